This is an optimization exercise on Yosys and OpenROAD, whose aim is small area and a short achievable clock period, not a production implementation. Where RTL was checked, it was by simulation tests only, not by an equivalence proof against the original. Order is by start time. A run may have started before the one above it ended, and the first run may already hold edits. The series may have gaps, and a smaller design here may also do less where the tests do not look. Only the layout flow was run in runs 1 to 4, 10, 11 and 15 to 23; the RTL was not checked for function there.

$ cat flow/run.sh
#!/bin/bash
# synth_recipe.tcl (not shown) runs the flow's synth.tcl, then flattens the netlist and writes it again
# the make line also repeats each setting of config.mk as NAME=value (left out here)
make -C /OpenROAD-flow-scripts/flow DESIGN_CONFIG=/design/flow/config.mk WORK_HOME=/design/flow/orfs CLKGATE_MAP_FILE= SYNTH_SCRIPT=/design/flow/synth_recipe.tcl finish
$ cat flow/config.mk
export PLATFORM = sky130hd
export DESIGN_NAME = roadrash_top
export DESIGN_NICKNAME = roadrash_top
export VERILOG_FILES = /design/flow/design.v
export SDC_FILE = /design/flow/constraint.sdc
export NUM_CORES = 4
export LEC_CHECK = 0
export CAP_MARGIN = 20
export CORE_MARGIN = 2
export CORE_UTILIZATION = 40
export SLEW_MARGIN = 20
$ cat flow/constraint.sdc
create_clock -name core_clock -period 80.0 [get_ports {clk}]
set_input_delay 16.0000 -clock core_clock [delete_from_list [all_inputs] [get_ports {clk}]]
set_output_delay 16.0000 -clock core_clock [all_outputs]
set_load 0.01 [all_outputs]
$ cat flow/design.v
`timescale 1ns / 1ps
module final_main #(
    parameter integer CLK_FREQUENCY_HZ = 20000
    )(
    input clk, reset,
    input [5:0] pBtns,
    output  reg [9:0]	bike_col_position,
	output	reg	[9:0]	left_car_row, left_car_column, right_car_row, right_car_column, middle_car_row, middle_car_column,
	output	reg	[2:0]	left_car_icon_num, right_car_icon_num, middle_car_icon_num, background_num,
	output  reg [7:0]   speed,
	output  reg [15:0]  distance
    );
	localparam  DIST_MAX            = 16'd30000;
	localparam  BIKE_INIT_ROW       = 10'd485;
	localparam  BIKE_INIT_COL       = 10'd454;
	localparam  BIKE_MAX_COL        = 10'd908;
	localparam  BIKE_MIN_COL        = 10'd0;
	localparam  BIKE_COL_PIXELS     = 10'd116;
	localparam  BIKE_COL_CHANGE     = 10'd8;
	localparam      COLUMN_MIN                      = 10'd0;
	localparam      COLUMN_MAX                      = 10'd1023;
	localparam		LEFT_CAR_POSITION_2				= 10'd400;
	localparam		LEFT_CAR_POSITION_3				= 10'd415;
	localparam		LEFT_CAR_POSITION_4				= 10'd430;
	localparam		LEFT_CAR_POSITION_5				= 10'd470;
	localparam		LEFT_CAR_POSITION_6				= 10'd512;
	localparam		LEFT_CAR_ROW_INIT				= 10'd400;
	localparam		LEFT_CAR_COL_INIT				= 10'd500;
	localparam		LEFT_CAR_POSITION_MAX   		= 10'd768;
	localparam		LEFT_CAR_COL_POSITION_4			= 10'd440;
	localparam		LEFT_CAR_COL_POSITION_5			= 10'd380;
	localparam		ROW_MAX							= 10'd767;
	localparam		RIGHT_CAR_POSITION_2			= 10'd400;
	localparam		RIGHT_CAR_POSITION_3			= 10'd415;
	localparam		RIGHT_CAR_POSITION_4			= 10'd430;
	localparam		RIGHT_CAR_POSITION_5			= 10'd470;
	localparam		RIGHT_CAR_POSITION_6			= 10'd512;
	localparam		RIGHT_CAR_ROW_INIT				= 10'd400;
	localparam		RIGHT_CAR_COL_INIT				= 10'd524;
	localparam		MIDDLE_CAR_POSITION_2			= 10'd400;
	localparam		MIDDLE_CAR_POSITION_3			= 10'd415;
	localparam		MIDDLE_CAR_POSITION_4			= 10'd430;
	localparam		MIDDLE_CAR_POSITION_5			= 10'd470;
	localparam		MIDDLE_CAR_POSITION_6			= 10'd512;
	localparam		MIDDLE_CAR_COL_POSITION_2		= 10'd495;
	localparam		MIDDLE_CAR_COL_POSITION_3		= 10'd495;
	localparam		MIDDLE_CAR_COL_POSITION_4		= 10'd479;
	localparam		MIDDLE_CAR_COL_POSITION_5		= 10'd383;
	localparam		MIDDLE_CAR_COL_POSITION_6		= 10'd383;
	localparam		MIDDLE_CAR_ROW_INIT				= 10'd400;
	localparam		MIDDLE_CAR_COL_INIT				= 10'd495;
	localparam		MIDDLE_CAR_ROW_MAX				= 10'd512;
    localparam          ONE_BIT_HIGH   = 1'b1;
    localparam          ONE_BIT_LOW    = 1'b0;
	localparam			UPDATE_FREQUENCY_1HZ	= 1;
	localparam			UPDATE_FREQUENCY_5HZ	= 5;
	localparam			UPDATE_FREQUENCY_10HZ	= 10;
    localparam          UPDATE_FREQUENCY_20HZ   = 20;
    localparam          UPDATE_FREQUENCY_40HZ   = 40;
	localparam			UPDATE_FREQUENCY_50HZ	= 50;
	localparam		 	CNTR_WIDTH 				= 32;
	localparam			COUNT_1_3HZ				= 3;
	localparam			COUNT_INIT				= 3'd2;
	reg			[CNTR_WIDTH-1:0]	clk_cnt_5hz, clk_cnt_10hz, clk_cnt_20hz, clk_cnt_40hz, clk_cnt_50hz, clk_cnt_1hz;
	reg			[7:0]				clk_cnt_1_3hz;
	wire		[CNTR_WIDTH-1:0]	top_cnt_1hz = ((CLK_FREQUENCY_HZ / UPDATE_FREQUENCY_1HZ) - 1);
    wire        [CNTR_WIDTH-1:0]    top_cnt_5hz = ((CLK_FREQUENCY_HZ / UPDATE_FREQUENCY_5HZ) - 1);
	wire		[CNTR_WIDTH-1:0]	top_cnt_10hz = ((CLK_FREQUENCY_HZ / UPDATE_FREQUENCY_10HZ) - 1);
    wire        [CNTR_WIDTH-1:0]    top_cnt_20hz = ((CLK_FREQUENCY_HZ / UPDATE_FREQUENCY_20HZ) - 1);
    wire        [CNTR_WIDTH-1:0]    top_cnt_40hz = ((CLK_FREQUENCY_HZ / UPDATE_FREQUENCY_40HZ) - 1);
    wire        [CNTR_WIDTH-1:0]    top_cnt_50hz = ((CLK_FREQUENCY_HZ / UPDATE_FREQUENCY_50HZ) - 1);
	reg								tick1hz, tick5hz, tick10hz, tick20hz, tick40hz, tick50hz, tick_1_3hz;	     
	reg				left_car_display_flag, right_car_display_flag, middle_car_display_flag;
	reg     [3:0]  	obstacle_flag;
	reg     [2:0]   count_init;
	reg             left_obstacle_flag, right_obstacle_flag, middle_obstacle_flag;
	reg     [7:0]   acceleration;
	reg             acceleration_flag, deceleration_flag;  
	always @(posedge clk) begin
		if (reset) begin
			clk_cnt_1hz <= {CNTR_WIDTH{1'b0}};
            tick1hz <= 1'b0;
            tick_1_3hz <= 1'b0;
            clk_cnt_1_3hz <= 2'd0;
            count_init <= COUNT_INIT;
            obstacle_flag <= 4'd2;
            left_obstacle_flag <= 1'b0;
            right_obstacle_flag <= 1'b0;
            middle_obstacle_flag <= 1'b0;
		end
		else if (clk_cnt_1hz == top_cnt_1hz) begin
		    tick1hz <= 1'b1;
    	   if (clk_cnt_1_3hz == COUNT_1_3HZ) begin
                tick_1_3hz <= 1'b1;
                clk_cnt_1_3hz <= 2'd0;
                if(count_init == 3'd0) begin
                    obstacle_flag <= obstacle_flag + 4'd7;					 
                    if (obstacle_flag[3:1] == 3'b111) begin					 
                        left_obstacle_flag <= 1'b0;							 
                        right_obstacle_flag <= 1'b0;
                        middle_obstacle_flag <= 1'b0;
                    end
                    else begin
                        left_obstacle_flag <= obstacle_flag[3];
                        right_obstacle_flag <= obstacle_flag[2];
                        middle_obstacle_flag <= obstacle_flag[1];
                    end                    
                end
                else begin
                    obstacle_flag <= obstacle_flag;
                    count_init <= count_init - 3'd1;
                    left_obstacle_flag <= 1'b0;
                    right_obstacle_flag <= 1'b0;
                    middle_obstacle_flag <= 1'b0;
                end
            end
            else begin
                clk_cnt_1_3hz <= clk_cnt_1_3hz + 2'd1;
                tick_1_3hz <= 1'b0;
                left_obstacle_flag <= 1'b0;
                right_obstacle_flag <= 1'b0;
                middle_obstacle_flag <= 1'b0;
            end
		    clk_cnt_1hz <= {CNTR_WIDTH{1'b0}};
		end
		else begin
		    clk_cnt_1hz <= clk_cnt_1hz + 1'b1;
		    tick1hz <= 1'b0;
		end
	end  
	always @(posedge clk) begin
		if (reset) begin
			clk_cnt_5hz <= {CNTR_WIDTH{1'b0}};
			tick5hz <= 1'b0;
		end
		else if (clk_cnt_5hz == top_cnt_5hz) begin
		    tick5hz <= 1'b1;
		    clk_cnt_5hz <= {CNTR_WIDTH{1'b0}};
		end
		else begin
		    clk_cnt_5hz <= clk_cnt_5hz + 1'b1;
		    tick5hz <= 1'b0;
		end
	end  
    always @(posedge clk) begin
        if (reset) begin
            clk_cnt_10hz <= {CNTR_WIDTH{1'b0}};
            tick10hz <= 1'b0;
        end
        else if (clk_cnt_10hz == top_cnt_10hz) begin
            tick10hz <= 1'b1;
            clk_cnt_10hz <= {CNTR_WIDTH{1'b0}};
        end
        else begin
            clk_cnt_10hz <= clk_cnt_10hz + 1'b1;
            tick10hz <= 1'b0;
        end
    end  
    always @(posedge clk) begin
        if (reset) begin
            clk_cnt_20hz <= {CNTR_WIDTH{1'b0}};
            tick20hz <= 1'b0;
        end
        else if (clk_cnt_20hz == top_cnt_20hz) begin
            tick20hz <= 1'b1;
            clk_cnt_20hz <= {CNTR_WIDTH{1'b0}};
        end
        else begin
            clk_cnt_20hz <= clk_cnt_20hz + 1'b1;
            tick20hz <= 1'b0;
        end
    end  
    always @(posedge clk) begin
        if (reset) begin
            clk_cnt_40hz <= {CNTR_WIDTH{1'b0}};
            tick40hz <= 1'b0;
        end
        else if (clk_cnt_40hz == top_cnt_40hz) begin
            tick40hz <= 1'b1;
            clk_cnt_40hz <= {CNTR_WIDTH{1'b0}};
        end
        else begin
            clk_cnt_40hz <= clk_cnt_40hz + 1'b1;
            tick40hz <= 1'b0;
        end
    end  
	always @(posedge clk) begin
		if (reset) begin
			clk_cnt_50hz <= {CNTR_WIDTH{1'b0}};
			tick50hz <= 1'b0;
		end
		else if (clk_cnt_50hz == top_cnt_50hz) begin
		    tick50hz <= 1'b1;
		    clk_cnt_50hz <= {CNTR_WIDTH{1'b0}};
		end
		else begin
		    clk_cnt_50hz <= clk_cnt_50hz + 1'b1;
		    tick50hz <= 1'b0;
		end
	end  
always @(posedge clk) begin
    if(reset) begin
        acceleration        <= 8'd0;
        deceleration_flag   <= 1'd0;
        acceleration_flag   <= 1'd0;
    end
    else if(tick50hz) begin
        if(pBtns[1]) begin
            if(acceleration == 8'd255) begin
                acceleration <= acceleration;
                acceleration_flag <= 1'd0;
                deceleration_flag <= 1'd1;
            end
            else begin
                acceleration <= acceleration + 8'd1;
                acceleration_flag <= 1'd0;
                deceleration_flag <= 1'd1;
            end
        end
        else if(pBtns[3]) begin
            if(acceleration == 8'd255) begin
                acceleration <= acceleration;
                acceleration_flag <= 1'd1;
                deceleration_flag <= 1'd0;
            end
            else begin
                acceleration <= acceleration + 8'd1;
                acceleration_flag <= 1'd1;
                deceleration_flag <= 1'd0;
            end
        end
        else begin
            acceleration <= 8'd0;
            acceleration_flag <= 1'd0;
            deceleration_flag <= 1'd1;
        end
    end
end
always @(posedge clk) begin
    if(reset) begin
        speed        <= 8'd0;
    end
    else if(tick50hz) begin
        if(deceleration_flag) begin
            if(speed > 8'd8) begin
                if(acceleration > 8'd63) begin
                    speed <= speed - 8'd2;
                end
                else if(acceleration > 8'd127) begin
                    speed <= speed - 8'd4;
                end
                else if(acceleration > 8'd191) begin
                    speed <= speed - 8'd8;
                end
                else begin
                    speed <= speed - 8'd1;
                end
            end
            else begin
                speed <= 8'd0;
            end
        end
        else if(acceleration_flag) begin
            if(speed < 8'd248) begin
                if(acceleration > 8'd191 ) begin
                    speed <= speed + 8'd8;
                end
                else if(acceleration > 8'd127) begin
                    speed <= speed + 8'd4;
                end
                else if(acceleration > 8'd63) begin
                    speed <= speed + 8'd2;
                end
                else begin
                    speed <= speed + 8'd1;
                end
            end
            else begin
                speed <= 8'd255;
            end
        end
    end
end
always @(posedge clk) begin
    if (reset) begin
        distance <= 16'd0;
    end
    else if(tick50hz) begin
        if(distance < (DIST_MAX - 16'd8)) begin
            if(speed < 8'd64) begin
                distance <= distance + 16'd1;
            end
            else if(speed < 8'd128) begin
                distance <= distance + 16'd2;
            end
            else if(speed < 8'd192) begin
                distance <= distance + 16'd4;
            end
            else begin
                distance <= distance + 16'd8;
            end
        end
        else begin
            distance <= DIST_MAX;
        end
    end
end
always @(posedge clk) begin
    if (reset) begin
        background_num <= 3'd0;
    end
    else if(speed == 8'd0) begin
        background_num <= background_num;
    end
    else if(speed < 8'd64) begin
        if(tick5hz) begin
            background_num <= background_num + 3'd1;
        end
        else begin
            background_num <= background_num;
        end
    end
    else if(speed < 8'd128) begin
        if(tick10hz) begin
            background_num <= background_num + 3'd1;
        end
        else begin
            background_num <= background_num;
        end
    end
    else if(speed < 8'd192) begin
        if(tick20hz) begin
            background_num <= background_num + 3'd1;
        end
        else begin
            background_num <= background_num;
        end
    end
    else begin
        if(tick40hz) begin
            background_num <= background_num + 3'd1;
        end
        else begin
            background_num <= background_num;
        end
    end
end
always @(posedge clk) begin
    if(reset) begin
        bike_col_position <= BIKE_INIT_COL;
    end
    else if(tick50hz) begin
        if(pBtns[2]) begin
            if(bike_col_position < BIKE_MAX_COL - BIKE_COL_CHANGE) begin
                bike_col_position <= bike_col_position + BIKE_COL_CHANGE;
            end
            else begin
                bike_col_position <= BIKE_MAX_COL;
            end
        end
        else if(pBtns[4]) begin
            if(bike_col_position > BIKE_COL_CHANGE) begin
                bike_col_position <= bike_col_position - BIKE_COL_CHANGE;
            end
            else begin
                bike_col_position <= BIKE_MIN_COL;
            end
        end
        else begin
            bike_col_position <= bike_col_position;
        end
    end
end
always @(posedge clk) begin
	if(reset) begin
		left_car_row <= ROW_MAX;
		left_car_column <= COLUMN_MAX;
		left_car_icon_num <= 3'd0;
	end
	else if(tick50hz) begin
        if(left_obstacle_flag) begin
            left_car_row <= LEFT_CAR_ROW_INIT;
            left_car_column <= LEFT_CAR_COL_INIT;
    		left_car_icon_num <= 3'd0;
        end
        else if(left_car_column < (COLUMN_MIN + 10'd5)) begin
            left_car_row <= left_car_row;
            left_car_column <= left_car_column;
            left_car_icon_num <= 3'd0;
        end
        else if(left_car_row < LEFT_CAR_POSITION_2) begin
            left_car_row <= left_car_row + 10'd1;
            left_car_column <= left_car_column - 10'd2;
            left_car_icon_num <= 3'd1;
        end
        else if(left_car_row < LEFT_CAR_POSITION_3) begin
            left_car_row <= left_car_row + 10'd1;
            left_car_column <= left_car_column - 10'd3;
            left_car_icon_num <= 3'd2;
        end
        else if(left_car_row == LEFT_CAR_POSITION_3) begin
            left_car_row <= left_car_row + 10'd1;
            left_car_column <= LEFT_CAR_COL_POSITION_4;
            left_car_icon_num <= 3'd3;
        end
        else if(left_car_row < LEFT_CAR_POSITION_4) begin
            left_car_row <= left_car_row + 10'd1;
            left_car_column <= left_car_column - 10'd4;
            left_car_icon_num <= 3'd3;
        end
        else if(left_car_row == LEFT_CAR_POSITION_4) begin
            left_car_row <= left_car_row + 10'd1;
            left_car_column <= LEFT_CAR_COL_POSITION_5;
            left_car_icon_num <= 3'd4;
        end
        else if(left_car_row < LEFT_CAR_POSITION_5) begin
            left_car_row <= left_car_row + 10'd1;
            left_car_column <= left_car_column - 10'd5;
            left_car_icon_num <= 3'd4;
        end
        else if(left_car_row < LEFT_CAR_POSITION_6) begin
            left_car_row <= left_car_row + 10'd1;
            left_car_column <= left_car_column - 10'd6;
            left_car_icon_num <= 3'd5;
        end
        else begin
            left_car_row <= left_car_row;
            left_car_column <= left_car_column;
            left_car_icon_num <= 3'd0;
        end
    end
end
always @(posedge clk) begin
	if(reset) begin
	    right_car_row <= ROW_MAX;
		right_car_column <= COLUMN_MAX;
		right_car_icon_num <= 3'd0;
	end
	else if(tick50hz) begin
        if(right_obstacle_flag) begin
            right_car_row <= RIGHT_CAR_ROW_INIT;
            right_car_column <= RIGHT_CAR_COL_INIT;
    		right_car_icon_num <= 3'd0;
        end
        else if(right_car_column > (COLUMN_MAX - 10'd5)) begin
            right_car_row <= right_car_row;
            right_car_column <= right_car_column;
            right_car_icon_num <= 3'd0;
        end
        else if(right_car_row < RIGHT_CAR_POSITION_2) begin
            right_car_row <= right_car_row + 10'd1;
            right_car_column <= right_car_column + 10'd2;
            right_car_icon_num <= 3'd1;
        end
        else if(right_car_row < RIGHT_CAR_POSITION_3) begin
            right_car_row <= right_car_row + 10'd1;
            right_car_column <= right_car_column + 10'd3;
            right_car_icon_num <= 3'd2;
        end
        else if(right_car_row < RIGHT_CAR_POSITION_4) begin
            right_car_row <= right_car_row + 10'd1;
            right_car_column <= right_car_column + 10'd4;
            right_car_icon_num <= 3'd3;
        end
        else if(right_car_row < RIGHT_CAR_POSITION_5) begin
            right_car_row <= right_car_row + 10'd1;
            right_car_column <= right_car_column + 10'd5;
            right_car_icon_num <= 3'd4;
        end
        else if(right_car_row < RIGHT_CAR_POSITION_6) begin
            right_car_row <= right_car_row + 10'd1;
            right_car_column <= right_car_column + 10'd6;
            right_car_icon_num <= 3'd5;
        end
        else begin
            right_car_row <= right_car_row;
            right_car_column <= right_car_column;
            right_car_icon_num <= 3'd0;
        end
    end
end
always @(posedge clk) begin
	if(reset) begin
		middle_car_row <= MIDDLE_CAR_ROW_INIT;
		middle_car_column <= MIDDLE_CAR_COL_INIT;
		middle_car_icon_num <= 3'd0;
	end
	else if(tick50hz) begin
        if(middle_obstacle_flag) begin
            middle_car_row <= MIDDLE_CAR_ROW_INIT;
            middle_car_column <= MIDDLE_CAR_COL_INIT;
    		middle_car_icon_num <= 3'd0;
        end
        else if(middle_car_row < MIDDLE_CAR_POSITION_2) begin
            middle_car_row <= middle_car_row + 10'd1;
            middle_car_column <= MIDDLE_CAR_COL_POSITION_2;
            middle_car_icon_num <= 3'd1;
        end
        else if(middle_car_row < MIDDLE_CAR_POSITION_3) begin
            middle_car_row <= middle_car_row + 10'd1;
            middle_car_column <= MIDDLE_CAR_COL_POSITION_3;
            middle_car_icon_num <= 3'd2;
        end
        else if(middle_car_row < MIDDLE_CAR_POSITION_4) begin
            middle_car_row <= middle_car_row + 10'd1;
            middle_car_column <= MIDDLE_CAR_COL_POSITION_4;
            middle_car_icon_num <= 3'd3;
        end
        else if(middle_car_row < MIDDLE_CAR_POSITION_5) begin
            middle_car_row <= middle_car_row + 10'd1;
            middle_car_column <= MIDDLE_CAR_COL_POSITION_5;
            middle_car_icon_num <= 3'd4;
        end
        else if(middle_car_row < MIDDLE_CAR_POSITION_6) begin
            middle_car_row <= middle_car_row + 10'd1;
            middle_car_column <= MIDDLE_CAR_COL_POSITION_6;
            middle_car_icon_num <= 3'd5;
        end
        else begin
            middle_car_row <= middle_car_row;
            middle_car_column <= middle_car_column;
            middle_car_icon_num <= 3'd0;
        end
    end
	else begin
        middle_car_row <= middle_car_row;
        middle_car_column <= middle_car_column;
        middle_car_icon_num <= 3'd0;
    end
end
endmodule
`timescale 1ns / 1ps
module bcd_module(
    input       clk,
    input       reset,
    input [19:0] score,
    input [7:0] speed,
    output reg [3:0] speed_hunds,
    output reg [3:0] speed_tens,
    output reg [3:0] speed_ones,
    output reg [3:0] score_ones,
    output reg [3:0] score_tens,
    output reg [3:0] score_hunds,
    output reg [3:0] score_thous,
    output reg [3:0] score_tenthous,
    output reg [3:0] score_hundthous
    );
    reg [7:0]   speed_temp;
    reg [19:0]  score_temp;
always @(*) begin
    speed_temp = speed;
    speed_ones = speed_temp % 8'd10;
    speed_temp = speed_temp / 8'd10;
    speed_tens = speed_temp % 8'd10;
    speed_temp = speed_temp / 8'd10;
    speed_hunds = speed_temp;
end
always @(*) begin
    score_temp = score;
    score_ones = score_temp % 20'd10;
    score_temp = score_temp / 20'd10;
    score_tens = score_temp % 20'd10;
    score_temp = score_temp / 20'd10;
    score_hunds = score_temp % 20'd10;
    score_temp = score_temp / 20'd10;
    score_thous = score_temp % 20'd10;
    score_temp = score_temp / 20'd10;
    score_tenthous = score_temp % 20'd10;
    score_temp = score_temp / 20'd10;
    score_hundthous = score_temp % 20'd10;
end
endmodule
module pwm_audio											 
#(  parameter integer   CLK_FREQUENCY_HZ        = 100000000, 
	parameter integer   OFFSET_MULT             = 30,
	parameter integer   OFFSET_ADD              = 400,
	parameter integer 	CNTR_WIDTH 	    		= 32,
	parameter DUTY_CYCLE_WIDTH                  = 8			
	)
    (input         					clk,				 	 
	input                           reset,
	input [7:0]                     speed,
	input [DUTY_CYCLE_WIDTH - 1:0]	duty_cycle,
	output	reg			pwm_audio_out
 );
   wire [15:0] speed_freq;
   assign speed_freq = (speed*OFFSET_MULT) + OFFSET_ADD; 	 
     reg            [DUTY_CYCLE_WIDTH-1:0]  counter;
     reg			[CNTR_WIDTH-1:0]	clk_cnt; 			 
   	 wire	        [CNTR_WIDTH-1:0]	top_cnt = ((CLK_FREQUENCY_HZ / speed_freq ) - 1);  
	 reg			tickhz;	
	always @(posedge clk) begin
            if (reset) begin
                clk_cnt <= {CNTR_WIDTH{1'b0}};   			 
                tickhz <= 1'b0;
            end 
            else if (clk_cnt >= top_cnt) begin   			 
                tickhz <= 1'b1;
                clk_cnt <= {CNTR_WIDTH{1'b0}};  
            end
            else begin
                clk_cnt <= clk_cnt + 1'b1;       			 
                tickhz <= 1'b0;
            end
        end
    always @(posedge clk) begin
	if (reset) begin										 
		pwm_audio_out 	<= 1'b0;
		counter	        <= 0;
	end
	else if (tickhz)  begin
		counter <= counter + 1;
		pwm_audio_out <= (duty_cycle) ? ((counter <= duty_cycle) ? 1'b1 : 1'b0) : 1'b0;  
	end
end
endmodule
`timescale 1ns / 1ps
module roadrash_top (
    input         clk,
    input         reset,
    input  [5:0]  pBtns,
    input  [7:0]  duty_cycle,
    output [9:0]  bike_col_position,
    output [9:0]  left_car_row, left_car_column,
    output [9:0]  right_car_row, right_car_column,
    output [9:0]  middle_car_row, middle_car_column,
    output [2:0]  left_car_icon_num, right_car_icon_num, middle_car_icon_num,
    output [2:0]  background_num,
    output [3:0]  speed_hunds, speed_tens, speed_ones,
    output [3:0]  score_ones, score_tens, score_hunds,
    output [3:0]  score_thous, score_tenthous, score_hundthous,
    output        pwm_audio_out
    );
    localparam integer CLK_FREQUENCY_HZ = 20000;
    wire [7:0]  speed;
    wire [15:0] distance;
    final_main #(.CLK_FREQUENCY_HZ(CLK_FREQUENCY_HZ)) CONTROLLER (
        .clk(clk), .reset(reset), .pBtns(pBtns),
        .bike_col_position(bike_col_position),
        .left_car_row(left_car_row), .left_car_column(left_car_column),
        .right_car_row(right_car_row), .right_car_column(right_car_column),
        .middle_car_row(middle_car_row), .middle_car_column(middle_car_column),
        .left_car_icon_num(left_car_icon_num), .right_car_icon_num(right_car_icon_num),
        .middle_car_icon_num(middle_car_icon_num), .background_num(background_num),
        .speed(speed), .distance(distance)
    );
    bcd_module BCD (
        .clk(clk), .reset(reset),
        .score({4'd0, distance}), .speed(speed),
        .speed_hunds(speed_hunds), .speed_tens(speed_tens), .speed_ones(speed_ones),
        .score_ones(score_ones), .score_tens(score_tens), .score_hunds(score_hunds),
        .score_thous(score_thous), .score_tenthous(score_tenthous),
        .score_hundthous(score_hundthous)
    );
    pwm_audio #(.CLK_FREQUENCY_HZ(CLK_FREQUENCY_HZ)) AUDIO (
        .clk(clk), .reset(reset), .speed(speed), .duty_cycle(duty_cycle),
        .pwm_audio_out(pwm_audio_out)
    );
endmodule
==> summary.md, run 1 <==
| Metric | Value |
|---|---|
| Vias/cell | 5.83 |
| Clk_skew | 51.0 ps |
| Crit path time final | ~75000 ps |
| Root buffer cell | clkbuf_16 |
| Core Box Area | 118000 sq um |
| GRT Util Overall | 0.225 |
| Nets@finish | around 7400 |
| EDFF count, synth | 0 |
| Top_reg_cell synth | dfxtp_1 |
| Setup slack after layout | 5190 ps |
| First-pass GRT wire length | ~230 mm |
| Slew HR | 0.227 |
| Sequential fraction of the synthesis area | 0.153 |
| Critical path's top delay family | compound AO/OA/AOI/OAI gates |
| Antenna violations before repair | 3 |
| CP most frequent cell | a21o_1 |
| Slew of the pin with the lowest slew margin | 1150 ps |
| Final Setup Violations | 0 |
| FF+latch area | around 7300 sq um |
| CP Capture Type | register |
| R2R depth | roughly 420 |
| # fillers | roughly 12000 |
| Yosys top cell area share | 0.153 |
| Area leader, netlist | dfxtp_1 |
| Buf/Inv on CP | 36 |
| Skew-Pair Late Insertion Delay | ~600 ps |
| Commonest cells in the netlist | nor2_1 (831), nand2_1 (598), a21oi_1 (554), ha_1 (422), o21ai_0 (398) |
| Max cap viols | 0 |
| Pin count of the biggest net entering global routing | 79 |
| Final period util | 0.935 |
| HPWL after DPL | 110 mm |
| IO Count | 135 |
| Detailed-route via count | 49417 |
| Detail Route Antenna Nets | 0 |
| Initial DRC Count | ~3300 |
| Antenna diodes | 0 |
| Worst min-delay path class | reg -> reg |
| Worst-path clk slew | roughly 60 ps |
| Largest cells by area after synthesis | dfxtp_1 (15%), ha_1 (11%), nor2_1 (6.5%), a21oi_1 (5.8%), xnor2_1 (5.8%) |
| Arr. time, crit path | 75300 ps |
| Async SR Flop Fraction | 0 |
| # DRC | 0 |
| CTS tree | yes |
| Initial core utilization | 0.403 |
| Die area | roughly 120000 sq um |
| Area grow syn2layout | 14.1% |
| Hold Fails Final Rpt | 0 |
| CP max FO | 15 |
| Multi-input gate area | 39200 sq um |
| Yosys warns | 3 |
| Kind of critical path | reg -> reg |
| CP Depth | 423 |
| CTS max path bufs | 3 |
| Wire per inst | 17.1 microns |
| First-pass DRT Iterations | 6 |
| #FFs+latches synth | 365 |
| Worst hold path depth | 1 |
| Mapped Avg Cell Area | 7.14 sq um |
| Chip width | ~350 microns |
| Post-synthesis cell count | 6678 |
| Slowest stage delay, CP | between 500 and 600 ps |
| Worst Path Required | 80490 ps |
| Site row count | 126 |
| Vias in the first global route | 45433 |
| GP Congestion | 0.916 |
| Setup_tns | 0 ps |
| Worst slack, placed | 539 ps |
| Die Height | 349 microns |
| H-tree depth | 2 |
| CP startpoint kind | register |
| Top-count cell post-synth | nor2_1 |
| Final Max Slew Viols | 0 |
| CP max-delay cell | fa_2 |
| FMAX | approximately 13 MHz |
| Global route overflow | 0 |
| Clk sinks | 365 |
| Total Wirelength | 145 mm |
| CTS Buf Count | 42 |
| Unique cell type count in the Yosys netlist | ~130 |
| IO buf count | 119 |
| Share of layout cells above drive strength 1 | 0.107 |
| Cell Area, Synth | between 40000 and 50000 sq um |
| Status | finished clean |
## registers in the layout, summed over array words and instances, names as in the netlist, 4 cells and up
signal and flops:
CONTROLLER.clk_cnt_1hz 32, CONTROLLER.clk_cnt_20hz 32, AUDIO.counter 8, CONTROLLER.right_car_column 10, AUDIO.clk_cnt 32, CONTROLLER.clk_cnt_40hz 32, CONTROLLER.clk_cnt_5hz 32, CONTROLLER.distance 16
CONTROLLER.clk_cnt_1_3hz 8, CONTROLLER.obstacle_flag 4, CONTROLLER.left_car_column 10, CONTROLLER.bike_col_position 9, CONTROLLER.clk_cnt_50hz 32, CONTROLLER.middle_car_row 10, CONTROLLER.acceleration 8, CONTROLLER.left_car_row 10
CONTROLLER.right_car_row 10, CONTROLLER.clk_cnt_10hz 32, CONTROLLER.speed 8
## layout by cell type, fill, tap and decap left out, types with 49 or more instances in the layout
master	count
a211oi_1	49
a21o_1	193
a21oi_1	527
a31oi_1	63
and2_1	75
and3_1	107
buf_4	283
clkdlybuf4s50_1	118
dfxtp_1	361
ha_1	413
inv_1	241
mux2_2	66
mux2i_1	57
nand2_1	595
nand2b_1	102
nand3_1	247
nand4_1	116
nor2_1	818
nor2b_1	67
nor3_1	149
nor4_1	77
o21a_1	81
o21ai_0	356
o21ai_1	62
or3_1	72
xnor2_1	310
xor2_1	279
## cell type report
class,count,area share
multi-input combinational,5831,0.720
sequential,365,0.134
timing repair buffer,416,0.0649
tap,1536,0.0353
clock buffer,52,0.0217
inverter,257,0.0181
clock inverter,24,0.00547
## per-stage QoR
| step | util | instance area [sq um] | hold slack, ps | cells |
|---|---|---|---|---|
| detailed placement | 0.439 | 51800 | 443 | 8349 |
| global placement | 0.438 | 51800 | 428 | 8347 |
| CTS | 0.451 | 53300 | 454 | 8425 |
| global route | 0.460 | 54400 | 490 | 8481 |
| floorplan | - | 47800 | 418 | 6699 |
| finish | 0.460 | 54400 | 450 | 8481 |
## path summary, 6_finish.rpt
| check | start | endpoint | slack (ps) |
|---|---|---|---|
| hold reg to reg | CONTROLLER.clk_cnt_20hz[0] | CONTROLLER.clk_cnt_20hz[0] | 450 |
| setup / recovery | CONTROLLER.speed[2] | AUDIO.clk_cnt[4] | 5190 |
| hold / removal | CONTROLLER.clk_cnt_20hz[0] | CONTROLLER.clk_cnt_20hz[0] | 450 |
| setup reg to reg | CONTROLLER.speed[2] | AUDIO.clk_cnt[4] | 5190 |
## kinds of logic (layout without fill, tap and decap cells)
family,after synthesis,in the layout,synth area share
and+or+nand+nor,2672,2674,0.274
xor gates and xnor gates,598,598,0.110
muxes,132,133,0.0306
buffers and inverters,506,749,0.0425
other,2,23,0.000157
DFF,365,365,0.153
adders and majority gates,443,443,0.118
AOI/OAI and AO/OA,1960,1960,0.271
## routing by layer
layer	routed length (microns)	GRT usage	vias up
met4	2830	0.0450	0
met5	0	0	-
met1	70000	0.314	23258
li1	-	-	24845
met3	6690	0.0194	169
met2	65700	0.379	1145
## what timing repair did
action,CTS,global route
resized for setup,0,200
setup endpoints to repair,0,33
hold endpoints to repair,0,0
buffers inserted,0,51
hold buffers,0,0
## worst reg2reg max path: cells and delay by family, from the launching register on
family	cells	cell delay [ps]
and+or+nand+nor	126	20580
muxes	8	1920
DFF	1	370
xor gates and xnor gates	3	550
adders and majority gates	31	9870
AOI/OAI and AO/OA	219	36110
buffers and inverters	36	5330
Power of run 1 is not shown: default switching activity piles up to over one toggle a cycle in this logic, so the estimate is an artifact.
==> run 2, diff against run 1 <==
==> flow/design.v (replaced) <==
`timescale 1ns / 1ps
module final_main #(
    parameter integer CLK_FREQUENCY_HZ = 20000
) (
    input             clk,
    input             reset,
    input       [5:0] pBtns,
    output reg  [9:0] bike_col_position,
    output reg  [9:0] left_car_row, left_car_column,
    output reg  [9:0] right_car_row, right_car_column,
    output reg  [9:0] middle_car_row, middle_car_column,
    output reg  [2:0] left_car_icon_num, right_car_icon_num, middle_car_icon_num,
    output reg  [2:0] background_num,
    output reg  [7:0] speed,
    output reg  [3:0] dist_ones, dist_tens, dist_hunds, dist_thous,
    output reg  [1:0] dist_tenthous
);
    reg [6:0] c;           
    reg [2:0] h8;          
    reg [2:0] d5, e5;      
    reg       tick50hz;
    reg       bg_step;
    wire w100 = (c == 7'd99);
    wire d4   = (d5 == 3'd4);
    wire ev50 = w100 & (h8[1:0] == 2'd3);
    wire ev40 = w100 & d4;
    wire ev20 = w100 & d4 & h8[0];
    wire ev10 = w100 & d4 & (h8[1:0] == 2'd3);
    wire ev5  = w100 & d4 & (h8 == 3'd7);
    wire ev1  = ev5 & (e5 == 3'd4);
    always @(posedge clk) begin
        if (reset) begin
            c  <= 7'd0;
            h8 <= 3'd0;
            d5 <= 3'd0;
            e5 <= 3'd0;
        end else if (w100) begin
            c  <= 7'd0;
            h8 <= h8 + 3'd1;
            d5 <= d4 ? 3'd0 : d5 + 3'd1;
            if (d4) e5 <= (e5 == 3'd4) ? 3'd0 : e5 + 3'd1;
        end else begin
            c <= c + 7'd1;
        end
    end
    always @(posedge clk) begin
        if (reset) begin
            tick50hz <= 1'b0;
            bg_step  <= 1'b0;
        end else begin
            tick50hz <= ev50;
            bg_step  <= (speed != 8'd0) &
                        ((speed < 8'd64)  ? ev5  :
                         (speed < 8'd128) ? ev10 :
                         (speed < 8'd192) ? ev20 : ev40);
        end
    end
    reg [1:0] sec_cnt;
    reg [1:0] count_init;
    reg [3:0] obstacle_flag;
    reg       left_obstacle_flag, right_obstacle_flag, middle_obstacle_flag;
    always @(posedge clk) begin
        if (reset) begin
            sec_cnt              <= 2'd0;
            count_init           <= 2'd2;
            obstacle_flag        <= 4'd2;
            left_obstacle_flag   <= 1'b0;
            right_obstacle_flag  <= 1'b0;
            middle_obstacle_flag <= 1'b0;
        end else if (ev1) begin
            sec_cnt              <= sec_cnt + 2'd1;
            left_obstacle_flag   <= 1'b0;
            right_obstacle_flag  <= 1'b0;
            middle_obstacle_flag <= 1'b0;
            if (sec_cnt == 2'd3) begin
                if (count_init == 2'd0) begin
                    obstacle_flag <= obstacle_flag + 4'd7;
                    if (obstacle_flag[3:1] != 3'b111) begin
                        left_obstacle_flag   <= obstacle_flag[3];
                        right_obstacle_flag  <= obstacle_flag[2];
                        middle_obstacle_flag <= obstacle_flag[1];
                    end
                end else begin
                    count_init <= count_init - 2'd1;
                end
            end
        end
    end
    reg [7:0] acceleration;
    reg       acceleration_flag, deceleration_flag;
    always @(posedge clk) begin
        if (reset) begin
            acceleration      <= 8'd0;
            acceleration_flag <= 1'b0;
            deceleration_flag <= 1'b0;
        end else if (tick50hz) begin
            if (pBtns[1] | pBtns[3]) begin
                if (acceleration[7:6] != 2'b11)
                    acceleration <= acceleration + 8'd1;
                acceleration_flag <= ~pBtns[1];
                deceleration_flag <= pBtns[1];
            end else begin
                acceleration      <= 8'd0;
                acceleration_flag <= 1'b0;
                deceleration_flag <= 1'b1;
            end
        end
    end
    always @(posedge clk) begin
        if (reset) begin
            speed <= 8'd0;
        end else if (tick50hz) begin
            if (deceleration_flag) begin
                if (speed > 8'd8)
                    speed <= speed - ((acceleration[7:6] != 2'b00) ? 8'd2 : 8'd1);
                else
                    speed <= 8'd0;
            end else if (acceleration_flag) begin
                if (speed < 8'd248)
                    speed <= speed + (acceleration[7:6] == 2'b11 ? 8'd8 :
                                      acceleration[7:6] == 2'b10 ? 8'd4 :
                                      acceleration[7:6] == 2'b01 ? 8'd2 : 8'd1);
                else
                    speed <= 8'd255;
            end
        end
    end
    wire [4:0] dist_add = (speed[7:6] == 2'b00) ? 5'd1 :
                          (speed[7:6] == 2'b01) ? 5'd2 :
                          (speed[7:6] == 2'b10) ? 5'd4 : 5'd8;
    wire [4:0] ones_sum = dist_add + dist_ones;
    wire       c0 = (ones_sum >= 5'd10);
    wire       c1 = c0 & (dist_tens == 4'd9);
    wire       c2 = c1 & (dist_hunds == 4'd9);
    wire       c3 = c2 & (dist_thous == 4'd9);
    wire       dist_sat = dist_tenthous[1] &
                          (dist_tenthous[0] | (dist_thous == 4'd9) & (dist_hunds == 4'd9) &
                           (dist_tens == 4'd9) & (dist_ones >= 4'd2));
    always @(posedge clk) begin
        if (reset) begin
            dist_ones     <= 4'd0;
            dist_tens     <= 4'd0;
            dist_hunds    <= 4'd0;
            dist_thous    <= 4'd0;
            dist_tenthous <= 2'd0;
        end else if (tick50hz) begin
            if (dist_sat) begin
                dist_ones     <= 4'd0;
                dist_tens     <= 4'd0;
                dist_hunds    <= 4'd0;
                dist_thous    <= 4'd0;
                dist_tenthous <= 2'd3;
            end else begin
                dist_ones <= c0 ? ones_sum - 5'd10 : ones_sum[3:0];
                if (c0) dist_tens  <= c1 ? 4'd0 : dist_tens + 4'd1;
                if (c1) dist_hunds <= c2 ? 4'd0 : dist_hunds + 4'd1;
                if (c2) dist_thous <= c3 ? 4'd0 : dist_thous + 4'd1;
                if (c3) dist_tenthous <= dist_tenthous + 2'd1;
            end
        end
    end
    always @(posedge clk) begin
        if (reset)
            background_num <= 3'd0;
        else if (bg_step)
            background_num <= background_num + 3'd1;
    end
    always @(posedge clk) begin
        if (reset) begin
            bike_col_position <= 10'd454;
        end else if (tick50hz) begin
            if (pBtns[2]) begin
                if (bike_col_position < 10'd900)
                    bike_col_position <= bike_col_position + 10'd8;
                else
                    bike_col_position <= 10'd908;
            end else if (pBtns[4]) begin
                if (bike_col_position > 10'd8)
                    bike_col_position <= bike_col_position - 10'd8;
                else
                    bike_col_position <= 10'd0;
            end
        end
    end
    always @(posedge clk) begin
        if (reset) begin
            left_car_row      <= 10'd767;
            left_car_column   <= 10'd1023;
            left_car_icon_num <= 3'd0;
        end else if (tick50hz) begin
            if (left_obstacle_flag) begin
                left_car_row      <= 10'd400;
                left_car_column   <= 10'd500;
                left_car_icon_num <= 3'd0;
            end else if (left_car_column < 10'd5 || left_car_row >= 10'd512) begin
                left_car_icon_num <= 3'd0;
            end else begin
                left_car_row <= left_car_row + 10'd1;
                if (left_car_row < 10'd400) begin
                    left_car_column   <= left_car_column - 10'd2;
                    left_car_icon_num <= 3'd1;
                end else if (left_car_row < 10'd415) begin
                    left_car_column   <= left_car_column - 10'd3;
                    left_car_icon_num <= 3'd2;
                end else if (left_car_row == 10'd415) begin
                    left_car_column   <= 10'd440;
                    left_car_icon_num <= 3'd3;
                end else if (left_car_row < 10'd430) begin
                    left_car_column   <= left_car_column - 10'd4;
                    left_car_icon_num <= 3'd3;
                end else if (left_car_row == 10'd430) begin
                    left_car_column   <= 10'd380;
                    left_car_icon_num <= 3'd4;
                end else if (left_car_row < 10'd470) begin
                    left_car_column   <= left_car_column - 10'd5;
                    left_car_icon_num <= 3'd4;
                end else begin
                    left_car_column   <= left_car_column - 10'd6;
                    left_car_icon_num <= 3'd5;
                end
            end
        end
    end
    always @(posedge clk) begin
        if (reset) begin
            right_car_row      <= 10'd767;
            right_car_column   <= 10'd1023;
            right_car_icon_num <= 3'd0;
        end else if (tick50hz) begin
            if (right_obstacle_flag) begin
                right_car_row      <= 10'd400;
                right_car_column   <= 10'd524;
                right_car_icon_num <= 3'd0;
            end else if (right_car_column > 10'd1018 || right_car_row >= 10'd512) begin
                right_car_icon_num <= 3'd0;
            end else begin
                right_car_row <= right_car_row + 10'd1;
                if (right_car_row < 10'd400) begin
                    right_car_column   <= right_car_column + 10'd2;
                    right_car_icon_num <= 3'd1;
                end else if (right_car_row < 10'd415) begin
                    right_car_column   <= right_car_column + 10'd3;
                    right_car_icon_num <= 3'd2;
                end else if (right_car_row < 10'd430) begin
                    right_car_column   <= right_car_column + 10'd4;
                    right_car_icon_num <= 3'd3;
                end else if (right_car_row < 10'd470) begin
                    right_car_column   <= right_car_column + 10'd5;
                    right_car_icon_num <= 3'd4;
                end else begin
                    right_car_column   <= right_car_column + 10'd6;
                    right_car_icon_num <= 3'd5;
                end
            end
        end
    end
    always @(posedge clk) begin
        if (reset) begin
            middle_car_row      <= 10'd400;
            middle_car_column   <= 10'd495;
            middle_car_icon_num <= 3'd0;
        end else if (tick50hz) begin
            if (middle_obstacle_flag) begin
                middle_car_row      <= 10'd400;
                middle_car_column   <= 10'd495;
                middle_car_icon_num <= 3'd0;
            end else if (middle_car_row >= 10'd512) begin
                middle_car_icon_num <= 3'd0;
            end else begin
                middle_car_row <= middle_car_row + 10'd1;
                if (middle_car_row < 10'd400) begin
                    middle_car_column   <= 10'd495;
                    middle_car_icon_num <= 3'd1;
                end else if (middle_car_row < 10'd415) begin
                    middle_car_column   <= 10'd495;
                    middle_car_icon_num <= 3'd2;
                end else if (middle_car_row < 10'd430) begin
                    middle_car_column   <= 10'd479;
                    middle_car_icon_num <= 3'd3;
                end else if (middle_car_row < 10'd470) begin
                    middle_car_column   <= 10'd383;
                    middle_car_icon_num <= 3'd4;
                end else begin
                    middle_car_column   <= 10'd383;
                    middle_car_icon_num <= 3'd5;
                end
            end
        end else begin
            middle_car_icon_num <= 3'd0;
        end
    end
endmodule
`timescale 1ns / 1ps
module bcd_module (
    input      [7:0] speed,
    output     [3:0] speed_hunds,
    output     [3:0] speed_tens,
    output     [3:0] speed_ones
);
    assign speed_ones  = speed % 8'd10;
    assign speed_tens  = (speed / 8'd10) % 8'd10;
    assign speed_hunds = speed / 8'd100;
endmodule
module pwm_audio #(
    parameter integer CLK_FREQUENCY_HZ = 20000
) (
    input            clk,
    input            reset,
    input      [7:0] speed,
    input      [7:0] duty_cycle,
    output reg       pwm_audio_out
);
    wire [5:0] top_cnt =
        (speed < 8'd1) ? 6'd49 :
        (speed < 8'd2) ? 6'd45 :
        (speed < 8'd3) ? 6'd42 :
        (speed < 8'd4) ? 6'd39 :
        (speed < 8'd5) ? 6'd37 :
        (speed < 8'd6) ? 6'd35 :
        (speed < 8'd7) ? 6'd33 :
        (speed < 8'd8) ? 6'd31 :
        (speed < 8'd9) ? 6'd30 :
        (speed < 8'd10) ? 6'd28 :
        (speed < 8'd11) ? 6'd27 :
        (speed < 8'd12) ? 6'd26 :
        (speed < 8'd13) ? 6'd25 :
        (speed < 8'd14) ? 6'd24 :
        (speed < 8'd15) ? 6'd23 :
        (speed < 8'd16) ? 6'd22 :
        (speed < 8'd17) ? 6'd21 :
        (speed < 8'd19) ? 6'd20 :
        (speed < 8'd21) ? 6'd19 :
        (speed < 8'd22) ? 6'd18 :
        (speed < 8'd24) ? 6'd17 :
        (speed < 8'd26) ? 6'd16 :
        (speed < 8'd29) ? 6'd15 :
        (speed < 8'd32) ? 6'd14 :
        (speed < 8'd35) ? 6'd13 :
        (speed < 8'd38) ? 6'd12 :
        (speed < 8'd43) ? 6'd11 :
        (speed < 8'd48) ? 6'd10 :
        (speed < 8'd54) ? 6'd9 :
        (speed < 8'd61) ? 6'd8 :
        (speed < 8'd71) ? 6'd7 :
        (speed < 8'd82) ? 6'd6 :
        (speed < 8'd98) ? 6'd5 :
        (speed < 8'd121) ? 6'd4 :
        (speed < 8'd154) ? 6'd3 :
        (speed < 8'd209) ? 6'd2 :
        6'd1;
    reg [5:0] clk_cnt;
    reg       tickhz;
    reg [7:0] counter;
    always @(posedge clk) begin
        if (reset) begin
            clk_cnt <= 6'd0;
            tickhz  <= 1'b0;
        end else if (clk_cnt >= top_cnt) begin
            clk_cnt <= 6'd0;
            tickhz  <= 1'b1;
        end else begin
            clk_cnt <= clk_cnt + 6'd1;
            tickhz  <= 1'b0;
        end
    end
    always @(posedge clk) begin
        if (reset) begin
            pwm_audio_out <= 1'b0;
            counter       <= 8'd0;
        end else if (tickhz) begin
            counter       <= counter + 8'd1;
            pwm_audio_out <= (duty_cycle != 8'd0) && (counter <= duty_cycle);
        end
    end
endmodule
`timescale 1ns / 1ps
module roadrash_top (
    input         clk,
    input         reset,
    input  [5:0]  pBtns,
    input  [7:0]  duty_cycle,
    output [9:0]  bike_col_position,
    output [9:0]  left_car_row, left_car_column,
    output [9:0]  right_car_row, right_car_column,
    output [9:0]  middle_car_row, middle_car_column,
    output [2:0]  left_car_icon_num, right_car_icon_num, middle_car_icon_num,
    output [2:0]  background_num,
    output [3:0]  speed_hunds, speed_tens, speed_ones,
    output [3:0]  score_ones, score_tens, score_hunds,
    output [3:0]  score_thous, score_tenthous, score_hundthous,
    output        pwm_audio_out
    );
    localparam integer CLK_FREQUENCY_HZ = 20000;
    wire [7:0] speed;
    wire [1:0] dist_tenthous;
    final_main #(.CLK_FREQUENCY_HZ(CLK_FREQUENCY_HZ)) CONTROLLER (
        .clk(clk), .reset(reset), .pBtns(pBtns),
        .bike_col_position(bike_col_position),
        .left_car_row(left_car_row), .left_car_column(left_car_column),
        .right_car_row(right_car_row), .right_car_column(right_car_column),
        .middle_car_row(middle_car_row), .middle_car_column(middle_car_column),
        .left_car_icon_num(left_car_icon_num), .right_car_icon_num(right_car_icon_num),
        .middle_car_icon_num(middle_car_icon_num), .background_num(background_num),
        .speed(speed),
        .dist_ones(score_ones), .dist_tens(score_tens), .dist_hunds(score_hunds),
        .dist_thous(score_thous), .dist_tenthous(dist_tenthous)
    );
    assign score_tenthous  = {2'b00, dist_tenthous};
    assign score_hundthous = 4'd0;
    bcd_module BCD (
        .speed(speed),
        .speed_hunds(speed_hunds), .speed_tens(speed_tens), .speed_ones(speed_ones)
    );
    pwm_audio #(.CLK_FREQUENCY_HZ(CLK_FREQUENCY_HZ)) AUDIO (
        .clk(clk), .reset(reset), .speed(speed), .duty_cycle(duty_cycle),
        .pwm_audio_out(pwm_audio_out)
    );
endmodule
==> summary.md, run 2 <==
| Metric | Value |
|---|---|
| Chip width | ~170 microns |
| Post-CTS Resized | 0 |
| Slew of the pin with the lowest slew margin | 1040 ps |
| CP Capture Type | output pin |
| Max cap viols | 0 |
| Reg2Reg Launch Point | CONTROLLER.speed[3] |
| CP max FO | 28 |
| Share of layout cells above drive strength 1 | 0.0535 |
| Nets@finish | 1590 |
| GP Congestion | roughly 0.9 |
| Area leader, netlist | dfxtp_1 |
| Slew HR | 0.301 |
| Total Wirelength | 29.4 mm |
| EDFF count, synth | 0 |
| Skew-Pair Late Insertion Delay | 430 ps |
| Post-synthesis cell count | 1436 |
| Global route overflow | 0 |
| Final Max Slew Viols | 0 |
| Initial core utilization | 0.406 |
| FMAX | 48.8 MHz |
| Hold-fix buffer count after cts | 0 |
| H-tree depth | 4 |
| CTS tree | yes |
| Yosys warns | 2 |
| Worst-path clk slew | 60 ps |
| Worst min-delay path class | reg -> reg |
| Site row count | 60 |
| # DRC | 0 |
| Hold path startpoint | CONTROLLER.c[0] |
| RSZ-0062 raised after global routing | false |
| CTS max path bufs | 2 |
| Kind of critical path | reg -> out |
| Die Height | 169 microns |
| Die area | 28700 sq um |
| First-pass DRT Iterations | 5 |
| Cell Area, Synth | 11000 sq um |
| Crit path time final | 20480 ps |
| Clk sinks | about 160 |
| IO buf count | 116 |
| HPWL after DPL | 20.6 mm |
| Detailed-route via count | 10384 |
| Hold Fails Final Rpt | 0 |
| Final Cell Area | 12800 sq um |
| Root buffer cell | clkbuf_16 |
| #FFs+latches synth | 155 |
| Clk_skew | 18.1 ps |
| Pin count of the biggest net entering global routing | 76 |
| Mapped Avg Cell Area | about 7.6 sq um |
| Sequential fraction of the synthesis area | 0.283 |
| Yosys top cell area share | 0.283 |
| CTS Buf Count | 17 |
| Core Box Area | 27000 sq um |
| Commonest cells in the netlist | dfxtp_1 (155), nor2_1 (155), nand2_1 (154), a21oi_1 (109), o21ai_0 (85) |
| CP startpoint kind | register |
| Status | finished clean |
| Top_reg_cell synth | dfxtp_1 |
| Antenna diodes | 0 |
| Crit path from | CONTROLLER.speed[3] |
| Detail Route Antenna Nets | 0 |
| Initial DRC Count | 754 |
| Arr. time, crit path | 4480 ps |
| Unique cell type count in the Yosys netlist | 98 |
| IO Count | ~140 |
| First-pass GRT wire length | 49.1 mm |
| GRT Util Overall | 0.206 |
| Largest cells by area after synthesis | dfxtp_1 (28%), ha_1 (8.0%), nor2_1 (5.3%), nand2_1 (5.3%), a21oi_1 (5.0%) |
| Final period util | 0.256 |
| Final Setup Violations | 0 |
| Setup_tns | 0 ps |
| Placed Area | about 12000 sq um |
| Area grow syn2layout | 16.9% |
| Worst Path Required | 64000 ps |
| Async SR Flop Fraction | 0 |
| Most frequent cells in the layout | dfxtp_1 (155), nor2_1 (155), nand2_1 (154) |
| Vias in the first global route | 9735 |
| Worst hold slack | 441 ps |
| Antenna violations before repair | 0 |
| Wire per inst | 15.9 microns |
| Vias/cell | 5.60 |
| Postcts setup bufs | 0 |
| # fillers | 2643 |
## run 2: cell types whose count changed in the layout (fill, tap and decap cells not counted), moves of 260 or more
cell	delta
nor2_1	-663
nand2_1	-441
a21oi_1	-418
ha_1	-343
buf_4	-272
o21ai_0	-271
xnor2_1	-260
## run 2: area by class of cell
class | instances | area, sq um | share of cell area
Clock buffer | 17 | 425 | 0.0332
Sequential cell | 155 | 3100 | 0.242
Multi-Input combinational cell | 1133 | 7160 | 0.559
Inverter | 68 | 255 | 0.0199
Timing Repair Buffer | 126 | 1230 | 0.0964
Tap cell | 341 | 427 | 0.0333
Clock inverter | 14 | 196 | 0.0154
## run 2: cell families (layout without fill, tap and decap cells)
logic type	count (synthesis)	count (layout)	synth area share
xor+xnor	83	83	0.0664
simple gates	537	537	0.234
buf+inv	162	225	0.0680
fa+ha+maj	73	73	0.0855
compound gates	407	407	0.245
flops	155	155	0.283
other cells	2	16	0.000686
mux	17	17	0.0168
## run 2: per-layer routing
metal  wire length [microns]  share of wire  GRT usage  vias up
met5                       0              0          0        -
met4                     495          0.017     0.0713        0
met3                    1320          0.045     0.0317       36
met2                   13300           0.45      0.328      269
met1                   14400           0.49      0.284     4867
li1                        -              -          -     5212
## run 2: per-stage QoR
step	std cells	setup WS [ps]	util
6_report	1854	59520	0.475
3_3_place_gp	1823	60010	0.452
3_5_place_dp	1823	60020	0.452
4_1_cts	1854	59550	0.475
2_1_floorplan	1450	61210	-
5_1_grt	1854	59330	0.475
## run 2: path summary, 6_finish.rpt
check                           to  slack [ps]  depth (start not counted)
setup reg to reg  AUDIO.clk_cnt[4]       76020                         16
hold reg to reg    CONTROLLER.c[0]         440                          1
setup / recovery     speed_tens[2]       59520                         10
hold / removal     CONTROLLER.c[0]         440                          1
## run 2: worst max-delay path: stages, from the launching register on
cell and delay [ps]:
dfxtp_1 1000, clkinv_1 530, o221ai_1 320, a21boi_1 420, o31ai_2 160, o21a_1 250, xnor2_1 140, ha_1 290
or2_2 300, o311ai_1 70, clkdlybuf4s50_1 580
Power of run 2 is not shown: the default activity estimate is doubtful for this run.
==> run 3, diff against run 2 <==
==> flow/design.v (replaced) <==
`timescale 1ns / 1ps
module final_main #(
    parameter integer CLK_FREQUENCY_HZ = 20000
) (
    input             clk,
    input             reset,
    input       [5:0] pBtns,
    output      [9:0] bike_col_position,
    output      [9:0] left_car_row, left_car_column,
    output      [9:0] right_car_row, right_car_column,
    output      [9:0] middle_car_row, middle_car_column,
    output reg  [2:0] left_car_icon_num, right_car_icon_num, middle_car_icon_num,
    output reg  [2:0] background_num,
    output reg  [7:0] speed,
    output reg  [7:0] speed_d,     
    output reg  [3:0] dist_ones, dist_tens, dist_hunds, dist_thous,
    output reg  [1:0] dist_tenthous
);
    reg [6:0] c;           
    reg [2:0] h8;          
    reg [2:0] d5, e5;      
    reg       tick50hz;
    reg       bg_step;
    wire w100 = (c == 7'd99);
    wire d4   = (d5 == 3'd4);
    wire ev50 = w100 & (h8[1:0] == 2'd3);
    wire ev40 = w100 & d4;
    wire ev20 = w100 & d4 & h8[0];
    wire ev10 = w100 & d4 & (h8[1:0] == 2'd3);
    wire ev5  = w100 & d4 & (h8 == 3'd7);
    wire ev1  = ev5 & (e5 == 3'd4);
    always @(posedge clk) begin
        if (reset) begin
            c  <= 7'd0;
            h8 <= 3'd0;
            d5 <= 3'd0;
            e5 <= 3'd0;
        end else if (w100) begin
            c  <= 7'd0;
            h8 <= h8 + 3'd1;
            d5 <= d4 ? 3'd0 : d5 + 3'd1;
            if (d4) e5 <= (e5 == 3'd4) ? 3'd0 : e5 + 3'd1;
        end else begin
            c <= c + 7'd1;
        end
    end
    always @(posedge clk) begin
        if (reset) begin
            tick50hz <= 1'b0;
            bg_step  <= 1'b0;
        end else begin
            tick50hz <= ev50;
            bg_step  <= (speed != 8'd0) &
                        ((speed[7:6] == 2'd0) ? ev5  :
                         (speed[7:6] == 2'd1) ? ev10 :
                         (speed[7:6] == 2'd2) ? ev20 : ev40);
        end
    end
    reg [1:0] sec_cnt;
    reg [1:0] count_init;
    reg [3:0] obst;
    always @(posedge clk) begin
        if (reset) begin
            sec_cnt    <= 2'd0;
            count_init <= 2'd2;
            obst       <= 4'd11;
        end else if (ev1) begin
            sec_cnt <= sec_cnt + 2'd1;
            if (sec_cnt == 2'd3) begin
                if (count_init[1] == count_init[0]) begin
                    obst       <= obst + 4'd7;
                    count_init <= 2'd3;
                end else begin
                    count_init <= count_init - 2'd1;
                end
            end
        end
    end
    wire obst_active          = (count_init == 2'd3) & (sec_cnt == 2'd0);
    wire left_obstacle_flag   = obst_active & obst[3] & ~(obst[2] & obst[1]);
    wire right_obstacle_flag  = obst_active & obst[2] & ~(obst[3] & obst[1]);
    wire middle_obstacle_flag = obst_active & obst[1] & ~(obst[3] & obst[2]);
    reg [7:0] acceleration;
    reg       acceleration_flag, deceleration_flag;
    always @(posedge clk) begin
        if (reset) begin
            acceleration      <= 8'd0;
            acceleration_flag <= 1'b0;
            deceleration_flag <= 1'b0;
        end else if (tick50hz) begin
            if (pBtns[1] | pBtns[3]) begin
                if (acceleration[7:6] != 2'b11)
                    acceleration <= acceleration + 8'd1;
                acceleration_flag <= ~pBtns[1];
                deceleration_flag <= pBtns[1];
            end else begin
                acceleration      <= 8'd0;
                acceleration_flag <= 1'b0;
                deceleration_flag <= 1'b1;
            end
        end
    end
    always @(*) begin
        speed_d = speed;
        if (reset) begin
            speed_d = 8'd0;
        end else if (tick50hz) begin
            if (deceleration_flag) begin
                if (speed > 8'd8)
                    speed_d = speed + sdelta;
                else
                    speed_d = 8'd0;
            end else if (acceleration_flag) begin
                if (speed < 8'd248)
                    speed_d = speed + sdelta;
                else
                    speed_d = 8'd255;
            end
        end
    end
    reg [7:0] sdelta;
    always @(*) begin
        if (deceleration_flag)
            sdelta = (acceleration[7:6] != 2'b00) ? 8'hfe : 8'hff;
        else
            sdelta = (acceleration[7:6] == 2'b11) ? 8'd8 :
                     (acceleration[7:6] == 2'b10) ? 8'd4 :
                     (acceleration[7:6] == 2'b01) ? 8'd2 : 8'd1;
    end
    always @(posedge clk)
        speed <= speed_d;
    wire [4:0] dist_add = (speed[7:6] == 2'b00) ? 5'd1 :
                          (speed[7:6] == 2'b01) ? 5'd2 :
                          (speed[7:6] == 2'b10) ? 5'd4 : 5'd8;
    wire [4:0] ones_sum = dist_add + dist_ones;
    wire       c0 = (ones_sum >= 5'd10);
    wire       c1 = c0 & (dist_tens == 4'd9);
    wire       c2 = c1 & (dist_hunds == 4'd9);
    wire       c3 = c2 & (dist_thous == 4'd9);
    wire       dist_sat = dist_tenthous[1] &
                          (dist_tenthous[0] | (dist_thous == 4'd9) & (dist_hunds == 4'd9) &
                           (dist_tens == 4'd9) & (dist_ones >= 4'd2));
    always @(posedge clk) begin
        if (reset) begin
            dist_ones     <= 4'd0;
            dist_tens     <= 4'd0;
            dist_hunds    <= 4'd0;
            dist_thous    <= 4'd0;
            dist_tenthous <= 2'd0;
        end else if (tick50hz) begin
            if (dist_sat) begin
                dist_ones     <= 4'd0;
                dist_tens     <= 4'd0;
                dist_hunds    <= 4'd0;
                dist_thous    <= 4'd0;
                dist_tenthous <= 2'd3;
            end else begin
                dist_ones <= c0 ? ones_sum - 5'd10 : ones_sum[3:0];
                if (c0) dist_tens  <= c1 ? 4'd0 : dist_tens + 4'd1;
                if (c1) dist_hunds <= c2 ? 4'd0 : dist_hunds + 4'd1;
                if (c2) dist_thous <= c3 ? 4'd0 : dist_thous + 4'd1;
                if (c3) dist_tenthous <= dist_tenthous + 2'd1;
            end
        end
    end
    always @(posedge clk) begin
        if (reset)
            background_num <= 3'd0;
        else if (bg_step)
            background_num <= background_num + 3'd1;
    end
    reg [9:1] bike_col;
    assign bike_col_position = {bike_col, 1'b0};
    always @(posedge clk) begin
        if (reset) begin
            bike_col <= 9'd227;
        end else if (tick50hz) begin
            if (pBtns[2] & (bike_col >= 9'd450))
                bike_col <= 9'd454;
            else if (~pBtns[2] & pBtns[4] & (bike_col <= 9'd4))
                bike_col <= 9'd0;
            else if (pBtns[2] | pBtns[4])
                bike_col <= bike_col + (pBtns[2] ? 9'd4 : 9'h1fc);
        end
    end
    reg [9:0] lrow;
    reg [9:0] lcol;
    assign left_car_row    = lrow;
    assign left_car_column = lcol;
    wire [6:0] lm    = lrow[6:0];
    wire       lhold = lrow[9];
    always @(posedge clk) begin
        if (reset) begin
            lrow              <= 10'd767;
            lcol              <= 10'd1023;
            left_car_icon_num <= 3'd0;
        end else if (tick50hz) begin
            if (left_obstacle_flag) begin
                lrow              <= 10'd400;
                lcol              <= 10'd500;
                left_car_icon_num <= 3'd0;
            end else if (lhold) begin
                left_car_icon_num <= 3'd0;
            end else begin
                lrow[6:0] <= lm + 7'd1;
                if (lm == 7'd127) lrow[9:7] <= 3'b100;
                lcol <= lcol - ldelta;
                left_car_icon_num <= licon;
            end
        end
    end
    reg [3:0] ldelta;
    reg [2:0] licon;
    always @(*) begin
        if (lm < 7'd31)       begin ldelta = 4'd3;  licon = 3'd2; end
        else if (lm == 7'd31) begin ldelta = 4'd15; licon = 3'd3; end
        else if (lm < 7'd46)  begin ldelta = 4'd4;  licon = 3'd3; end
        else if (lm < 7'd86)  begin ldelta = (lm == 7'd46) ? 4'd4 : 4'd5; licon = 3'd4; end
        else                  begin ldelta = 4'd6;  licon = 3'd5; end
    end
    reg [9:8] rrow_hi;
    reg [6:0] rm;
    reg [8:0] rcol;
    assign right_car_row    = {rrow_hi, 1'b1, rm};
    assign right_car_column = {1'b1, rcol};
    wire rhold = ((rcol[8:3] == 6'b111111) & (rcol[2] | (rcol[1] & rcol[0])));
    always @(posedge clk) begin
        if (reset) begin
            rrow_hi            <= 2'b10;
            rm                 <= 7'd127;
            rcol               <= 9'd511;
            right_car_icon_num <= 3'd0;
        end else if (tick50hz) begin
            if (right_obstacle_flag) begin
                rrow_hi            <= 2'b01;
                rm                 <= 7'd16;
                rcol               <= 9'd12;
                right_car_icon_num <= 3'd0;
            end else if (rhold) begin
                right_car_icon_num <= 3'd0;
            end else begin
                rm <= rm + 7'd1;
                rcol <= rcol + rdelta;
                right_car_icon_num <= ricon;
            end
        end
    end
    reg [2:0] rdelta;
    reg [2:0] ricon;
    always @(*) begin
        if (rm < 7'd31)      begin rdelta = 3'd3; ricon = 3'd2; end
        else if (rm < 7'd46) begin rdelta = 3'd4; ricon = 3'd3; end
        else if (rm < 7'd86) begin rdelta = 3'd5; ricon = 3'd4; end
        else                 begin rdelta = 3'd6; ricon = 3'd5; end
    end
    reg       mrow_hi;     
    reg [6:0] mm;
    reg       mcol7, mcol5, mcol4;
    assign middle_car_row    = {~mrow_hi, mrow_hi, mrow_hi, mm};
    assign middle_car_column = {2'b01, mcol7, 1'b1, mcol5, mcol4, 4'b1111};
    always @(posedge clk) begin
        if (reset) begin
            mrow_hi             <= 1'b1;
            mm                  <= 7'd16;
            {mcol7, mcol5, mcol4} <= 3'b110;
            middle_car_icon_num <= 3'd0;
        end else if (tick50hz) begin
            if (middle_obstacle_flag) begin
                mrow_hi             <= 1'b1;
                mm                  <= 7'd16;
                {mcol7, mcol5, mcol4} <= 3'b110;
                middle_car_icon_num <= 3'd0;
            end else if (!mrow_hi) begin
                middle_car_icon_num <= 3'd0;
            end else begin
                mm <= mm + 7'd1;
                if (mm == 7'd127) mrow_hi <= 1'b0;
                if (mm < 7'd31) begin
                    {mcol7, mcol5, mcol4} <= 3'b110;
                    middle_car_icon_num   <= 3'd2;
                end else if (mm < 7'd46) begin
                    {mcol7, mcol5, mcol4} <= 3'b101;
                    middle_car_icon_num   <= 3'd3;
                end else if (mm < 7'd86) begin
                    {mcol7, mcol5, mcol4} <= 3'b011;
                    middle_car_icon_num   <= 3'd4;
                end else begin
                    {mcol7, mcol5, mcol4} <= 3'b011;
                    middle_car_icon_num   <= 3'd5;
                end
            end
        end else begin
            middle_car_icon_num <= 3'd0;
        end
    end
endmodule
`timescale 1ns / 1ps
module bcd_module (
    input            clk,
    input      [7:0] speed_next,
    output reg [1:0] speed_hunds,
    output reg [3:0] speed_tens,
    output reg [3:0] speed_ones
);
    function [3:0] add3;
        input [3:0] x;
        begin
            add3[3] = x[3] | (x[2] & (x[1] | x[0]));
            add3[2] = (x[2] & ~x[1] & ~x[0]) | (x[3] & x[0]);
            add3[1] = (~x[3] & ~x[2] & x[1]) | (x[2] & x[1] & x[0]) | (x[3] & ~x[0]);
            add3[0] = (~x[3] & ~x[2] & x[0]) | (x[2] & x[1] & ~x[0]) | (x[3] & ~x[0]);
        end
    endfunction
    wire [7:0] s = speed_next;
    wire [3:0] a1 = add3({1'b0, s[7:5]});
    wire [3:0] a2 = add3({a1[2:0], s[4]});
    wire [3:0] a3 = add3({a2[2:0], s[3]});
    wire [3:0] a4 = add3({a3[2:0], s[2]});
    wire [3:0] a5 = add3({1'b0, a1[3], a2[3], a3[3]});
    wire [3:0] a6 = add3({a4[2:0], s[1]});
    wire [3:0] a7 = add3({a5[2:0], a4[3]});
    always @(posedge clk) begin
        speed_ones  <= {a6[2:0], s[0]};
        speed_tens  <= {a7[2:0], a6[3]};
        speed_hunds <= {a5[3], a7[3]};
    end
endmodule
module pwm_audio #(
    parameter integer CLK_FREQUENCY_HZ = 20000
) (
    input            clk,
    input            reset,
    input      [7:0] speed,
    input      [7:0] duty_cycle,
    output reg       pwm_audio_out
);
    reg  [5:0] clk_cnt;
    reg        tickhz;
    reg  [7:0] counter;
    wire [8:0] min_speed;
    pwm_min_speed LUT (.cnt(clk_cnt), .min_speed(min_speed));
    wire top_reached = ~min_speed[8] & ~less8(speed, min_speed[7:0]);
    wire duty_high   = ~less8(duty_cycle, counter);
    function less8;              
        input [7:0] a, b;
        integer i;
        begin
            less8 = 1'b0;
            for (i = 0; i < 8; i = i + 1)
                less8 = (~a[i] & b[i]) | (~(a[i] ^ b[i]) & less8);
        end
    endfunction
    always @(posedge clk) begin
        if (reset) begin
            clk_cnt <= 6'd0;
            tickhz  <= 1'b0;
        end else if (top_reached) begin
            clk_cnt <= 6'd0;
            tickhz  <= 1'b1;
        end else begin
            clk_cnt <= clk_cnt + 6'd1;
            tickhz  <= 1'b0;
        end
    end
    always @(posedge clk) begin
        if (reset) begin
            pwm_audio_out <= 1'b0;
            counter       <= 8'd0;
        end else if (tickhz) begin
            counter       <= counter + 8'd1;
            pwm_audio_out <= (duty_cycle != 8'd0) & duty_high;
        end
    end
endmodule
module pwm_min_speed (
    input  [5:0] cnt,
    output [8:0] min_speed
);
  wire new_n16, new_n17, new_n18, new_n19, new_n21, new_n22, new_n23,
    new_n25, new_n26, new_n27, new_n28, new_n29, new_n31, new_n32, new_n33,
    new_n34, new_n35, new_n36, new_n38, new_n39, new_n40, new_n41, new_n42,
    new_n43, new_n44, new_n45, new_n46, new_n47, new_n48, new_n49, new_n50,
    new_n52, new_n53, new_n54, new_n55, new_n56, new_n57, new_n58, new_n59,
    new_n60, new_n61, new_n62, new_n63, new_n64, new_n65, new_n66, new_n68,
    new_n69, new_n70, new_n71, new_n72, new_n73, new_n74, new_n75, new_n76,
    new_n77, new_n78, new_n79, new_n80, new_n81, new_n82, new_n83, new_n84,
    new_n86, new_n87, new_n88, new_n89, new_n90, new_n91, new_n92, new_n93,
    new_n94, new_n95, new_n96, new_n97, new_n98, new_n99, new_n100,
    new_n101, new_n102, new_n104, new_n105, new_n106, new_n107, new_n108,
    new_n109, new_n110, new_n111, new_n112, new_n113, new_n114, new_n115,
    new_n116, new_n117, new_n118, new_n119, new_n120, new_n121, new_n122,
    new_n123, new_n124, new_n125, new_n126, new_n127;
  assign new_n16 = ~cnt[5] & ~cnt[4];
  assign new_n17 = ~cnt[3] & new_n16;
  assign new_n18 = ~cnt[1] & ~cnt[0];
  assign new_n19 = ~cnt[2] & new_n18;
  assign min_speed[8] = new_n17 & new_n19;
  assign new_n21 = cnt[1] & cnt[0];
  assign new_n22 = ~cnt[2] & ~new_n21;
  assign new_n23 = new_n17 & ~new_n18;
  assign min_speed[7] = new_n22 & new_n23;
  assign new_n25 = ~cnt[2] & cnt[0];
  assign new_n26 = cnt[2] & ~cnt[1];
  assign new_n27 = ~new_n25 & ~new_n26;
  assign new_n28 = cnt[2] & ~cnt[0];
  assign new_n29 = new_n27 & ~new_n28;
  assign min_speed[6] = new_n17 & ~new_n29;
  assign new_n31 = cnt[3] & cnt[2];
  assign new_n32 = ~cnt[3] & ~new_n21;
  assign new_n33 = ~new_n31 & ~new_n32;
  assign new_n34 = ~cnt[3] & cnt[0];
  assign new_n35 = new_n26 & ~new_n34;
  assign new_n36 = ~new_n33 & ~new_n35;
  assign min_speed[5] = new_n16 & ~new_n36;
  assign new_n38 = ~cnt[3] & ~cnt[2];
  assign new_n39 = cnt[1] & new_n38;
  assign new_n40 = cnt[4] & cnt[1];
  assign new_n41 = ~cnt[2] & ~cnt[1];
  assign new_n42 = cnt[2] & cnt[1];
  assign new_n43 = ~new_n41 & ~new_n42;
  assign new_n44 = ~cnt[4] & ~new_n43;
  assign new_n45 = cnt[3] & ~new_n44;
  assign new_n46 = ~cnt[3] & ~cnt[0];
  assign new_n47 = ~cnt[4] & new_n46;
  assign new_n48 = ~new_n40 & ~new_n47;
  assign new_n49 = ~new_n45 & new_n48;
  assign new_n50 = ~new_n39 & ~new_n49;
  assign min_speed[4] = ~cnt[5] & ~new_n50;
  assign new_n52 = cnt[3] & ~new_n27;
  assign new_n53 = ~new_n19 & ~new_n52;
  assign new_n54 = ~cnt[5] & cnt[4];
  assign new_n55 = ~new_n53 & new_n54;
  assign new_n56 = ~cnt[4] & ~cnt[3];
  assign new_n57 = cnt[3] & cnt[0];
  assign new_n58 = cnt[1] & ~new_n38;
  assign new_n59 = ~cnt[5] & ~new_n57;
  assign new_n60 = new_n58 & new_n59;
  assign new_n61 = ~new_n56 & new_n60;
  assign new_n62 = cnt[3] & ~cnt[2];
  assign new_n63 = cnt[1] & new_n16;
  assign new_n64 = ~new_n28 & ~new_n62;
  assign new_n65 = new_n63 & new_n64;
  assign new_n66 = ~new_n61 & ~new_n65;
  assign min_speed[3] = new_n55 | ~new_n66;
  assign new_n68 = cnt[5] & ~cnt[3];
  assign new_n69 = ~new_n42 & new_n68;
  assign new_n70 = cnt[3] & ~new_n28;
  assign new_n71 = ~new_n25 & new_n70;
  assign new_n72 = cnt[5] & ~new_n46;
  assign new_n73 = new_n58 & ~new_n72;
  assign new_n74 = ~new_n71 & new_n73;
  assign new_n75 = ~new_n69 & ~new_n74;
  assign new_n76 = ~cnt[4] & ~new_n75;
  assign new_n77 = ~cnt[4] & cnt[0];
  assign new_n78 = new_n41 & ~new_n46;
  assign new_n79 = cnt[3] & ~cnt[0];
  assign new_n80 = ~new_n25 & new_n40;
  assign new_n81 = ~new_n79 & new_n80;
  assign new_n82 = ~new_n78 & ~new_n81;
  assign new_n83 = ~cnt[5] & ~new_n77;
  assign new_n84 = ~new_n82 & new_n83;
  assign min_speed[2] = new_n76 | new_n84;
  assign new_n86 = ~new_n31 & ~new_n38;
  assign new_n87 = new_n21 & new_n86;
  assign new_n88 = ~new_n22 & ~new_n87;
  assign new_n89 = cnt[5] & ~new_n88;
  assign new_n90 = new_n18 & new_n31;
  assign new_n91 = ~new_n89 & ~new_n90;
  assign new_n92 = ~cnt[4] & ~new_n91;
  assign new_n93 = ~cnt[1] & cnt[0];
  assign new_n94 = new_n70 & ~new_n93;
  assign new_n95 = new_n32 & ~new_n41;
  assign new_n96 = ~new_n94 & ~new_n95;
  assign new_n97 = new_n16 & ~new_n96;
  assign new_n98 = ~cnt[1] & ~new_n38;
  assign new_n99 = ~cnt[0] & ~new_n86;
  assign new_n100 = new_n54 & ~new_n98;
  assign new_n101 = ~new_n99 & new_n100;
  assign new_n102 = ~new_n97 & ~new_n101;
  assign min_speed[1] = new_n92 | ~new_n102;
  assign new_n104 = cnt[2] & new_n57;
  assign new_n105 = ~cnt[1] & ~new_n31;
  assign new_n106 = ~new_n34 & new_n105;
  assign new_n107 = ~new_n104 & ~new_n106;
  assign new_n108 = cnt[5] & ~new_n107;
  assign new_n109 = ~cnt[5] & ~cnt[2];
  assign new_n110 = new_n34 & new_n109;
  assign new_n111 = cnt[1] & ~new_n70;
  assign new_n112 = new_n72 & new_n111;
  assign new_n113 = ~new_n60 & ~new_n110;
  assign new_n114 = ~new_n112 & new_n113;
  assign new_n115 = ~new_n108 & new_n114;
  assign new_n116 = ~cnt[4] & ~new_n115;
  assign new_n117 = cnt[4] & new_n86;
  assign new_n118 = ~cnt[1] & new_n31;
  assign new_n119 = ~new_n117 & ~new_n118;
  assign new_n120 = ~cnt[5] & ~new_n119;
  assign new_n121 = cnt[4] & new_n41;
  assign new_n122 = new_n68 & new_n121;
  assign new_n123 = ~new_n120 & ~new_n122;
  assign new_n124 = ~cnt[0] & ~new_n123;
  assign new_n125 = ~new_n39 & ~new_n104;
  assign new_n126 = new_n54 & ~new_n125;
  assign new_n127 = ~new_n116 & ~new_n126;
  assign min_speed[0] = new_n124 | ~new_n127;
endmodule
`timescale 1ns / 1ps
module roadrash_top (
    input         clk,
    input         reset,
    input  [5:0]  pBtns,
    input  [7:0]  duty_cycle,
    output [9:0]  bike_col_position,
    output [9:0]  left_car_row, left_car_column,
    output [9:0]  right_car_row, right_car_column,
    output [9:0]  middle_car_row, middle_car_column,
    output [2:0]  left_car_icon_num, right_car_icon_num, middle_car_icon_num,
    output [2:0]  background_num,
    output [3:0]  speed_hunds, speed_tens, speed_ones,
    output [3:0]  score_ones, score_tens, score_hunds,
    output [3:0]  score_thous, score_tenthous, score_hundthous,
    output        pwm_audio_out
    );
    localparam integer CLK_FREQUENCY_HZ = 20000;
    wire [7:0] speed, speed_next;
    wire [1:0] dist_tenthous, speed_h;
    final_main #(.CLK_FREQUENCY_HZ(CLK_FREQUENCY_HZ)) CONTROLLER (
        .clk(clk), .reset(reset), .pBtns(pBtns),
        .bike_col_position(bike_col_position),
        .left_car_row(left_car_row), .left_car_column(left_car_column),
        .right_car_row(right_car_row), .right_car_column(right_car_column),
        .middle_car_row(middle_car_row), .middle_car_column(middle_car_column),
        .left_car_icon_num(left_car_icon_num), .right_car_icon_num(right_car_icon_num),
        .middle_car_icon_num(middle_car_icon_num), .background_num(background_num),
        .speed(speed), .speed_d(speed_next),
        .dist_ones(score_ones), .dist_tens(score_tens), .dist_hunds(score_hunds),
        .dist_thous(score_thous), .dist_tenthous(dist_tenthous)
    );
    assign score_tenthous  = {2'b00, dist_tenthous};
    assign score_hundthous = 4'd0;
    bcd_module BCD (
        .clk(clk), .speed_next(speed_next),
        .speed_hunds(speed_h), .speed_tens(speed_tens), .speed_ones(speed_ones)
    );
    assign speed_hunds = {2'b00, speed_h};
    pwm_audio #(.CLK_FREQUENCY_HZ(CLK_FREQUENCY_HZ)) AUDIO (
        .clk(clk), .reset(reset), .speed(speed), .duty_cycle(duty_cycle),
        .pwm_audio_out(pwm_audio_out)
    );
endmodule
==> summary.md, run 3 <==
| Metric | Value |
|---|---|
| Clk sinks | between 150 and 200 |
| CTS max path bufs | 2 |
| Detailed-route via count | 8277 |
| Skew-Pair Late Insertion Delay | 430 ps |
| Chip width | 157 microns |
| GP Congestion | 0.834 |
| Post-Synth Adder-Cell Area | 0.106 |
| Initial core utilization | 0.410 |
| #FFs+latches synth | 157 |
| Die area | 24500 sq um |
| XOR/XNOR share of the synthesized area | 0.0659 |
| Area leader, netlist | dfxtp_1 |
| R2R depth | 14 |
| Post-CTS Resized | 0 |
| Status | finished clean |
| RSZ-0062 raised after global routing | false |
| Core Box Area | ~23000 sq um |
| Wire per inst | 14.1 microns |
| Root buffer cell | clkbuf_16 |
| Detail Route Antenna Nets | 0 |
| Initial DRC Count | 617 |
| Hold Fails Final Rpt | 0 |
| Antenna violations before repair | 0 |
| Antenna diodes | 0 |
| Compound-gate portion of the synthesized area | 0.193 |
| Buf/Inv on CP | 3 |
| Total Wirelength | 21.8 mm |
| Site row count | between 50 and 60 |
| WHS Endpoint | CONTROLLER.c[0] |
| Final period util | 0.227 |
| Largest cells by area after synthesis | dfxtp_1 (34%), ha_1 (9.5%), nor2_1 (5.4%), o21ai_0 (4.7%), a21oi_1 (4.6%) |
| Worst-path clk slew | 60 ps |
| IO Count | roughly 140 |
| CTS tree | yes |
| Reg-to-reg endpoint | BCD.speed_ones[1] |
| Main combinational cell family by area after synthesis | simple AND/OR/NAND/NOR gates |
| Sequential fraction of the synthesis area | 0.338 |
| Worst hold path depth | 1 |
| CP startpoint kind | primary input |
| Critical path's top delay family | compound AO/OA/AOI/OAI gates |
| Biggest regs | CONTROLLER.lcol x10, CONTROLLER.lrow x10 |
| HPWL after DPL | 15.5 mm |
| Flop2flop setup slack | 75910 ps |
| Unique cell type count in the Yosys netlist | 81 |
| # DRC | 0 |
| Global route overflow | 0 |
| CTS Buf Count | 17 |
| Worst hold slack | 437 ps |
| CP max-delay cell | or4_4 |
| Mapped Avg Cell Area | 8.03 sq um |
| IO buf count | 114 |
| Slew of the pin with the lowest slew margin | 884 ps |
| Placed Instances | 1513 |
| Final Max Slew Viols | 0 |
| Postcts setup bufs | 0 |
| Slowest stage delay, CP | 620 ps |
| Post-synthesis cell count | 1159 |
| Nets@finish | approximately 1300 |
| Async SR Flop Fraction | 0 |
| Commonest non-fill, non-tap cell in the layout | dfxtp_1 |
| Most frequent cells in the layout | dfxtp_1 (157), nor2_1 (133), clkdlybuf4s50_1 (113) |
| Post-synthesis mux area share | 0.0140 |
| First-pass GRT wire length | 36.4 mm |
| Hold path startpoint | CONTROLLER.c[0] |
| Hold-fix buffer count after cts | 0 |
| Non-Filler Instances | 1545 |
| First-pass DRT Iterations | 5 |
| Crit path time final | 18200 ps |
| Cell Area, Synth | roughly 9300 sq um |
| DR top layer | met4 |
| Worst min-delay path class | reg -> reg |
| Post-Synth Simple-Gate Area | 0.216 |
| Met1 wire length | between 10 and 15 mm |
| Final Setup Violations | 0 |
| CP Capture Type | register |
| Pin count of the biggest net entering global routing | 75 |
| Yosys warns | 3 |
| Setup_tns | 0 ps |
| Util after Layout | 0.489 |
| FMAX | 55.0 MHz |
| CP max FO | 16 |
| Reg2Reg Launch Point | CONTROLLER.deceleration_flag |
| Routed length on met2 | 9.71 mm |
| Worst Path Required | 80350 ps |
| EDFF count, synth | 0 |
| DR WL met3 | 885 microns |
| Vias/cell | 5.36 |
| Kind of critical path | in -> reg |
| # fillers | roughly 2200 |
| GRT Util Overall | 0.178 |
| Top_reg_cell synth | dfxtp_1 |
| Max cap viols | 0 |
| Arr. time, crit path | 18550 ps |
| Top-count cell post-synth | dfxtp_1 |
| Vias in the first global route | between 7000 and 8000 |
| Area grow syn2layout | 19.4% |
| Clk_skew | 11.3 ps |
| Slew HR | 0.406 |
| Critical path cell sequence | buf_2 -> clkinv_1 -> o21a_1 -> o21ai_0 -> a31o_1 -> inv_1 -> or4_4 -> a21oi_4 -> nor4_4 -> a21boi_1 -> o21ai_1 |
| Yosys top cell area share | 0.338 |
| Commonest cells in the netlist | dfxtp_1 (157), nor2_1 (133), nand2_1 (95), o21ai_0 (87), a21oi_1 (86) |
| H-tree depth | 4 |
| Share of layout cells above drive strength 1 | 0.0444 |
| Die Height | approximately 160 microns |
## run 3: changes by cell type after synthesis, moves of 7 or more
cell      delta
a31oi_1      -8
a21oi_1     -23
o21ai_1      -7
nand2_1     -59
a21o_1      -11
a22oi_1     -10
and3_1       -8
clkbuf_1    -26
nand3_1     -16
xnor2_1     -19
o211ai_1     -7
nor2_1      -22
## run 3: stage by stage
stage	worst slack (ps)	area, sq um
2_1_floorplan	61910	9360
3_3_place_gp	61350	10500
4_1_cts	61850	11100
6_report	61800	11100
5_1_grt	61610	11100
3_5_place_dp	61400	10500
## run 3: logic make-up (layout without fill, tap and decap cells)
family                     count (synthesis)  count (layout)
buffers and inverters                    138             223
DFF                                      157             157
and+or+nand+nor                          415             415
xor gates and xnor gates                  70              70
adders and majority gates                 76              76
muxes                                     13              13
other                                      2              18
AOI/OAI and AO/OA                        288             288
## run 3: layout make-up
class                           instances  area, sq um  area share
Multi-Input combinational cell        880         5600       0.504
Sequential cell                       157         3140       0.283
Timing Repair Buffer                  118         1170       0.105
Clock buffer                           18          429      0.0386
Tap cell                              285          357      0.0321
Inverter                               73          274      0.0247
Clock inverter                         14          135      0.0122
## run 3: routing by layer
| metal | track usage | up-vias |
|---|---|---|
| li1 | - | 4211 |
| met1 | 0.244 | 3851 |
| met2 | 0.286 | 195 |
| met3 | 0.0324 | 20 |
| met4 | 0.0537 | 0 |
| met5 | 0 | - |
## run 3: worst max-delay path by stage
stage	startpoint	to	slack, ps	cells after the start
floorplan	reset	BCD.speed_ones[1]	61910	10
global placement	reset	BCD.speed_ones[1]	61350	11
detailed placement	pBtns[2]	CONTROLLER.bike_col[9]	61400	12
CTS	reset	BCD.speed_ones[1]	61850	11
global route	reset	BCD.speed_ones[1]	61610	11
finish	reset	BCD.speed_ones[1]	61800	11
Power of run 3 is not shown: the default activity estimate is doubtful for this run.
==> run 4, diff against run 3 <==
--- a/flow/design.v
+++ b/flow/design.v
@@ -12,7 +12,7 @@
     output reg  [2:0] left_car_icon_num, right_car_icon_num, middle_car_icon_num,
     output reg  [2:0] background_num,
     output reg  [7:0] speed,
-    output reg  [7:0] speed_d,     
+    output reg  [7:0] speed_step,  
     output reg  [3:0] dist_ones, dist_tens, dist_hunds, dist_thous,
     output reg  [1:0] dist_tenthous
 );
@@ -101,20 +101,18 @@
         end
     end
     always @(*) begin
-        speed_d = speed;
-        if (reset) begin
-            speed_d = 8'd0;
-        end else if (tick50hz) begin
+        speed_step = speed;
+        if (tick50hz) begin
             if (deceleration_flag) begin
                 if (speed > 8'd8)
-                    speed_d = speed + sdelta;
+                    speed_step = speed + sdelta;
                 else
-                    speed_d = 8'd0;
+                    speed_step = 8'd0;
             end else if (acceleration_flag) begin
                 if (speed < 8'd248)
-                    speed_d = speed + sdelta;
+                    speed_step = speed + sdelta;
                 else
-                    speed_d = 8'd255;
+                    speed_step = 8'd255;
             end
         end
     end
@@ -128,7 +126,7 @@
                      (acceleration[7:6] == 2'b01) ? 8'd2 : 8'd1;
     end
     always @(posedge clk)
-        speed <= speed_d;
+        speed <= reset ? 8'd0 : speed_step;
     wire [4:0] dist_add = (speed[7:6] == 2'b00) ? 5'd1 :
                           (speed[7:6] == 2'b01) ? 5'd2 :
                           (speed[7:6] == 2'b10) ? 5'd4 : 5'd8;
@@ -297,7 +295,8 @@
 `timescale 1ns / 1ps
 module bcd_module (
     input            clk,
-    input      [7:0] speed_next,
+    input            reset,
+    input      [7:0] speed_next,      
     output reg [1:0] speed_hunds,
     output reg [3:0] speed_tens,
     output reg [3:0] speed_ones
@@ -320,9 +319,15 @@
     wire [3:0] a6 = add3({a4[2:0], s[1]});
     wire [3:0] a7 = add3({a5[2:0], a4[3]});
     always @(posedge clk) begin
-        speed_ones  <= {a6[2:0], s[0]};
-        speed_tens  <= {a7[2:0], a6[3]};
-        speed_hunds <= {a5[3], a7[3]};
+        if (reset) begin
+            speed_ones  <= 4'd0;
+            speed_tens  <= 4'd0;
+            speed_hunds <= 2'd0;
+        end else begin
+            speed_ones  <= {a6[2:0], s[0]};
+            speed_tens  <= {a7[2:0], a6[3]};
+            speed_hunds <= {a5[3], a7[3]};
+        end
     end
 endmodule
 module pwm_audio #(
@@ -532,14 +537,14 @@
         .middle_car_row(middle_car_row), .middle_car_column(middle_car_column),
         .left_car_icon_num(left_car_icon_num), .right_car_icon_num(right_car_icon_num),
         .middle_car_icon_num(middle_car_icon_num), .background_num(background_num),
-        .speed(speed), .speed_d(speed_next),
+        .speed(speed), .speed_step(speed_next),
         .dist_ones(score_ones), .dist_tens(score_tens), .dist_hunds(score_hunds),
         .dist_thous(score_thous), .dist_tenthous(dist_tenthous)
     );
     assign score_tenthous  = {2'b00, dist_tenthous};
     assign score_hundthous = 4'd0;
     bcd_module BCD (
-        .clk(clk), .speed_next(speed_next),
+        .clk(clk), .reset(reset), .speed_next(speed_next),
         .speed_hunds(speed_h), .speed_tens(speed_tens), .speed_ones(speed_ones)
     );
     assign speed_hunds = {2'b00, speed_h};
==> flow/flow/run.sh (new file) <==
#!/bin/bash
# Layout flow: the standard flow (standard.sh), unchanged synthesis and
# floorplan, with the port buffers made from sky130_fd_sc_hd__buf_1 instead of
# the delay cell buffer_ports picks by default (it takes the weakest buffer).
# Each step's full output goes to a log file in this folder.
set -euo pipefail
export BUFFER_PORTS_ARGS="-buffer_cell sky130_fd_sc_hd__buf_1"
bash standard.sh synth > synth.log 2>&1
bash standard.sh finish > layout.log 2>&1
==> flow/standard.sh (new file) <==
#!/bin/bash
# synth_recipe.tcl (not shown) runs the flow's synth.tcl, then flattens the netlist and writes it again
# the make line also repeats each setting of config.mk as NAME=value (left out here)
make -C /OpenROAD-flow-scripts/flow DESIGN_CONFIG=/design/flow/config.mk WORK_HOME=/design/flow/orfs CLKGATE_MAP_FILE= SYNTH_SCRIPT=/design/flow/synth_recipe.tcl "${@:-finish}"
removed: flow/run.sh
==> summary.md, run 4 <==
| Metric | Value |
|---|---|
| IO buf count | 114 |
| CP max FO | 7 |
| Main combinational cell family by area after synthesis | simple AND/OR/NAND/NOR gates |
| Die Height | 159 microns |
| Root buffer cell | clkbuf_16 |
| Worst slack, placed | 61750 ps |
| Routed length on met2 | 10.1 mm |
| Post-CTS Resized | 0 |
| Yosys warns | 3 |
| Commonest cells in the netlist | dfxtp_1 (157), nor2_1 (147), nand2_1 (113), a21oi_1 (75) |
| Area grow syn2layout | 11.4% |
| CTS max path bufs | 2 |
| Skew-Pair Late Insertion Delay | 430 ps |
| Vias in the first global route | 7480 |
| #FFs+latches synth | between 150 and 200 |
| Slew HR | 0.410 |
| Slew of the pin with the lowest slew margin | 878 ps |
| EDFF count, synth | 0 |
| Post-synthesis cell count | between 1000 and 1500 |
| Util after Layout | 0.456 |
| Sequential fraction of the synthesis area | 0.326 |
| Yosys top cell area share | 0.326 |
| Async SR Flop Fraction | 0 |
| Worst-path clk slew | 80 ps |
| Hold-fix buffer count after cts | 0 |
| CP Capture Type | register |
| Global route overflow | 0 |
| Final Max Slew Viols | 0 |
| Die area | 25400 sq um |
| Clk sinks | 157 |
| Compound-gate portion of the synthesized area | 0.194 |
| Site row count | 56 |
| Kind of critical path | in -> reg |
| Crit path time final | 17800 ps |
| HPWL after DPL | 15.8 mm |
| Cell Area, Synth | 9640 sq um |
| XOR/XNOR share of the synthesized area | 0.0627 |
| DR top layer | met4 |
| Post-Synth Simple-Gate Area | 0.228 |
| Arr. time, crit path | roughly 18000 ps |
| Total Wirelength | between 20 and 25 mm |
| Biggest regs | CONTROLLER.lcol x10, CONTROLLER.lrow x10 |
| Unique cell type count in the Yosys netlist | 87 |
| Commonest non-fill, non-tap cell in the layout | dfxtp_1 |
| GRT Util Overall | 0.175 |
| Top_reg_cell synth | dfxtp_1 |
| Clk_skew | about 19 ps |
| CTS tree | yes |
| Initial DRC Count | between 500 and 600 |
| H-tree depth | 4 |
| Largest cells by area after synthesis | dfxtp_1 (33%), ha_1 (9.2%), nor2_1 (5.7%), nand2_1 (4.4%), a21oi_1 (3.9%) |
| CTS Buf Count | 17 |
| Final Setup Violations | 0 |
| Post-synthesis mux area share | 0.0163 |
| Detail Route Antenna Nets | 0 |
| Nets@finish | ~1400 |
| Chip width | 159 microns |
| Setup_tns | 0 ps |
| Postcts setup bufs | 0 |
| GP Congestion | 0.863 |
| FMAX | 56.2 MHz |
| Antenna violations before repair | 0 |
| Flop2flop setup slack | ~76000 ps |
| Setup slack after layout | 62200 ps |
| RSZ-0062 raised after global routing | false |
| Vias/cell | 5.25 |
| Max cap viols | 0 |
| Most frequent cells in the layout | dfxtp_1 (157), nor2_1 (147), nand2_1 (113), buf_1 (113), a21oi_1 (75) |
| Detailed-route via count | 8406 |
| Hold Fails Final Rpt | 0 |
| CP startpoint kind | primary input |
| Wire per inst | 14.1 microns |
| Initial core utilization | 0.410 |
| Core Box Area | 23500 sq um |
| Post-Synth Adder-Cell Area | 0.103 |
| Pin count of the biggest net entering global routing | 68 |
| Antenna diodes | 0 |
| Worst min-delay path class | reg -> reg |
| Worst Path Required | 80290 ps |
| Share of layout cells above drive strength 1 | 0.0570 |
| # DRC | 0 |
| Top-count cell post-synth | dfxtp_1 |
| DR WL met3 | ~960 microns |
| Mapped Avg Cell Area | 8.10 sq um |
| IO Count | 135 |
| Final period util | 0.223 |
| Area leader, netlist | dfxtp_1 |
| First-pass GRT wire length | 37.5 mm |
| First-pass DRT Iterations | 5 |
| Met1 wire length | 11.4 mm |
| Status | finished clean |
## run 4: changes by cell type after synthesis, moves of 5 or more
cell,before,now
a21o_1,12,17
a21oi_1,86,75
a22oi_1,7,12
a31oi_1,10,15
nand2_1,95,113
nand2b_1,13,21
nand4b_1,0,5
nor2_1,133,147
nor3_2,1,6
o21ai_0,87,71
## run 4: per-layer routing
layer / up-vias / track usage
met1: 3910 / 0.251
met5: - / 0
met4: 0 / 0.0393
li1: 4309 / -
met3: 11 / 0.0349
met2: 176 / 0.273
## run 4: critical path, stage by stage
cell	delay (ps)
buf_1	320
inv_1	200
ha_1	370
nor2b_1	140
o21ai_0	150
nand2b_1	100
a21o_1	190
a21oi_1	180
xnor2_1	150
nor3_1	60
o21ai_0	140
a21oi_1	80
## run 4: cell families (layout without fill, tap and decap cells)
logic type / Yosys count / count (layout)
other: 2 / 18
buffers and inverters: 140 / 214
xor gates and xnor gates: 69 / 69
adders and majority gates: 76 / 76
and+or+nand+nor: 451 / 451
DFF: 157 / 157
muxes: 14 / 14
AOI/OAI and AO/OA: 282 / 282
## run 4: layout make-up
type | count | area [sq um]
Multi-Input combinational cell | 910 | 5890
Fill cell | 2381 | 12800
Tap cell | 319 | 399
Sequential cell | 157 | 3140
Clock inverter | 15 | 188
Inverter | 65 | 244
Clock buffer | 17 | 425
Timing Repair Buffer | 117 | 454
## run 4: worst paths after layout
kind         cells after the start                      to                          from
max                             12  CONTROLLER.bike_col[9]                      pBtns[2]
min                              1         CONTROLLER.c[0]               CONTROLLER.c[0]
max reg2reg                     12       BCD.speed_ones[1]  CONTROLLER.deceleration_flag
min reg2reg                      1         CONTROLLER.c[0]               CONTROLLER.c[0]
## run 4: stage by stage
stage | cell area, sq um | instances | hold slack [ps]
2_1_floorplan | 9700 | 1207 | 413
3_3_place_gp | 10100 | 1568 | 429
3_5_place_dp | 10100 | 1568 | 441
4_1_cts | 10700 | 1600 | 451
5_1_grt | 10700 | 1600 | 475
6_report | 10700 | 1600 | 448
Power of run 4 is not shown: the default activity estimate is doubtful for this run.
==> run 5, diff against run 4 <==
==> flow/design.v (replaced) <==
`timescale 1ns / 1ps
module final_main #(
    parameter integer CLK_FREQUENCY_HZ = 20000
) (
    input             clk,
    input             reset,
    input       [5:0] pBtns,
    output      [9:0] bike_col_position,
    output      [9:0] left_car_row, left_car_column,
    output      [9:0] right_car_row, right_car_column,
    output      [9:0] middle_car_row, middle_car_column,
    output reg  [2:0] left_car_icon_num, right_car_icon_num, middle_car_icon_num,
    output reg  [2:0] background_num,
    output      [1:0] speed_hunds,
    output      [3:0] speed_tens, speed_ones,
    output reg  [3:0] dist_ones, dist_tens, dist_hunds, dist_thous,
    output reg  [1:0] dist_tenthous
);
    reg [6:0] c;           
    reg [2:0] h8;          
    reg [2:0] d5, e5;      
    reg       tick50hz;
    reg       bg_step;
    wire [1:0] speed_range;    
    wire       speed_zero;
    wire w100 = (c == 7'd99);
    wire d4   = (d5 == 3'd4);
    wire ev50 = w100 & (h8[1:0] == 2'd3);
    wire ev40 = w100 & d4;
    wire ev20 = w100 & d4 & h8[0];
    wire ev10 = w100 & d4 & (h8[1:0] == 2'd3);
    wire ev5  = w100 & d4 & (h8 == 3'd7);
    wire ev1  = ev5 & (e5 == 3'd4);
    always @(posedge clk) begin
        if (reset) begin
            c  <= 7'd0;
            h8 <= 3'd0;
            d5 <= 3'd0;
            e5 <= 3'd0;
        end else if (w100) begin
            c  <= 7'd0;
            h8 <= h8 + 3'd1;
            d5 <= d4 ? 3'd0 : d5 + 3'd1;
            if (d4) e5 <= (e5 == 3'd4) ? 3'd0 : e5 + 3'd1;
        end else begin
            c <= c + 7'd1;
        end
    end
    always @(posedge clk) begin
        if (reset) begin
            tick50hz <= 1'b0;
            bg_step  <= 1'b0;
        end else begin
            tick50hz <= ev50;
            bg_step  <= ~speed_zero &
                        ((speed_range == 2'd0) ? ev5  :
                         (speed_range == 2'd1) ? ev10 :
                         (speed_range == 2'd2) ? ev20 : ev40);
        end
    end
    reg [1:0] sec_cnt;
    reg [1:0] count_init;
    reg [3:0] obst;
    always @(posedge clk) begin
        if (reset) begin
            sec_cnt    <= 2'd0;
            count_init <= 2'd2;
            obst       <= 4'd11;
        end else if (ev1) begin
            sec_cnt <= sec_cnt + 2'd1;
            if (sec_cnt == 2'd3) begin
                if (count_init[1] == count_init[0]) begin
                    obst       <= obst + 4'd7;
                    count_init <= 2'd3;
                end else begin
                    count_init <= count_init - 2'd1;
                end
            end
        end
    end
    wire obst_active          = (count_init == 2'd3) & (sec_cnt == 2'd0);
    wire left_obstacle_flag   = obst_active & obst[3] & ~(obst[2] & obst[1]);
    wire right_obstacle_flag  = obst_active & obst[2] & ~(obst[3] & obst[1]);
    wire middle_obstacle_flag = obst_active & obst[1] & ~(obst[3] & obst[2]);
    reg [7:0] acceleration;
    reg       acceleration_flag, deceleration_flag;
    always @(posedge clk) begin
        if (reset) begin
            acceleration      <= 8'd0;
            acceleration_flag <= 1'b0;
            deceleration_flag <= 1'b0;
        end else if (tick50hz) begin
            if (pBtns[1] | pBtns[3]) begin
                if (acceleration[7:6] != 2'b11)
                    acceleration <= acceleration + 8'd1;
                acceleration_flag <= ~pBtns[1];
                deceleration_flag <= pBtns[1];
            end else begin
                acceleration      <= 8'd0;
                acceleration_flag <= 1'b0;
                deceleration_flag <= 1'b1;
            end
        end
    end
    bcd_module SPEED (
        .clk(clk), .reset(reset), .tick(tick50hz),
        .decelerate(deceleration_flag), .accelerate(acceleration_flag),
        .acceleration_range(acceleration[7:6]),
        .speed_hunds(speed_hunds), .speed_tens(speed_tens), .speed_ones(speed_ones),
        .speed_range(speed_range), .speed_zero(speed_zero)
    );
    wire [4:0] dist_add = (speed_range == 2'b00) ? 5'd1 :
                          (speed_range == 2'b01) ? 5'd2 :
                          (speed_range == 2'b10) ? 5'd4 : 5'd8;
    wire [4:0] ones_sum = dist_add + dist_ones;
    wire       c0 = (ones_sum >= 5'd10);
    wire       c1 = c0 & (dist_tens == 4'd9);
    wire       c2 = c1 & (dist_hunds == 4'd9);
    wire       c3 = c2 & (dist_thous == 4'd9);
    wire       dist_sat = dist_tenthous[1] &
                          (dist_tenthous[0] | (dist_thous == 4'd9) & (dist_hunds == 4'd9) &
                           (dist_tens == 4'd9) & (dist_ones >= 4'd2));
    always @(posedge clk) begin
        if (reset) begin
            dist_ones     <= 4'd0;
            dist_tens     <= 4'd0;
            dist_hunds    <= 4'd0;
            dist_thous    <= 4'd0;
            dist_tenthous <= 2'd0;
        end else if (tick50hz) begin
            if (dist_sat) begin
                dist_ones     <= 4'd0;
                dist_tens     <= 4'd0;
                dist_hunds    <= 4'd0;
                dist_thous    <= 4'd0;
                dist_tenthous <= 2'd3;
            end else begin
                dist_ones <= c0 ? ones_sum - 5'd10 : ones_sum[3:0];
                if (c0) dist_tens  <= c1 ? 4'd0 : dist_tens + 4'd1;
                if (c1) dist_hunds <= c2 ? 4'd0 : dist_hunds + 4'd1;
                if (c2) dist_thous <= c3 ? 4'd0 : dist_thous + 4'd1;
                if (c3) dist_tenthous <= dist_tenthous + 2'd1;
            end
        end
    end
    always @(posedge clk) begin
        if (reset)
            background_num <= 3'd0;
        else if (bg_step)
            background_num <= background_num + 3'd1;
    end
    reg [9:1] bike_col;
    assign bike_col_position = {bike_col, 1'b0};
    wire [9:1] bike_right = (bike_col >= 9'd450) ? 9'd454 : bike_col + 9'd4;
    wire [9:1] bike_left  = (bike_col <= 9'd4)   ? 9'd0   : bike_col - 9'd4;
    always @(posedge clk) begin
        if (reset) begin
            bike_col <= 9'd227;
        end else if (tick50hz) begin
            if (pBtns[2])
                bike_col <= bike_right;
            else if (pBtns[4])
                bike_col <= bike_left;
        end
    end
    reg [9:0] lrow;
    reg [9:0] lcol;
    assign left_car_row    = lrow;
    assign left_car_column = lcol;
    wire [6:0] lm    = lrow[6:0];
    wire       lhold = lrow[9];
    reg [3:0] ldelta;
    reg [2:0] licon;
    always @(posedge clk) begin
        if (reset) begin
            lrow              <= 10'd767;
            lcol              <= 10'd1023;
            left_car_icon_num <= 3'd0;
        end else if (tick50hz) begin
            if (left_obstacle_flag) begin
                lrow              <= 10'd400;
                lcol              <= 10'd500;
                left_car_icon_num <= 3'd0;
            end else if (lhold) begin
                left_car_icon_num <= 3'd0;
            end else begin
                lrow[6:0] <= lm + 7'd1;
                if (lm == 7'd127) lrow[9:7] <= 3'b100;
                lcol <= lcol - ldelta;
                left_car_icon_num <= licon;
            end
        end
    end
    always @(*) begin
        if (lm < 7'd31)       begin ldelta = 4'd3;  licon = 3'd2; end
        else if (lm == 7'd31) begin ldelta = 4'd15; licon = 3'd3; end
        else if (lm < 7'd46)  begin ldelta = 4'd4;  licon = 3'd3; end
        else if (lm < 7'd86)  begin ldelta = (lm == 7'd46) ? 4'd4 : 4'd5; licon = 3'd4; end
        else                  begin ldelta = 4'd6;  licon = 3'd5; end
    end
    reg [9:8] rrow_hi;
    reg [6:0] rm;
    reg [8:0] rcol;
    assign right_car_row    = {rrow_hi, 1'b1, rm};
    assign right_car_column = {1'b1, rcol};
    wire rhold = ((rcol[8:3] == 6'b111111) & (rcol[2] | (rcol[1] & rcol[0])));
    reg [2:0] rdelta;
    reg [2:0] ricon;
    always @(posedge clk) begin
        if (reset) begin
            rrow_hi            <= 2'b10;
            rm                 <= 7'd127;
            rcol               <= 9'd511;
            right_car_icon_num <= 3'd0;
        end else if (tick50hz) begin
            if (right_obstacle_flag) begin
                rrow_hi            <= 2'b01;
                rm                 <= 7'd16;
                rcol               <= 9'd12;
                right_car_icon_num <= 3'd0;
            end else if (rhold) begin
                right_car_icon_num <= 3'd0;
            end else begin
                rm <= rm + 7'd1;
                rcol <= rcol + rdelta;
                right_car_icon_num <= ricon;
            end
        end
    end
    always @(*) begin
        if (rm < 7'd31)      begin rdelta = 3'd3; ricon = 3'd2; end
        else if (rm < 7'd46) begin rdelta = 3'd4; ricon = 3'd3; end
        else if (rm < 7'd86) begin rdelta = 3'd5; ricon = 3'd4; end
        else                 begin rdelta = 3'd6; ricon = 3'd5; end
    end
    reg       mrow_hi;     
    reg [6:0] mm;
    reg       mcol7, mcol5, mcol4;
    assign middle_car_row    = {~mrow_hi, mrow_hi, mrow_hi, mm};
    assign middle_car_column = {2'b01, mcol7, 1'b1, mcol5, mcol4, 4'b1111};
    always @(posedge clk) begin
        if (reset) begin
            mrow_hi             <= 1'b1;
            mm                  <= 7'd16;
            {mcol7, mcol5, mcol4} <= 3'b110;
            middle_car_icon_num <= 3'd0;
        end else if (tick50hz) begin
            if (middle_obstacle_flag) begin
                mrow_hi             <= 1'b1;
                mm                  <= 7'd16;
                {mcol7, mcol5, mcol4} <= 3'b110;
                middle_car_icon_num <= 3'd0;
            end else if (!mrow_hi) begin
                middle_car_icon_num <= 3'd0;
            end else begin
                mm <= mm + 7'd1;
                if (mm == 7'd127) mrow_hi <= 1'b0;
                if (mm < 7'd31) begin
                    {mcol7, mcol5, mcol4} <= 3'b110;
                    middle_car_icon_num   <= 3'd2;
                end else if (mm < 7'd46) begin
                    {mcol7, mcol5, mcol4} <= 3'b101;
                    middle_car_icon_num   <= 3'd3;
                end else if (mm < 7'd86) begin
                    {mcol7, mcol5, mcol4} <= 3'b011;
                    middle_car_icon_num   <= 3'd4;
                end else begin
                    {mcol7, mcol5, mcol4} <= 3'b011;
                    middle_car_icon_num   <= 3'd5;
                end
            end
        end else begin
            middle_car_icon_num <= 3'd0;
        end
    end
endmodule
`timescale 1ns / 1ps
module bcd_module (
    input            clk,
    input            reset,
    input            tick,
    input            decelerate,
    input            accelerate,
    input      [1:0] acceleration_range,
    output reg [1:0] speed_hunds,
    output reg [3:0] speed_tens,
    output reg [3:0] speed_ones,
    output     [1:0] speed_range,
    output           speed_zero
);
    wire [1:0] h = speed_hunds;
    wire [3:0] t = speed_tens;
    wire [3:0] o = speed_ones;
    wire above8   = (h != 2'd0) | (t != 4'd0) | (o == 4'd9);
    wire below248 = ~h[1] | (t < 4'd4) | ((t == 4'd4) & (o < 4'd8));
    wire below64  = (h == 2'd0) & ((t < 4'd6) | ((t == 4'd6) & (o < 4'd4)));
    wire below128 = (h == 2'd0) | ((h == 2'd1) & ((t < 4'd2) | ((t == 4'd2) & (o < 4'd8))));
    wire below192 = (h == 2'd0) | ((h == 2'd1) & ((t < 4'd9) | (o < 4'd2)));
    assign speed_range = below64 ? 2'd0 : below128 ? 2'd1 : below192 ? 2'd2 : 2'd3;
    assign speed_zero  = (h == 2'd0) & (t == 4'd0) & (o == 4'd0);
    wire [3:0] up   = (acceleration_range == 2'd3) ? 4'd8 :
                      (acceleration_range == 2'd2) ? 4'd4 :
                      (acceleration_range == 2'd1) ? 4'd2 : 4'd1;
    wire [1:0] down = (acceleration_range != 2'd0) ? 2'd2 : 2'd1;
    wire [4:0] o_up = o + up;
    wire       carry  = (o_up >= 5'd10);
    wire       borrow = (o < {2'b00, down});
    wire [3:0] o_inc  = carry ? o_up[3:0] - 4'd10 : o_up[3:0];
    wire [3:0] o_dec  = borrow ? o + 4'd10 - {2'b00, down} : o - {2'b00, down};
    wire [3:0] t_inc  = (t == 4'd9) ? 4'd0 : t + 4'd1;
    wire [3:0] t_dec  = (t == 4'd0) ? 4'd9 : t - 4'd1;
    always @(posedge clk) begin
        if (reset) begin
            speed_hunds <= 2'd0;
            speed_tens  <= 4'd0;
            speed_ones  <= 4'd0;
        end else if (tick) begin
            if (decelerate) begin
                if (above8) begin
                    speed_ones <= o_dec;
                    if (borrow) begin
                        speed_tens <= t_dec;
                        if (t == 4'd0) speed_hunds <= h - 2'd1;
                    end
                end else begin
                    speed_hunds <= 2'd0;
                    speed_tens  <= 4'd0;
                    speed_ones  <= 4'd0;
                end
            end else if (accelerate) begin
                if (below248) begin
                    speed_ones <= o_inc;
                    if (carry) begin
                        speed_tens <= t_inc;
                        if (t == 4'd9) speed_hunds <= h + 2'd1;
                    end
                end else begin
                    speed_hunds <= 2'd2;
                    speed_tens  <= 4'd5;
                    speed_ones  <= 4'd5;
                end
            end
        end
    end
endmodule
module pwm_audio #(
    parameter integer CLK_FREQUENCY_HZ = 20000
) (
    input            clk,
    input            reset,
    input      [9:0] speed,        
    input      [7:0] duty_cycle,
    output reg       pwm_audio_out
);
    reg  [5:0] clk_cnt;
    reg        tickhz;
    reg  [7:0] counter;
    wire [9:0] min_speed;
    pwm_min_speed LUT (.cnt(clk_cnt), .min_speed(min_speed));
    wire top_reached = ~less10(speed, min_speed);
    wire duty_high   = ~less10({2'b00, duty_cycle}, {2'b00, counter});
    function less10;             
        input [9:0] a, b;
        integer i;
        begin
            less10 = 1'b0;
            for (i = 0; i < 10; i = i + 1)
                less10 = (~a[i] & b[i]) | (~(a[i] ^ b[i]) & less10);
        end
    endfunction
    always @(posedge clk) begin
        if (reset) begin
            clk_cnt <= 6'd0;
            tickhz  <= 1'b0;
        end else if (top_reached) begin
            clk_cnt <= 6'd0;
            tickhz  <= 1'b1;
        end else begin
            clk_cnt <= clk_cnt + 6'd1;
            tickhz  <= 1'b0;
        end
    end
    always @(posedge clk) begin
        if (reset) begin
            pwm_audio_out <= 1'b0;
            counter       <= 8'd0;
        end else if (tickhz) begin
            counter       <= counter + 8'd1;
            pwm_audio_out <= (duty_cycle != 8'd0) & duty_high;
        end
    end
endmodule
module pwm_min_speed (
    input  [5:0] cnt,
    output [9:0] min_speed
);
  wire new_n17, new_n18, new_n19, new_n21, new_n22, new_n24, new_n26,
    new_n27, new_n28, new_n29, new_n30, new_n31, new_n32, new_n33, new_n35,
    new_n36, new_n37, new_n38, new_n39, new_n40, new_n41, new_n43, new_n44,
    new_n45, new_n46, new_n47, new_n48, new_n49, new_n50, new_n51, new_n52,
    new_n54, new_n55, new_n56, new_n57, new_n58, new_n59, new_n60, new_n61,
    new_n62, new_n63, new_n64, new_n65, new_n67, new_n68, new_n69, new_n70,
    new_n71, new_n72, new_n73, new_n74, new_n75, new_n76, new_n77, new_n78,
    new_n79, new_n81, new_n82, new_n83, new_n84, new_n85, new_n86, new_n87,
    new_n88, new_n89, new_n90, new_n91, new_n92, new_n93, new_n94, new_n95,
    new_n96, new_n97, new_n98, new_n99, new_n100, new_n101, new_n102,
    new_n104, new_n105, new_n106, new_n107, new_n108, new_n109, new_n110,
    new_n111, new_n112, new_n113, new_n114, new_n115, new_n116, new_n117,
    new_n118, new_n119, new_n120, new_n121, new_n122, new_n123, new_n124,
    new_n125, new_n126, new_n127, new_n128;
  assign new_n17 = ~cnt[3] & ~cnt[2];
  assign new_n18 = ~cnt[5] & ~cnt[1];
  assign new_n19 = ~cnt[4] & new_n18;
  assign min_speed[9] = new_n17 & new_n19;
  assign new_n21 = ~cnt[5] & ~cnt[4];
  assign new_n22 = cnt[1] & new_n17;
  assign min_speed[8] = new_n21 & new_n22;
  assign new_n24 = ~cnt[3] & cnt[2];
  assign min_speed[7] = new_n19 & new_n24;
  assign new_n26 = cnt[3] & cnt[2];
  assign new_n27 = cnt[1] & cnt[0];
  assign new_n28 = ~cnt[3] & cnt[0];
  assign new_n29 = ~new_n27 & ~new_n28;
  assign new_n30 = ~cnt[2] & ~new_n29;
  assign new_n31 = cnt[2] & ~cnt[1];
  assign new_n32 = new_n21 & ~new_n26;
  assign new_n33 = ~new_n31 & new_n32;
  assign min_speed[6] = ~new_n30 & new_n33;
  assign new_n35 = ~cnt[2] & ~new_n27;
  assign new_n36 = cnt[4] & ~new_n35;
  assign new_n37 = cnt[4] & ~cnt[3];
  assign new_n38 = ~cnt[3] & ~cnt[1];
  assign new_n39 = ~new_n35 & ~new_n38;
  assign new_n40 = ~new_n37 & ~new_n39;
  assign new_n41 = ~cnt[5] & ~new_n36;
  assign min_speed[5] = ~new_n40 & new_n41;
  assign new_n43 = ~cnt[4] & ~cnt[0];
  assign new_n44 = ~cnt[3] & ~new_n43;
  assign new_n45 = ~new_n36 & new_n44;
  assign new_n46 = ~cnt[4] & ~cnt[1];
  assign new_n47 = ~cnt[2] & ~new_n43;
  assign new_n48 = ~new_n46 & new_n47;
  assign new_n49 = new_n46 & ~new_n47;
  assign new_n50 = cnt[3] & ~new_n48;
  assign new_n51 = ~new_n49 & new_n50;
  assign new_n52 = ~cnt[5] & ~new_n45;
  assign min_speed[4] = ~new_n51 & new_n52;
  assign new_n54 = cnt[3] & cnt[1];
  assign new_n55 = ~new_n24 & ~new_n54;
  assign new_n56 = new_n36 & new_n55;
  assign new_n57 = cnt[2] & cnt[0];
  assign new_n58 = ~cnt[4] & cnt[0];
  assign new_n59 = ~cnt[2] & ~new_n58;
  assign new_n60 = new_n54 & ~new_n59;
  assign new_n61 = ~cnt[0] & ~new_n24;
  assign new_n62 = new_n46 & ~new_n61;
  assign new_n63 = ~new_n60 & ~new_n62;
  assign new_n64 = ~new_n57 & ~new_n63;
  assign new_n65 = ~new_n56 & ~new_n64;
  assign min_speed[3] = ~cnt[5] & ~new_n65;
  assign new_n67 = ~cnt[2] & cnt[1];
  assign new_n68 = new_n37 & ~new_n67;
  assign new_n69 = ~cnt[4] & new_n55;
  assign new_n70 = ~new_n68 & ~new_n69;
  assign new_n71 = ~cnt[0] & ~new_n70;
  assign new_n72 = ~new_n37 & ~new_n54;
  assign new_n73 = new_n57 & ~new_n72;
  assign new_n74 = ~new_n71 & ~new_n73;
  assign new_n75 = ~cnt[5] & ~new_n74;
  assign new_n76 = cnt[2] & new_n27;
  assign new_n77 = cnt[5] & ~cnt[3];
  assign new_n78 = ~cnt[4] & new_n77;
  assign new_n79 = ~new_n76 & new_n78;
  assign min_speed[2] = new_n75 | new_n79;
  assign new_n81 = cnt[3] & ~cnt[0];
  assign new_n82 = ~cnt[5] & ~new_n81;
  assign new_n83 = ~new_n17 & ~new_n26;
  assign new_n84 = new_n58 & new_n83;
  assign new_n85 = ~cnt[2] & new_n43;
  assign new_n86 = ~new_n84 & ~new_n85;
  assign new_n87 = ~new_n82 & ~new_n86;
  assign new_n88 = ~cnt[5] & cnt[0];
  assign new_n89 = new_n26 & new_n88;
  assign new_n90 = ~new_n87 & ~new_n89;
  assign new_n91 = cnt[1] & ~new_n90;
  assign new_n92 = ~cnt[3] & ~cnt[0];
  assign new_n93 = ~cnt[5] & ~new_n92;
  assign new_n94 = cnt[2] & ~new_n81;
  assign new_n95 = ~new_n93 & new_n94;
  assign new_n96 = ~new_n57 & new_n93;
  assign new_n97 = new_n46 & ~new_n95;
  assign new_n98 = ~new_n96 & new_n97;
  assign new_n99 = ~new_n28 & ~new_n83;
  assign new_n100 = cnt[4] & new_n18;
  assign new_n101 = ~new_n99 & new_n100;
  assign new_n102 = ~new_n98 & ~new_n101;
  assign min_speed[1] = new_n91 | ~new_n102;
  assign new_n104 = cnt[5] & ~new_n28;
  assign new_n105 = ~cnt[0] & new_n26;
  assign new_n106 = new_n104 & ~new_n105;
  assign new_n107 = ~new_n24 & new_n82;
  assign new_n108 = cnt[1] & ~new_n106;
  assign new_n109 = ~new_n107 & new_n108;
  assign new_n110 = ~new_n38 & ~new_n57;
  assign new_n111 = new_n104 & ~new_n110;
  assign new_n112 = cnt[5] & ~cnt[1];
  assign new_n113 = ~new_n28 & ~new_n112;
  assign new_n114 = ~cnt[2] & ~new_n77;
  assign new_n115 = ~new_n113 & new_n114;
  assign new_n116 = ~new_n111 & ~new_n115;
  assign new_n117 = ~new_n109 & new_n116;
  assign new_n118 = ~cnt[4] & ~new_n117;
  assign new_n119 = ~new_n22 & ~new_n26;
  assign new_n120 = new_n82 & ~new_n119;
  assign new_n121 = ~new_n83 & ~new_n112;
  assign new_n122 = cnt[5] & ~new_n17;
  assign new_n123 = ~cnt[0] & ~new_n122;
  assign new_n124 = ~new_n121 & new_n123;
  assign new_n125 = ~new_n120 & ~new_n124;
  assign new_n126 = cnt[4] & ~new_n125;
  assign new_n127 = new_n18 & new_n105;
  assign new_n128 = ~new_n126 & ~new_n127;
  assign min_speed[0] = new_n118 | ~new_n128;
endmodule
`timescale 1ns / 1ps
module roadrash_top (
    input         clk,
    input         reset,
    input  [5:0]  pBtns,
    input  [7:0]  duty_cycle,
    output [9:0]  bike_col_position,
    output [9:0]  left_car_row, left_car_column,
    output [9:0]  right_car_row, right_car_column,
    output [9:0]  middle_car_row, middle_car_column,
    output [2:0]  left_car_icon_num, right_car_icon_num, middle_car_icon_num,
    output [2:0]  background_num,
    output [3:0]  speed_hunds, speed_tens, speed_ones,
    output [3:0]  score_ones, score_tens, score_hunds,
    output [3:0]  score_thous, score_tenthous, score_hundthous,
    output        pwm_audio_out
    );
    localparam integer CLK_FREQUENCY_HZ = 20000;
    wire [1:0] dist_tenthous, speed_h;
    final_main #(.CLK_FREQUENCY_HZ(CLK_FREQUENCY_HZ)) CONTROLLER (
        .clk(clk), .reset(reset), .pBtns(pBtns),
        .bike_col_position(bike_col_position),
        .left_car_row(left_car_row), .left_car_column(left_car_column),
        .right_car_row(right_car_row), .right_car_column(right_car_column),
        .middle_car_row(middle_car_row), .middle_car_column(middle_car_column),
        .left_car_icon_num(left_car_icon_num), .right_car_icon_num(right_car_icon_num),
        .middle_car_icon_num(middle_car_icon_num), .background_num(background_num),
        .speed_hunds(speed_h), .speed_tens(speed_tens), .speed_ones(speed_ones),
        .dist_ones(score_ones), .dist_tens(score_tens), .dist_hunds(score_hunds),
        .dist_thous(score_thous), .dist_tenthous(dist_tenthous)
    );
    assign score_tenthous  = {2'b00, dist_tenthous};
    assign score_hundthous = 4'd0;
    assign speed_hunds = {2'b00, speed_h};
    pwm_audio #(.CLK_FREQUENCY_HZ(CLK_FREQUENCY_HZ)) AUDIO (
        .clk(clk), .reset(reset), .speed({speed_h, speed_tens, speed_ones}), .duty_cycle(duty_cycle),
        .pwm_audio_out(pwm_audio_out)
    );
endmodule
==> flow/flow/run.sh (replaced) <==
#!/bin/bash
set -euo pipefail
rm -rf scripts_area
cp -r "$FLOW_HOME/scripts" scripts_area
cp flow/abc_area.script scripts_area/abc_area.script
SCRIPTS_DIR="$PWD/scripts_area" ADDER_MAP_FILE= bash standard.sh synth > synth.log 2>&1
BUFFER_PORTS_ARGS="-buffer_cell sky130_fd_sc_hd__buf_1" bash standard.sh finish > layout.log 2>&1
==> flow/flow/abc_area.script (new file) <==
strash
&get -n
&fraig -x
&put
dc2
strash
&get -n
&dch -f
&nf -R 1000
&put
topo
--- a/flow/config.mk
+++ b/flow/config.mk
@@ -5,6 +5,7 @@
 export SDC_FILE = /design/flow/constraint.sdc
 export NUM_CORES = 4
 export LEC_CHECK = 0
+export ABC_AREA = 1
 export CAP_MARGIN = 20
 export CORE_MARGIN = 2
 export CORE_UTILIZATION = 40
==> summary.md, run 5 <==
| Metric | Value |
|---|---|
| Skew-Pair Late Insertion Delay | 420 ps |
| Final period util | 0.220 |
| Mapped Avg Cell Area | 7.66 sq um |
| Slowest stage delay, CP | 670 ps |
| Slew HR | 0.354 |
| Critical path cell sequence | buf_2 -> clkinv_1 -> buf_4 -> and2_0 -> o21ai_0 -> a21oi_1 |
| Detail Route Antenna Nets | 0 |
| CTS tree | yes |
| Area grow syn2layout | 16.5% |
| Crit path time final | 17610 ps |
| Die area | between 15000 and 20000 sq um |
| Unique cell type count in the Yosys netlist | 53 |
| CP max-delay cell | clkinv_1 |
| Core Box Area | 18600 sq um |
| Final Setup Violations | 0 |
| Biggest regs | CONTROLLER.lcol x10, CONTROLLER.lrow x10 |
| Critical path's top delay family | buffers and inverters |
| Wire per inst | roughly 14 microns |
| Async SR Flop Fraction | 0 |
| Share of layout cells above drive strength 1 | 0.0311 |
| Site row count | 50 |
| Total Wirelength | 18.9 mm |
| CTS max path bufs | 2 |
| Slew of the pin with the lowest slew margin | 961 ps |
| RSZ-0062 raised after global routing | false |
| Worst min-delay path class | reg -> reg |
| Initial DRC Count | slightly below 400 |
| Top-count cell post-synth | dfxtp_1 |
| Max cap viols | 0 |
| IO buf count | 114 |
| GRT Util Overall | 0.189 |
| Setup_tns | 0 ps |
| Worst Path Required | 80300 ps |
| Status | finished clean |
| Hold Fails Final Rpt | 0 |
| Detailed-route via count | 7336 |
| Worst-path clk slew | 60 ps |
| Vias in the first global route | 6394 |
| Nets@finish | 1128 |
| Area leader, netlist | dfxtp_1 |
| First-pass GRT wire length | a little over 30 mm |
| Antenna diodes | 0 |
| # DRC | 0 |
| Initial core utilization | 0.405 |
| Buf/Inv on CP | 3 |
| CP startpoint kind | primary input |
| Commonest cells in the netlist | dfxtp_1 (150), nor2_1 (129), a21oi_1 (124), nand2_1 (112), o21ai_0 (88) |
| Most frequent cells in the layout | dfxtp_1 (150), nor2_1 (129), a21oi_1 (124) |
| Post-synthesis cell count | 982 |
| Yosys warns | 3 |
| First-pass DRT Iterations | 5 |
| Root buffer cell | clkbuf_16 |
| Vias/cell | 5.40 |
| Clk_skew | around 8.8 ps |
| HPWL after DPL | 13.3 mm |
| Cell Area, Synth | 7530 sq um |
| #FFs+latches synth | 150 |
| EDFF count, synth | 0 |
| Top_reg_cell synth | dfxtp_1 |
| FMAX | 56.8 MHz |
| Kind of critical path | in -> reg |
| Hold-fix buffer count after cts | 0 |
| Postcts setup bufs | 0 |
| CTS Buf Count | 17 |
| CP Capture Type | register |
| Clk sinks | 150 |
| Pin count of the biggest net entering global routing | 70 |
| Post-CTS Resized | 0 |
| Global route overflow | 0 |
| Yosys top cell area share | 0.399 |
| Final Max Slew Viols | 0 |
| Chip width | 141 microns |
| Antenna violations before repair | 0 |
| Largest cells by area after synthesis | dfxtp_1 (40%), a21oi_1 (8.2%), nor2_1 (6.4%), o21ai_0 (5.9%), nand2_1 (5.6%) |
| GP Congestion | 0.847 |
| Commonest non-fill, non-tap cell in the layout | dfxtp_1 |
| CP max FO | 23 |
| Die Height | 141 microns |
| H-tree depth | 4 |
| Sequential fraction of the synthesis area | 0.399 |
| IO Count | 135 |
| Arr. time, crit path | approximately 18000 ps |
## run 5: cell types whose count changed in the layout (fill, tap and decap cells not counted), moves of 10 or more
cell,change
a21o_1,-10
a21oi_1,+49
and2_0,+13
and3_1,+13
clkinv_1,+18
ha_1,-71
inv_1,-63
mux2i_1,-11
nand2b_1,-13
nand3_1,-16
nor2_1,-18
nor3_1,+24
o21ai_0,+16
xor2_1,-22
## run 5: worst paths after layout
| kind | slack (ps) | cells after the start | end | start |
|---|---|---|---|---|
| worst max-delay path | 62390 | 6 | CONTROLLER.mm[1] | reset |
| worst min register to register | 450 | 1 | CONTROLLER.d5[2] | CONTROLLER.d5[2] |
| worst min-delay path | 450 | 1 | CONTROLLER.d5[2] | CONTROLLER.d5[2] |
| worst max register to register | 76310 | 15 | CONTROLLER.dist_thous[2] | CONTROLLER.SPEED.speed_ones[3] |
## run 5: through the flow
stage,utilization,instances,setup WS (ps),hold slack (ps),area (sq um)
detailed placement,0.439,1327,61960,439,8170
global route,0.472,1358,62230,462,8760
global placement,0.439,1327,61950,429,8170
finish,0.472,1358,62390,448,8760
floorplan,-,998,62540,422,7590
CTS,0.472,1358,62410,451,8760
## run 5: cells by family after synthesis
kind of cell	share of synthesized area
fa+ha+maj	0.00266
xor+xnor	0.0477
compound gates	0.245
mux	0.00582
flops	0.399
simple gates	0.266
other cells	0.000998
buf+inv	0.0334
## run 5: routing by layer
layer / global-route usage / part of all wire / vias to the layer above
li1: - / - / 3802
met1: 0.259 / 0.49 / 3348
met2: 0.294 / 0.45 / 167
met3: 0.0445 / 0.049 / 19
met4: 0.0621 / 0.011 / 0
met5: 0 / 0 / -
## run 5: layout make-up
type / count / area, sq um
clock buffer: 22 / 474
clock inverter: 9 / 125
inverter: 19 / 71.3
fill: 1865 / 9820
tap: 234 / 293
multi-input combinational: 805 / 4330
timing repair buffer: 119 / 467
sequential: 150 / 3000
Power of run 5 is not shown: the default activity estimate is doubtful for this run.
==> run 6, diff against run 5 <==
--- a/flow/config.mk
+++ b/flow/config.mk
@@ -9,4 +9,6 @@
 export CAP_MARGIN = 20
 export CORE_MARGIN = 2
 export CORE_UTILIZATION = 40
+export CTS_BUF_LIST = sky130_fd_sc_hd__clkbuf_8
+export CTS_CLUSTER_SIZE = 30
 export SLEW_MARGIN = 20
==> summary.md, run 6 <==
| Metric | Value |
|---|---|
| Root buffer cell | clkbuf_8 |
| Busiest grt layer | met2 |
| Global route overflow | 0 |
| Max cap viols | 0 |
| Vias/cell | ~5.4 |
| Worst-path clk slew | 70 ps |
| # fillers | 1879 |
| Total Wirelength | 18.9 mm |
| Status | finished clean |
| CTS Buf Count | 17 |
| Routing usage on met1 | 0.258 |
| CP Capture Type | register |
| Crit path time final | 17580 ps |
| HPWL after DPL | 13.3 mm |
| Unique cell type count in the Yosys netlist | 53 |
| Slew of the pin with the lowest slew margin | 967 ps |
| Met3 Use GR | 0.0377 |
| Vias in the first global route | 6365 |
| Met2 GRT Util | 0.296 |
| Sequential fraction of the synthesis area | 0.399 |
| First-pass DRT Iterations | 5 |
| Top-count cell post-synth | dfxtp_1 |
| Commonest cells in the netlist | dfxtp_1 (150), nor2_1 (129), a21oi_1 (124), nand2_1 (112), o21ai_0 (88) |
| First-pass GRT wire length | 31.1 mm |
| Antenna diodes | 0 |
| IO buf count | 114 |
| Slew HR | 0.349 |
| Main combinational cell family by area after synthesis | simple AND/OR/NAND/NOR gates |
| Initial core utilization | 0.405 |
| Post-synthesis cell count | 982 |
| Antenna violations before repair | 0 |
| XOR/XNOR share of the synthesized area | 0.0477 |
| Clk sinks | 150 |
| Share of layout cells above drive strength 1 | 0.0311 |
| Largest cells by area after synthesis | dfxtp_1 (40%), a21oi_1 (8.2%), nor2_1 (6.4%), o21ai_0 (5.9%), nand2_1 (5.6%) |
| Top_reg_cell synth | dfxtp_1 |
| Die area | 19900 sq um |
| Worst min-delay path class | reg -> reg |
| Post-Synth Simple-Gate Area | 0.266 |
| # DRC | 0 |
| Area leader, netlist | dfxtp_1 |
| Postcts setup bufs | 0 |
| Detail Route Antenna Nets | 0 |
| Pin count of the biggest net entering global routing | 70 |
| Kind of critical path | in -> reg |
| Hold Fails Final Rpt | 0 |
| Most frequent cells in the layout | dfxtp_1 (150), nor2_1 (129), a21oi_1 (124) |
| Cell Area, Synth | about 7500 sq um |
| Arr. time, crit path | 17910 ps |
| FMAX | approximately 57 MHz |
| Worst hold slack | 449 ps |
| CP startpoint kind | primary input |
| RSZ-0062 raised after global routing | false |
| EDFF count, synth | 0 |
| Post-Synth Adder-Cell Area | 0.00266 |
| Final period util | 0.220 |
| Yosys warns | 3 |
| Clk_skew | 12.3 ps |
| GP Congestion | approximately 0.85 |
| Skew-Pair Late Insertion Delay | 450 ps |
| Worst Path Required | 80320 ps |
| Yosys top cell area share | 0.399 |
| Biggest regs | CONTROLLER.lcol x10, CONTROLLER.lrow x10 |
| Chip width | 141 microns |
| Nets@finish | 1128 |
| Hold-fix buffer count after cts | 0 |
| Area grow syn2layout | 13.9% |
| Async SR Flop Fraction | 0 |
| Wire per inst | roughly 14 microns |
| CP max FO | 23 |
| Initial DRC Count | 375 |
| Mapped Avg Cell Area | 7.66 sq um |
| Post-synthesis mux area share | 0.00582 |
| H-tree depth | 4 |
| Die Height | roughly 140 microns |
| Detailed-route via count | 7313 |
| Final Max Slew Viols | 0 |
| Site row count | 50 |
| CTS tree | yes |
| Compound-gate portion of the synthesized area | 0.245 |
| IO Count | 135 |
| Final Setup Violations | 0 |
| Post-CTS Resized | 0 |
| GRT Util Overall | 0.188 |
| Core Box Area | 18600 sq um |
| Commonest non-fill, non-tap cell in the layout | dfxtp_1 |
| #FFs+latches synth | 150 |
| Setup_tns | 0 ps |
| CTS max path bufs | 2 |
## run 6: cell counts after synthesis
No cell type changed its count.
## run 6: cell families (layout without fill, tap and decap cells)
kind of cell | count (synthesis) | in the layout
other cells | 2 | 18
compound gates | 311 | 311
buf+inv | 43 | 169
flops | 150 | 150
mux | 4 | 4
simple gates | 429 | 429
fa+ha+maj | 2 | 2
xor+xnor | 41 | 41
## run 6: final timing paths
check,startpoint,to,slack [ps],depth (start not counted)
worst max-delay path,reset,CONTROLLER.mm[1],62420,6
worst min-delay path,CONTROLLER.d5[2],CONTROLLER.d5[2],450,1
worst max register to register,CONTROLLER.SPEED.speed_ones[3],CONTROLLER.dist_thous[2],76320,15
worst min register to register,CONTROLLER.d5[2],CONTROLLER.d5[2],450,1
## run 6: through the flow
step,instances,cell area (sq um),util,setup slack [ps]
floorplan,998,7590,-,62540
global placement,1327,8170,0.439,61950
detailed placement,1327,8170,0.439,61960
CTS,1358,8570,0.461,62450
global route,1358,8570,0.461,62260
finish,1358,8570,0.461,62420
## run 6: metal layers
layer  up-vias  part of all wire
met5         -                 0
met4         0             0.014
met3        15             0.047
met2       165              0.45
met1      3348              0.49
li1       3785                 -
## run 6: cell type report
class                           instances  area (sq um)  area share
Clock buffer                           20           275      0.0321
Multi-Input combinational cell        805          4330       0.505
Tap cell                              234           293      0.0342
Clock inverter                         11           133      0.0155
Inverter                               19          71.3     0.00832
Timing Repair Buffer                  119           467      0.0544
Sequential cell                       150          3000       0.350
## run 6: worst max-delay path, stage by stage
cell and delay (ps):
buf_2 310, clkinv_1 680, buf_4 470, and2_0 260
o21ai_0 120, a21oi_1 50
Power of run 6 is not shown: the default activity estimate is doubtful for this run.
==> run 7, diff against run 6 <==
==> flow/flow/run.sh (replaced) <==
#!/bin/bash
set -euo pipefail
rm -rf scripts_area
cp -r "$FLOW_HOME/scripts" scripts_area
cp flow/abc_area.script scripts_area/abc_area.script
SCRIPTS_DIR="$PWD/scripts_area" ADDER_MAP_FILE= bash standard.sh synth > synth.log 2>&1
SETUP_SLACK_MARGIN=63 BUFFER_PORTS_ARGS="-buffer_cell sky130_fd_sc_hd__buf_1" bash standard.sh finish > layout.log 2>&1
==> summary.md, run 7 <==
| Metric | Value |
|---|---|
| Vias/cell | roughly 5.4 |
| Hold path startpoint | CONTROLLER.rrow_hi[9] |
| Placed Area | 8190 sq um |
| Max cap viols | 0 |
| Global route overflow | 0 |
| Area grow syn2layout | 26.1% |
| IO Count | 135 |
| Biggest regs | CONTROLLER.lcol x10, CONTROLLER.lrow x10 |
| Initial core utilization | 0.405 |
| Vias in the first global route | a little under 7000 |
| Sequential fraction of the synthesis area | 0.399 |
| Arr. time, crit path | 17480 ps |
| Mapped Avg Cell Area | 7.66 sq um |
| GRT Util Overall | 0.201 |
| Most frequent cells in the layout | nor2_1 (129), a21oi_1 (123), nand2_1 (112) |
| Skew-Pair Late Insertion Delay | approximately 440 ps |
| First-pass GRT wire length | 33.1 mm |
| Wire per inst | 14.4 microns |
| Share of layout cells above drive strength 1 | 0.239 |
| Critical path cell sequence | buf_4 -> clkinv_8 -> maj3_2 -> maj3_2 -> a21oi_2 -> a21oi_1 -> a21oi_1 -> a221oi_1 -> o2bb2ai_1 -> nand3_1 -> a21oi_1 |
| CP startpoint kind | primary input |
| Chip width | ~140 microns |
| Setup_tns | 0 ps |
| Critical path's top delay family | compound AO/OA/AOI/OAI gates |
| Root buffer cell | clkbuf_8 |
| Slew HR | 0.466 |
| Largest cells by area after synthesis | dfxtp_1 (40%), a21oi_1 (8.2%), nor2_1 (6.4%), o21ai_0 (5.9%), nand2_1 (5.6%) |
| Post-synthesis cell count | 982 |
| Antenna diodes | 0 |
| CTS Buf Count | 17 |
| Buf/Inv on CP | 2 |
| FMAX | approximately 60 MHz |
| CTS tree | yes |
| Async SR Flop Fraction | 0 |
| Die Height | 141 microns |
| Crit path time final | 17110 ps |
| Commonest non-fill, non-tap cell in the layout | nor2_1 |
| CP Depth | 11 |
| Detailed-route via count | between 7000 and 8000 |
| Initial DRC Count | 296 |
| Setup slack after layout | between 60000 and 70000 ps |
| Cell Area, Synth | between 7000 and 8000 sq um |
| R2R depth | 18 |
| Placed Instances | 1327 |
| Nets@finish | 1195 |
| Crit path from | duty_cycle[1] |
| Total Wirelength | approximately 21 mm |
| GP Congestion | 0.817 |
| Non-Filler Instances | 1426 |
| Die area | 19900 sq um |
| #FFs+latches synth | 150 |
| Final Setup Violations | 0 |
| Kind of critical path | in -> reg |
| CP max FO | 2 |
| First-pass DRT Iterations | 9 |
| Area leader, netlist | dfxtp_1 |
| # DRC | 0 |
| Worst min-delay path class | reg -> reg |
| CP max-delay cell | maj3_2 |
| Final Max Slew Viols | 0 |
| Final Cell Area | 9490 sq um |
| Final period util | 0.214 |
| Detail Route Antenna Nets | 0 |
| RSZ-0062 raised after global routing | true |
| Pin count of the biggest net entering global routing | 70 |
| Unique cell type count in the Yosys netlist | 53 |
| Clk sinks | 150 |
| CTS max path bufs | 2 |
| Reg2Reg Launch Point | CONTROLLER.SPEED.speed_tens[0] |
| Yosys top cell area share | 0.399 |
| CP most frequent cell | a21oi_1 |
| Commonest cells in the netlist | dfxtp_1 (150), nor2_1 (129), a21oi_1 (124), nand2_1 (112), o21ai_0 (88) |
| Status | finished clean |
| CP Capture Type | register |
| Worst Path Required | 80370 ps |
| Core Box Area | roughly 19000 sq um |
| Hold Fails Final Rpt | 0 |
| Site row count | 50 |
| Top_reg_cell synth | dfxtp_1 |
| Worst slack, placed | between 60000 and 70000 ps |
| EDFF count, synth | 0 |
| Slowest stage delay, CP | 300 ps |
| Worst hold path depth | 2 |
| Top-count cell post-synth | dfxtp_1 |
| IO buf count | 114 |
| HPWL after DPL | around 13 mm |
| Clk_skew | 12.5 ps |
| Worst-path clk slew | 80 ps |
| Yosys warns | 3 |
| Antenna violations before repair | 0 |
| Slew of the pin with the lowest slew margin | 796 ps |
| H-tree depth | 4 |
==> run 7: cell type report <==
type / count / area, sq um
Fill cell: 1839 / 9090
Multi-Input combinational cell: 805 / 4340
Sequential cell: 150 / 3240
Timing Repair Buffer: 186 / 1160
Tap cell: 234 / 293
Clock buffer: 17 / 234
Clock inverter: 15 / 138
Inverter: 19 / 86.3
==> run 7: cell families (layout without fill, tap and decap cells) <==
kind of cell,Yosys count,after routing,synth area share
simple gates,429,429,0.266
compound gates,311,311,0.245
flops,150,150,0.399
buf+inv,43,237,0.0334
xor+xnor,41,41,0.0477
mux,4,4,0.00582
fa+ha+maj,2,2,0.00266
other cells,2,18,0.000998
==> run 7: worst reg2reg max path: stages (launching register included) <==
cell and delay (ps):
dfxtp_4 350, buf_4 160, or2_0 280, nor2_1 150, nor2b_1 80, a31oi_1 360, and2_0 280, nand2_1 90
nor2b_1 140, xnor2_1 230, nor2_1 70, nor2_1 160, o21ai_0 150, nand2_1 150, nand2_1 120, nor2_1 390
and3_1 250, o21ai_0 80, a21oi_1 130
==> run 7: timing repair <==
action / in CTS / in global routing
hold buffers: 0 / 0
buffers inserted: 18 / 49
gates resized for setup: 172 / 83
pin swaps: 1 / 1
endpoints found under the setup margin: 92 / 78
==> run 7: worst paths after layout <==
| check | to | slack, ps |
|---|---|---|
| worst max-delay path | AUDIO.pwm_audio_out | 62890 |
| worst min-delay path | CONTROLLER.rrow_hi[9] | 450 |
| worst max register to register | CONTROLLER.dist_thous[2] | 76300 |
| worst min register to register | CONTROLLER.rrow_hi[9] | 450 |
==> run 7: metal layers <==
metal  up-vias  global-route usage  share of wire
li1       3907                   -              -
met1      3596               0.269           0.47
met3        18              0.0421          0.044
met2       179               0.332           0.47
met5         -                   0              0
met4         0              0.0542         0.0090
==> run 7: per-stage QoR <==
stage,hold WS (ps),utilization
after floorplan,422,-
after global placement,431,0.441
after detailed placement,439,0.441
after CTS,452,0.482
after global routing,472,0.511
final,450,0.511
Power of run 7 is not shown: the default activity estimate is doubtful for this run.
==> run 8, diff against run 7 <==
==> flow/flow/run.sh (replaced) <==
#!/bin/bash
set -euo pipefail
rm -rf scripts_area
cp -r "$FLOW_HOME/scripts" scripts_area
cp flow/abc_area.script scripts_area/abc_area.script
SCRIPTS_DIR="$PWD/scripts_area" ADDER_MAP_FILE= bash standard.sh synth > synth.log 2>&1
BUFFER_PORTS_ARGS="-buffer_cell sky130_fd_sc_hd__buf_1" bash standard.sh finish > layout.log 2>&1
==> flow/flow/abc_area.script (replaced) <==
strash
&get -n
&fraig -x
&put
dc2
strash
&get -n
&deepsyn -T 30
&put
strash
&get -n
&dch -f
&nf -R 1000
&put
topo
==> summary.md, run 8 <==
| Metric | Value |
|---|---|
| Kind of critical path | in -> reg |
| Vias in the first global route | 5839 |
| Die Height | 137 microns |
| Max cap viols | 0 |
| Clk sinks | 150 |
| Nets@finish | 1041 |
| Commonest non-fill, non-tap cell in the layout | dfxtp_1 |
| Detail Route Antenna Nets | 0 |
| Commonest cells in the netlist | dfxtp_1 (150), nor2_1 (114), nand2_1 (90), a21oi_1 (80), o21ai_0 (65) |
| #FFs+latches synth | 150 |
| First-pass GRT wire length | 28.0 mm |
| EDFF count, synth | 0 |
| CP startpoint kind | primary input |
| Flop2flop setup slack | 76640 ps |
| Hold-fix buffer count after cts | 0 |
| First-pass DRT Iterations | 5 |
| Yosys warns | 3 |
| GP Congestion | 0.856 |
| Top_reg_cell synth | dfxtp_1 |
| Pin count of the biggest net entering global routing | 49 |
| Worst Path Required | 80330 ps |
| Worst min-delay path class | reg -> reg |
| GRT Util Overall | 0.184 |
| Detailed-route via count | 6730 |
| Async SR Flop Fraction | 0 |
| IO buf count | between 100 and 150 |
| H-tree depth | 4 |
| Chip width | between 100 and 150 microns |
| Worst-path clk slew | 80 ps |
| Area grow syn2layout | 14.6% |
| CP max FO | 48 |
| Area leader, netlist | dfxtp_1 |
| Setup_tns | 0 ps |
| Util after Layout | 0.470 |
| Skew-Pair Late Insertion Delay | approximately 450 ps |
| FMAX | about 57 MHz |
| Worst hold slack | 448 ps |
| Arr. time, crit path | around 18000 ps |
| Slew of the pin with the lowest slew margin | 956 ps |
| HPWL after DPL | 11.9 mm |
| Final Max Slew Viols | 0 |
| Post-synthesis cell count | 894 |
| Biggest regs | CONTROLLER.lcol x10, CONTROLLER.lrow x10 |
| Yosys top cell area share | 0.422 |
| Final Setup Violations | 0 |
| Hold Fails Final Rpt | 0 |
| Sequential fraction of the synthesis area | 0.422 |
| Hold path startpoint | CONTROLLER.rrow_hi[9] |
| Slew HR | 0.357 |
| Site row count | 48 |
| Mapped Avg Cell Area | slightly below 8 sq um |
| Initial core utilization | 0.410 |
| Reg2Reg Launch Point | CONTROLLER.SPEED.speed_ones[3] |
| IO Count | 135 |
| Share of layout cells above drive strength 1 | 0.0376 |
| Most frequent cells in the layout | dfxtp_1 (150), nor2_1 (114), buf_1 (113) |
| CTS max path bufs | 2 |
| Status | finished clean |
| Antenna diodes | 0 |
| Largest cells by area after synthesis | dfxtp_1 (42%), nor2_1 (6.0%), a21oi_1 (5.6%), nand2_1 (4.7%), o21ai_0 (4.6%) |
| CTS tree | yes |
| Post-CTS Resized | 0 |
| Antenna violations before repair | 0 |
| Postcts setup bufs | 0 |
| Wire per inst | 13.4 microns |
| Unique cell type count in the Yosys netlist | 56 |
| # DRC | 0 |
| Core Box Area | 17400 sq um |
| CTS Buf Count | 17 |
| Total Wirelength | 16.9 mm |
| Cell Area, Synth | slightly above 7000 sq um |
| Clk_skew | 10.8 ps |
| Crit path time final | around 18000 ps |
| Final period util | 0.220 |
| Die area | 18900 sq um |
| Root buffer cell | clkbuf_8 |
| Initial DRC Count | 411 |
| RSZ-0062 raised after global routing | false |
| Crit path from | reset |
| Vias/cell | 5.33 |
| Placed Instances | 1231 |
| Global route overflow | 0 |
| Non-Filler Instances | 1263 |
| Top-count cell post-synth | dfxtp_1 |
| CP Capture Type | register |
[run 8: cell count changes in the layout (fill, tap and decap cells not counted), moves of 22 or more]
cell      before  now
buf_1         18  113
dfxtp_4       55    0
buf_4         75    6
a21oi_1      123   80
nand2_1      112   90
clkbuf_2      29    1
dfxtp_2       25    0
dfxtp_1       70  150
buf_2         54    0
[run 8: path summary, 6_finish.rpt]
| check | cells after the start | to |
|---|---|---|
| worst min-delay path | 2 | CONTROLLER.rrow_hi[9] |
| worst max register to register | 16 | CONTROLLER.dist_tenthous[0] |
| worst min register to register | 2 | CONTROLLER.rrow_hi[9] |
| worst max-delay path | 6 | CONTROLLER.h8[2] |
[run 8: area by class of cell]
cell class	count	area (sq um)
fill	1797	9210
clock inverter	12	128
clock buffer	20	275
timing repair buffer	120	474
multi-input combinational	711	3900
inverter	25	93.8
tap	225	282
sequential	150	3000
[run 8: metal layers]
layer | vias to the layer above | part of all wire | global-route usage
met5 | - | 0 | 0
met4 | 0 | 0.012 | 0.0515
met3 | 16 | 0.043 | 0.0475
met2 | 140 | 0.45 | 0.282
met1 | 3072 | 0.49 | 0.256
li1 | 3502 | - | -
[run 8: per-stage QoR]
step	setup WS, ps	instance area [sq um]
finish	62420	8150
global route	62260	8150
CTS	62410	8150
detailed placement	61910	7750
global placement	61930	7750
floorplan	62330	7170
[run 8: worst max-delay path: stages]
cell	delay [ps]
clkbuf_2	80
buf_4	460
clkinv_1	450
buf_4	390
and3_1	240
mux2_1	280
[run 8: kinds of logic after synthesis]
group,Yosys count,share of synthesized area
flip-flops,150,0.422
adder cells (fa/ha/maj),5,0.00704
buffers and inverters,49,0.0385
AO/OA/AOI/OAI,254,0.220
multiplexers,3,0.00440
XOR/XNOR,22,0.0271
other,2,0.00106
AND/OR/NAND/NOR,409,0.280
Power of run 8 is not shown: the default activity estimate is doubtful for this run.
==> run 9, diff against run 8 <==
--- a/flow/config.mk
+++ b/flow/config.mk
@@ -8,7 +8,7 @@
 export ABC_AREA = 1
 export CAP_MARGIN = 20
 export CORE_MARGIN = 2
-export CORE_UTILIZATION = 40
+export CORE_UTILIZATION = 65
 export CTS_BUF_LIST = sky130_fd_sc_hd__clkbuf_8
 export CTS_CLUSTER_SIZE = 30
 export SLEW_MARGIN = 20
==> summary.md, run 9 <==
| Metric | Value |
|---|---|
| First-pass GRT wire length | 27.2 mm |
| Die area | 11800 sq um |
| Hold-fix buffer count after cts | 0 |
| First-pass DRT Iterations | 5 |
| Slowest stage delay, CP | 360 ps |
| Root buffer cell | clkbuf_8 |
| Nets@finish | approximately 1000 |
| Wire per inst | about 14 microns |
| Core Box Area | 10700 sq um |
| Global route overflow | 0 |
| Share of layout cells above drive strength 1 | 0.0318 |
| #FFs+latches synth | 150 |
| H-tree depth | 4 |
| Status | finished clean |
| IO Count | 135 |
| R2R depth | 16 |
| Chip width | 109 microns |
| Arr. time, crit path | approximately 18000 ps |
| Total Wirelength | between 15 and 20 mm |
| Skew-Pair Late Insertion Delay | ~440 ps |
| Clk_skew | 15.0 ps |
| Detail Route Antenna Nets | 0 |
| Area grow syn2layout | 12.9% |
| EDFF count, synth | 0 |
| CTS max path bufs | 2 |
| Most frequent cells in the layout | dfxtp_1 (150), nor2_1 (114), buf_1 (113) |
| Async SR Flop Fraction | 0 |
| GRT Util Overall | 0.284 |
| Worst hold path depth | 2 |
| CTS Buf Count | 17 |
| Initial core utilization | 0.662 |
| Yosys warns | 3 |
| Vias/cell | 5.92 |
| CTS tree | yes |
| Cell Area, Synth | roughly 7100 sq um |
| Worst Path Required | about 80000 ps |
| Sequential fraction of the synthesis area | 0.422 |
| Util after Layout | 0.748 |
| Site row count | 38 |
| Area leader, netlist | dfxtp_1 |
| Hold path startpoint | CONTROLLER.rrow_hi[9] |
| Worst min-delay path class | reg -> reg |
| CP max FO | 2 |
| Mapped Avg Cell Area | 7.96 sq um |
| Final period util | 0.218 |
| Worst-path clk slew | 80 ps |
| Hold Fails Final Rpt | 0 |
| Die Height | 109 microns |
| Slew HR | 0.407 |
| Final Setup Violations | 0 |
| Vias in the first global route | approximately 6000 |
| Antenna diodes | 0 |
| HPWL after DPL | 11.8 mm |
| Crit path time final | 17440 ps |
| CP Capture Type | register |
| Clk sinks | 150 |
| Detailed-route via count | 6969 |
| Post-synthesis cell count | 894 |
| Flop2flop setup slack | roughly 77000 ps |
| Final Max Slew Viols | 0 |
| Post-CTS Resized | 0 |
| Biggest regs | CONTROLLER.lcol x10, CONTROLLER.lrow x10 |
| CP startpoint kind | primary input |
| Max cap viols | 0 |
| Yosys top cell area share | 0.422 |
| Slew of the pin with the lowest slew margin | 881 ps |
| Largest cells by area after synthesis | dfxtp_1 (42%), nor2_1 (6.0%), a21oi_1 (5.6%), nand2_1 (4.7%), o21ai_0 (4.6%) |
| Postcts setup bufs | 0 |
| CP most frequent cell | maj3_1 |
| WHS Endpoint | CONTROLLER.rrow_hi[9] |
| Reg2Reg Launch Point | CONTROLLER.SPEED.speed_ones[2] |
| Antenna violations before repair | 0 |
| Kind of critical path | in -> reg |
| Unique cell type count in the Yosys netlist | 56 |
| RSZ-0062 raised after global routing | false |
| Top-count cell post-synth | dfxtp_1 |
| FMAX | 57.3 MHz |
| Setup_tns | 0 ps |
| Critical path cell sequence | buf_1 -> nor2b_1 -> maj3_1 -> maj3_1 -> maj3_1 -> o21ai_0 -> a21oi_1 -> a221oi_1 -> o221a_1 |
| Initial DRC Count | 560 |
| Pin count of the biggest net entering global routing | between 40 and 50 |
| # DRC | 0 |
| GP Congestion | between 0.8 and 0.9 |
| Commonest non-fill, non-tap cell in the layout | dfxtp_1 |
| IO buf count | between 100 and 150 |
| Reg-to-reg endpoint | CONTROLLER.dist_tenthous[0] |
| CP max-delay cell | maj3_1 |
| Top_reg_cell synth | dfxtp_1 |
| Commonest cells in the netlist | dfxtp_1 (150), nor2_1 (114), nand2_1 (90), a21oi_1 (80), o21ai_0 (65) |
==> run 9: worst max path at each step <==
stage | startpoint | endpoint
floorplan | duty_cycle[0] | AUDIO.pwm_audio_out
global placement | duty_cycle[0] | AUDIO.pwm_audio_out
detailed placement | duty_cycle[1] | AUDIO.pwm_audio_out
CTS | duty_cycle[1] | AUDIO.pwm_audio_out
global route | duty_cycle[1] | AUDIO.pwm_audio_out
finish | duty_cycle[0] | AUDIO.pwm_audio_out
==> run 9: cells by family (layout without fill, tap and decap cells) <==
kind of cell    after synthesis  after routing  share of synthesized area
other cells                   2             18                    0.00106
xor+xnor                     22             22                     0.0271
flops                       150            150                      0.422
simple gates                409            409                      0.280
mux                           3              3                    0.00440
fa+ha+maj                     5              5                    0.00704
compound gates              254            254                      0.220
buf+inv                      49            176                     0.0385
==> run 9: area by class of cell <==
class	count	area, sq um
Clock buffer	21	289
Clock inverter	11	109
Fill cell	818	2710
Inverter	25	93.8
Multi-Input combinational cell	711	3900
Sequential cell	150	3000
Tap cell	140	175
Timing Repair Buffer	119	467
==> run 9: worst max-delay path: cells and delay by family <==
kind / cells / cell delay, ps
adder cells (fa/ha/maj): 3 / 1060
AO/OA/AOI/OAI: 4 / 620
AND/OR/NAND/NOR: 1 / 60
buffers and inverters: 1 / 100
==> run 9: stage by stage <==
step	hold slack [ps]	setup slack, ps	instances	cell area [sq um]
floorplan	442	62330	910	7170
global placement	430	62150	1145	7630
detailed placement	438	62130	1145	7630
CTS	448	62600	1177	8030
global route	468	62400	1177	8030
finish	445	62560	1177	8030
==> run 9: layer usage <==
metal / track usage / share of wire
met2: 0.482 / 0.48
met3: 0.0538 / 0.062
met1: 0.354 / 0.44
met4: 0.118 / 0.016
met5: 0 / 0
Power of run 9 is not shown: the default activity estimate is doubtful for this run.
==> run 10, diff against run 9 <==
--- a/flow/design.v
+++ b/flow/design.v
@@ -163,29 +163,29 @@
                 bike_col <= bike_left;
         end
     end
-    reg [9:0] lrow;
+    reg [8:0] lrow;
     reg [9:0] lcol;
-    assign left_car_row    = lrow;
+    assign left_car_row    = {~lrow[8], lrow};
     assign left_car_column = lcol;
     wire [6:0] lm    = lrow[6:0];
-    wire       lhold = lrow[9];
+    wire       lhold = ~lrow[8];
     reg [3:0] ldelta;
     reg [2:0] licon;
     always @(posedge clk) begin
         if (reset) begin
-            lrow              <= 10'd767;
+            lrow              <= 9'h0ff;        
             lcol              <= 10'd1023;
             left_car_icon_num <= 3'd0;
         end else if (tick50hz) begin
             if (left_obstacle_flag) begin
-                lrow              <= 10'd400;
+                lrow              <= 9'h190;        
                 lcol              <= 10'd500;
                 left_car_icon_num <= 3'd0;
             end else if (lhold) begin
                 left_car_icon_num <= 3'd0;
             end else begin
                 lrow[6:0] <= lm + 7'd1;
-                if (lm == 7'd127) lrow[9:7] <= 3'b100;
+                if (lm == 7'd127) lrow[8:7] <= 2'b00;    
                 lcol <= lcol - ldelta;
                 left_car_icon_num <= licon;
             end
@@ -198,23 +198,23 @@
         else if (lm < 7'd86)  begin ldelta = (lm == 7'd46) ? 4'd4 : 4'd5; licon = 3'd4; end
         else                  begin ldelta = 4'd6;  licon = 3'd5; end
     end
-    reg [9:8] rrow_hi;
+    reg       rrow8;
     reg [6:0] rm;
     reg [8:0] rcol;
-    assign right_car_row    = {rrow_hi, 1'b1, rm};
+    assign right_car_row    = {~rrow8, rrow8, 1'b1, rm};
     assign right_car_column = {1'b1, rcol};
     wire rhold = ((rcol[8:3] == 6'b111111) & (rcol[2] | (rcol[1] & rcol[0])));
     reg [2:0] rdelta;
     reg [2:0] ricon;
     always @(posedge clk) begin
         if (reset) begin
-            rrow_hi            <= 2'b10;
+            rrow8              <= 1'b0;
             rm                 <= 7'd127;
             rcol               <= 9'd511;
             right_car_icon_num <= 3'd0;
         end else if (tick50hz) begin
             if (right_obstacle_flag) begin
-                rrow_hi            <= 2'b01;
+                rrow8              <= 1'b1;
                 rm                 <= 7'd16;
                 rcol               <= 9'd12;
                 right_car_icon_num <= 3'd0;
==> summary.md, run 10 <==
| Metric | Value |
|---|---|
| CP max FO | 2 |
| Vias in the first global route | 6069 |
| Worst Path Required | roughly 80000 ps |
| Unique cell type count in the Yosys netlist | 56 |
| Die area | 11700 sq um |
| HPWL after DPL | roughly 11 mm |
| Hold-fix buffer count after cts | 0 |
| FMAX | 57.1 MHz |
| CP most frequent cell | maj3_1 |
| CP max-delay cell | maj3_1 |
| Nets@finish | 1045 |
| Setup slack after layout | ~62000 ps |
| IO buf count | 114 |
| Arr. time, crit path | about 18000 ps |
| Most flops, register | CONTROLLER.lcol |
| Sequential fraction of the synthesis area | 0.422 |
| Core Box Area | 10400 sq um |
| Slew HR | 0.353 |
| Max reg flops | 10 |
| Die Height | about 110 microns |
| Initial core utilization | 0.675 |
| Critical path cell sequence | buf_1 -> nand2b_1 -> maj3_1 -> maj3_1 -> maj3_1 -> o21ai_0 -> a22oi_1 -> o21a_1 -> o221a_1 |
| IO Count | between 100 and 150 |
| Most frequent cells in the layout | dfxtp_1 (148), nand2_1 (121), buf_1 (113) |
| Largest cells by area after synthesis | dfxtp_1 (42%), a21oi_1 (7.1%), nand2_1 (6.5%), nor2_1 (5.4%), o21ai_0 (4.8%) |
| Area leader, netlist | dfxtp_1 |
| Slowest stage delay, CP | about 360 ps |
| R2R depth | 15 |
| Max cap viols | 0 |
| Site row count | 37 |
| Post-synthesis cell count | 899 |
| Mapped Avg Cell Area | between 7 and 8 sq um |
| Setup crit end | AUDIO.pwm_audio_out |
| Crit path time final | 17510 ps |
| Commonest cells in the netlist | dfxtp_1 (148), nand2_1 (121), nor2_1 (102), a21oi_1 (100), o21ai_0 (67) |
| Reg2Reg Launch Point | CONTROLLER.tick50hz |
| Status | finished clean |
| Wire per inst | 14.0 microns |
| Commonest non-fill, non-tap cell in the layout | dfxtp_1 |
| Util after Layout | 0.771 |
| Global route overflow | 0 |
| Antenna diodes | 0 |
| Top_reg_cell synth | dfxtp_1 |
| CP startpoint kind | primary input |
| Detail Route Antenna Nets | 0 |
| Total Wirelength | 16.4 mm |
| RSZ-0062 raised after global routing | false |
| Root buffer cell | clkbuf_8 |
| Area grow syn2layout | 14.3% |
| Flop2flop setup slack | 76390 ps |
| Worst min-delay path class | reg -> reg |
| Final Max Slew Viols | 0 |
| # DRC | 0 |
| Clk_skew | 12.7 ps |
| Hold Fails Final Rpt | 0 |
| Async SR Flop Fraction | 0 |
| Cell Area, Synth | between 7000 and 8000 sq um |
| Setup_tns | 0 ps |
| CP Capture Type | register |
| Worst-path clk slew | 80 ps |
| Yosys top cell area share | 0.422 |
| Skew-Pair Late Insertion Delay | 460 ps |
| First-pass GRT wire length | 27.4 mm |
| Yosys warns | 3 |
| Crit path from | duty_cycle[0] |
| Slew of the pin with the lowest slew margin | roughly 970 ps |
| Antenna violations before repair | 0 |
| Share of layout cells above drive strength 1 | 0.0355 |
| GP Congestion | 0.930 |
| Reg-to-reg endpoint | CONTROLLER.lcol[9] |
| EDFF count, synth | 0 |
| Postcts setup bufs | 0 |
| Clk sinks | 148 |
| CTS Buf Count | 17 |
| H-tree depth | 4 |
| Chip width | 108 microns |
| #FFs+latches synth | roughly 150 |
| First-pass DRT Iterations | 6 |
| Post-CTS Resized | 0 |
| Kind of critical path | in -> reg |
| CTS max path bufs | 2 |
| Pin count of the biggest net entering global routing | between 50 and 60 |
| Final Setup Violations | 0 |
| Final period util | 0.219 |
| CTS tree | yes |
| Vias/cell | about 6 |
| Initial DRC Count | 641 |
| Top-count cell post-synth | dfxtp_1 |
| GRT Util Overall | 0.290 |
| Worst slack, placed | 62030 ps |
| Detailed-route via count | 6911 |
-- run 10: layout make-up --
| type | instances | area, sq um |
|---|---|---|
| Inverter | 22 | 82.6 |
| Clock inverter | 15 | 254 |
| Tap cell | 136 | 170 |
| Clock buffer | 17 | 234 |
| Multi-Input combinational cell | 721 | 3860 |
| Fill cell | 824 | 2380 |
| Sequential cell | 148 | 2960 |
| Timing Repair Buffer | 119 | 467 |
-- run 10: worst min path at each step --
stage | from | depth (start not counted) | slack [ps] | to
final | CONTROLLER.bike_col[1] | 2 | 460 | CONTROLLER.bike_col[1]
after global routing | CONTROLLER.bike_col[1] | 2 | 480 | CONTROLLER.bike_col[1]
after CTS | CONTROLLER.bike_col[1] | 2 | 460 | CONTROLLER.bike_col[1]
after detailed placement | CONTROLLER.bike_col[1] | 2 | 450 | CONTROLLER.bike_col[1]
after global placement | CONTROLLER.acceleration_flag | 2 | 440 | CONTROLLER.acceleration_flag
after floorplan | CONTROLLER.acceleration_flag | 2 | 420 | CONTROLLER.acceleration_flag
-- run 10: critical path: cells and delay by family --
kind,cells,cell delay (ps)
compound gates,4,580
buf+inv,1,80
simple gates,1,140
fa+ha+maj,3,1050
-- run 10: kinds of logic (layout without fill, tap and decap cells) --
kind of cell	after synthesis	in the layout	share of synthesized area
simple gates	409	409	0.275
compound gates	271	271	0.235
flops	148	148	0.422
buf+inv	46	173	0.0374
xor+xnor	19	19	0.0237
fa+ha+maj	3	3	0.00427
other cells	2	18	0.00107
mux	1	1	0.00142
-- run 10: through the flow --
step	cell area [sq um]	cells	hold slack (ps)
5_1_grt	8030	1178	483
3_3_place_gp	7540	1146	441
6_report	8030	1178	458
3_5_place_dp	7540	1146	449
4_1_cts	8030	1178	461
2_1_floorplan	7090	915	420
-- run 10: layer usage --
metal  GRT usage  routed length, microns  up-vias
li1            -                       -     3494
met1       0.378                    7610     3148
met2       0.474                    7500      246
met3      0.0687                    1050       23
met4      0.0962                     274        0
met5           0                       0        -
Power of run 10 is not shown: the default activity estimate is doubtful for this run.
==> run 11, diff against run 10 <==
==> flow/flow/run.sh (replaced) <==
#!/bin/bash
set -euo pipefail
rm -rf scripts_area
cp -r "$FLOW_HOME/scripts" scripts_area
cp flow/abc_area.script scripts_area/abc_area.script
SCRIPTS_DIR="$PWD/scripts_area" ADDER_MAP_FILE= bash standard.sh synth > synth.log 2>&1
SETUP_SLACK_MARGIN=62.75 BUFFER_PORTS_ARGS="-buffer_cell sky130_fd_sc_hd__buf_1" bash standard.sh finish > layout.log 2>&1
==> summary.md, run 11 <==
| Metric | Value |
|---|---|
| Util after Layout | 0.772 |
| First-pass GRT wire length | about 27 mm |
| Status | finished clean |
| Site row count | 37 |
| H-tree depth | 4 |
| Multi-input gate area | 3900 sq um |
| Final Max Slew Viols | 0 |
| CTS max path bufs | 2 |
| CP startpoint kind | primary input |
| Clk sinks | ~150 |
| Chip width | 108 microns |
| Most flops, register | CONTROLLER.lcol |
| Final Cell Area | 8050 sq um |
| Worst Path Required | 80330 ps |
| Core Box Area | 10400 sq um |
| Kind of critical path | in -> reg |
| Wire per inst | 13.8 microns |
| Die Height | 108 microns |
| Setup slack after layout | 62730 ps |
| First-pass DRT Iterations | 5 |
| Flop2flop setup slack | 76390 ps |
| Area leader, netlist | dfxtp_1 |
| Most frequent cells in the layout | dfxtp_1 (141), nand2_1 (119), buf_1 (111) |
| Share of layout cells above drive strength 1 | 0.0557 |
| IO Count | 135 |
| CTS tree | yes |
| FF+latch area | just under 3000 sq um |
| Root buffer cell | clkbuf_8 |
| Hold Fails Final Rpt | 0 |
| Vias in the first global route | 5913 |
| Final Setup Violations | 0 |
| Async SR Flop Fraction | 0 |
| FMAX | 57.9 MHz |
| Pin count of the biggest net entering global routing | 58 |
| Initial core utilization | 0.675 |
| RSZ-0062 raised after global routing | true |
| Crit path time final | approximately 17000 ps |
| Top_reg_cell synth | dfxtp_1 |
| Worst-path clk slew | 70 ps |
| Final period util | 0.216 |
| Skew-Pair Late Insertion Delay | 440 ps |
| Mapped Avg Cell Area | just under 8 sq um |
| Slew HR | 0.320 |
| Worst min-delay path class | reg -> reg |
| Global route overflow | 0 |
| Max cap viols | 0 |
| GRT Util Overall | 0.283 |
| Critical path cell sequence | buf_6 -> nand2b_4 -> maj3_2 -> maj3_2 -> maj3_2 -> o21ai_2 -> a22oi_1 -> o21a_1 -> o221a_1 |
| GP Congestion | 0.928 |
| CP most frequent cell | maj3_2 |
| CTS Buf Count | 17 |
| Slew of the pin with the lowest slew margin | 1020 ps |
| Detail Route Antenna Nets | 0 |
| Postcts setup bufs | 0 |
| # fillers | a little over 800 |
| Antenna diodes | 0 |
| IO buf count | between 100 and 150 |
| Area grow syn2layout | 14.5% |
| Unique cell type count in the Yosys netlist | 56 |
| Sequential fraction of the synthesis area | 0.422 |
| Initial DRC Count | around 500 |
| Top-count cell post-synth | dfxtp_1 |
| CP Capture Type | register |
| Yosys warns | 3 |
| Commonest non-fill, non-tap cell in the layout | dfxtp_1 |
| #FFs+latches synth | 148 |
| Arr. time, crit path | 17610 ps |
| Detailed-route via count | 6917 |
| CP max FO | 2 |
| Worst slack, placed | 61670 ps |
| Antenna violations before repair | 0 |
| HPWL after DPL | 10.9 mm |
| Post-synthesis cell count | ~900 |
| Nets@finish | 1044 |
| Slowest stage delay, CP | roughly 310 ps |
| Die area | between 10000 and 15000 sq um |
| Clk_skew | 6.42 ps |
| Largest cells by area after synthesis | dfxtp_1 (42%), a21oi_1 (7.1%), nand2_1 (6.5%), nor2_1 (5.4%), o21ai_0 (4.8%) |
| Setup_tns | 0 ps |
| Total Wirelength | 16.3 mm |
| Yosys top cell area share | 0.422 |
| Max reg flops | 10 |
| Vias/cell | 5.88 |
| EDFF count, synth | 0 |
| Placed Area | 7560 sq um |
| # DRC | 0 |
| Commonest cells in the netlist | dfxtp_1 (148), nand2_1 (121), nor2_1 (102), a21oi_1 (100), o21ai_0 (67) |
| CP max-delay cell | maj3_2 |
| Cell Area, Synth | 7030 sq um |
## run 11: cell counts after synthesis
Identical to the previous run, type by type.
## run 11: layout make-up
class	instances	share of cell area
sequential	148	0.369
inverter	22	0.0118
timing repair buffer	118	0.0591
clock buffer	20	0.0342
multi-input combinational	721	0.485
clock inverter	12	0.0197
tap	136	0.0211
## run 11: final timing paths
path | cells past startpoint | startpoint | end
max reg2reg | 16 | AUDIO.clk_cnt[4] | AUDIO.clk_cnt[4]
min reg2reg | 2 | CONTROLLER.lrow[7] | CONTROLLER.lrow[7]
min | 2 | CONTROLLER.lrow[7] | CONTROLLER.lrow[7]
max | 9 | duty_cycle[0] | AUDIO.pwm_audio_out
## run 11: logic make-up after synthesis
kind of cell / Yosys count / share of synthesized area
simple gates: 409 / 0.275
compound gates: 271 / 0.235
flops: 148 / 0.422
buf+inv: 46 / 0.0374
xor+xnor: 19 / 0.0237
fa+ha+maj: 3 / 0.00427
other cells: 2 / 0.00107
mux: 1 / 0.00142
## run 11: what timing repair did
action                     in CTS  in global routing
hold buffers                    0                  0
pin swaps                       1                  0
setup endpoints to repair      34                 13
hold endpoints to repair        0                  0
gates resized for setup         5                 15
## run 11: through the flow
stage | instances | hold slack, ps
2_1_floorplan | 915 | 420
3_3_place_gp | 1145 | 431
3_5_place_dp | 1145 | 449
4_1_cts | 1177 | 460
5_1_grt | 1177 | 482
6_report | 1177 | 460
## run 11: critical path, delay by kind of cell
kind / cells / cell delay [ps]
adders and majority gates: 3 / 890
buffers and inverters: 1 / 90
AOI/OAI and AO/OA: 4 / 500
and+or+nand+nor: 1 / 120
## run 11: per-layer routing
layer	vias up	share of wire	global-route usage
met4	0	0.016	0.105
met3	31	0.069	0.0591
met1	3118	0.46	0.382
met2	260	0.45	0.447
met5	-	0	0
li1	3508	-	-
Power of run 11 is not shown: the default activity estimate is doubtful for this run.
==> run 12, diff against run 11 <==
--- a/flow/design.v
+++ b/flow/design.v
@@ -358,7 +358,19 @@
     wire [9:0] min_speed;
     pwm_min_speed LUT (.cnt(clk_cnt), .min_speed(min_speed));
     wire top_reached = ~less10(speed, min_speed);
-    wire duty_high   = ~less10({2'b00, duty_cycle}, {2'b00, counter});
+    wire duty_lo_less = less4(duty_cycle[3:0], counter[3:0]);
+    wire duty_hi_less = less4(duty_cycle[7:4], counter[7:4]);
+    wire duty_hi_eq   = (duty_cycle[7:4] == counter[7:4]);
+    wire duty_high    = ~(duty_hi_less | (duty_hi_eq & duty_lo_less));
+    function less4;              
+        input [3:0] a, b;
+        integer i;
+        begin
+            less4 = 1'b0;
+            for (i = 0; i < 4; i = i + 1)
+                less4 = (~a[i] & b[i]) | (~(a[i] ^ b[i]) & less4);
+        end
+    endfunction
     function less10;             
         input [9:0] a, b;
         integer i;
==> summary.md, run 12 <==
| Metric | Value |
|---|---|
| Area grow syn2layout | 13.8% |
| Worst-path clk slew | approximately 80 ps |
| Detail Route Antenna Nets | 0 |
| Yosys warns | 3 |
| Mapped Avg Cell Area | 7.82 sq um |
| IO buf count | 114 |
| # DRC | 0 |
| Top_reg_cell synth | dfxtp_1 |
| Slew of the pin with the lowest slew margin | around 990 ps |
| HPWL after DPL | 10.9 mm |
| Top-count cell post-synth | dfxtp_1 |
| Skew-Pair Late Insertion Delay | 460 ps |
| Arr. time, crit path | 1160 ps |
| Area leader, netlist | dfxtp_1 |
| Share of layout cells above drive strength 1 | 0.0462 |
| GRT Util Overall | 0.281 |
| Antenna diodes | 0 |
| Initial core utilization | 0.674 |
| Pin count of the biggest net entering global routing | 59 |
| Core Box Area | just over 10000 sq um |
| Critical path's top delay family | flip-flops |
| Total Wirelength | about 16 mm |
| Die Height | between 100 and 150 microns |
| Postcts setup bufs | 0 |
| Worst Path Required | 64000 ps |
| Async SR Flop Fraction | 0 |
| IO Count | between 100 and 150 |
| Hold Fails Final Rpt | 0 |
| First-pass DRT Iterations | 5 |
| CP Capture Type | output pin |
| Post-CTS Resized | 4 |
| GP Congestion | roughly 0.86 |
| Worst min-delay path class | reg -> reg |
| Chip width | 108 microns |
| Final Max Slew Viols | 0 |
| Vias in the first global route | 5938 |
| CTS tree | yes |
| Wire per inst | 13.7 microns |
| Antenna violations before repair | 0 |
| Sequential fraction of the synthesis area | 0.424 |
| #FFs+latches synth | 148 |
| Most flops, register | CONTROLLER.lcol |
| Most frequent cells in the layout | dfxtp_1 (139), nor2_1 (114), buf_1 (113) |
| Setup_tns | 0 ps |
| Initial DRC Count | ~430 |
| Die area | about 12000 sq um |
| Global route overflow | 0 |
| Max cap viols | 0 |
| RSZ-0062 raised after global routing | false |
| FMAX | slightly below 60 MHz |
| Largest cells by area after synthesis | dfxtp_1 (42%), a21oi_1 (6.7%), nor2_1 (6.1%), nand2_1 (6.0%), o21ai_0 (4.2%) |
| Post-synthesis cell count | 894 |
| FF+latch area | 2970 sq um |
| CP max FO | 11 |
| Commonest non-fill, non-tap cell in the layout | dfxtp_1 |
| Commonest cells in the netlist | dfxtp_1 (148), nor2_1 (114), nand2_1 (111), a21oi_1 (93), o21ai_0 (59) |
| CTS Buf Count | 17 |
| Detailed-route via count | 6865 |
| CP startpoint kind | register |
| Slew HR | 0.328 |
| CP max-delay cell | dfxtp_1 |
| # fillers | 785 |
| Max reg flops | 10 |
| Site row count | 37 |
| Root buffer cell | clkbuf_8 |
| Buf/Inv on CP | 1 |
| Kind of critical path | reg -> out |
| EDFF count, synth | 0 |
| First-pass GRT wire length | 26.4 mm |
| Clk_skew | 11.7 ps |
| Final period util | 0.215 |
| Status | finished clean |
| Final Setup Violations | 0 |
| H-tree depth | 4 |
| Vias/cell | about 5.8 |
| Yosys top cell area share | 0.424 |
| Slowest stage delay, CP | between 500 and 600 ps |
| Clk sinks | 148 |
| Critical path cell sequence | buf_1 |
| CTS max path bufs | 2 |
| Unique cell type count in the Yosys netlist | between 50 and 60 |
| Multi-input gate area | between 3000 and 4000 sq um |
| Cell Area, Synth | between 6000 and 7000 sq um |
| Hold-fix buffer count after cts | 0 |
| Nets@finish | around 1000 |
| Crit path time final | 17160 ps |
run 12: changes by cell type in the layout (fill, tap and decap cells not counted), sizes merged, moves of 6 or more:
cell | before | now
nand3 | 19 | 30
nor2b | 16 | 9
xnor2 | 8 | 15
nand2 | 121 | 111
clkinvlp | 0 | 6
a21oi | 100 | 93
o21ai | 67 | 59
nor2 | 102 | 114
run 12: final timing paths:
kind	from	to	slack [ps]	cells past startpoint
setup / recovery	CONTROLLER.SPEED.speed_ones[1]	speed_ones[1]	62840	1
hold / removal	CONTROLLER.bike_col[1]	CONTROLLER.bike_col[1]	450	2
setup reg to reg	AUDIO.clk_cnt[1]	AUDIO.clk_cnt[2]	76450	17
hold reg to reg	CONTROLLER.bike_col[1]	CONTROLLER.bike_col[1]	450	2
run 12: area by class of cell:
cell class                 count  area share
inverter                      23      0.0109
timing repair buffer         120      0.0606
multi-input combinational    715       0.481
clock buffer                  17      0.0294
clock inverter                15      0.0230
tap                          136      0.0214
sequential                   148       0.374
run 12: per-layer routing:
metal	vias up	global-route usage	routed length [microns]
met5	-	0	0
met4	0	0.0952	192
met3	20	0.0720	1170
met2	252	0.455	7380
met1	3121	0.364	7360
li1	3472	-	-
run 12: cell families (layout without fill, tap and decap cells):
logic type,count (synthesis),count (layout),share of synthesized area
flip-flops,148,148,0.424
multiplexers,1,1,0.00143
AND/OR/NAND/NOR,420,420,0.287
other,2,18,0.00107
adder cells (fa/ha/maj),3,3,0.00430
buffers and inverters,47,175,0.0381
AO/OA/AOI/OAI,250,250,0.215
XOR/XNOR,23,23,0.0288
run 12: stage by stage:
step / hold slack (ps) / std cells / utilization / cell area, sq um / setup WS, ps
2_1_floorplan: 434 / 910 / - / 7050 / 62780
3_3_place_gp: 437 / 1142 / 0.724 / 7510 / 62150
3_5_place_dp: 435 / 1142 / 0.724 / 7510 / 62140
4_1_cts: 450 / 1174 / 0.765 / 7940 / 62770
5_1_grt: 474 / 1174 / 0.767 / 7950 / 62750
6_report: 453 / 1174 / 0.767 / 7950 / 62840
Power of run 12 is not shown: the default activity estimate is doubtful for this run.
==> run 13, diff against run 12 <==
--- a/flow/config.mk
+++ b/flow/config.mk
@@ -8,7 +8,7 @@
 export ABC_AREA = 1
 export CAP_MARGIN = 20
 export CORE_MARGIN = 2
-export CORE_UTILIZATION = 65
+export CORE_UTILIZATION = 80
 export CTS_BUF_LIST = sky130_fd_sc_hd__clkbuf_8
 export CTS_CLUSTER_SIZE = 30
 export SLEW_MARGIN = 20
==> summary.md, run 13 <==
| Metric | Value |
|---|---|
| Status | finished clean |
| FMAX | 57.7 MHz |
| Final Cell Area | 7920 sq um |
| Initial core utilization | 0.813 |
| WHS Endpoint | CONTROLLER.left_car_icon_num[2] |
| Flop2flop setup slack | 76060 ps |
| Clk_skew | 16.3 ps |
| Multi-input gate area | 3830 sq um |
| Commonest cells in the netlist | dfxtp_1 (148), nor2_1 (114), nand2_1 (111), a21oi_1 (93), o21ai_0 (59) |
| Vias in the first global route | 7326 |
| HPWL after DPL | about 12 mm |
| Kind of critical path | in -> reg |
| Worst Path Required | between 80000 and 90000 ps |
| Arr. time, crit path | between 15000 and 20000 ps |
| Yosys top cell area share | 0.424 |
| Nets@finish | 1040 |
| Area leader, netlist | dfxtp_1 |
| Reg2Reg Launch Point | CONTROLLER.tick50hz |
| # fillers | 340 |
| Chip width | 97.5 microns |
| Final Setup Violations | 0 |
| FF+latch area | 2970 sq um |
| Vias/cell | 7.02 |
| IO buf count | 114 |
| GRT Util Overall | 0.451 |
| Clk sinks | between 100 and 150 |
| Async SR Flop Fraction | 0 |
| Skew-Pair Late Insertion Delay | about 460 ps |
| Detail Route Antenna Nets | 0 |
| Sequential fraction of the synthesis area | 0.424 |
| Area grow syn2layout | 13.4% |
| Pin count of the biggest net entering global routing | 59 |
| First-pass DRT Iterations | 8 |
| Post-Synth Adder-Cell Area | 0.00430 |
| Compound-gate portion of the synthesized area | 0.215 |
| Placed Area | 7470 sq um |
| XOR/XNOR share of the synthesized area | 0.0288 |
| Global route overflow | 0 |
| Die Height | 97.5 microns |
| Slew HR | 0.312 |
| Core Box Area | 8590 sq um |
| EDFF count, synth | 0 |
| IO Count | around 140 |
| Max cap viols | 0 |
| Top-count cell post-synth | dfxtp_1 |
| Unique cell type count in the Yosys netlist | 54 |
| Commonest non-fill, non-tap cell in the layout | dfxtp_1 |
| Detailed-route via count | 8034 |
| Setup_tns | 0 ps |
| Initial DRC Count | roughly 1100 |
| CP max FO | 58 |
| Mapped Avg Cell Area | 7.82 sq um |
| Post-synthesis cell count | 894 |
| Reg-to-reg endpoint | CONTROLLER.lcol[9] |
| Most frequent cells in the layout | dfxtp_1 (142), nor2_1 (114), buf_1 (112) |
| RSZ-0062 raised after global routing | true |
| Slew of the pin with the lowest slew margin | a little over 1000 ps |
| Cell Area, Synth | 6990 sq um |
| Worst min-delay path class | reg -> reg |
| Main combinational cell family by area after synthesis | simple AND/OR/NAND/NOR gates |
| Hold-fix buffer count after cts | 0 |
| Hold path startpoint | CONTROLLER.left_car_icon_num[2] |
| # DRC | 0 |
| CP Capture Type | register |
| Max reg flops | 10 |
| CTS tree | yes |
| Largest cells by area after synthesis | dfxtp_1 (42%), a21oi_1 (6.7%), nor2_1 (6.1%), nand2_1 (6.0%), o21ai_0 (4.2%) |
| CP startpoint kind | primary input |
| Yosys warns | 3 |
| Worst hold path depth | 1 |
| Total Wirelength | 22.4 mm |
| Post-synthesis mux area share | 0.00143 |
| Wire per inst | slightly below 20 microns |
| R2R depth | 12 |
| Share of layout cells above drive strength 1 | 0.0425 |
| Worst-path clk slew | 90 ps |
| H-tree depth | 4 |
| Die area | 9500 sq um |
| Post-Synth Simple-Gate Area | 0.287 |
| Antenna diodes | 0 |
| GP Congestion | 0.916 |
| Antenna violations before repair | 0 |
| Final period util | 0.217 |
| Hold Fails Final Rpt | 0 |
| Root buffer cell | clkbuf_8 |
| #FFs+latches synth | 148 |
| CTS max path bufs | 2 |
| Top_reg_cell synth | dfxtp_1 |
| Final Max Slew Viols | 0 |
| First-pass GRT wire length | 35.3 mm |
| Crit path time final | 17320 ps |
| CTS Buf Count | 17 |
| Site row count | 34 |
| Most flops, register | CONTROLLER.lcol |
run 13: changes by cell type in the layout (fill, tap and decap cells not counted), sizes merged:
cell	before	now
buf	119	117
bufinv	3	4
clkbuf	18	19
clkinv	26	25
clkinvlp	6	4
inv	3	4
run 13: cells by family after synthesis:
logic type,Yosys count
flip-flops,148
buffers and inverters,47
AO/OA/AOI/OAI,250
AND/OR/NAND/NOR,420
multiplexers,1
other,2
adder cells (fa/ha/maj),3
XOR/XNOR,23
run 13: worst max path at each step:
stage	start	end	slack [ps]
after floorplan	reset	CONTROLLER.acceleration[2]	62780
after global placement	reset	CONTROLLER.acceleration[2]	61960
after detailed placement	reset	CONTROLLER.acceleration[2]	61900
after CTS	reset	CONTROLLER.acceleration[2]	62730
after global routing	reset	CONTROLLER.SPEED.speed_ones[1]	62520
final	reset	CONTROLLER.SPEED.speed_ones[1]	62680
run 13: timing repair:
action | in CTS | in global routing
pin swaps | 0 | 0
resized for setup | 5 | 8
endpoints found under the setup margin | 25 | 14
endpoints found under the hold margin | 0 | 0
setup buffers | 0 | 0
run 13: area by class of cell:
cell class / instances / share of cell area
Clock inverter: 14 / 0.0240
Multi-Input combinational cell: 715 / 0.483
Sequential cell: 148 / 0.375
Tap cell: 108 / 0.0171
Clock buffer: 17 / 0.0295
Timing Repair Buffer: 119 / 0.0600
Inverter: 23 / 0.0111
run 13: worst max-delay path, cell delays in order:
cell	delay, ps
clkbuf_2	100
buf_8	340
a31oi_1	180
o21ai_1	540
nand2_1	130
xnor2_1	240
a21oi_1	80
run 13: metrics by stage:
stage               worst slack, ps   util  instances  hold slack [ps]
finish                        62680  0.922       1144              473
global route                  62520  0.922       1144              479
CTS                           62730  0.920       1144              476
detailed placement            61900  0.869       1113              456
global placement              61960  0.869       1113              433
floorplan                     62780      -        910              434
run 13: layer usage:
metal | global-route usage | up-vias | part of all wire | wire [microns]
met3 | 0.106 | 193 | 0.12 | 2770
met5 | 0 | - | 0 | 0
li1 | - | 3456 | - | -
met1 | 0.536 | 3597 | 0.35 | 7750
met4 | 0.232 | 0 | 0.057 | 1290
met2 | 0.761 | 788 | 0.47 | 10600
Power of run 13 is not shown: the default activity estimate is doubtful for this run.
==> run 14, diff against run 13 <==
==> flow/flow/run.sh (replaced) <==
#!/bin/bash
# Layout flow: the standard flow (standard.sh) with these changes.
#  * The port buffers are sky130_fd_sc_hd__buf_1 instead of the delay cell
#    buffer_ports picks by default (the weakest buffer).
#  * repair_timing (after CTS and global routing) works to a setup margin of
#    62.75 ns, so it also shortens the slowest input and output paths.
# Floorplan, power grid, tap cells, placement, CTS and routing are ORFS's.
# Each step's full output goes to a log file in this folder.
set -euo pipefail
rm -rf scripts_area
cp -r "$FLOW_HOME/scripts" scripts_area
cp flow/abc_area.script scripts_area/abc_area.script
SCRIPTS_DIR="$PWD/scripts_area" ADDER_MAP_FILE= bash standard.sh synth > synth.log 2>&1
SETUP_SLACK_MARGIN=62.75 BUFFER_PORTS_ARGS="-buffer_cell sky130_fd_sc_hd__buf_1" \
  bash standard.sh finish > layout.log 2>&1
--- a/flow/config.mk
+++ b/flow/config.mk
@@ -8,7 +8,7 @@
 export ABC_AREA = 1
 export CAP_MARGIN = 20
 export CORE_MARGIN = 2
-export CORE_UTILIZATION = 80
+export CORE_UTILIZATION = 65
 export CTS_BUF_LIST = sky130_fd_sc_hd__clkbuf_8
 export CTS_CLUSTER_SIZE = 30
 export SLEW_MARGIN = 20
==> summary.md, run 14 <==
| Metric | Value |
|---|---|
| CP max FO | 11 |
| Share of layout cells above drive strength 1 | 0.0462 |
| Async SR Flop Fraction | 0 |
| Worst-path clk slew | 80 ps |
| Post-synthesis mux area share | 0.00143 |
| Die area | 11600 sq um |
| Clk sinks | between 100 and 150 |
| IO Count | 135 |
| CP max-delay cell | dfxtp_1 |
| FF+latch area | 2970 sq um |
| Compound-gate portion of the synthesized area | 0.215 |
| Clk_skew | between 10 and 15 ps |
| Antenna violations before repair | 0 |
| CTS Buf Count | 17 |
| Post-Synth Adder-Cell Area | 0.00430 |
| Yosys warns | 3 |
| First-pass DRT Iterations | 5 |
| Initial DRC Count | 427 |
| RSZ-0062 raised after global routing | false |
| First-pass GRT wire length | 26.4 mm |
| Global route overflow | 0 |
| Skew-Pair Late Insertion Delay | around 460 ps |
| Final Setup Violations | 0 |
| GP Congestion | between 0.8 and 0.9 |
| Worst min-delay path class | reg -> reg |
| Critical path cell sequence | buf_1 |
| Hold Fails Final Rpt | 0 |
| CP startpoint kind | register |
| Max reg flops | 10 |
| Post-Synth Simple-Gate Area | 0.287 |
| Slew of the pin with the lowest slew margin | 995 ps |
| Largest cells by area after synthesis | dfxtp_1 (42%), a21oi_1 (6.7%), nor2_1 (6.1%), nand2_1 (6.0%), o21ai_0 (4.2%) |
| Mapped Avg Cell Area | 7.82 sq um |
| Chip width | 108 microns |
| Yosys top cell area share | 0.424 |
| Slowest stage delay, CP | 520 ps |
| Die Height | 108 microns |
| CTS max path bufs | 2 |
| Antenna diodes | 0 |
| # DRC | 0 |
| IO buf count | roughly 110 |
| Reg2Reg Launch Point | AUDIO.clk_cnt[1] |
| Hold path startpoint | CONTROLLER.bike_col[1] |
| Area grow syn2layout | 13.8% |
| Critical path's top delay family | flip-flops |
| Cell Area, Synth | 6990 sq um |
| Most frequent cells in the layout | dfxtp_1 (139), nor2_1 (114), buf_1 (113) |
| Top-count cell post-synth | dfxtp_1 |
| Total Wirelength | 16.1 mm |
| Core Box Area | 10400 sq um |
| Pin count of the biggest net entering global routing | 59 |
| Vias in the first global route | between 5000 and 6000 |
| Unique cell type count in the Yosys netlist | 54 |
| Nets@finish | 1041 |
| Arr. time, crit path | 1160 ps |
| Final Max Slew Viols | 0 |
| CP Capture Type | output pin |
| Detail Route Antenna Nets | 0 |
| Area leader, netlist | dfxtp_1 |
| FMAX | 58.3 MHz |
| Status | finished clean |
| Setup_tns | 0 ps |
| Hold-fix buffer count after cts | 0 |
| Multi-input gate area | 3820 sq um |
| Detailed-route via count | 6865 |
| Vias/cell | 5.85 |
| Commonest cells in the netlist | dfxtp_1 (148), nor2_1 (114), nand2_1 (111), a21oi_1 (93), o21ai_0 (59) |
| Worst Path Required | 64000 ps |
| Initial core utilization | 0.674 |
| #FFs+latches synth | about 150 |
| Crit path time final | 17160 ps |
| Final period util | 0.215 |
| Top_reg_cell synth | dfxtp_1 |
| Buf/Inv on CP | 1 |
| Max cap viols | 0 |
| # fillers | 785 |
| EDFF count, synth | 0 |
| Commonest non-fill, non-tap cell in the layout | dfxtp_1 |
| Root buffer cell | clkbuf_8 |
| Post-synthesis cell count | 894 |
| Slew HR | 0.328 |
| Main combinational cell family by area after synthesis | simple AND/OR/NAND/NOR gates |
| XOR/XNOR share of the synthesized area | 0.0288 |
| Wire per inst | 13.7 microns |
| Sequential fraction of the synthesis area | 0.424 |
| Crit path from | CONTROLLER.SPEED.speed_ones[1] |
| H-tree depth | 4 |
| Most flops, register | CONTROLLER.lcol |
| Site row count | 37 |
| HPWL after DPL | 10.9 mm |
| Kind of critical path | reg -> out |
| GRT Util Overall | 0.281 |
| CTS tree | yes |
[run 14: final cells by class]
type                            instances  share of cell area
Clock inverter                         15              0.0230
Timing Repair Buffer                  120              0.0606
Clock buffer                           17              0.0294
Inverter                               23              0.0109
Multi-Input combinational cell        715               0.481
Tap cell                              136              0.0214
Sequential cell                       148               0.374
[run 14: worst paths after layout]
check                            to  slack [ps]  cells past startpoint
max                   speed_ones[1]       62840                      1
min          CONTROLLER.bike_col[1]         450                      2
max reg2reg        AUDIO.clk_cnt[2]       76450                     17
min reg2reg  CONTROLLER.bike_col[1]         450                      2
[run 14: what timing repair did]
item                       4_1_cts  5_1_grt
gates resized for setup          4       10
buffers inserted                 0        0
setup endpoints to repair       13       15
gates cloned                     0        0
[run 14: logic make-up (layout without fill, tap and decap cells)]
kind of cell / Yosys count / count (layout)
AND/OR/NAND/NOR: 420 / 420
adder cells (fa/ha/maj): 3 / 3
multiplexers: 1 / 1
other: 2 / 18
AO/OA/AOI/OAI: 250 / 250
flip-flops: 148 / 148
XOR/XNOR: 23 / 23
buffers and inverters: 47 / 175
[run 14: layer usage]
layer  wire, microns  vias up  share of wire  global-route usage
met2            7380      252           0.46               0.455
li1                -     3472              -                   -
met4             192        0          0.012              0.0952
met5               0        -              0                   0
met1            7360     3121           0.46               0.364
met3            1170       20          0.072              0.0720
[run 14: worst register-to-register path, stage by stage, from the launching register on]
cell and delay [ps]:
dfxtp_1 650, nand2_1 130, or2_0 240, nand2_1 120, nand2_1 60, a21oi_1 170
nor4_1 80, or3_1 350, maj3_1 360, maj3_1 350, o21ai_0 80, nand2_1 70
o221ai_1 70, a21oi_1 90, a211oi_1 210, a21oi_1 120, nor2_1 190, and3_1 170
[run 14: metrics by stage]
stage / instances / utilization / hold slack, ps / setup slack (ps) / instance area (sq um)
6_report: 1174 / 0.767 / 453 / 62840 / 7950
5_1_grt: 1174 / 0.767 / 474 / 62750 / 7950
4_1_cts: 1174 / 0.765 / 450 / 62770 / 7940
3_5_place_dp: 1142 / 0.724 / 435 / 62140 / 7510
3_3_place_gp: 1142 / 0.724 / 437 / 62150 / 7510
2_1_floorplan: 910 / - / 434 / 62780 / 7050
Power of run 14 is not shown: the default activity estimate is doubtful for this run.
==> run 15, diff against run 14 <==
--- a/flow/design.v
+++ b/flow/design.v
@@ -23,7 +23,7 @@
     reg       bg_step;
     wire [1:0] speed_range;    
     wire       speed_zero;
-    wire w100 = (c == 7'd99);
+    wire w100 = (c == C_LAST);
     wire d4   = (d5 == 3'd4);
     wire ev50 = w100 & (h8[1:0] == 2'd3);
     wire ev40 = w100 & d4;
@@ -31,19 +31,21 @@
     wire ev10 = w100 & d4 & (h8[1:0] == 2'd3);
     wire ev5  = w100 & d4 & (h8 == 3'd7);
     wire ev1  = ev5 & (e5 == 3'd4);
+    localparam [6:0] C_FIRST = 7'b0000001;
+    localparam [6:0] C_LAST  = 7'b1011101;
     always @(posedge clk) begin
         if (reset) begin
-            c  <= 7'd0;
+            c  <= C_FIRST;
             h8 <= 3'd0;
             d5 <= 3'd0;
             e5 <= 3'd0;
         end else if (w100) begin
-            c  <= 7'd0;
+            c  <= C_FIRST;
             h8 <= h8 + 3'd1;
             d5 <= d4 ? 3'd0 : d5 + 3'd1;
             if (d4) e5 <= (e5 == 3'd4) ? 3'd0 : e5 + 3'd1;
         end else begin
-            c <= c + 7'd1;
+            c <= {c[5:0], c[6] ^ c[5]};
         end
     end
     always @(posedge clk) begin
==> summary.md, run 15 <==
| Metric | Value |
|---|---|
| Status | finished clean |
| Root buffer cell | clkbuf_8 |
| Largest cells by area after synthesis | dfxtp_1 (43%), a21oi_1 (6.3%), nor2_1 (5.8%), nand2_1 (5.6%), o21ai_0 (5.3%) |
| Mapped Avg Cell Area | 7.84 sq um |
| Detailed-route via count | 7004 |
| Clk_skew | 10.9 ps |
| FF+latch area | between 2000 and 3000 sq um |
| Final Max Slew Viols | 0 |
| Worst hold slack | 458 ps |
| Core Box Area | slightly above 10000 sq um |
| CTS Buf Count | 17 |
| Setup_tns | 0 ps |
| HPWL after DPL | 11.9 mm |
| Crit path time final | ~18000 ps |
| Detail Route Antenna Nets | 0 |
| Critical path cell sequence | buf_1 -> nand2b_4 -> maj3_2 -> maj3_2 -> maj3_2 -> o21ai_1 -> o21ai_1 -> maj3_2 -> maj3_2 -> a21oi_2 -> o22ai_1 -> and2_0 |
| # DRC | 0 |
| RSZ-0062 raised after global routing | true |
| CP max-delay cell | maj3_2 |
| Chip width | 107 microns |
| Worst-path clk slew | 80 ps |
| Hold Fails Final Rpt | 0 |
| Slew HR | 0.404 |
| Worst Path Required | around 80000 ps |
| Cell Area, Synth | 6950 sq um |
| Yosys warns | 3 |
| FMAX | around 56 MHz |
| First-pass DRT Iterations | 5 |
| Sequential fraction of the synthesis area | 0.426 |
| IO buf count | 114 |
| Unique cell type count in the Yosys netlist | 54 |
| EDFF count, synth | 0 |
| Slowest stage delay, CP | 300 ps |
| Vias in the first global route | approximately 6400 |
| GRT Util Overall | 0.295 |
| # fillers | 786 |
| Commonest non-fill, non-tap cell in the layout | dfxtp_1 |
| Met2 GRT Util | 0.519 |
| Wire per inst | 14.9 microns |
| IO Count | 135 |
| Util after Layout | 0.772 |
| CP startpoint kind | primary input |
| Hold-fix buffer count after cts | 0 |
| Max cap viols | 0 |
| Initial DRC Count | 602 |
| Pin count of the biggest net entering global routing | 59 |
| Top_reg_cell synth | dfxtp_1 |
| Most frequent cells in the layout | dfxtp_1 (143), buf_1 (112), nor2_1 (108) |
| Antenna diodes | 0 |
| CTS max path bufs | 2 |
| Routing usage on met1 | 0.346 |
| Commonest cells in the netlist | dfxtp_1 (148), nor2_1 (108), nand2_1 (103), a21oi_1 (87), o21ai_0 (74) |
| GP Congestion | 0.918 |
| Final Setup Violations | 0 |
| Arr. time, crit path | ~18000 ps |
| CP most frequent cell | maj3_2 |
| #FFs+latches synth | ~150 |
| Vias/cell | between 6 and 7 |
| Die area | between 10000 and 15000 sq um |
| Most flops, register | CONTROLLER.lcol |
| CP max FO | 2 |
| Antenna violations before repair | 0 |
| Slew of the pin with the lowest slew margin | 885 ps |
| Buf/Inv on CP | 1 |
| Clk sinks | 148 |
| CTS tree | yes |
| CP Capture Type | register |
| Site row count | 37 |
| Nets@finish | 1034 |
| H-tree depth | 4 |
| Top-count cell post-synth | dfxtp_1 |
| Skew-Pair Late Insertion Delay | about 450 ps |
| Yosys top cell area share | 0.426 |
| Multi-input gate area | 3850 sq um |
| First-pass GRT wire length | 27.7 mm |
| Post-synthesis cell count | 887 |
| Max reg flops | 10 |
| Global route overflow | 0 |
| Worst min-delay path class | reg -> reg |
| Initial core utilization | 0.670 |
| Busiest grt layer | met2 |
| Total Wirelength | 17.4 mm |
| Share of layout cells above drive strength 1 | 0.0621 |
| Met3 Use GR | 0.0660 |
| Area leader, netlist | dfxtp_1 |
| Final period util | 0.223 |
| Kind of critical path | in -> reg |
| Critical path's top delay family | adder cells |
| Die Height | 107 microns |
| Area grow syn2layout | 15.2% |
| Async SR Flop Fraction | 0 |
==> run 15: cell types whose count changed in the layout (fill, tap and decap cells not counted), moves of 6 or more <==
| cell | previous run | this run |
|---|---|---|
| a21oi_1 | 93 | 85 |
| and2_0 | 17 | 25 |
| nand2_1 | 111 | 100 |
| nor2_1 | 114 | 108 |
| nor2b_1 | 9 | 17 |
| nor3_1 | 44 | 52 |
| o21ai_0 | 58 | 70 |
| or2_0 | 9 | 3 |
| xnor2_1 | 15 | 9 |
==> run 15: path summary, 6_finish.rpt <==
check	slack (ps)	from	to	cells past startpoint
worst max register to register	76330	CONTROLLER.lrow[8]	CONTROLLER.lcol[9]	16
worst max-delay path	62190	duty_cycle[0]	AUDIO.pwm_audio_out	12
worst min register to register	460	CONTROLLER.c[2]	CONTROLLER.c[3]	1
worst min-delay path	460	CONTROLLER.c[2]	CONTROLLER.c[3]	1
==> run 15: cell families after synthesis <==
logic type,synth area share
muxes,0.00144
DFF,0.426
and+or+nand+nor,0.282
adders and majority gates,0.0101
buffers and inverters,0.0389
other,0.00108
xor gates and xnor gates,0.0214
AOI/OAI and AO/OA,0.219
==> run 15: final cells by class <==
| type | instances | area share |
|---|---|---|
| multi-input cells | 707 | 0.481 |
| well taps | 136 | 0.0213 |
| inverters | 24 | 0.0128 |
| clock buffers | 19 | 0.0327 |
| flip-flops and latches | 148 | 0.371 |
| repair buffers | 120 | 0.0622 |
| clock inverters | 13 | 0.0197 |
==> run 15: what timing repair did <==
item	4_1_cts	5_1_grt
buffers inserted	1	2
setup endpoints to repair	61	14
resized for setup	7	22
pin swaps	3	4
cloned	0	0
==> run 15: per-layer routing <==
metal  vias up  share of wire
met5         -              0
met2       293           0.50
met1      3238           0.42
met3        43          0.069
met4         0          0.017
li1       3430              -
==> run 15: per-stage QoR <==
step                area, sq um  cells  setup WS, ps
floorplan                  7040    903         61920
global placement           7480   1132         61750
detailed placement         7480   1132         61710
CTS                        7930   1165         62220
global route               8010   1167         62150
finish                     8010   1167         62190
Power of run 15 is not shown: the default activity estimate is doubtful for this run.
==> run 16, diff against run 15 <==
--- a/flow/config.mk
+++ b/flow/config.mk
@@ -10,5 +10,5 @@
 export CORE_MARGIN = 2
 export CORE_UTILIZATION = 65
 export CTS_BUF_LIST = sky130_fd_sc_hd__clkbuf_8
-export CTS_CLUSTER_SIZE = 30
+export CTS_CLUSTER_SIZE = 50
 export SLEW_MARGIN = 20
==> summary.md, run 16 <==
| Metric | Value |
|---|---|
| Status | finished clean |
| CTS max path bufs | 2 |
| Most frequent cells in the layout | dfxtp_1 (143), buf_1 (112), nor2_1 (108) |
| Share of layout cells above drive strength 1 | 0.0621 |
| Sequential fraction of the synthesis area | 0.426 |
| Initial core utilization | 0.670 |
| Site row count | 37 |
| Skew-Pair Late Insertion Delay | 450 ps |
| Area grow syn2layout | 15.2% |
| IO buf count | 114 |
| Unique cell type count in the Yosys netlist | 54 |
| H-tree depth | 4 |
| Post-Synth Simple-Gate Area | 0.282 |
| Main combinational cell family by area after synthesis | simple AND/OR/NAND/NOR gates |
| Die Height | roughly 110 microns |
| Worst-path clk slew | 80 ps |
| Pin count of the biggest net entering global routing | 59 |
| Die area | 11500 sq um |
| Most flops, register | CONTROLLER.lcol |
| Commonest non-fill, non-tap cell in the layout | dfxtp_1 |
| Crit path time final | 17810 ps |
| Commonest cells in the netlist | dfxtp_1 (148), nor2_1 (108), nand2_1 (103), a21oi_1 (87), o21ai_0 (74) |
| HPWL after DPL | between 10 and 15 mm |
| Yosys top cell area share | 0.426 |
| Slew of the pin with the lowest slew margin | 885 ps |
| Antenna violations before repair | 0 |
| Nets@finish | 1034 |
| Antenna diodes | 0 |
| GRT Util Overall | 0.295 |
| Cell Area, Synth | 6950 sq um |
| CP Capture Type | register |
| Core Box Area | just over 10000 sq um |
| Worst Path Required | 80340 ps |
| Arr. time, crit path | 18150 ps |
| Detailed-route via count | 7004 |
| Async SR Flop Fraction | 0 |
| Total Wirelength | 17.4 mm |
| #FFs+latches synth | around 150 |
| Setup_tns | 0 ps |
| # DRC | 0 |
| Mapped Avg Cell Area | 7.84 sq um |
| Clk_skew | 10.9 ps |
| Hold Fails Final Rpt | 0 |
| Post-Synth Adder-Cell Area | 0.0101 |
| Final Setup Violations | 0 |
| IO Count | 135 |
| Final Max Slew Viols | 0 |
| FMAX | 56.2 MHz |
| Final period util | 0.223 |
| Worst hold slack | ~460 ps |
| Global route overflow | 0 |
| Vias/cell | ~6 |
| Root buffer cell | clkbuf_8 |
| Initial DRC Count | 602 |
| Post-synthesis mux area share | 0.00144 |
| Vias in the first global route | 6367 |
| CTS tree | yes |
| Top_reg_cell synth | dfxtp_1 |
| First-pass DRT Iterations | 5 |
| Max cap viols | 0 |
| CP max FO | 2 |
| Chip width | 107 microns |
| Compound-gate portion of the synthesized area | 0.219 |
| CP startpoint kind | primary input |
| RSZ-0062 raised after global routing | true |
| GP Congestion | between 0.9 and 1 |
| XOR/XNOR share of the synthesized area | 0.0214 |
| Hold-fix buffer count after cts | 0 |
| Detail Route Antenna Nets | 0 |
| Top-count cell post-synth | dfxtp_1 |
| Clk sinks | 148 |
| Wire per inst | roughly 15 microns |
| EDFF count, synth | 0 |
| Post-synthesis cell count | 887 |
| Multi-input gate area | 3850 sq um |
| Largest cells by area after synthesis | dfxtp_1 (43%), a21oi_1 (6.3%), nor2_1 (5.8%), nand2_1 (5.6%), o21ai_0 (5.3%) |
| # fillers | between 700 and 800 |
| Worst min-delay path class | reg -> reg |
| Kind of critical path | in -> reg |
| Worst slack, placed | a little over 60000 ps |
| Slew HR | 0.404 |
| Setup slack after layout | approximately 62000 ps |
| Max reg flops | 10 |
| CTS Buf Count | 17 |
| Area leader, netlist | dfxtp_1 |
| FF+latch area | approximately 3000 sq um |
| First-pass GRT wire length | 27.7 mm |
| Yosys warns | 3 |
run 16: worst paths after layout:
kind,startpoint,to,slack [ps],cells past startpoint
max,duty_cycle[0],AUDIO.pwm_audio_out,62190,12
max reg2reg,CONTROLLER.lrow[8],CONTROLLER.lcol[9],76330,16
min,CONTROLLER.c[2],CONTROLLER.c[3],460,1
min reg2reg,CONTROLLER.c[2],CONTROLLER.c[3],460,1
run 16: cell families after synthesis:
| logic type | Yosys count |
|---|---|
| and+or+nand+nor | 410 |
| AOI/OAI and AO/OA | 254 |
| DFF | 148 |
| buffers and inverters | 48 |
| xor gates and xnor gates | 17 |
| adders and majority gates | 7 |
| other | 2 |
| muxes | 1 |
run 16: routing by layer:
metal	vias to the layer above	global-route usage	routed length, microns	part of all wire
li1	3430	-	-	-
met1	3238	0.346	7250	0.42
met2	293	0.519	8600	0.50
met3	43	0.0660	1200	0.069
met4	0	0.122	302	0.017
met5	-	0	0	0
run 16: timing repair:
action | in CTS | in global routing
pin swaps | 3 | 4
buffers inserted | 1 | 2
resized for setup | 7 | 22
endpoints found under the setup margin | 61 | 14
run 16: stage by stage:
stage               utilization  cells  instance area, sq um
detailed placement        0.721   1132                  7480
global route              0.772   1167                  8010
global placement          0.721   1132                  7480
floorplan                     -    903                  7040
finish                    0.772   1167                  8010
CTS                       0.764   1165                  7930
run 16: worst max-delay path: stages:
cell and delay, ps:
buf_1 80, nand2b_4 130, maj3_2 290, maj3_2 300
maj3_2 290, o21ai_1 80, o21ai_1 90, maj3_2 290
maj3_2 300, a21oi_2 100, o22ai_1 70, and2_0 130
run 16: area by class of cell:
class	instances	area share
Sequential cell	148	0.371
Timing Repair Buffer	120	0.0622
Inverter	24	0.0128
Clock buffer	19	0.0327
Clock inverter	13	0.0197
Tap cell	136	0.0213
Multi-Input combinational cell	707	0.481
Power of run 16 is not shown: the default activity estimate is doubtful for this run.
==> run 17, diff against run 16 <==
--- a/flow/design.v
+++ b/flow/design.v
@@ -360,19 +360,17 @@
     wire [9:0] min_speed;
     pwm_min_speed LUT (.cnt(clk_cnt), .min_speed(min_speed));
     wire top_reached = ~less10(speed, min_speed);
-    wire duty_lo_less = less4(duty_cycle[3:0], counter[3:0]);
-    wire duty_hi_less = less4(duty_cycle[7:4], counter[7:4]);
-    wire duty_hi_eq   = (duty_cycle[7:4] == counter[7:4]);
-    wire duty_high    = ~(duty_hi_less | (duty_hi_eq & duty_lo_less));
-    function less4;              
-        input [3:0] a, b;
-        integer i;
-        begin
-            less4 = 1'b0;
-            for (i = 0; i < 4; i = i + 1)
-                less4 = (~a[i] & b[i]) | (~(a[i] ^ b[i]) & less4);
-        end
-    endfunction
+    wire [3:0] lt2, eq2;
+    wire [1:0] lt4, eq4;
+    wire       lt8, eq8;
+    pwm_cmp2 C0 (.a(duty_cycle[1:0]), .b(counter[1:0]), .lt(lt2[0]), .eq(eq2[0]));
+    pwm_cmp2 C1 (.a(duty_cycle[3:2]), .b(counter[3:2]), .lt(lt2[1]), .eq(eq2[1]));
+    pwm_cmp2 C2 (.a(duty_cycle[5:4]), .b(counter[5:4]), .lt(lt2[2]), .eq(eq2[2]));
+    pwm_cmp2 C3 (.a(duty_cycle[7:6]), .b(counter[7:6]), .lt(lt2[3]), .eq(eq2[3]));
+    pwm_cmb  M0 (.lt_lo(lt2[0]), .eq_lo(eq2[0]), .lt_hi(lt2[1]), .eq_hi(eq2[1]), .lt(lt4[0]), .eq(eq4[0]));
+    pwm_cmb  M1 (.lt_lo(lt2[2]), .eq_lo(eq2[2]), .lt_hi(lt2[3]), .eq_hi(eq2[3]), .lt(lt4[1]), .eq(eq4[1]));
+    pwm_cmb  M2 (.lt_lo(lt4[0]), .eq_lo(eq4[0]), .lt_hi(lt4[1]), .eq_hi(eq4[1]), .lt(lt8), .eq(eq8));
+    wire       duty_high = ~lt8;      
     function less10;             
         input [9:0] a, b;
         integer i;
@@ -404,6 +402,20 @@
         end
     end
 endmodule
+module pwm_cmp2 (
+    input  [1:0] a, b,
+    output       lt, eq
+);
+    assign lt = (~a[1] & b[1]) | (~(a[1] ^ b[1]) & ~a[0] & b[0]);
+    assign eq = (a == b);
+endmodule
+module pwm_cmb (
+    input  lt_lo, eq_lo, lt_hi, eq_hi,
+    output lt, eq
+);
+    assign lt = lt_hi | (eq_hi & lt_lo);
+    assign eq = eq_hi & eq_lo;
+endmodule
 module pwm_min_speed (
     input  [5:0] cnt,
     output [9:0] min_speed
--- a/flow/flow/run.sh
+++ b/flow/flow/run.sh
@@ -10,6 +10,7 @@
 rm -rf scripts_area
 cp -r "$FLOW_HOME/scripts" scripts_area
 cp flow/abc_area.script scripts_area/abc_area.script
-SCRIPTS_DIR="$PWD/scripts_area" ADDER_MAP_FILE= bash standard.sh synth > synth.log 2>&1
+SCRIPTS_DIR="$PWD/scripts_area" ADDER_MAP_FILE= SYNTH_KEEP_MODULES="pwm_cmp2 pwm_cmb" \
+  bash standard.sh synth > synth.log 2>&1
 SETUP_SLACK_MARGIN=62.75 BUFFER_PORTS_ARGS="-buffer_cell sky130_fd_sc_hd__buf_1" \
   bash standard.sh finish > layout.log 2>&1
--- a/flow/config.mk
+++ b/flow/config.mk
@@ -10,5 +10,5 @@
 export CORE_MARGIN = 2
 export CORE_UTILIZATION = 65
 export CTS_BUF_LIST = sky130_fd_sc_hd__clkbuf_8
-export CTS_CLUSTER_SIZE = 50
+export CTS_CLUSTER_SIZE = 30
 export SLEW_MARGIN = 20
==> summary.md, run 17 <==
| Metric | Value |
|---|---|
| Setup_tns | 0 ps |
| Nets@finish | 1034 |
| FMAX | 58.2 MHz |
| CP startpoint kind | register |
| Die area | 11600 sq um |
| Clk_skew | 7.59 ps |
| Site row count | 37 |
| H-tree depth | 4 |
| CTS Buf Count | 17 |
| Most flops, register | CONTROLLER.lcol |
| CTS tree | yes |
| # fillers | 791 |
| DR top layer | met4 |
| Critical path cell sequence | buf_1 |
| IO buf count | between 100 and 150 |
| Worst Path Required | 64000 ps |
| Clk sinks | between 100 and 150 |
| Met1 wire length | 6.96 mm |
| Crit path time final | ~17000 ps |
| Initial DRC Count | 474 |
| CTS max path bufs | 2 |
| CP max-delay cell | dfxtp_1 |
| HPWL after DPL | 10.6 mm |
| Buf/Inv on CP | 1 |
| Final period util | 0.215 |
| Worst min-delay path class | reg -> reg |
| Cell Area, Synth | 7000 sq um |
| CP Capture Type | output pin |
| Antenna diodes | 0 |
| RSZ-0062 raised after global routing | false |
| Detail Route Antenna Nets | 0 |
| Slew HR | 0.429 |
| Post-synthesis cell count | 891 |
| Slowest stage delay, CP | 550 ps |
| Final Max Slew Viols | 0 |
| Global route overflow | 0 |
| Share of layout cells above drive strength 1 | 0.0446 |
| Chip width | 108 microns |
| Root buffer cell | clkbuf_8 |
| Arr. time, crit path | 1180 ps |
| Worst-path clk slew | about 80 ps |
| Final Setup Violations | 0 |
| Skew-Pair Late Insertion Delay | 450 ps |
| Status | finished clean |
| Core Box Area | 10400 sq um |
| Max cap viols | 0 |
| CP max FO | 11 |
| Slew of the pin with the lowest slew margin | between 800 and 900 ps |
| Area grow syn2layout | 14.2% |
| Antenna violations before repair | 0 |
| GP Congestion | 0.953 |
| Vias in the first global route | 5891 |
| Postcts setup bufs | 0 |
| Routed length on met2 | approximately 7.4 mm |
| Hold-fix buffer count after cts | 0 |
| Yosys warns | 3 |
| Most frequent cells in the layout | dfxtp_1 (143), buf_1 (113), nor2_1 (100) |
| Hold Fails Final Rpt | 0 |
| Max reg flops | 10 |
| Mapped Avg Cell Area | 7.85 sq um |
| Detailed-route via count | 6734 |
| First-pass GRT wire length | roughly 26 mm |
| Commonest non-fill, non-tap cell in the layout | dfxtp_1 |
| IO Count | 135 |
| Wire per inst | 13.3 microns |
| Vias/cell | between 5 and 6 |
| Die Height | between 100 and 150 microns |
| Critical path's top delay family | flip-flops |
| Initial core utilization | 0.675 |
| First-pass DRT Iterations | 5 |
| Total Wirelength | 15.5 mm |
| DR WL met3 | 1.04 mm |
| Pin count of the biggest net entering global routing | 46 |
| Kind of critical path | reg -> out |
| GRT Util Overall | 0.277 |
| # DRC | 0 |
==> run 17: cell types whose count changed in the layout (fill, tap and decap cells not counted), moves of 5 or more <==
cell / delta
a21o_1: +6
o21a_1: -5
nand2_1: -5
or2_0: +5
o21ai_0: +8
clkinv_1: +9
nor3_1: -7
maj3_2: -5
nor2_1: -8
xnor2_1: +8
==> run 17: per-stage QoR <==
step | hold WS [ps] | cells | worst slack (ps) | instance area (sq um) | utilization
after floorplan | 422 | 907 | 62580 | 7090 | -
after global placement | 427 | 1135 | 61680 | 7530 | 0.726
after detailed placement | 440 | 1135 | 61660 | 7530 | 0.726
after CTS | 462 | 1167 | 62750 | 7980 | 0.769
after global routing | 478 | 1167 | 62750 | 7990 | 0.771
final | 460 | 1167 | 62820 | 7990 | 0.771
==> run 17: final cells by class <==
type,instances,area [sq um],share of cell area
multi-input combinational,703,3840,0.480
sequential,148,2970,0.371
timing repair buffer,116,452,0.0565
clock buffer,20,275,0.0344
tap,136,170,0.0213
clock inverter,12,155,0.0194
inverter,32,133,0.0166
==> run 17: what timing repair did <==
action / CTS / global route
setup endpoints to repair: 45 / 12
hold endpoints to repair: 0 / 0
pin swaps: 0 / 1
gates resized for setup: 6 / 6
==> run 17: path summary, 6_finish.rpt <==
path | endpoint | slack [ps] | cells past startpoint | startpoint
worst max-delay path | speed_tens[0] | 62820 | 1 | CONTROLLER.SPEED.speed_tens[0]
worst min-delay path | CONTROLLER.c[3] | 460 | 1 | CONTROLLER.c[2]
worst max register to register | AUDIO.clk_cnt[3] | 76410 | 17 | AUDIO.clk_cnt[3]
worst min register to register | CONTROLLER.c[3] | 460 | 1 | CONTROLLER.c[2]
==> run 17: per-layer routing <==
metal | global-route usage | up-vias
li1 | - | 3412
met1 | 0.355 | 3050
met2 | 0.462 | 255
met3 | 0.0642 | 17
met4 | 0.0897 | 0
met5 | 0 | -
Power of run 17 is not shown: the default activity estimate is doubtful for this run.
==> run 18, diff against run 17 <==
--- a/flow/config.mk
+++ b/flow/config.mk
@@ -9,6 +9,7 @@
 export CAP_MARGIN = 20
 export CORE_MARGIN = 2
 export CORE_UTILIZATION = 65
-export CTS_BUF_LIST = sky130_fd_sc_hd__clkbuf_8
+export CTS_BUF_LIST = sky130_fd_sc_hd__clkbuf_16
+export CTS_CLUSTER_DIAMETER = 80
 export CTS_CLUSTER_SIZE = 30
 export SLEW_MARGIN = 20
==> summary.md, run 18 <==
| Metric | Value |
|---|---|
| CTS max path bufs | 2 |
| GP Congestion | 0.953 |
| R2R depth | 17 |
| Setup_tns | 0 ps |
| CP startpoint kind | register |
| Chip width | 108 microns |
| Most frequent cells in the layout | dfxtp_1 (146), buf_1 (112), nor2_1 (100) |
| First-pass GRT wire length | 27.2 mm |
| CTS Buf Count | 17 |
| Initial core utilization | 0.675 |
| Slew of the pin with the lowest slew margin | 818 ps |
| Root buffer cell | clkbuf_16 |
| Vias in the first global route | 6049 |
| Worst Path Required | 64000 ps |
| Cell Area, Synth | approximately 7000 sq um |
| Final Max Slew Viols | 0 |
| Share of layout cells above drive strength 1 | 0.0426 |
| Max cap viols | 0 |
| Detail Route Antenna Nets | 0 |
| Post-synthesis cell count | 891 |
| Final period util | 0.215 |
| # fillers | roughly 770 |
| First-pass DRT Iterations | 7 |
| Final Setup Violations | 0 |
| Hold-fix buffer count after cts | 0 |
| FMAX | 58.1 MHz |
| Clk sinks | 148 |
| Die area | 11600 sq um |
| Crit path time final | 17220 ps |
| Flop2flop setup slack | 76330 ps |
| Commonest non-fill, non-tap cell in the layout | dfxtp_1 |
| Die Height | 108 microns |
| RSZ-0062 raised after global routing | false |
| H-tree depth | 4 |
| WHS Endpoint | CONTROLLER.c[3] |
| Vias/cell | between 5 and 6 |
| HPWL after DPL | 10.6 mm |
| IO Count | roughly 140 |
| Kind of critical path | reg -> out |
| Critical path's top delay family | flip-flops |
| Skew-Pair Late Insertion Delay | 420 ps |
| Core Box Area | 10400 sq um |
| CP Capture Type | output pin |
| GRT Util Overall | 0.287 |
| Clk_skew | roughly 8.5 ps |
| Status | finished clean |
| Hold Fails Final Rpt | 0 |
| # DRC | 0 |
| Area grow syn2layout | 16.8% |
| Reg-to-reg endpoint | CONTROLLER.lcol[9] |
| Wire per inst | between 10 and 15 microns |
| Initial DRC Count | between 500 and 600 |
| Worst min-delay path class | reg -> reg |
| CP max-delay cell | dfxtp_1 |
| Nets@finish | ~1000 |
| Worst hold path depth | 1 |
| Most flops, register | CONTROLLER.lcol |
| Mapped Avg Cell Area | approximately 7.9 sq um |
| Antenna violations before repair | 0 |
| Critical path cell sequence | buf_1 |
| Buf/Inv on CP | 1 |
| Reg2Reg Launch Point | CONTROLLER.lrow[8] |
| Slew HR | 0.449 |
| IO buf count | 114 |
| Pin count of the biggest net entering global routing | 46 |
| Antenna diodes | 0 |
| Detailed-route via count | 6766 |
| Site row count | 37 |
| CTS tree | yes |
| Total Wirelength | between 15 and 20 mm |
| Hold path startpoint | CONTROLLER.c[2] |
| Max reg flops | 10 |
| Worst-path clk slew | about 60 ps |
| CP max FO | 13 |
| Arr. time, crit path | 1220 ps |
| Slowest stage delay, CP | 590 ps |
| Global route overflow | 0 |
| Yosys warns | 3 |
## run 18: per-layer routing
metal / vias to the layer above / wire length (microns) / global-route usage / part of all wire
met5: - / 0 / 0 / 0
met4: 0 / 246 / 0.109 / 0.015
met3: 25 / 977 / 0.0575 / 0.060
met2: 240 / 7800 / 0.482 / 0.48
met1: 3084 / 7180 / 0.364 / 0.44
li1: 3417 / - / - / -
## run 18: worst max-delay path by stage
stage / startpoint / endpoint / slack (ps) / cells after the start
after floorplan: pBtns[4] / CONTROLLER.bike_col[6] / 62580 / 7
after global placement: reset / CONTROLLER.dist_tens[3] / 61680 / 8
after detailed placement: reset / CONTROLLER.dist_tens[3] / 61660 / 8
after CTS: CONTROLLER.SPEED.speed_ones[3] / speed_ones[3] / 62770 / 1
after global routing: pBtns[4] / CONTROLLER.bike_col[6] / 62730 / 8
final: CONTROLLER.SPEED.speed_ones[2] / speed_ones[2] / 62780 / 1
## run 18: area by class of cell
class	instances	area, sq um	area share
Multi-Input combinational cell	703	3840	0.470
Clock buffer	17	425	0.0520
Sequential cell	148	2970	0.363
Timing Repair Buffer	118	473	0.0579
Inverter	32	133	0.0162
Tap cell	136	170	0.0208
Clock inverter	15	166	0.0204
## run 18: repair_timing
item / in CTS / in global routing
gates resized for setup: 4 / 8
pin swaps: 0 / 4
gates cloned: 0 / 0
endpoints found under the setup margin: 51 / 11
buffers inserted: 0 / 2
## run 18: stage by stage
stage	hold WS [ps]	std cells	area (sq um)	setup WS [ps]	utilization
2_1_floorplan	422	907	7090	62580	-
5_1_grt	482	1169	8170	62730	0.788
4_1_cts	457	1167	8140	62770	0.785
3_3_place_gp	427	1135	7530	61680	0.726
3_5_place_dp	440	1135	7530	61660	0.726
6_report	456	1169	8170	62780	0.788
Power of run 18 is not shown: the default activity estimate is doubtful for this run.
==> run 19, diff against run 18 <==
--- a/flow/config.mk
+++ b/flow/config.mk
@@ -9,7 +9,7 @@
 export CAP_MARGIN = 20
 export CORE_MARGIN = 2
 export CORE_UTILIZATION = 65
-export CTS_BUF_LIST = sky130_fd_sc_hd__clkbuf_16
-export CTS_CLUSTER_DIAMETER = 80
-export CTS_CLUSTER_SIZE = 30
+export CTS_BUF_LIST = sky130_fd_sc_hd__clkbuf_8
+export CTS_CLUSTER_DIAMETER = 100
+export CTS_CLUSTER_SIZE = 40
 export SLEW_MARGIN = 20
==> summary.md, run 19 <==
| Metric | Value |
|---|---|
| # fillers | 791 |
| Vias/cell | 5.77 |
| Most frequent cells in the layout | dfxtp_1 (143), buf_1 (113), nor2_1 (100) |
| CP max FO | 11 |
| CTS max path bufs | 2 |
| IO Count | 135 |
| Hold-fix buffer count after cts | 0 |
| Site row count | 37 |
| Clk sinks | 148 |
| Critical path's top delay family | flip-flops |
| Initial core utilization | 0.675 |
| GP Congestion | 0.953 |
| Max cap viols | 0 |
| Kind of critical path | reg -> out |
| Multi-input gate area | approximately 3800 sq um |
| Setup slack after layout | 62820 ps |
| Global route overflow | 0 |
| RSZ-0062 raised after global routing | false |
| Commonest non-fill, non-tap cell in the layout | dfxtp_1 |
| Hold Fails Final Rpt | 0 |
| Worst hold slack | 460 ps |
| Cell Area, Synth | 7000 sq um |
| Chip width | about 110 microns |
| CP startpoint kind | register |
| Detail Route Antenna Nets | 0 |
| Max reg flops | 10 |
| Final Max Slew Viols | 0 |
| HPWL after DPL | 10.6 mm |
| Mapped Avg Cell Area | 7.85 sq um |
| Critical path cell sequence | buf_1 |
| H-tree depth | 4 |
| Slew HR | 0.429 |
| Detailed-route via count | 6734 |
| CP max-delay cell | dfxtp_1 |
| Core Box Area | 10400 sq um |
| Pin count of the biggest net entering global routing | 46 |
| Arr. time, crit path | 1180 ps |
| CTS Buf Count | 17 |
| Total Wirelength | 15.5 mm |
| CP Capture Type | output pin |
| Die Height | 108 microns |
| Worst Path Required | 64000 ps |
| IO buf count | around 110 |
| Final period util | 0.215 |
| Root buffer cell | clkbuf_8 |
| Clk_skew | 7.59 ps |
| Antenna diodes | 0 |
| Most flops, register | CONTROLLER.lcol |
| Slew of the pin with the lowest slew margin | 848 ps |
| Vias in the first global route | 5891 |
| GRT Util Overall | 0.277 |
| Worst-path clk slew | 80 ps |
| Nets@finish | 1034 |
| Initial DRC Count | 474 |
| Wire per inst | 13.3 microns |
| Worst min-delay path class | reg -> reg |
| Share of layout cells above drive strength 1 | 0.0446 |
| Postcts setup bufs | 0 |
| FF+latch area | 2970 sq um |
| First-pass DRT Iterations | 5 |
| # DRC | 0 |
| Status | finished clean |
| Crit path time final | 17180 ps |
| Die area | ~12000 sq um |
| Setup_tns | 0 ps |
| CTS tree | yes |
| Buf/Inv on CP | 1 |
| Yosys warns | 3 |
| FMAX | a little under 60 MHz |
| Post-synthesis cell count | 891 |
| Slowest stage delay, CP | 550 ps |
| Final Setup Violations | 0 |
| First-pass GRT wire length | between 20 and 30 mm |
| Worst slack, placed | 61660 ps |
| Area grow syn2layout | 14.2% |
| Skew-Pair Late Insertion Delay | 450 ps |
| Antenna violations before repair | 0 |
[run 19: changes by cell type in the layout (fill, tap and decap cells not counted), sizes merged]
cell,change
buf,-1
clkbuf,+2
clkinv,-3
[run 19: what timing repair did]
item / 4_1_cts / 5_1_grt
endpoints found under the setup margin: 45 / 12
gates resized for setup: 6 / 6
pin swaps: 0 / 1
[run 19: per-layer routing]
layer / vias to the layer above / part of all wire / GRT usage / wire length (microns)
met1: 3050 / 0.45 / 0.355 / 6960
li1: 3412 / - / - / -
met2: 255 / 0.47 / 0.462 / 7370
met3: 17 / 0.067 / 0.0642 / 1040
met4: 0 / 0.011 / 0.0897 / 176
met5: - / 0 / 0 / 0
[run 19: layout make-up]
class | count | area share
multi-input cells | 703 | 0.480
flip-flops and latches | 148 | 0.371
repair buffers | 116 | 0.0565
clock buffers | 20 | 0.0344
well taps | 136 | 0.0213
clock inverters | 12 | 0.0194
inverters | 32 | 0.0166
[run 19: stage by stage]
step           utilization  cell area (sq um)  instances
2_1_floorplan            -               7090        907
3_3_place_gp         0.726               7530       1135
3_5_place_dp         0.726               7530       1135
4_1_cts              0.769               7980       1167
5_1_grt              0.771               7990       1167
6_report             0.771               7990       1167
[run 19: worst paths after layout]
path                                  start          endpoint  slack, ps  cells after the start
min                         CONTROLLER.c[2]   CONTROLLER.c[3]        460                      1
min reg2reg                 CONTROLLER.c[2]   CONTROLLER.c[3]        460                      1
max          CONTROLLER.SPEED.speed_tens[0]     speed_tens[0]      62820                      1
max reg2reg                AUDIO.clk_cnt[3]  AUDIO.clk_cnt[3]      76410                     17
Power of run 19 is not shown: the default activity estimate is doubtful for this run.
==> run 20, diff against run 19 <==
--- a/flow/design.v
+++ b/flow/design.v
@@ -33,19 +33,18 @@
     wire ev1  = ev5 & (e5 == 3'd4);
     localparam [6:0] C_FIRST = 7'b0000001;
     localparam [6:0] C_LAST  = 7'b1011101;
+    wire d_wrap = w100 & d4;                   
     always @(posedge clk) begin
         if (reset) begin
             c  <= C_FIRST;
             h8 <= 3'd0;
             d5 <= 3'd0;
             e5 <= 3'd0;
-        end else if (w100) begin
-            c  <= C_FIRST;
-            h8 <= h8 + 3'd1;
-            d5 <= d4 ? 3'd0 : d5 + 3'd1;
-            if (d4) e5 <= (e5 == 3'd4) ? 3'd0 : e5 + 3'd1;
         end else begin
-            c <= {c[5:0], c[6] ^ c[5]};
+            c  <= w100 ? C_FIRST : {c[5:0], c[6] ^ c[5]};
+            h8 <= h8 + {2'd0, w100};
+            d5 <= d_wrap ? 3'd0 : d5 + {2'd0, w100};
+            e5 <= (d_wrap & (e5 == 3'd4)) ? 3'd0 : e5 + {2'd0, d_wrap};
         end
     end
     always @(posedge clk) begin
@@ -122,6 +121,13 @@
     wire       dist_sat = dist_tenthous[1] &
                           (dist_tenthous[0] | (dist_thous == 4'd9) & (dist_hunds == 4'd9) &
                            (dist_tens == 4'd9) & (dist_ones >= 4'd2));
+    wire       cin0 = tick50hz & c0;
+    wire       cin1 = tick50hz & c1;
+    wire       cin2 = tick50hz & c2;
+    wire       cin3 = tick50hz & c3;
+    wire [3:0] tens_up  = dist_tens  + {3'd0, cin0};
+    wire [3:0] hunds_up = dist_hunds + {3'd0, cin1};
+    wire [3:0] thous_up = dist_thous + {3'd0, cin2};
     always @(posedge clk) begin
         if (reset) begin
             dist_ones     <= 4'd0;
@@ -129,27 +135,25 @@
             dist_hunds    <= 4'd0;
             dist_thous    <= 4'd0;
             dist_tenthous <= 2'd0;
-        end else if (tick50hz) begin
-            if (dist_sat) begin
-                dist_ones     <= 4'd0;
-                dist_tens     <= 4'd0;
-                dist_hunds    <= 4'd0;
-                dist_thous    <= 4'd0;
-                dist_tenthous <= 2'd3;
-            end else begin
-                dist_ones <= c0 ? ones_sum - 5'd10 : ones_sum[3:0];
-                if (c0) dist_tens  <= c1 ? 4'd0 : dist_tens + 4'd1;
-                if (c1) dist_hunds <= c2 ? 4'd0 : dist_hunds + 4'd1;
-                if (c2) dist_thous <= c3 ? 4'd0 : dist_thous + 4'd1;
-                if (c3) dist_tenthous <= dist_tenthous + 2'd1;
-            end
+        end else if (tick50hz & dist_sat) begin
+            dist_ones     <= 4'd0;
+            dist_tens     <= 4'd0;
+            dist_hunds    <= 4'd0;
+            dist_thous    <= 4'd0;
+            dist_tenthous <= 2'd3;
+        end else begin
+            if (tick50hz) dist_ones <= c0 ? ones_sum - 5'd10 : ones_sum[3:0];
+            dist_tens     <= (tens_up  == 4'd10) ? 4'd0 : tens_up;
+            dist_hunds    <= (hunds_up == 4'd10) ? 4'd0 : hunds_up;
+            dist_thous    <= (thous_up == 4'd10) ? 4'd0 : thous_up;
+            dist_tenthous <= dist_tenthous + {1'b0, cin3};
         end
     end
     always @(posedge clk) begin
         if (reset)
             background_num <= 3'd0;
-        else if (bg_step)
-            background_num <= background_num + 3'd1;
+        else
+            background_num <= background_num + {2'd0, bg_step};
     end
     reg [9:1] bike_col;
     assign bike_col_position = {bike_col, 1'b0};
@@ -173,26 +177,27 @@
     wire       lhold = ~lrow[8];
     reg [3:0] ldelta;
     reg [2:0] licon;
+    wire lstep = tick50hz & ~left_obstacle_flag & ~lhold;
+    wire lload = tick50hz & left_obstacle_flag;
     always @(posedge clk) begin
         if (reset) begin
-            lrow              <= 9'h0ff;        
-            lcol              <= 10'd1023;
-            left_car_icon_num <= 3'd0;
-        end else if (tick50hz) begin
-            if (left_obstacle_flag) begin
-                lrow              <= 9'h190;        
-                lcol              <= 10'd500;
-                left_car_icon_num <= 3'd0;
-            end else if (lhold) begin
-                left_car_icon_num <= 3'd0;
-            end else begin
-                lrow[6:0] <= lm + 7'd1;
-                if (lm == 7'd127) lrow[8:7] <= 2'b00;    
-                lcol <= lcol - ldelta;
-                left_car_icon_num <= licon;
-            end
+            lrow <= 9'h0ff;        
+            lcol <= 10'd1023;
+        end else if (lload) begin
+            lrow <= 9'h190;        
+            lcol <= 10'd500;
+        end else begin
+            lrow[6:0] <= lm + {6'd0, lstep};
+            if (lstep & (lm == 7'd127)) lrow[8:7] <= 2'b00;    
+            lcol <= lcol - (lstep ? ldelta : 4'd0);
         end
     end
+    always @(posedge clk) begin
+        if (reset)
+            left_car_icon_num <= 3'd0;
+        else if (tick50hz)
+            left_car_icon_num <= lstep ? licon : 3'd0;
+    end
     always @(*) begin
         if (lm < 7'd31)       begin ldelta = 4'd3;  licon = 3'd2; end
         else if (lm == 7'd31) begin ldelta = 4'd15; licon = 3'd3; end
@@ -208,27 +213,28 @@
     wire rhold = ((rcol[8:3] == 6'b111111) & (rcol[2] | (rcol[1] & rcol[0])));
     reg [2:0] rdelta;
     reg [2:0] ricon;
+    wire rstep = tick50hz & ~right_obstacle_flag & ~rhold;
+    wire rload = tick50hz & right_obstacle_flag;
     always @(posedge clk) begin
         if (reset) begin
-            rrow8              <= 1'b0;
-            rm                 <= 7'd127;
-            rcol               <= 9'd511;
-            right_car_icon_num <= 3'd0;
-        end else if (tick50hz) begin
-            if (right_obstacle_flag) begin
-                rrow8              <= 1'b1;
-                rm                 <= 7'd16;
-                rcol               <= 9'd12;
-                right_car_icon_num <= 3'd0;
-            end else if (rhold) begin
-                right_car_icon_num <= 3'd0;
-            end else begin
-                rm <= rm + 7'd1;
-                rcol <= rcol + rdelta;
-                right_car_icon_num <= ricon;
-            end
+            rrow8 <= 1'b0;
+            rm    <= 7'd127;
+            rcol  <= 9'd511;
+        end else if (rload) begin
+            rrow8 <= 1'b1;
+            rm    <= 7'd16;
+            rcol  <= 9'd12;
+        end else begin
+            rm   <= rm + {6'd0, rstep};
+            rcol <= rcol + (rstep ? rdelta : 3'd0);
         end
     end
+    always @(posedge clk) begin
+        if (reset)
+            right_car_icon_num <= 3'd0;
+        else if (tick50hz)
+            right_car_icon_num <= rstep ? ricon : 3'd0;
+    end
     always @(*) begin
         if (rm < 7'd31)      begin rdelta = 3'd3; ricon = 3'd2; end
         else if (rm < 7'd46) begin rdelta = 3'd4; ricon = 3'd3; end
@@ -240,41 +246,28 @@
     reg       mcol7, mcol5, mcol4;
     assign middle_car_row    = {~mrow_hi, mrow_hi, mrow_hi, mm};
     assign middle_car_column = {2'b01, mcol7, 1'b1, mcol5, mcol4, 4'b1111};
+    wire mstep = tick50hz & ~middle_obstacle_flag & mrow_hi;
+    wire mload = tick50hz & middle_obstacle_flag;
+    reg [2:0] mcol_next, micon;
+    always @(*) begin
+        if (mm < 7'd31)      begin mcol_next = 3'b110; micon = 3'd2; end
+        else if (mm < 7'd46) begin mcol_next = 3'b101; micon = 3'd3; end
+        else if (mm < 7'd86) begin mcol_next = 3'b011; micon = 3'd4; end
+        else                 begin mcol_next = 3'b011; micon = 3'd5; end
+    end
     always @(posedge clk) begin
-        if (reset) begin
-            mrow_hi             <= 1'b1;
-            mm                  <= 7'd16;
+        if (reset | mload) begin
+            mrow_hi               <= 1'b1;
+            mm                    <= 7'd16;
             {mcol7, mcol5, mcol4} <= 3'b110;
-            middle_car_icon_num <= 3'd0;
-        end else if (tick50hz) begin
-            if (middle_obstacle_flag) begin
-                mrow_hi             <= 1'b1;
-                mm                  <= 7'd16;
-                {mcol7, mcol5, mcol4} <= 3'b110;
-                middle_car_icon_num <= 3'd0;
-            end else if (!mrow_hi) begin
-                middle_car_icon_num <= 3'd0;
-            end else begin
-                mm <= mm + 7'd1;
-                if (mm == 7'd127) mrow_hi <= 1'b0;
-                if (mm < 7'd31) begin
-                    {mcol7, mcol5, mcol4} <= 3'b110;
-                    middle_car_icon_num   <= 3'd2;
-                end else if (mm < 7'd46) begin
-                    {mcol7, mcol5, mcol4} <= 3'b101;
-                    middle_car_icon_num   <= 3'd3;
-                end else if (mm < 7'd86) begin
-                    {mcol7, mcol5, mcol4} <= 3'b011;
-                    middle_car_icon_num   <= 3'd4;
-                end else begin
-                    {mcol7, mcol5, mcol4} <= 3'b011;
-                    middle_car_icon_num   <= 3'd5;
-                end
-            end
         end else begin
-            middle_car_icon_num <= 3'd0;
+            mm <= mm + {6'd0, mstep};
+            if (mstep & (mm == 7'd127)) mrow_hi <= 1'b0;
+            if (mstep) {mcol7, mcol5, mcol4} <= mcol_next;
         end
     end
+    always @(posedge clk)
+        middle_car_icon_num <= (~reset & mstep) ? micon : 3'd0;
 endmodule
 `timescale 1ns / 1ps
 module bcd_module (
@@ -393,13 +386,16 @@
         end
     end
     always @(posedge clk) begin
-        if (reset) begin
+        if (reset)
+            counter <= 8'd0;
+        else
+            counter <= counter + {7'd0, tickhz};
+    end
+    always @(posedge clk) begin
+        if (reset)
             pwm_audio_out <= 1'b0;
-            counter       <= 8'd0;
-        end else if (tickhz) begin
-            counter       <= counter + 8'd1;
+        else if (tickhz)
             pwm_audio_out <= (duty_cycle != 8'd0) & duty_high;
-        end
     end
 endmodule
 module pwm_cmp2 (
--- a/flow/config.mk
+++ b/flow/config.mk
@@ -10,6 +10,5 @@
 export CORE_MARGIN = 2
 export CORE_UTILIZATION = 65
 export CTS_BUF_LIST = sky130_fd_sc_hd__clkbuf_8
-export CTS_CLUSTER_DIAMETER = 100
-export CTS_CLUSTER_SIZE = 40
+export CTS_CLUSTER_SIZE = 30
 export SLEW_MARGIN = 20
==> summary.md, run 20 <==
| Metric | Value |
|---|---|
| CTS max path bufs | 2 |
| Flop2flop setup slack | 75780 ps |
| Skew-Pair Late Insertion Delay | 450 ps |
| Detailed-route via count | between 6000 and 7000 |
| Initial DRC Count | a little over 500 |
| Setup_tns | 0 ps |
| Hold-fix buffer count after cts | 0 |
| Global route overflow | 0 |
| # fillers | 865 |
| CP max-delay cell | dfxtp_1 |
| CP max FO | 9 |
| Wire per inst | between 10 and 15 microns |
| # DRC | 0 |
| CTS Buf Count | 17 |
| Final Setup Violations | 0 |
| Slowest stage delay, CP | approximately 510 ps |
| First-pass GRT wire length | about 27 mm |
| Clk sinks | 148 |
| Max reg flops | 10 |
| Worst Path Required | ~64000 ps |
| Final Max Slew Viols | 0 |
| Mapped Avg Cell Area | 7.88 sq um |
| GRT Util Overall | 0.284 |
| Site row count | 38 |
| Clk_skew | 12.0 ps |
| Crit path time final | 17170 ps |
| Buf/Inv on CP | 1 |
| Vias/cell | 5.83 |
| Arr. time, crit path | 1170 ps |
| Slew of the pin with the lowest slew margin | around 900 ps |
| Root buffer cell | clkbuf_8 |
| Slew HR | 0.406 |
| Total Wirelength | about 16 mm |
| Most frequent cells in the layout | dfxtp_1 (140), nor2_1 (114), buf_1 (113) |
| Die area | 11800 sq um |
| CP Capture Type | output pin |
| CTS tree | yes |
| Critical path cell sequence | buf_1 |
| R2R depth | 18 |
| Area grow syn2layout | 13.7% |
| Cell Area, Synth | about 7100 sq um |
| Antenna diodes | 0 |
| Status | finished clean |
| Most flops, register | CONTROLLER.lcol |
| Nets@finish | roughly 1000 |
| Post-synthesis cell count | roughly 900 |
| CP Depth | 1 |
| HPWL after DPL | 11.3 mm |
| Chip width | around 110 microns |
| IO Count | ~140 |
| Setup crit end | speed_hunds[0] |
| Yosys warns | 3 |
| Detail Route Antenna Nets | 0 |
| Worst min-delay path class | reg -> reg |
| Initial core utilization | 0.660 |
| Kind of critical path | reg -> out |
| Worst-path clk slew | approximately 80 ps |
| FMAX | 58.2 MHz |
| Postcts setup bufs | 0 |
| Critical path's top delay family | flip-flops |
| Commonest non-fill, non-tap cell in the layout | dfxtp_1 |
| Vias in the first global route | 5935 |
| Final period util | 0.215 |
| Share of layout cells above drive strength 1 | 0.0423 |
| Pin count of the biggest net entering global routing | 49 |
| Antenna violations before repair | 0 |
| Hold Fails Final Rpt | 0 |
| Util after Layout | 0.750 |
| IO buf count | 114 |
| Reg2Reg Launch Point | CONTROLLER.count_init[1] |
| Max cap viols | 0 |
| RSZ-0062 raised after global routing | false |
| CP startpoint kind | register |
| First-pass DRT Iterations | 5 |
| H-tree depth | 4 |
| Core Box Area | roughly 11000 sq um |
| GP Congestion | around 0.9 |
| Die Height | 108 microns |
| Crit path from | CONTROLLER.SPEED.speed_hunds[0] |
| Reg-to-reg endpoint | CONTROLLER.lcol[9] |
==> run 20: cell type report <==
type                            count  area (sq um)  area share
Timing Repair Buffer              117           455      0.0565
Inverter                           28           118      0.0146
Sequential cell                   148          2970       0.369
Clock buffer                       19           262      0.0325
Tap cell                          140           175      0.0217
Clock inverter                     12           163      0.0202
Multi-Input combinational cell    715          3910       0.486
==> run 20: stage by stage <==
stage	hold WS (ps)	std cells	area [sq um]	worst slack, ps
after floorplan	422	915	7160	62780
after global placement	431	1148	7610	61720
after detailed placement	437	1148	7610	61710
after CTS	462	1179	8050	62730
after global routing	487	1179	8060	62760
final	461	1179	8060	62830
==> run 20: how the worst min path moves through the flow <==
stage | from | end | slack (ps) | cells after the start
floorplan | CONTROLLER.c[0] | CONTROLLER.c[1] | 420 | 1
CTS | CONTROLLER.lrow[7] | CONTROLLER.lrow[7] | 460 | 2
global route | CONTROLLER.c[1] | CONTROLLER.c[2] | 490 | 1
finish | CONTROLLER.c[0] | CONTROLLER.c[1] | 460 | 1
global placement | CONTROLLER.bike_col[1] | CONTROLLER.bike_col[1] | 430 | 2
detailed placement | CONTROLLER.c[4] | CONTROLLER.c[5] | 440 | 1
==> run 20: repair_timing <==
| action | in CTS | in global routing |
|---|---|---|
| endpoints found under the setup margin | 49 | 17 |
| cloned | 0 | 0 |
| gates resized for setup | 4 | 7 |
==> run 20: routing by layer <==
metal  vias up  share of wire  track usage
li1       3469              -            -
met1      3169           0.46        0.377
met2       212           0.46        0.460
met3        23          0.057       0.0705
met4         0          0.015       0.0824
met5         -              0            0
Power of run 20 is not shown: the default activity estimate is doubtful for this run.
==> run 21, diff against run 20 <==
==> flow/flow/abc_area.script (replaced) <==
strash
&get -n
&fraig -x
&put
dc2
strash
&get -n
&deepsyn -T 60
&put
strash
&get -n
&dch -f
&nf -R 1000
&put
topo
==> summary.md, run 21 <==
| Metric | Value |
|---|---|
| Status | finished clean |
| CTS Buf Count | 17 |
| Critical path's top delay family | flip-flops |
| Worst-path clk slew | approximately 80 ps |
| Die area | about 12000 sq um |
| Reg-to-reg endpoint | CONTROLLER.lcol[9] |
| Most frequent cells in the layout | dfxtp_1 (143), buf_1 (113), nor2_1 (107) |
| CTS tree | yes |
| H-tree depth | 4 |
| IO buf count | 114 |
| Global route overflow | 0 |
| Share of layout cells above drive strength 1 | 0.0434 |
| Vias in the first global route | 6225 |
| Clk sinks | about 150 |
| Root buffer cell | clkbuf_8 |
| Crit path time final | 17180 ps |
| Final Setup Violations | 0 |
| Pin count of the biggest net entering global routing | 52 |
| Yosys warns | 3 |
| Slew of the pin with the lowest slew margin | 680 ps |
| Cell Area, Synth | roughly 7000 sq um |
| CTS max path bufs | 2 |
| Arr. time, crit path | 1180 ps |
| Commonest non-fill, non-tap cell in the layout | dfxtp_1 |
| Detail Route Antenna Nets | 0 |
| Core Box Area | 10400 sq um |
| Site row count | 37 |
| Reg2Reg Launch Point | CONTROLLER.obst[2] |
| Wire per inst | 14.1 microns |
| CP Capture Type | output pin |
| # fillers | 791 |
| CP Depth | 1 |
| Buf/Inv on CP | 1 |
| Chip width | between 100 and 150 microns |
| Initial DRC Count | 503 |
| Skew-Pair Late Insertion Delay | about 450 ps |
| Nets@finish | 1016 |
| Slew HR | 0.543 |
| Setup crit end | speed_ones[2] |
| Final Max Slew Viols | 0 |
| Crit path from | CONTROLLER.SPEED.speed_ones[2] |
| Post-synthesis cell count | 872 |
| Critical path cell sequence | buf_1 |
| RSZ-0062 raised after global routing | false |
| FMAX | a little under 60 MHz |
| First-pass GRT wire length | around 27 mm |
| Slowest stage delay, CP | 540 ps |
| Antenna diodes | 0 |
| GP Congestion | 0.908 |
| Detailed-route via count | 6782 |
| HPWL after DPL | 11.5 mm |
| Mapped Avg Cell Area | 8.03 sq um |
| # DRC | 0 |
| Postcts setup bufs | 0 |
| Util after Layout | 0.764 |
| CP max FO | 12 |
| Most flops, register | CONTROLLER.lcol |
| Die Height | 108 microns |
| CP startpoint kind | register |
| Hold Fails Final Rpt | 0 |
| CP max-delay cell | dfxtp_1 |
| IO Count | about 140 |
| Setup_tns | 0 ps |
| Flop2flop setup slack | 75540 ps |
| Final period util | 0.215 |
| Max reg flops | 10 |
| GRT Util Overall | 0.282 |
| Area grow syn2layout | 13.2% |
| Worst min-delay path class | reg -> reg |
| Kind of critical path | reg -> out |
| Worst Path Required | 64000 ps |
| Vias/cell | 5.90 |
| First-pass DRT Iterations | 5 |
| Clk_skew | 10.1 ps |
| R2R depth | 18 |
| Max cap viols | 0 |
| Initial core utilization | 0.675 |
| Antenna violations before repair | 0 |
| Total Wirelength | between 15 and 20 mm |
==> run 21: cell types whose count changed in the layout (fill, tap and decap cells not counted), sizes merged, moves of 4 or more <==
cell | before | now
a22oi | 4 | 0
clkinv | 31 | 37
nand2 | 101 | 80
nand3 | 21 | 26
nor2 | 114 | 108
o21ai | 81 | 64
o22ai | 6 | 13
or3 | 4 | 8
xnor2 | 17 | 24
==> run 21: metal layers <==
layer,track usage,share of wire,up-vias
met4,0.0998,0.014,0
li1,-,-,3377
met3,0.0702,0.060,29
met1,0.338,0.44,3156
met5,0,0,-
met2,0.488,0.49,220
==> run 21: worst min-delay path by stage <==
stage | from | cells after the start | end
after CTS | CONTROLLER.bike_col[1] | 2 | CONTROLLER.bike_col[1]
after detailed placement | CONTROLLER.bike_col[1] | 2 | CONTROLLER.bike_col[1]
after floorplan | CONTROLLER.c[0] | 1 | CONTROLLER.c[1]
after global placement | CONTROLLER.c[2] | 1 | CONTROLLER.c[3]
after global routing | CONTROLLER.lrow[7] | 2 | CONTROLLER.lrow[7]
final | CONTROLLER.bike_col[1] | 2 | CONTROLLER.bike_col[1]
==> run 21: tightest hold or removal path, cell delays in order (launching register included) <==
cell     delay, ps
dfxtp_1        310
nand2_1         50
nand2_1         40
==> run 21: per-stage QoR <==
step | std cells | area [sq um] | hold slack [ps] | setup slack, ps
finish | 1149 | 7920 | 448 | 62820
floorplan | 888 | 7060 | 422 | 62750
detailed placement | 1117 | 7500 | 436 | 61960
global route | 1149 | 7920 | 463 | 62750
global placement | 1117 | 7500 | 430 | 62050
CTS | 1149 | 7910 | 447 | 62750
==> run 21: area by class of cell <==
cell class	count	area, sq um	share of cell area
multi-input cells	684	3800	0.480
flip-flops and latches	148	2970	0.375
repair buffers	117	458	0.0578
inverters	32	121	0.0153
clock buffers	18	248	0.0313
clock inverters	14	153	0.0193
well taps	136	170	0.0215
==> run 21: what timing repair did <==
| item | 4_1_cts | 5_1_grt |
|---|---|---|
| endpoints found under the setup margin | 30 | 16 |
| hold buffers | 0 | 0 |
| resized for setup | 4 | 7 |
Power of run 21 is not shown: the default activity estimate is doubtful for this run.
==> run 22, diff against run 21 <==
==> flow/flow/run.sh (replaced) <==
#!/bin/bash
# Layout flow: the standard flow (standard.sh) with these changes.
#  * The port buffers are sky130_fd_sc_hd__buf_1 instead of the delay cell
#    buffer_ports picks by default (the weakest buffer).
#  * repair_timing (after CTS and global routing) works to a setup margin of
#    62.85 ns, so it also shortens the slowest input and output paths.
# Floorplan, power grid, tap cells, placement, CTS and routing are ORFS's.
# Each step's full output goes to a log file in this folder.
set -euo pipefail
rm -rf scripts_area
cp -r "$FLOW_HOME/scripts" scripts_area
cp flow/abc_area.script scripts_area/abc_area.script
SCRIPTS_DIR="$PWD/scripts_area" ADDER_MAP_FILE= SYNTH_KEEP_MODULES="pwm_cmp2 pwm_cmb" \
  bash standard.sh synth > synth.log 2>&1
SETUP_SLACK_MARGIN=62.85 BUFFER_PORTS_ARGS="-buffer_cell sky130_fd_sc_hd__buf_1" \
  bash standard.sh finish > layout.log 2>&1
==> summary.md, run 22 <==
| Metric | Value |
|---|---|
| Status | finished clean |
| Pin count of the biggest net entering global routing | 52 |
| Final Max Slew Viols | 0 |
| CP Capture Type | register |
| Cell Area, Synth | 7000 sq um |
| Root buffer cell | clkbuf_8 |
| Detail Route Antenna Nets | 0 |
| Max reg flops | 10 |
| Initial core utilization | 0.675 |
| Postcts setup bufs | 0 |
| Flop2flop setup slack | 75730 ps |
| Multi-input gate area | 3830 sq um |
| Vias/cell | 5.94 |
| Reg2Reg Launch Point | CONTROLLER.obst[2] |
| GP Congestion | 0.912 |
| FF+latch area | 2980 sq um |
| Site row count | 37 |
| First-pass DRT Iterations | 6 |
| RSZ-0062 raised after global routing | true |
| CP max FO | 51 |
| Wire per inst | around 15 microns |
| IO Count | 135 |
| Detailed-route via count | 6817 |
| Slew of the pin with the lowest slew margin | 656 ps |
| GRT Util Overall | 0.288 |
| DR top layer | met4 |
| Worst-path clk slew | 90 ps |
| Area grow syn2layout | 13.6% |
| CTS Buf Count | 17 |
| Total Wirelength | around 17 mm |
| Worst hold path depth | 2 |
| Worst min-delay path class | reg -> reg |
| Die Height | 108 microns |
| Post-synthesis cell count | about 870 |
| Clk sinks | approximately 150 |
| Reg-to-reg endpoint | CONTROLLER.lcol[9] |
| DR WL met3 | 1.03 mm |
| Max cap viols | 0 |
| Vias in the first global route | around 6200 |
| Commonest non-fill, non-tap cell in the layout | dfxtp_1 |
| First-pass GRT wire length | 27.6 mm |
| WHS Endpoint | CONTROLLER.lrow[7] |
| Clk_skew | 13.8 ps |
| Initial DRC Count | 538 |
| FMAX | 58.5 MHz |
| Hold path startpoint | CONTROLLER.lrow[7] |
| Most frequent cells in the layout | dfxtp_1 (137), buf_1 (113), nor2_1 (107) |
| Die area | 11600 sq um |
| Crit path time final | 17110 ps |
| Mapped Avg Cell Area | 8.03 sq um |
| Final period util | 0.214 |
| Global route overflow | 0 |
| Share of layout cells above drive strength 1 | 0.0534 |
| # DRC | 0 |
| Hold Fails Final Rpt | 0 |
| Arr. time, crit path | 17410 ps |
| Core Box Area | between 10000 and 15000 sq um |
| Antenna diodes | 0 |
| Nets@finish | 1015 |
| Crit path from | reset |
| Routed length on met2 | 8.28 mm |
| CP startpoint kind | primary input |
| Worst Path Required | 80300 ps |
| Most flops, register | CONTROLLER.lcol |
| Slew HR | 0.561 |
| Yosys warns | 3 |
| Final Setup Violations | 0 |
| Antenna violations before repair | 0 |
| HPWL after DPL | 11.7 mm |
| CTS tree | yes |
| R2R depth | 18 |
| Setup_tns | 0 ps |
| Met1 wire length | 7.23 mm |
| Skew-Pair Late Insertion Delay | 440 ps |
| H-tree depth | 4 |
| # fillers | 800 |
| Kind of critical path | in -> reg |
| CTS max path bufs | 2 |
| Chip width | around 110 microns |
| IO buf count | 114 |
[run 22: through the flow]
| step | std cells | hold WS, ps | area [sq um] | utilization | worst slack, ps |
|---|---|---|---|---|---|
| floorplan | 888 | 422 | 7080 | - | 62780 |
| global placement | 1116 | 431 | 7520 | 0.725 | 62070 |
| detailed placement | 1116 | 441 | 7520 | 0.725 | 61990 |
| CTS | 1148 | 453 | 7940 | 0.765 | 62870 |
| global route | 1148 | 478 | 7950 | 0.767 | 62820 |
| finish | 1148 | 452 | 7950 | 0.767 | 62890 |
[run 22: layout make-up]
| cell class | count | share of cell area |
|---|---|---|
| Tap cell | 136 | 0.0214 |
| Clock inverter | 14 | 0.0190 |
| Inverter | 32 | 0.0157 |
| Multi-Input combinational cell | 684 | 0.482 |
| Clock buffer | 18 | 0.0312 |
| Timing Repair Buffer | 116 | 0.0563 |
| Sequential cell | 148 | 0.374 |
[run 22: timing repair]
action	4_1_cts	5_1_grt
hold buffers	0	0
resized for setup	11	7
endpoints found under the setup margin	66	9
[run 22: how the worst max path moves through the flow]
stage | slack (ps) | end | depth (start not counted)
floorplan | 62780 | CONTROLLER.bike_col[9] | 7
finish | 62890 | CONTROLLER.d5[2] | 6
detailed placement | 61990 | CONTROLLER.d5[2] | 6
global placement | 62070 | CONTROLLER.d5[2] | 6
CTS | 62870 | speed_ones[0] | 1
global route | 62820 | CONTROLLER.d5[2] | 6
[run 22: per-layer routing]
layer  vias to the layer above  track usage
met2                       259        0.516
met5                         -            0
met1                      3154        0.357
li1                       3378            -
met4                         0       0.0852
met3                        26       0.0454
[run 22: worst max-delay path, cell delays in order]
cell and delay (ps):
clkbuf_2 90, buf_6 380, clkinv_4 380, and3_1 270, o21ai_0 160, o31ai_1 90
Power of run 22 is not shown: the default activity estimate is doubtful for this run.
==> run 23, diff against run 22 <==
==> flow/flow/run.sh (replaced) <==
#!/bin/bash
# Layout flow: the standard flow (standard.sh) with these changes.
#  * The port buffers are sky130_fd_sc_hd__buf_1 instead of the delay cell
#    buffer_ports picks by default (the weakest buffer).
#  * repair_timing (after CTS and global routing) works to a setup margin of
#    62.95 ns, so it also shortens the slowest input and output paths.
# Floorplan, power grid, tap cells, placement, CTS and routing are ORFS's.
# Each step's full output goes to a log file in this folder.
set -euo pipefail
rm -rf scripts_area
cp -r "$FLOW_HOME/scripts" scripts_area
cp flow/abc_area.script scripts_area/abc_area.script
SCRIPTS_DIR="$PWD/scripts_area" ADDER_MAP_FILE= SYNTH_KEEP_MODULES="pwm_cmp2 pwm_cmb" \
  bash standard.sh synth > synth.log 2>&1
SETUP_SLACK_MARGIN=62.95 BUFFER_PORTS_ARGS="-buffer_cell sky130_fd_sc_hd__buf_1" \
  bash standard.sh finish > layout.log 2>&1
==> summary.md, run 23 <==
| Metric | Value |
|---|---|
| Status | finished clean |
| Commonest non-fill, non-tap cell in the layout | nor2_1 |
| # fillers | 749 |
| R2R depth | 17 |
| HPWL after DPL | 11.5 mm |
| Max reg flops | 10 |
| Total Wirelength | between 15 and 20 mm |
| CP Capture Type | register |
| Nets@finish | 1029 |
| GRT Util Overall | 0.284 |
| Yosys warns | 3 |
| Initial core utilization | 0.675 |
| CTS Buf Count | 17 |
| GP Congestion | around 0.9 |
| Routing usage on met1 | 0.347 |
| Area grow syn2layout | 16.9% |
| Cell Area, Synth | approximately 7000 sq um |
| Worst-path clk slew | roughly 80 ps |
| Slowest stage delay, CP | roughly 500 ps |
| CP startpoint kind | primary input |
| Reg-to-reg endpoint | CONTROLLER.lcol[9] |
| Antenna violations before repair | 0 |
| Root buffer cell | clkbuf_8 |
| Final Max Slew Viols | 0 |
| Worst min-delay path class | reg -> reg |
| Clk_skew | 11.6 ps |
| FF+latch area | just over 3000 sq um |
| First-pass GRT wire length | between 20 and 30 mm |
| CP max FO | 51 |
| Reg2Reg Launch Point | CONTROLLER.count_init[1] |
| Mapped Avg Cell Area | between 8 and 9 sq um |
| H-tree depth | 4 |
| Skew-Pair Late Insertion Delay | between 400 and 500 ps |
| Detail Route Antenna Nets | 0 |
| CP max-delay cell | or2_2 |
| Vias in the first global route | 6133 |
| IO Count | 135 |
| Multi-input gate area | 3860 sq um |
| Hold Fails Final Rpt | 0 |
| Global route overflow | 0 |
| Die area | ~12000 sq um |
| Crit path from | reset |
| Slew of the pin with the lowest slew margin | 709 ps |
| Busiest grt layer | met2 |
| Arr. time, crit path | ~17000 ps |
| Clk sinks | 148 |
| Die Height | 108 microns |
| Core Box Area | 10400 sq um |
| Kind of critical path | in -> reg |
| Antenna diodes | 0 |
| First-pass DRT Iterations | 5 |
| Max cap viols | 0 |
| Share of layout cells above drive strength 1 | 0.123 |
| Post-synthesis cell count | 872 |
| Crit path time final | 17060 ps |
| Site row count | 37 |
| Met3 Use GR | 0.0539 |
| FMAX | 58.6 MHz |
| Setup crit end | CONTROLLER.dist_thous[2] |
| Wire per inst | 14.6 microns |
| Flop2flop setup slack | 75600 ps |
| Hold-fix buffer count after cts | 0 |
| Vias/cell | around 6 |
| CTS max path bufs | 2 |
| Detailed-route via count | 6943 |
| CTS tree | yes |
| Slew HR | 0.515 |
| Most flops, register | CONTROLLER.lcol |
| Critical path cell sequence | clkbuf_2 -> buf_6 -> or2_2 -> a311oi_1 -> a21boi_0 |
| Initial DRC Count | 511 |
| IO buf count | 114 |
| Final Setup Violations | 0 |
| # DRC | 0 |
| Pin count of the biggest net entering global routing | 52 |
| Setup_tns | 0 ps |
| Final period util | 0.213 |
| Most frequent cells in the layout | nor2_1 (107), dfxtp_1 (102), buf_1 (95) |
| RSZ-0062 raised after global routing | true |
| Worst Path Required | 80350 ps |
| Met2 GRT Util | 0.497 |
| Chip width | 108 microns |
run 23: cell type report:
type	count	area share
clock buffer	23	0.0387
clock inverter	8	0.00918
inverter	32	0.0156
multi-input combinational	684	0.472
sequential	148	0.373
tap	136	0.0208
timing repair buffer	130	0.0707
run 23: worst max-delay path: cells and delay by family:
family,cells,cell delay (ps)
AO/OA/AOI/OAI,2,560
buffers and inverters,2,320
AND/OR/NAND/NOR,1,500
run 23: how the worst min path moves through the flow:
stage                                      start                endpoint  slack, ps  cells past startpoint
after floorplan                  CONTROLLER.c[0]         CONTROLLER.c[1]        420                      1
after global placement    CONTROLLER.bike_col[1]  CONTROLLER.bike_col[1]        430                      2
after detailed placement      CONTROLLER.lrow[7]      CONTROLLER.lrow[7]        430                      2
after CTS                     CONTROLLER.lrow[7]      CONTROLLER.lrow[7]        450                      2
after global routing            CONTROLLER.rrow8        CONTROLLER.rrow8        490                      2
final                         CONTROLLER.lrow[7]      CONTROLLER.lrow[7]        450                      2
run 23: metrics by stage:
step	std cells	hold WS, ps	worst slack (ps)	cell area (sq um)	utilization
2_1_floorplan	888	422	62780	7090	-
4_1_cts	1148	452	62950	7990	0.771
6_report	1161	452	62940	8180	0.789
3_5_place_dp	1116	433	62040	7520	0.726
5_1_grt	1161	486	62930	8180	0.789
3_3_place_gp	1116	431	62080	7520	0.726
run 23: what timing repair did:
action,in CTS,in global routing
buffers inserted,1,13
resized for setup,44,47
pin swaps,0,4
setup endpoints to repair,114,49
run 23: routing by layer:
| layer | share of wire | up-vias |
|---|---|---|
| met1 | 0.43 | 3195 |
| met4 | 0.017 | 0 |
| met5 | 0 | - |
| met3 | 0.062 | 38 |
| met2 | 0.49 | 299 |
| li1 | - | 3411 |
Power of run 23 is not shown: the default activity estimate is doubtful for this run.
==> run 24, diff against run 23 <==
--- a/flow/design.v
+++ b/flow/design.v
@@ -23,6 +23,8 @@
     reg       bg_step;
     wire [1:0] speed_range;    
     wire       speed_zero;
+    localparam [6:0] C_FIRST = 7'b0000001;
+    localparam [6:0] C_LAST  = 7'b1011101;
     wire w100 = (c == C_LAST);
     wire d4   = (d5 == 3'd4);
     wire ev50 = w100 & (h8[1:0] == 2'd3);
@@ -31,8 +33,6 @@
     wire ev10 = w100 & d4 & (h8[1:0] == 2'd3);
     wire ev5  = w100 & d4 & (h8 == 3'd7);
     wire ev1  = ev5 & (e5 == 3'd4);
-    localparam [6:0] C_FIRST = 7'b0000001;
-    localparam [6:0] C_LAST  = 7'b1011101;
     wire d_wrap = w100 & d4;                   
     always @(posedge clk) begin
         if (reset) begin
==> flow/flow/run.sh (replaced) <==
#!/bin/bash
# Layout flow: the standard flow (standard.sh) with these changes.
#  * The port buffers are sky130_fd_sc_hd__buf_1 instead of the delay cell
#    buffer_ports picks by default (the weakest buffer).
#  * repair_timing (after CTS and global routing) works to a setup margin of
#    62.75 ns, so it also shortens the slowest input and output paths.
# Floorplan, power grid, tap cells, placement, CTS and routing are ORFS's.
# Each step's full output goes to a log file in this folder.
set -euo pipefail
rm -rf scripts_area
cp -r "$FLOW_HOME/scripts" scripts_area
cp flow/abc_area.script scripts_area/abc_area.script
SCRIPTS_DIR="$PWD/scripts_area" ADDER_MAP_FILE= SYNTH_KEEP_MODULES="pwm_cmp2 pwm_cmb" \
  bash standard.sh synth > synth.log 2>&1
SETUP_SLACK_MARGIN=62.75 BUFFER_PORTS_ARGS="-buffer_cell sky130_fd_sc_hd__buf_1" \
  bash standard.sh finish > layout.log 2>&1
==> summary.md, run 24 <==
| Metric | Value |
|---|---|
| Flop2flop setup slack | 75540 ps |
| Area grow syn2layout | 13.2% |
| Nets@finish | 1016 |
| FMAX | 58.2 MHz |
| Crit path time final | 17180 ps |
| Max cap viols | 0 |
| Arr. time, crit path | 1180 ps |
| First-pass GRT wire length | 26.8 mm |
| CTS max path bufs | 2 |
| Commonest non-fill, non-tap cell in the layout | dfxtp_1 |
| IO buf count | 114 |
| Critical path's top delay family | flip-flops |
| CP max FO | 12 |
| Max reg flops | 10 |
| Antenna violations before repair | 0 |
| Hold path startpoint | CONTROLLER.bike_col[1] |
| Final period util | 0.215 |
| Yosys warns | 3 |
| Worst hold path depth | 2 |
| Busiest grt layer | met2 |
| Chip width | 108 microns |
| RSZ-0062 raised after global routing | false |
| Initial DRC Count | 503 |
| GP Congestion | just over 0.9 |
| Global route overflow | 0 |
| CP Capture Type | output pin |
| Reg-to-reg endpoint | CONTROLLER.lcol[9] |
| Detailed-route via count | about 6800 |
| Buf/Inv on CP | 1 |
| Antenna diodes | 0 |
| CP max-delay cell | dfxtp_1 |
| GRT Util Overall | 0.282 |
| Clk sinks | 148 |
| H-tree depth | 4 |
| Postcts setup bufs | 0 |
| Cell Area, Synth | 7000 sq um |
| First-pass DRT Iterations | 5 |
| Setup slack after layout | 62820 ps |
| Share of layout cells above drive strength 1 | 0.0434 |
| Worst-path clk slew | 80 ps |
| Total Wirelength | 16.2 mm |
| Vias/cell | 5.90 |
| Kind of critical path | reg -> out |
| Worst slack, placed | slightly above 60000 ps |
| HPWL after DPL | around 11 mm |
| CP startpoint kind | register |
| Vias in the first global route | 6225 |
| Critical path cell sequence | buf_1 |
| Slew of the pin with the lowest slew margin | 680 ps |
| Pin count of the biggest net entering global routing | 52 |
| Skew-Pair Late Insertion Delay | ~450 ps |
| CTS Buf Count | 17 |
| Detail Route Antenna Nets | 0 |
| Most flops, register | CONTROLLER.lcol |
| Clk_skew | 10.1 ps |
| Setup_tns | 0 ps |
| Multi-input gate area | roughly 3800 sq um |
| Site row count | 37 |
| WHS Endpoint | CONTROLLER.bike_col[1] |
| Core Box Area | 10400 sq um |
| Worst Path Required | ~64000 ps |
| Reg2Reg Launch Point | CONTROLLER.obst[2] |
| Hold-fix buffer count after cts | 0 |
| FF+latch area | 2970 sq um |
| R2R depth | 18 |
| IO Count | 135 |
| Hold Fails Final Rpt | 0 |
| Wire per inst | approximately 14 microns |
| Met3 Use GR | 0.0702 |
| # DRC | 0 |
| Routing usage on met1 | 0.338 |
| Mapped Avg Cell Area | approximately 8.0 sq um |
| Worst min-delay path class | reg -> reg |
| # fillers | a little under 800 |
| Final Setup Violations | 0 |
| CTS tree | yes |
| Die area | roughly 12000 sq um |
| Status | finished clean |
| Met2 GRT Util | 0.488 |
| Initial core utilization | 0.675 |
| Die Height | 108 microns |
| Post-synthesis cell count | between 800 and 900 |
| Most frequent cells in the layout | dfxtp_1 (143), buf_1 (113), nor2_1 (107) |
| Final Max Slew Viols | 0 |
| Slew HR | 0.543 |
| Root buffer cell | clkbuf_8 |
| Slowest stage delay, CP | 540 ps |
## run 24: repair_timing
action,CTS,global route
endpoints found under the setup margin,30,16
cloned,0,0
gates resized for setup,4,7
## run 24: worst max-delay path by stage
stage	cells past startpoint	from	to	slack, ps
floorplan	7	pBtns[2]	CONTROLLER.bike_col[9]	62750
global placement	7	reset	CONTROLLER.acceleration[2]	62050
detailed placement	7	reset	CONTROLLER.acceleration[5]	61960
CTS	2	CONTROLLER.mrow_hi	middle_car_row[9]	62750
global route	1	CONTROLLER.SPEED.speed_ones[2]	speed_ones[2]	62750
finish	1	CONTROLLER.SPEED.speed_ones[2]	speed_ones[2]	62820
## run 24: layer usage
metal	part of all wire	wire length [microns]	vias to the layer above
met5	0	0	-
li1	-	-	3377
met3	0.060	978	29
met2	0.49	7930	220
met1	0.44	7040	3156
met4	0.014	223	0
## run 24: metrics by stage
step,area (sq um),cells,util,hold WS (ps)
after floorplan,7060,888,-,422
after global placement,7500,1117,0.723,430
after detailed placement,7500,1117,0.723,436
after CTS,7910,1149,0.763,447
after global routing,7920,1149,0.764,463
final,7920,1149,0.764,448
## run 24: layout make-up
class / instances / area share
clock buffers: 18 / 0.0313
clock inverters: 14 / 0.0193
inverters: 32 / 0.0153
multi-input cells: 684 / 0.480
flip-flops and latches: 148 / 0.375
well taps: 136 / 0.0215
repair buffers: 117 / 0.0578
Power of run 24 is not shown: the default activity estimate is doubtful for this run.
==> run 25, diff against run 24 <==
==> flow/flow/abc_area.script (replaced) <==
strash
&get -n
&fraig -x
&put
dc2
strash
&get -n
&deepsyn -T 120
&put
strash
&get -n
&dch -f
&nf -R 1000
&put
topo
==> summary.md, run 25 <==
| Metric | Value |
|---|---|
| Setup_tns | 0 ps |
| Yosys warns | 3 |
| FMAX | 58.1 MHz |
| Hold Fails Final Rpt | 0 |
| HPWL after DPL | 11.7 mm |
| CTS max path bufs | 2 |
| Initial DRC Count | 532 |
| GRT Util Overall | 0.286 |
| CP max FO | 12 |
| Initial core utilization | 0.674 |
| First-pass DRT Iterations | 5 |
| Setup slack after layout | 62800 ps |
| First-pass GRT wire length | 27.2 mm |
| GP Congestion | 0.892 |
| Clk_skew | between 10 and 15 ps |
| Pin count of the biggest net entering global routing | 53 |
| Arr. time, crit path | 1200 ps |
| Max reg flops | 10 |
| Total Wirelength | 16.7 mm |
| Die area | 11600 sq um |
| H-tree depth | 4 |
| Detail Route Antenna Nets | 0 |
| # DRC | 0 |
| Area grow syn2layout | 13.7% |
| Vias in the first global route | roughly 6200 |
| Worst Path Required | ~64000 ps |
| Slew HR | 0.455 |
| Final Max Slew Viols | 0 |
| Mapped Avg Cell Area | 7.88 sq um |
| Crit path time final | ~17000 ps |
| Root buffer cell | clkbuf_8 |
| IO buf count | 114 |
| Chip width | 108 microns |
| Hold path startpoint | CONTROLLER.bike_col[1] |
| CP Capture Type | output pin |
| Final Setup Violations | 0 |
| WHS Endpoint | CONTROLLER.bike_col[1] |
| Clk sinks | 148 |
| # fillers | 795 |
| Status | finished clean |
| Worst-path clk slew | 80 ps |
| Die Height | 108 microns |
| Share of layout cells above drive strength 1 | 0.0397 |
| Most frequent cells in the layout | dfxtp_1 (145), buf_1 (113), nand2_1 (108) |
| Reg2Reg Launch Point | CONTROLLER.tick50hz |
| Flop2flop setup slack | 75360 ps |
| Critical path's top delay family | flip-flops |
| CP startpoint kind | register |
| Slowest stage delay, CP | 570 ps |
| Core Box Area | 10400 sq um |
| Detailed-route via count | between 6000 and 7000 |
| Reg-to-reg endpoint | CONTROLLER.lcol[9] |
| Antenna violations before repair | 0 |
| Most flops, register | CONTROLLER.lcol |
| Global route overflow | 0 |
| Max cap viols | 0 |
| CP max-delay cell | dfxtp_1 |
| Commonest non-fill, non-tap cell in the layout | dfxtp_1 |
| Kind of critical path | reg -> out |
| CTS tree | yes |
| Vias/cell | 5.87 |
| IO Count | 135 |
| Antenna diodes | 0 |
| Post-synthesis cell count | just under 900 |
| RSZ-0062 raised after global routing | false |
| Worst hold path depth | 2 |
| R2R depth | 15 |
| Cell Area, Synth | around 7000 sq um |
| Critical path cell sequence | buf_1 |
| Worst min-delay path class | reg -> reg |
| Worst slack, placed | about 62000 ps |
| Buf/Inv on CP | 1 |
| Slew of the pin with the lowest slew margin | 816 ps |
| Wire per inst | 14.3 microns |
| Final period util | 0.215 |
| Site row count | 37 |
| Hold-fix buffer count after cts | 0 |
| Skew-Pair Late Insertion Delay | 440 ps |
| Nets@finish | 1035 |
| CTS Buf Count | 17 |
## run 25: cell count changes in the layout (fill, tap and decap cells not counted), sizes merged, moves of 6 or more
cell   before  now
nor2      108  102
or3         8   17
nand2      80  108
a21oi      75   82
## run 25: timing repair
item                                    4_1_cts  5_1_grt
gates resized for setup                       5        2
endpoints found under the setup margin       10        5
setup buffers                                 0        0
## run 25: metrics by stage
step | utilization | instance area, sq um | hold slack, ps | cells
after floorplan | - | 7090 | 422 | 907
after global placement | 0.723 | 7530 | 430 | 1136
after detailed placement | 0.723 | 7530 | 436 | 1136
after CTS | 0.766 | 7980 | 448 | 1168
after global routing | 0.766 | 7980 | 476 | 1168
final | 0.766 | 7980 | 445 | 1168
## run 25: worst max path at each step
stage | from | to | slack, ps | cells after the start
after global routing | CONTROLLER.SPEED.speed_tens[1] | speed_tens[1] | 62760 | 1
after CTS | CONTROLLER.SPEED.speed_tens[2] | speed_tens[2] | 62800 | 1
after floorplan | pBtns[4] | CONTROLLER.bike_col[6] | 62760 | 6
after global placement | reset | CONTROLLER.mcol4 | 62310 | 7
final | CONTROLLER.SPEED.speed_tens[2] | speed_tens[2] | 62800 | 1
after detailed placement | reset | CONTROLLER.acceleration[2] | 62260 | 7
## run 25: area by class of cell
cell class | count | area [sq um] | area share
tap | 136 | 170 | 0.0213
timing repair buffer | 117 | 455 | 0.0571
sequential | 148 | 2970 | 0.372
multi-input combinational | 705 | 3840 | 0.481
inverter | 30 | 113 | 0.0141
clock inverter | 11 | 149 | 0.0187
clock buffer | 21 | 289 | 0.0362
## run 25: routing by layer
| layer | wire [microns] | vias to the layer above | part of all wire | track usage |
|---|---|---|---|---|
| met5 | 0 | - | 0 | 0 |
| li1 | - | 3413 | - | - |
| met3 | 902 | 26 | 0.054 | 0.0521 |
| met4 | 229 | 0 | 0.014 | 0.115 |
| met1 | 7310 | 3187 | 0.44 | 0.342 |
| met2 | 8240 | 235 | 0.49 | 0.508 |
Power of run 25 is not shown: the default activity estimate is doubtful for this run.
==> run 26, diff against run 25 <==
==> flow/flow/abc_area.script (replaced) <==
strash
&get -n
&fraig -x
&put
dc2
strash
&get -n
&deepsyn -T 60
&put
strash
&get -n
&dch -f
&nf -R 1000
&put
topo
--- a/flow/config.mk
+++ b/flow/config.mk
@@ -9,6 +9,6 @@
 export CAP_MARGIN = 20
 export CORE_MARGIN = 2
 export CORE_UTILIZATION = 65
-export CTS_BUF_LIST = sky130_fd_sc_hd__clkbuf_8
+export CTS_BUF_LIST = sky130_fd_sc_hd__clkbuf_4 sky130_fd_sc_hd__clkbuf_8
 export CTS_CLUSTER_SIZE = 30
 export SLEW_MARGIN = 20
==> summary.md, run 26 <==
| Metric | Value |
|---|---|
| Total Wirelength | 16.2 mm |
| Clk sinks | 148 |
| First-pass GRT wire length | 26.8 mm |
| Final Max Slew Viols | 0 |
| Skew-Pair Late Insertion Delay | ~450 ps |
| Wire per inst | approximately 14 microns |
| Met2 GRT Util | 0.488 |
| Met3 Use GR | 0.0702 |
| Max cap viols | 0 |
| CTS Buf Count | 17 |
| GRT Util Overall | 0.282 |
| Hold-fix buffer count after cts | 0 |
| CP max-delay cell | dfxtp_1 |
| RSZ-0062 raised after global routing | false |
| Arr. time, crit path | about 1200 ps |
| CP startpoint kind | register |
| Reg2Reg Launch Point | CONTROLLER.obst[2] |
| Critical path cell sequence | buf_1 |
| Worst min-delay path class | reg -> reg |
| First-pass DRT Iterations | 5 |
| Crit path from | CONTROLLER.SPEED.speed_ones[2] |
| CTS max path bufs | 2 |
| Die Height | 108 microns |
| Crit path time final | approximately 17000 ps |
| Critical path's top delay family | flip-flops |
| Setup_tns | 0 ps |
| Chip width | around 110 microns |
| Slew HR | 0.543 |
| Kind of critical path | reg -> out |
| GP Congestion | 0.908 |
| Slew of the pin with the lowest slew margin | 680 ps |
| Die area | 11600 sq um |
| Core Box Area | 10400 sq um |
| HPWL after DPL | 11.5 mm |
| Pin count of the biggest net entering global routing | 52 |
| Antenna diodes | 0 |
| Post-synthesis cell count | roughly 870 |
| Most flops, register | CONTROLLER.lcol |
| Site row count | 37 |
| Share of layout cells above drive strength 1 | 0.0434 |
| Worst Path Required | approximately 64000 ps |
| Area grow syn2layout | 13.2% |
| IO Count | ~140 |
| FMAX | between 50 and 60 MHz |
| Nets@finish | just over 1000 |
| CP Capture Type | output pin |
| Antenna violations before repair | 0 |
| Mapped Avg Cell Area | 8.03 sq um |
| Final period util | 0.215 |
| Buf/Inv on CP | 1 |
| Status | finished clean |
| Detailed-route via count | 6782 |
| Commonest non-fill, non-tap cell in the layout | dfxtp_1 |
| CTS tree | yes |
| Yosys warns | 3 |
| Clk_skew | 10.1 ps |
| Initial DRC Count | 503 |
| # fillers | 791 |
| Busiest grt layer | met2 |
| Slowest stage delay, CP | around 540 ps |
| Detail Route Antenna Nets | 0 |
| Vias/cell | about 5.9 |
| Max reg flops | 10 |
| IO buf count | ~110 |
| Root buffer cell | clkbuf_8 |
| Initial core utilization | 0.675 |
| CP max FO | 12 |
| Global route overflow | 0 |
| Most frequent cells in the layout | dfxtp_1 (143), buf_1 (113), nor2_1 (107) |
| H-tree depth | 4 |
| # DRC | 0 |
| Hold path startpoint | CONTROLLER.bike_col[1] |
| Cell Area, Synth | 7000 sq um |
| Vias in the first global route | a little over 6000 |
| Hold Fails Final Rpt | 0 |
| Worst-path clk slew | 80 ps |
| Final Setup Violations | 0 |
| Routing usage on met1 | 0.338 |
==> run 26: path summary, 6_finish.rpt <==
kind                                                to  slack, ps  depth (start not counted)
worst max-delay path                     speed_ones[2]      62820                          1
worst max register to register      CONTROLLER.lcol[9]      75540                         18
worst min-delay path            CONTROLLER.bike_col[1]        450                          2
worst min register to register  CONTROLLER.bike_col[1]        450                          2
==> run 26: area by class of cell <==
cell class / instances / area (sq um) / share of cell area
Clock buffer: 18 / 248 / 0.0313
Clock inverter: 14 / 153 / 0.0193
Inverter: 32 / 121 / 0.0153
Multi-Input combinational cell: 684 / 3800 / 0.480
Sequential cell: 148 / 2970 / 0.375
Tap cell: 136 / 170 / 0.0215
Timing Repair Buffer: 117 / 458 / 0.0578
==> run 26: routing by layer <==
metal	vias to the layer above	share of wire
met5	-	0
met4	0	0.014
met3	29	0.060
met2	220	0.49
met1	3156	0.44
li1	3377	-
==> run 26: worst min-delay path, stage by stage (launching register included) <==
cell and delay [ps]:
dfxtp_1 310, nand2_1 50, nand2_1 40
==> run 26: what timing repair did <==
action / 4_1_cts / 5_1_grt
setup buffers: 0 / 0
pin swaps: 0 / 0
gates resized for setup: 4 / 7
endpoints found under the hold margin: 0 / 0
setup endpoints to repair: 30 / 16
==> run 26: stage by stage <==
step	hold slack (ps)	cell area [sq um]	setup WS [ps]	cells	util
global route	463	7920	62750	1149	0.764
finish	448	7920	62820	1149	0.764
CTS	447	7910	62750	1149	0.763
floorplan	422	7060	62750	888	-
detailed placement	436	7500	61960	1117	0.723
global placement	430	7500	62050	1117	0.723
Power of run 26 is not shown: the default activity estimate is doubtful for this run.

-- separate check: timing with driven ports --
Ports are ideal in the flow. The routed layouts listed here were re-timed in OpenROAD. Step 1 (the two cells are an assumption about what drives the block):
set clk [get_ports {clk}]
set_driving_cell -lib_cell sky130_fd_sc_hd__clkbuf_16 $clk
set_driving_cell -lib_cell sky130_fd_sc_hd__buf_2 [delete_from_list [all_inputs] $clk]
Step 2 times the ports against the registers' clock, not the clock port: input delays grow and output delays shrink by t, the midpoint of the rising clock arrivals with the driver on. Three values: ideal ports, drivers, drivers and shift; two values: the first two.
run | t (ns) | slack for setup (ns) | worst setup path after step 2 | latest minus earliest clock arrival (ns)
run 1 | 0.637 | 5.193 / 5.193 / 5.193 | register to register | 0.052 / 0.052
run 2 | 0.471 | 59.516 / 59.469 / 59.940 | register to output | 0.019 / 0.018
run 3 | 0.468 | 61.804 / 61.819 / 61.352 | input to register | 0.014 / 0.013
run 4 | 0.473 | 62.196 / 62.222 / 61.749 | input to register | 0.018 / 0.018
run 5 | 0.458 | 62.394 / 62.406 / 61.948 | input to register | 0.009 / 0.010
run 6 | 0.483 | 62.417 / 62.432 / 61.949 | input to register | 0.013 / 0.012
run 7 | 0.476 | 62.890 / 62.906 / 62.430 | input to register | 0.014 / 0.014
run 8 | 0.479 | 62.418 / 62.428 / 61.949 | input to register | 0.013 / 0.013
run 9 | 0.472 | 62.557 / 62.572 / 62.100 | input to register | 0.017 / 0.016
run 10 | 0.489 | 62.493 / 62.507 / 62.017 | input to register | 0.013 / 0.013
run 11 | 0.477 | 62.726 / 62.731 / 62.253 | input to register | 0.007 / 0.007
run 12 | 0.486 | 62.839 / 62.804 / 62.464 | input to register | 0.012 / 0.012
run 13 | 0.488 | 62.679 / 62.695 / 62.207 | input to register | 0.017 / 0.016
run 14 | 0.486 | 62.839 / 62.804 / 62.464 | input to register | 0.012 / 0.012
run 15 | 0.474 | 62.193 / 62.204 / 61.729 | input to register | 0.011 / 0.011
run 16 | 0.474 | 62.193 / 62.204 / 61.729 | input to register | 0.011 / 0.011
run 17 | 0.480 | 62.816 / 62.780 / 62.394 | input to register | 0.009 / 0.010
run 18 | 0.456 | 62.780 / 62.740 / 62.400 | input to register | 0.008 / 0.009
run 19 | 0.480 | 62.816 / 62.780 / 62.394 | input to register | 0.009 / 0.010
run 20 | 0.483 | 62.831 / 62.796 / 62.398 | input to register | 0.013 / 0.014
run 21 | 0.479 | 62.823 / 62.786 / 62.381 | input to register | 0.011 / 0.011
run 22 | 0.465 | 62.895 / 62.868 / 62.437 | input to register | 0.013 / 0.014
run 23 | 0.468 | 62.944 / 62.953 / 62.489 | input to register | 0.012 / 0.012
run 24 | 0.479 | 62.823 / 62.786 / 62.381 | input to register | 0.011 / 0.011
run 25 | 0.468 | 62.801 / 62.766 / 62.383 | input to register | 0.011 / 0.010
run 26 | 0.479 | 62.823 / 62.786 / 62.381 | input to register | 0.011 / 0.011
After both steps setup and hold are still met in every run listed. For run 10, which loses most, drivers alone change the setup slack by +0.014 ns; drivers and shift together by -0.476 ns.
